Source: an optimization exercise on an open RTL-to-GDS flow (aim: a short achievable clock period and few clock cycles). Production flows keep margins and buffers that such runs may drop.
In this exercise RTL edits were held to simulation tests only and were not proved equivalent to the original.
The runs stand in the order in which they began. Some may have run side by side, so a run need not build on the results above it, and the first need not be the original design.
Some runs may be left out. An edit can pass the tests and still lose a function that they never use.
Power and IR drop assume default switching activity.

===== design/flow/run.sh =====
#!/bin/bash
# synth_recipe.tcl (not shown) runs the flow's synth.tcl, then flattens the netlist and writes it again
# the make line also repeats each setting of config.mk as NAME=value (left out here)
make -C /OpenROAD-flow-scripts/flow DESIGN_CONFIG=/design/flow/config.mk WORK_HOME=/design/flow/orfs CLKGATE_MAP_FILE= SYNTH_SCRIPT=/design/flow/synth_recipe.tcl finish

===== design/flow/config.mk =====
export PLATFORM = sky130hd
export DESIGN_NAME = cpu
export DESIGN_NICKNAME = cpu
export VERILOG_FILES = /design/flow/design.v
export SDC_FILE = /design/flow/constraint.sdc
export NUM_CORES = 4
export LEC_CHECK = 0
export ABC_CLOCK_PERIOD_IN_PS = 3000
export CAP_MARGIN = 20
export CORE_MARGIN = 2
export CORE_UTILIZATION = 40
export SETUP_SLACK_MARGIN = 4.0
export SLEW_MARGIN = 20
export TNS_END_PERCENT = 100

===== design/flow/constraint.sdc =====
create_clock -name core_clock -period 7.0 [get_ports {clk}]
set_input_delay 1.4000 -clock core_clock [delete_from_list [all_inputs] [get_ports {clk}]]
set_output_delay 1.4000 -clock core_clock [all_outputs]
set_load 0.01 [all_outputs]

===== design/flow/design.v =====
module cpu(clk, reset, read_data, mem_addr, mem_cmd, out, N, V, Z, w);
    input clk, reset;
    input [15:0] read_data;
    output [8:0] mem_addr;
    output [1:0] mem_cmd;
    output [15:0] out;
    output N, V, Z, w;
    reg [127:0] rf;             
    reg [2:0]  flags;           
    reg [15:0] ir;              
    reg [8:0]  ir_pc;
    reg        irv;             
    reg        fq;              
    reg [8:0]  fa;
    reg [8:0]  pc_f;            
    reg        ld_q;            
    reg [7:0]  ld_wr;
    reg        halted;
    reg [1:0]  cmd_q;
    reg        use_maddr;
    reg [8:0]  maddr;
    reg [15:0] sdata;
    reg        ev;
    reg [15:0] opA, opB;
    reg        cin;
    reg [7:0]  e_wr;            
    reg [7:0]  e_ldrd;          
    reg        e_add, e_and, e_cmp, e_ld, e_st, e_redir, e_halt;
    assign mem_cmd = cmd_q;
    assign mem_addr = use_maddr ? maddr : pc_f;
    assign out = sdata;
    assign {V, N, Z} = flags;
    assign w = halted | e_halt;
    wire [15:0] sum = opA + opB + {15'b0, cin};
    wire [15:0] e_res = e_add ? sum : e_and ? (opA & opB) : opB;
    wire zf = &(opA ^ opB);
    wire vf = (opA[15] == opB[15]) & (sum[15] != opA[15]);
    wire [2:0] flags_n = e_cmp ? {vf, sum[15], zf} : flags;
    wire [15:0] wdata = ld_q ? read_data : e_res;
    wire [7:0]  we = ld_wr | e_wr;
    reg  [127:0] rf_n;
    integer k;
    always @(*) begin
        for (k = 0; k < 8; k = k + 1)
            rf_n[16*k +: 16] = we[k] ? wdata : rf[16*k +: 16];
    end
    wire arriving = fq & ~e_redir & ~e_halt & ~halted;
    wire irv_n = arriving | (irv & ~ev);
    wire ev_n = irv_n & ~e_ld & ~e_halt & ~halted;
    wire [15:0] nir = ld_q ? ir : read_data;
    wire [8:0]  npc = ld_q ? ir_pc : fa;
    wire [2:0] opc = nir[15:13];
    wire [1:0] op = nir[12:11];
    wire [2:0] rn = nir[10:8], rd = nir[7:5], rm = nir[2:0];
    wire [1:0] sh = nir[4:3];
    wire d_movi = (opc == 3'b110) & (op == 2'b10);
    wire d_movr = (opc == 3'b110) & (op == 2'b00);
    wire d_add  = (opc == 3'b101) & (op == 2'b00);
    wire d_cmp  = (opc == 3'b101) & (op == 2'b01);
    wire d_and  = (opc == 3'b101) & (op == 2'b10);
    wire d_mvn  = (opc == 3'b101) & (op == 2'b11);
    wire d_ldr  = (opc == 3'b011) & (op == 2'b00);
    wire d_str  = (opc == 3'b100) & (op == 2'b00);
    wire d_b    = (opc == 3'b001) & (op == 2'b00);
    wire d_bl   = (opc == 3'b010) & (op == 2'b11) & (rn == 3'b111);
    wire d_blx  = (opc == 3'b010) & (op == 2'b10) & (rn == 3'b111);
    wire d_bx   = (opc == 3'b010) & (op == 2'b00) & (rn == 3'b000);
    wire d_halt = ~(d_movi | d_movr | d_add | d_cmp | d_and | d_mvn | d_ldr | d_str |
                    d_b | d_bl | d_blx | d_bx);
    wire [15:0] vA = rf_n[16*rn +: 16];
    wire [15:0] vM = rf_n[16*rm +: 16];
    wire [15:0] vD = rf_n[16*rd +: 16];
    reg [15:0] vMs;
    always @(*) begin
        case (sh)
            2'b00: vMs = vM;
            2'b01: vMs = {vM[14:0], 1'b0};
            2'b10: vMs = {1'b0, vM[15:1]};
            default: vMs = {vM[15], vM[15:1]};
        endcase
    end
    wire [8:0] npc1 = npc + 9'd1;
    wire [15:0] sx8 = {{8{nir[7]}}, nir[7:0]};
    wire [8:0] sx5 = {{4{nir[4]}}, nir[4:0]};
    wire [15:0] opB_n = d_movi ? sx8 :
                        (d_bl | d_blx) ? {7'b0, npc1} :
                        (d_cmp | d_mvn) ? ~vMs : vMs;
    reg taken;
    always @(*) begin
        case (rn)
            3'd0: taken = 1'b1;
            3'd1: taken = (flags_n == 3'b001);
            3'd2: taken = ~flags_n[0];
            3'd3: taken = (flags_n == 3'b100) | (flags_n == 3'b010);
            3'd4: taken = (flags_n == 3'b100) | (flags_n == 3'b010) | (flags_n == 3'b001);
            default: taken = 1'b0;
        endcase
    end
    wire d_redir = (d_b & taken) | d_bl | d_blx | d_bx;
    wire [8:0] maddr_n = (d_ldr | d_str) ? vA[8:0] + sx5 :
                         (d_b | d_bl) ? npc1 + sx8[8:0] :
                         (d_blx & (rd == 3'b111)) ? npc1 : vD[8:0];
    wire [7:0] rd_oh = 8'b1 << rd;
    wire [7:0] rn_oh = 8'b1 << rn;
    wire [7:0] wr_n = d_movi ? rn_oh :
                      (d_movr | d_add | d_and | d_mvn) ? rd_oh :
                      (d_bl | d_blx) ? 8'b1000_0000 : 8'b0;
    wire halted_n = halted | e_halt;
    wire n_ld = ev_n & d_ldr, n_st = ev_n & d_str, n_redir = ev_n & d_redir;
    wire n_halt = ev_n & d_halt;
    wire fetching = cmd_q[1] & ~e_ld;
    wire [8:0] addr_now = mem_addr;
    always @(posedge clk) begin
        rf <= rf_n;
        flags <= flags_n;
        opA <= vA;
        opB <= opB_n;
        sdata <= vD;
        maddr <= maddr_n;
        cin <= d_cmp;
        e_add <= d_add | d_cmp;
        e_and <= d_and;
        e_ldrd <= rd_oh;
        ir <= arriving ? read_data : ir;
        ir_pc <= arriving ? fa : ir_pc;
        fa <= addr_now;
        if (reset) begin
            irv <= 1'b0;
            fq <= 1'b0;
            pc_f <= 9'd0;
            ld_q <= 1'b0;
            ld_wr <= 8'b0;
            halted <= 1'b0;
            cmd_q <= 2'b10;
            use_maddr <= 1'b0;
            ev <= 1'b0;
            e_wr <= 8'b0;
            e_cmp <= 1'b0;
            e_ld <= 1'b0;
            e_st <= 1'b0;
            e_redir <= 1'b0;
            e_halt <= 1'b0;
        end else begin
            irv <= irv_n;
            fq <= fetching;
            pc_f <= fetching ? addr_now + 9'd1 : pc_f;
            ld_q <= e_ld;
            ld_wr <= e_ld ? e_ldrd : 8'b0;
            halted <= halted_n;
            ev <= ev_n;
            e_wr <= ev_n ? wr_n : 8'b0;
            e_cmp <= ev_n & d_cmp;
            e_ld <= n_ld;
            e_st <= n_st;
            e_redir <= n_redir;
            e_halt <= n_halt;
            if (halted_n | n_halt) begin
                cmd_q <= 2'b00;
                use_maddr <= 1'b0;
            end else if (n_st) begin
                cmd_q <= 2'b01;
                use_maddr <= 1'b1;
            end else begin
                cmd_q <= 2'b10;
                use_maddr <= n_ld | n_redir;
            end
        end
    end
endmodule

==> results.sh, run 1 <==
export IMPL_status="finished clean"
export IMPL_fin_cells=2718
export IMPL_timing_hold_worst_path_depth=0
export IMPL_final_common_cell="dfxtp_1"
export IMPL_globalplace_congestion=0.9597
export IMPL_timing_final_hold_violations=0
export IMPL_p_leak_nw=8.609
export IMPL_cts_buffers=31
export IMPL_synth_distinct_cells=93
export IMPL_placement_rows=73
export IMPL_cts_tree="yes"
export IMPL_post_route_cells_drive_above_1_share=0.2906
export IMPL_async_reset_ff_frac=0
export IMPL_clock_sinks=270
export IMPL_multi_input_area_sq_mm=0.01188
export IMPL_post_route_drc=0
export IMPL_power_density_cell_area_mw_per_mm2=269.2
export IMPL_worst_path_max_fanout=7
export IMPL_final_max_slew_violation_count=0
export IMPL_count_of_maximum_capacitance_violations=0
export IMPL_floorplan_initialDensity=0.4062
export IMPL_number_of_enable_flip_flop_cells_after_synthesis=25
export IMPL_ant_nets=0
export IMPL_route_detailed_wl_per_inst_microns=26.57
export IMPL_setup_violations=0
export IMPL_cp_data_required_time_ns=7.49
export IMPL_yosysWarnings=1
export IMPL_synth_seq_cells=270
export IMPL_num_io_pins=49
export IMPL_dpl_cell_count=2498
export IMPL_worst_ir_drop_vdd_mv=0.2037
export IMPL_grt_remaining_overflow=0
export IMPL_cts_max_path_buffers=3
export IMPL_filler_cell_count=3508
export IMPL_drt_pass1_iter_count=9
export IMPL_syn_instance_count=2024
export IMPL_reg_clk_slew_reported_paths_ns=0.07
export IMPL_worstSetupPathType="reg -> reg"
export IMPL_time_the_final_worst_path_needs_with_i_o_delays_and_setup_ns=4.501
export IMPL_die_height_microns=205.3
export IMPL_vias_per_cell=6.538
export IMPL_buffer_ports_inserted=48
export IMPL_grt_max_degree=61
export IMPL_final_setup_tns_ns=0
export IMPL_coreArea_sq_mm=0.03991
export IMPL_rsz_0062_raised_after_global_routing="true"
export IMPL_design_die_area_sq_mm=0.04216
export IMPL_final_cell_mix="dfxtp_1 (241), nand2_1 (218), nor2_1 (207)"
export IMPL_min_path_type="reg -> reg"
export IMPL_die_width_microns=205.3
export IMPL_seq_area_frac_synth=0.3488
export IMPL_root_buffer="clkbuf_16"
export IMPL_dp_hpwl_microns=45440
export IMPL_post_route_period_util=0.6430
export IMPL_total_number_of_vias=17770
export IMPL_critical_path_arrival_ns=4.99
export IMPL_layout_core_utilization=0.5483
export IMPL_final_cell_area_sq_mm=0.02189
export IMPL_syn_area_sq_mm=0.01621
export IMPL_ys_flop_type="dfxtp_1"
export IMPL_clock_latency_ns=0.60
export IMPL_grt_pass1_vias=16420
export IMPL_design_final_nets=2225
export IMPL_timing_hold_ws_ns=0.4167
export IMPL_grt_pass1_wl_microns=103700
export IMPL_max_freq_ghz=0.2222
export IMPL_clock_tree_htree_level_count=1
export IMPL_ctsHoldBuffers=0
export IMPL_timing_critical_path_to_type="flop"
export IMPL_drt_first_iter_violations=2612
export IMPL_detail_route_wirelength_microns=72230
export IMPL_detailed_place_area_sq_mm=0.01741
export IMPL_transition_at_the_pin_with_the_smallest_max_transition_slack_ns=1.074
export IMPL_track_usage=0.3289
export IMPL_synth_area_per_cell_sq_um=8.011
export IMPL_fin_skew_ns=0.01585
export IMPL_timing_slew_headroom=0.2795
export IMPL_cp_start_kind="flop"
export IMPL_syn_to_final_growth_pct=34.98
export IMPL_antenna_found_initial=0
export IMPL_register_area_sq_mm=0.005668
export IMPL_reg2reg_depth=21
-- critical path, cell delays in order, from the launching register on --
cell and delay (ns):
dfxtp_4 0.36, inv_2 0.07, fa_2 0.21, inv_2 0.04, fa_2 0.35, a21o_1 0.22, a221o_2 0.41, xor2_4 0.18
a211oi_4 0.48, or2_4 0.33, o21ai_4 0.09, nor2_1 0.10, nor3_1 0.06, nor3_2 0.24, a31oi_4 0.09, ha_4 0.30
inv_2 0.04, o21bai_1 0.13, a21oi_1 0.09, xnor2_1 0.19, xnor2_1 0.10, a221o_1 0.29
-- final timing paths --
| kind | from | end | slack, ns |
|---|---|---|---|
| worst min-delay path | fa[7]$_DFF_P_ | ir_pc[7]$_DFFE_PP_ | 0.42 |
| worst min register to register | fa[7]$_DFF_P_ | ir_pc[7]$_DFFE_PP_ | 0.42 |
| worst max-delay path | opA[0]$_DFF_P_ | maddr[8]$_DFF_P_ | 2.50 |
| worst max register to register | opA[0]$_DFF_P_ | maddr[8]$_DFF_P_ | 2.50 |
-- cell type report --
cell class,count,area share
flip-flops and latches,270,0.2590
multi-input cells,1548,0.5430
clock inverters,15,0.007432
inverters,72,0.01464
repair inverters,1,0.0004002
diodes,1,0.0001143
clock buffers,41,0.03950
repair buffers,245,0.1059
well taps,525,0.03001
-- stage by stage --
stage | setup WS [ns] | power, mW
after floorplan | 2.672 | 3.096
after global placement | 1.523 | 3.571
after detailed placement | 1.468 | 3.602
after CTS | 2.598 | 5.602
after global routing | 2.382 | 6.111
final | 2.499 | 5.892
-- cells by family after synthesis --
family / synth area share
DFF: 0.3488
xor gates and xnor gates: 0.02215
buffers and inverters: 0.05155
and+or+nand+nor: 0.2061
adders and majority gates: 0.03118
muxes: 0.08133
AOI/OAI and AO/OA: 0.2589
-- synth_stat cells, types with 12 or more instances --
library cell	count	area, sq um
o211ai_1	44	330.3
a21oi_1	135	675.7
nor2_1	228	855.8
inv_1	66	247.7
o22ai_1	19	118.9
nand4_1	12	75.07
o311ai_0	12	105.1
and3_1	15	93.84
buf_2	20	100.1
edfxtp_1	25	750.7
ha_1	34	425.4
or2_2	15	93.84
clkbuf_1	99	371.6
dfxtp_1	245	4905
and2_1	25	156.4
xnor2_1	31	271.5
nand2_1	231	867.1
o31ai_1	13	97.59
a22oi_1	18	135.1
nor3_1	58	290.3
nand3_1	73	365.4
a211oi_1	35	262.8
buf_1	15	56.30
a31oi_1	30	187.7
mux2_2	41	461.7
mux2i_1	68	680.7
o21ai_0	112	560.5
or3_1	29	181.4
a221oi_1	13	113.9
a211o_1	15	131.4
a21o_1	20	150.1
-- timing repair --
item | 4_1_cts | 5_1_grt
setup buffers | 103 | 51
setup endpoints to repair | 138 | 119
cloned | 7 | 2
gates resized for setup | 349 | 153
pin swaps | 78 | 82
-- layer usage --
metal,GRT usage,wire length (microns),vias to the layer above
met5,0,0,-
met4,0.1778,4517,0
met3,0.07998,8441,280
met2,0.4896,30780,1229
met1,0.4377,28490,8520
li1,-,-,7741
-- power breakdown --
group          switching, mW  internal [mW]  total, mW
registers              0.137           1.84       1.97
clock network          0.709          0.975       1.68
logic                   1.32          0.913       2.24
-- state kept, by name, indices dropped and copies added (netlist names), 16 cells and up --
register,count
rf,128
ir,16
opA,16
opB,16
sdata,16
Testbench counts, summed over its fixed seeds: cycles 21,574.
==> run 2: changes to the inputs <==
--- a/design/flow/config.mk
+++ b/design/flow/config.mk
@@ -7,3 +7,2 @@
 export LEC_CHECK = 0
-export ABC_CLOCK_PERIOD_IN_PS = 3000
 export CAP_MARGIN = 20
@@ -11,4 +10,2 @@
 export CORE_UTILIZATION = 40
-export SETUP_SLACK_MARGIN = 4.0
 export SLEW_MARGIN = 20
-export TNS_END_PERCENT = 100
==> run 2 against run 1 <==
Compared with the run above: still clean; critical path depth unchanged; non-clock buffer count down 150; maximum frequency down 15%; design area is 16% lower; global-route usage fell by 1.7 points; power is 6.7% lower; hold slack better by 0.0046 ns; area after synthesis unchanged; via count fell by 6.6%; core utilization shrank 8.7 points; sequential cell count is the same; clock power up 12%.
==> results.sh, run 2 <==
export IMPL_grt_max_degree=62
export IMPL_die_width_microns=205.3
export IMPL_yosys_area_top_type_share=0.3025
export IMPL_synth_seq_cells=270
export IMPL_floorplan_initialDensity=0.4062
export IMPL_final_setup_tns_ns=0
export IMPL_timing_hold_ws_ns=0.4213
export IMPL_status="finished clean"
export IMPL_post_route_cells_drive_above_1_share=0.1019
export IMPL_setup_violations=0
export IMPL_async_reset_ff_frac=0
export IMPL_design_die_area_sq_mm=0.04216
export IMPL_regMostFlops="rf"
export IMPL_ctsHoldBuffers=0
export IMPL_drt_first_iter_violations=2303
export IMPL_seq_area_frac_synth=0.3488
export IMPL_cts_max_path_buffers=3
export IMPL_syn_area_sq_mm=0.01621
export IMPL_post_route_drc=0
export IMPL_timing_slew_headroom=0.2386
export IMPL_post_cts_resized_instances=0
export IMPL_timing_final_hold_violations=0
export IMPL_fin_skew_ns=0.02061
export IMPL_grt_pass1_wl_microns=97960
export IMPL_cp_start_kind="flop"
export IMPL_post_synth_main_area_contributors="dfxtp_1 (30%), nand2_1 (5.3%), nor2_1 (5.3%)"
export IMPL_detail_route_wirelength_microns=66360
export IMPL_grt_remaining_overflow=0
export IMPL_time_the_final_worst_path_needs_with_i_o_delays_and_setup_ns=5.306
export IMPL_clock_latency_ns=0.56
export IMPL_drt_pass1_iter_count=8
export IMPL_worstSetupPathType="reg -> reg"
export IMPL_syn_to_final_growth_pct=13.60
export IMPL_grt_pass1_vias=15250
export IMPL_syn_instance_count=2024
export IMPL_final_common_cell="dfxtp_1"
export IMPL_most_used_standard_cell_by_instance_count_after_synthesis="dfxtp_1"
export IMPL_critical_path_arrival_ns=5.75
export IMPL_antenna_found_initial=4
export IMPL_num_io_pins=49
export IMPL_coreArea_sq_mm=0.03991
export IMPL_worst_ir_drop_vdd_mv=0.1782
export IMPL_reg_clk_slew_reported_paths_ns=0.06
export IMPL_yosys_area_top_type="dfxtp_1"
export IMPL_die_height_microns=205.3
export IMPL_cts_buffers=35
export IMPL_route_detailed_wl_per_inst_microns=25.83
export IMPL_worst_path_max_fanout=8
export IMPL_number_of_enable_flip_flop_cells_after_synthesis=25
export IMPL_rsz_0062_raised_after_global_routing="false"
export IMPL_synth_area_per_cell_sq_um=8.011
export IMPL_dp_hpwl_microns=47050
export IMPL_crit_path_start="opA[0]$_DFF_P_"
export IMPL_regToRegStartpoint="opA[0]$_DFF_P_"
export IMPL_p_leak_nw=7.335
export IMPL_min_path_type="reg -> reg"
export IMPL_ant_nets=0
export IMPL_vias_per_cell=6.461
export IMPL_ys_top_cells_by_count="dfxtp_1 (245), nand2_1 (231), nor2_1 (228), a21oi_1 (135), o21ai_0 (112)"
export IMPL_globalplace_congestion=0.9649
export IMPL_cts_tree="yes"
export IMPL_track_usage=0.3123
export IMPL_transition_at_the_pin_with_the_smallest_max_transition_slack_ns=1.133
export IMPL_max_freq_ghz=0.1885
export IMPL_min_delay_start="e_ldrd[1]$_DFF_P_"
export IMPL_timing_critical_path_to_type="flop"
export IMPL_clock_sinks=270
export IMPL_final_max_slew_violation_count=0
export IMPL_buffer_ports_inserted=48
export IMPL_largest_register_ff_count=128
export IMPL_count_of_maximum_capacitance_violations=0
export IMPL_clock_tree_htree_level_count=2
export IMPL_design_final_nets=2073
export IMPL_total_number_of_vias=16600
export IMPL_final_cell_mix="dfxtp_1 (244), nand2_1 (231), nor2_1 (226)"
export IMPL_placement_rows=73
export IMPL_cp_data_required_time_ns=7.44
export IMPL_power_density_cell_area_mw_per_mm2=298.5
export IMPL_cts_post_setup_buffers_inserted=0
export IMPL_synth_distinct_cells=93
export IMPL_r2r_slack_ns=1.69
export IMPL_yosysWarnings=1
export IMPL_post_route_period_util=0.7581
export IMPL_ys_flop_type="dfxtp_1"
export IMPL_filler_cell_count=3898
export IMPL_finalPower_mw=5.498
export IMPL_root_buffer="clkbuf_16"
run 2: metal layers:
metal / global-route usage / share of wire / vias up
met5: 0 / 0.00023 / -
met3: 0.06969 / 0.11 / 193
met4: 0.1585 / 0.052 / 2
li1: - / - / 7415
met2: 0.4494 / 0.41 / 982
met1: 0.4359 / 0.43 / 8007
run 2: critical path, cell delays in order (launching register included):
cell and delay (ns):
dfxtp_1 0.36, inv_1 0.10, fa_1 0.22, inv_1 0.07, fa_1 0.41, a21o_1 0.20, a221o_1 0.46, xor2_1 0.21
a211oi_2 0.70, or2_1 0.36, o21ai_0 0.23, nor2_1 0.15, nor3_1 0.06, nor3_1 0.22, a31oi_1 0.14, ha_1 0.40
inv_1 0.09, o21bai_1 0.07, a21oi_1 0.18, xnor2_1 0.15, xnor2_1 0.09, a221o_1 0.30
run 2: cell families (layout without fill, tap and decap cells):
logic type,count (synthesis),count (layout),share of synthesized area
XOR/XNOR,41,41,0.02215
flip-flops,270,270,0.3488
AO/OA/AOI/OAI,610,610,0.2589
adder cells (fa/ha/maj),38,38,0.03118
buffers and inverters,211,229,0.05155
other,0,2,0
AND/OR/NAND/NOR,736,736,0.2061
multiplexers,118,118,0.08133
run 2: cell type report:
class                   instances  area (sq um)  area share
well taps                     525         656.9     0.03566
clock inverters                13         177.7    0.009645
clock buffers                  49          1010     0.05482
inverters                      72         270.3     0.01467
diodes                          2         5.005   0.0002717
repair buffers                 95         845.8     0.04592
multi-input cells            1543          9796      0.5318
flip-flops and latches        270          5659      0.3072
run 2: path summary, 6_finish.rpt:
path                              end  depth (start not counted)
hold reg to reg   ld_wr[1]$_SDFF_PP0_                          1
hold / removal    ld_wr[1]$_SDFF_PP0_                          1
setup / recovery     maddr[8]$_DFF_P_                         21
setup reg to reg     maddr[8]$_DFF_P_                         21
run 2: report_power, final:
part	switching (mW)	internal, mW	leakage (nW)	total (mW)
logic	1.06	0.592	4.49	1.65
registers	0.125	1.84	2.26	1.96
clock network	0.734	1.15	0.586	1.89
total	1.91	3.58	7.34	5.50
run 2: metrics by stage:
step	utilization	setup slack, ns	area, sq um	cells
4_1_cts	0.4611	1.637	18400	2566
5_1_grt	0.4614	1.361	18420	2567
3_5_place_dp	0.4313	1.289	17220	2504
2_1_floorplan	-	2.026	16210	2024
6_report	0.4615	1.694	18420	2569
3_3_place_gp	0.4312	1.365	17210	2504
==> run 3: changes to the inputs <==
==> design/flow/design.v (replaced) <==
module cpu(clk, reset, read_data, mem_addr, mem_cmd, out, N, V, Z, w);
    input clk, reset;
    input [15:0] read_data;
    output [8:0] mem_addr;
    output [1:0] mem_cmd;
    output [15:0] out;
    output N, V, Z, w;
    function [16:0] ks16(input [15:0] a, input [15:0] b, input ci);
        reg [15:0] p, g0, p0, g1, p1, g2, p2, g3, p3, g4;
        integer i;
        begin
            p = a ^ b;
            g0 = a & b;
            g0[0] = (a[0] & b[0]) | (p[0] & ci);
            p0 = p;
            for (i = 0; i < 16; i = i + 1) begin
                g1[i] = (i >= 1) ? g0[i] | (p0[i] & g0[i-1]) : g0[i];
                p1[i] = (i >= 1) ? p0[i] & p0[i-1] : p0[i];
            end
            for (i = 0; i < 16; i = i + 1) begin
                g2[i] = (i >= 2) ? g1[i] | (p1[i] & g1[i-2]) : g1[i];
                p2[i] = (i >= 2) ? p1[i] & p1[i-2] : p1[i];
            end
            for (i = 0; i < 16; i = i + 1) begin
                g3[i] = (i >= 4) ? g2[i] | (p2[i] & g2[i-4]) : g2[i];
                p3[i] = (i >= 4) ? p2[i] & p2[i-4] : p2[i];
            end
            for (i = 0; i < 16; i = i + 1)
                g4[i] = (i >= 8) ? g3[i] | (p3[i] & g3[i-8]) : g3[i];
            ks16 = {g4[15], p ^ {g4[14:0], ci}};
        end
    endfunction
    function [8:0] inc9(input [8:0] x);
        reg [16:0] t;
        begin
            t = ks16({7'b0, x}, 16'b0, 1'b1);
            inc9 = t[8:0];
        end
    endfunction
    function [8:0] add_sx5(input [8:0] r, input [4:0] i);
        reg [16:0] lo, up, dn;
        reg [3:0] hi;
        begin
            lo = ks16({11'b0, r[4:0]}, {11'b0, i}, 1'b0);
            up = ks16({12'b0, r[8:5]}, 16'b0, 1'b1);
            dn = ks16({12'b0, r[8:5]}, 16'h000f, 1'b0);
            case ({i[4], lo[5]})
                2'b01: hi = up[3:0];
                2'b10: hi = dn[3:0];
                default: hi = r[8:5];
            endcase
            add_sx5 = {hi, lo[4:0]};
        end
    endfunction
    function [15:0] shinv(input [15:0] x, input [1:0] s, input inv);
        reg [15:0] y;
        begin
            case (s)
                2'b00: y = x;
                2'b01: y = {x[14:0], 1'b0};
                2'b10: y = {1'b0, x[15:1]};
                default: y = {x[15], x[15:1]};
            endcase
            shinv = y ^ {16{inv}};
        end
    endfunction
    function [15:0] sel16(input [127:0] v, input [7:0] s);
        integer j;
        begin
            sel16 = 16'b0;
            for (j = 0; j < 8; j = j + 1)
                sel16 = sel16 | (v[16*j +: 16] & {16{s[j]}});
        end
    endfunction
    function [8:0] sel9(input [71:0] v, input [7:0] s);
        integer j;
        begin
            sel9 = 9'b0;
            for (j = 0; j < 8; j = j + 1)
                sel9 = sel9 | (v[9*j +: 9] & {9{s[j]}});
        end
    endfunction
    function cond_ok(input [2:0] c, input [2:0] f);
        case (c)
            3'd0: cond_ok = 1'b1;
            3'd1: cond_ok = (f == 3'b001);
            3'd2: cond_ok = ~f[0];
            3'd3: cond_ok = (f == 3'b100) | (f == 3'b010);
            3'd4: cond_ok = (f == 3'b100) | (f == 3'b010) | (f == 3'b001);
            default: cond_ok = 1'b0;
        endcase
    endfunction
    reg [127:0] rf;             
    reg [2:0]  flags;           
    reg [15:0] ir;              
    reg        irv;             
    reg        hold;            
    reg        fq;              
    reg [8:0]  pc_f;            
    reg        ld_q;            
    reg [7:0]  ld_wr;
    reg        halted;
    reg        w_q;
    reg [1:0]  cmd_q;
    reg        use_mem, use_jmp;
    reg [8:0]  mmem, mjmp;
    reg [15:0] sdata;
    reg        pA, pB, pD, pM, pT;   
    reg        y_ld, y_st, y_redir, y_halt, y_cmp, y_and, y_fast;
    reg [7:0]  y_wr, y_ldrd;
    reg        ev;
    reg [15:0] opA, opB, resA, resB;
    reg        bypA, bypB;
    reg        cin;
    reg [7:0]  e_wr;            
    reg        e_fast;          
    reg [7:0]  e_ldrd;
    reg        e_and, e_cmp, e_ld, e_st, e_redir, e_halt;
    assign mem_cmd = cmd_q;
    assign mem_addr = use_mem ? mmem : use_jmp ? mjmp : pc_f;
    assign out = sdata;
    assign {V, N, Z} = flags;
    assign w = w_q;
    wire [15:0] A = bypA ? resA : opA;
    wire [15:0] B = bypB ? resB : opB;
    wire [16:0] sumc = ks16(A, B, cin);
    wire [15:0] sum = sumc[15:0];
    wire [15:0] e_res = e_and ? (A & B) : sum;
    wire zf = &(A ^ B);
    wire s15 = sum[15];
    wire same15 = (A[15] == B[15]);
    wire v1 = same15 & ~A[15];     
    wire v0 = same15 & A[15];      
    wire [2:0] flags_n = e_cmp ? {same15 & (s15 ^ A[15]), s15, zf} : flags;
    wire [15:0] wdata = ld_q ? read_data : e_res;
    wire [7:0]  we = ld_wr | e_wr;
    reg  [127:0] rf_n;
    reg  [127:0] rf_fast;       
    reg  [127:0] shv;           
    reg  [71:0]  addr_k;        
    reg  [71:0]  base_k;
    integer k;
    wire arriving = fq & ~e_redir & ~e_halt & ~halted;
    wire [15:0] inst = read_data;
    wire [2:0] opc = inst[15:13];
    wire [1:0] op = inst[12:11];
    wire [2:0] rn = inst[10:8], rd = inst[7:5], rm = inst[2:0];
    wire [1:0] sh = inst[4:3];
    wire [4:0] im5 = inst[4:0];
    wire d_movi = (opc == 3'b110) & (op == 2'b10);
    wire d_movr = (opc == 3'b110) & (op == 2'b00);
    wire d_add  = (opc == 3'b101) & (op == 2'b00);
    wire d_cmp  = (opc == 3'b101) & (op == 2'b01);
    wire d_and  = (opc == 3'b101) & (op == 2'b10);
    wire d_mvn  = (opc == 3'b101) & (op == 2'b11);
    wire d_ldr  = (opc == 3'b011) & (op == 2'b00);
    wire d_str  = (opc == 3'b100) & (op == 2'b00);
    wire d_b    = (opc == 3'b001) & (op == 2'b00);
    wire d_bl   = (opc == 3'b010) & (op == 2'b11) & (rn == 3'b111);
    wire d_blx  = (opc == 3'b010) & (op == 2'b10) & (rn == 3'b111);
    wire d_bx   = (opc == 3'b010) & (op == 2'b00) & (rn == 3'b000);
    wire d_halt = ~(d_movi | d_movr | d_add | d_cmp | d_and | d_mvn | d_ldr | d_str |
                    d_b | d_bl | d_blx | d_bx);
    wire d_regA = d_add | d_cmp | d_and;                    
    wire d_regB = d_movr | d_add | d_cmp | d_and | d_mvn;   
    wire d_inv  = d_cmp | d_mvn;
    wire d_mem  = d_ldr | d_str;
    wire d_tgt  = d_bx | (d_blx & (rd != 3'b111));          
    wire [7:0] rd_oh = 8'b1 << rd;
    wire [7:0] rn_oh = 8'b1 << rn;
    wire [7:0] rm_oh = 8'b1 << rm;
    always @(*) begin
        for (k = 0; k < 8; k = k + 1) begin
            rf_n[16*k +: 16] = we[k] ? wdata : rf[16*k +: 16];
            rf_fast[16*k +: 16] = (e_fast & e_wr[k]) ? opB : rf[16*k +: 16];
            shv[16*k +: 16] = shinv(rf[16*k +: 16], sh, d_inv);
            base_k[9*k +: 9] = rf_fast[16*k +: 9];
            addr_k[9*k +: 9] = add_sx5(rf_fast[16*k +: 9], im5);
        end
    end
    wire [15:0] rA = sel16(rf, rn_oh);
    wire [15:0] rD = sel16(rf, rd_oh);
    wire [15:0] rMs = sel16(shv, rm_oh);
    wire [15:0] sx8 = {{8{inst[7]}}, inst[7:0]};
    wire [15:0] a_opA = d_regA ? rA : 16'b0;
    wire [15:0] a_opB = d_movi ? sx8 : (d_bl | d_blx) ? {7'b0, pc_f} : rMs;
    wire e_wr_rn = |(e_wr & rn_oh);
    wire e_wr_rm = |(e_wr & rm_oh);
    wire e_wr_rd = |(e_wr & rd_oh);
    wire a_bypA = d_regA & e_wr_rn;
    wire a_bypB = d_regB & e_wr_rm;
    wire [15:0] a_resB = shinv(e_res, sh, d_inv);
    wire [15:0] a_sdata = e_wr_rd ? e_res : rD;
    wire tk_old = cond_ok(rn, flags);
    wire tk1 = cond_ok(rn, {v1, 1'b1, zf});
    wire tk0 = cond_ok(rn, {v0, 1'b0, zf});
    wire taken = e_cmp ? (s15 ? tk1 : tk0) : tk_old;
    wire a_redir = (d_b & taken) | d_bl | d_blx | d_bx;
    wire [8:0] a_mem = sel9(addr_k, rn_oh);
    wire [16:0] br_s = ks16({7'b0, pc_f}, {7'b0, sx8[8:0]}, 1'b0);
    wire [8:0] a_jmp = (d_b | d_bl) ? br_s[8:0] : d_tgt ? sel9(base_k, rd_oh) : pc_f;
    wire a_hz = (d_mem & e_wr_rn & ~e_fast) | (d_tgt & e_wr_rd & ~e_fast);
    wire hz_n = arriving & a_hz;
    wire hold_n = arriving & (e_ld | a_hz);
    wire [7:0] pend = e_ld ? e_ldrd : e_wr;     
    wire [7:0] a_wr = d_movi ? rn_oh :
                      (d_movr | d_add | d_and | d_mvn) ? rd_oh :
                      (d_bl | d_blx) ? 8'b1000_0000 : 8'b0;
    wire c_ld    = hold ? y_ld : d_ldr;
    wire c_st    = hold ? y_st : d_str;
    wire c_redir = hold ? y_redir : a_redir;
    wire c_halt  = hold ? y_halt : d_halt;
    wire c_cmp   = hold ? y_cmp : d_cmp;
    wire c_and   = hold ? y_and : d_and;
    wire c_fast  = hold ? y_fast : (d_movi | d_bl | d_blx);
    wire [7:0] c_wr   = hold ? y_wr : a_wr;
    wire [7:0] c_ldrd = hold ? y_ldrd : rd_oh;
    wire irv_n = arriving | (irv & ~ev);
    wire ev_n = irv_n & ~e_ld & ~e_halt & ~halted & ~hz_n;
    wire [15:0] src = ld_q ? read_data : resA;
    wire y_inv = (ir[15:11] == 5'b10101) | (ir[15:11] == 5'b10111);
    wire halted_n = halted | e_halt;
    wire n_ld = ev_n & c_ld, n_st = ev_n & c_st, n_redir = ev_n & c_redir;
    wire n_halt = ev_n & c_halt;
    wire fetching = cmd_q[1] & ~e_ld;
    always @(posedge clk) begin
        rf <= rf_n;
        flags <= flags_n;
        resA <= e_res;
        resB <= a_resB;
        if (pA) opA <= src; else if (arriving) opA <= a_opA;
        if (pB) opB <= shinv(src, ir[4:3], y_inv); else if (arriving) opB <= a_opB;
        if (pD) sdata <= src; else if (arriving) sdata <= a_sdata;
        if (pM) mmem <= add_sx5(src[8:0], ir[4:0]); else if (arriving) mmem <= a_mem;
        if (pT) mjmp <= src[8:0]; else if (arriving) mjmp <= a_jmp;
        bypA <= arriving & a_bypA;
        bypB <= arriving & a_bypB;
        pA <= hold_n & d_regA & |(rn_oh & pend);
        pB <= hold_n & d_regB & |(rm_oh & pend);
        pD <= hold_n & |(rd_oh & pend);
        pM <= hold_n & d_mem & |(rn_oh & pend);
        pT <= hold_n & d_tgt & |(rd_oh & pend);
        if (arriving) begin
            ir <= read_data;
            y_ld <= d_ldr;
            y_st <= d_str;
            y_redir <= a_redir;
            y_halt <= d_halt;
            y_cmp <= d_cmp;
            y_and <= d_and;
            y_fast <= d_movi | d_bl | d_blx;
            y_wr <= a_wr;
            y_ldrd <= rd_oh;
        end
        cin <= c_cmp;
        e_and <= c_and;
        e_fast <= c_fast;
        e_ldrd <= c_ldrd;
        if (reset) begin
            irv <= 1'b0;
            hold <= 1'b0;
            fq <= 1'b0;
            pc_f <= 9'd0;
            ld_q <= 1'b0;
            ld_wr <= 8'b0;
            halted <= 1'b0;
            w_q <= 1'b0;
            cmd_q <= 2'b10;
            use_mem <= 1'b0;
            use_jmp <= 1'b0;
            ev <= 1'b0;
            e_wr <= 8'b0;
            e_cmp <= 1'b0;
            e_ld <= 1'b0;
            e_st <= 1'b0;
            e_redir <= 1'b0;
            e_halt <= 1'b0;
        end else begin
            irv <= irv_n;
            hold <= hold_n;
            fq <= fetching & ~hz_n;
            pc_f <= (fetching & ~hz_n) ? inc9(mem_addr) : pc_f;
            ld_q <= e_ld;
            ld_wr <= e_ld ? e_ldrd : 8'b0;
            halted <= halted_n;
            w_q <= halted_n | n_halt;
            ev <= ev_n;
            e_wr <= ev_n ? c_wr : 8'b0;
            e_cmp <= ev_n & c_cmp;
            e_ld <= n_ld;
            e_st <= n_st;
            e_redir <= n_redir;
            e_halt <= n_halt;
            if (halted_n | n_halt) begin
                cmd_q <= 2'b00;
                use_mem <= 1'b0;
                use_jmp <= 1'b0;
            end else begin
                cmd_q <= n_st ? 2'b01 : 2'b10;
                use_mem <= n_ld | n_st;
                use_jmp <= n_redir;
            end
        end
    end
endmodule
--- a/design/flow/config.mk
+++ b/design/flow/config.mk
@@ -7,2 +7,3 @@
 export LEC_CHECK = 0
+export ABC_CLOCK_PERIOD_IN_PS = 3000
 export CAP_MARGIN = 20
@@ -10,2 +11,4 @@
 export CORE_UTILIZATION = 40
+export SETUP_SLACK_MARGIN = 4.0
 export SLEW_MARGIN = 20
+export TNS_END_PERCENT = 100
==> run 3 against run 2 <==
Compared with the run above: hold slack gained 0.023 ns; power grew 48%; sequential power grew 31%; critical path type unchanged; highest routed layer unchanged.
==> results.sh, run 3 <==
export IMPL_status="finished clean"
export IMPL_cts_tree="yes"
export IMPL_critical_path_arrival_ns=3.93
export IMPL_cp_data_required_time_ns=7.32
export IMPL_timing_critical_path_to_type="flop"
export IMPL_post_route_drc=0
export IMPL_cp_start_kind="flop"
export IMPL_antenna_found_initial=7
export IMPL_filler_cell_count=5310
export IMPL_met2WireLength_microns=52090
export IMPL_floorplan_initialDensity=0.4043
export IMPL_dpl_cell_count=3409
export IMPL_p_leak_nw=12.67
export IMPL_pre_cts_ws_ns=1.667
export IMPL_post_route_period_util=0.5150
export IMPL_track_usage=0.3714
export IMPL_total_number_of_vias=26160
export IMPL_grt_remaining_overflow=0
export IMPL_design_die_area_sq_mm=0.06440
export IMPL_routed_top_layer="met5"
export IMPL_fin_cells=3779
export IMPL_layout_core_utilization=0.5425
export IMPL_buffer_ports_inserted=48
export IMPL_final_setup_tns_ns=0
export IMPL_synth_area_per_cell_sq_um=9.325
export IMPL_most_used_standard_cell_by_instance_count_after_synthesis="mux2i_1"
export IMPL_worstSetupPathType="reg -> reg"
export IMPL_count_of_maximum_capacitance_violations=0
export IMPL_async_reset_ff_frac=0
export IMPL_dp_hpwl_microns=80230
export IMPL_min_path_type="reg -> reg"
export IMPL_clock_latency_ns=0.59
export IMPL_die_height_microns=253.8
export IMPL_setup_violations=0
export IMPL_number_of_enable_flip_flop_cells_after_synthesis=229
export IMPL_post_route_cells_drive_above_1_share=0.3391
export IMPL_worst_path_max_fanout=6
export IMPL_time_the_final_worst_path_needs_with_i_o_delays_and_setup_ns=3.605
export IMPL_syn_area_sq_mm=0.02495
export IMPL_grt_pass1_wl_microns=172500
export IMPL_grt_pass1_vias=23930
export IMPL_globalplace_congestion=0.9888
export IMPL_cts_max_path_buffers=3
export IMPL_final_max_slew_violation_count=0
export IMPL_cts_buffers=39
export IMPL_met3_length_microns=17820
export IMPL_ant_nets=0
export IMPL_post_synth_main_area_contributors="edfxtp_1 (28%), mux2i_1 (9.6%), dfxtp_1 (7.2%)"
export IMPL_ys_flop_type="edfxtp_1"
export IMPL_clock_sinks=319
export IMPL_seq_area_frac_synth=0.3478
export IMPL_fin_skew_ns=0.02889
export IMPL_num_io_pins=49
export IMPL_yosys_area_top_type_share=0.2756
export IMPL_clock_tree_htree_level_count=2
export IMPL_yosysWarnings=1
export IMPL_synth_seq_cells=319
export IMPL_largest_register_ff_count=128
export IMPL_placement_rows=91
export IMPL_die_width_microns=253.8
export IMPL_regMostFlops="rf"
export IMPL_yosys_area_top_type="edfxtp_1"
export IMPL_timing_slew_headroom=0.1843
export IMPL_vias_per_cell=6.922
export IMPL_design_final_nets=3045
export IMPL_synth_distinct_cells=82
export IMPL_route_detailed_wl_per_inst_microns=33.48
export IMPL_detailed_place_area_sq_mm=0.02658
export IMPL_reg_clk_slew_reported_paths_ns=0.06
export IMPL_layout_setup_ws_ns=3.395
export IMPL_power_density_cell_area_mw_per_mm2=242.2
export IMPL_max_freq_ghz=0.2774
export IMPL_drt_first_iter_violations=4137
export IMPL_final_cell_mix="edfxtp_1 (229), buf_4 (219), mux2i_1 (216)"
export IMPL_transition_at_the_pin_with_the_smallest_max_transition_slack_ns=1.222
export IMPL_final_common_cell="edfxtp_1"
export IMPL_ys_top_cells_by_count="mux2i_1 (240), edfxtp_1 (229), nand2_1 (206), o21ai_0 (185), a22oi_1 (183)"
export IMPL_drt_pass1_iter_count=10
export IMPL_detail_route_wirelength_microns=126500
export IMPL_root_buffer="clkbuf_16"
export IMPL_grt_max_degree=62
export IMPL_timing_final_hold_violations=0
export IMPL_syn_to_final_growth_pct=34.18
export IMPL_detail_route_wirelength_met1_microns=46840
export IMPL_worst_ir_drop_vdd_mv=0.1768
export IMPL_coreArea_sq_mm=0.06171
export IMPL_rsz_0062_raised_after_global_routing="true"
export IMPL_syn_instance_count=2676
export IMPL_ctsHoldBuffers=0
export IMPL_final_cell_area_sq_mm=0.03348
run 3: cell types whose count changed in the layout (fill, tap and decap cells not counted), moves of 39 or more:
cell | previous run | this run
mux2i_1 | 66 | 216
dfxtp_1 | 244 | 72
a21oi_1 | 134 | 95
nor3_1 | 57 | 16
a22oi_1 | 18 | 160
buf_4 | 46 | 219
edfxtp_1 | 25 | 229
ha_4 | 0 | 42
nor2_1 | 226 | 114
nand2_1 | 231 | 185
nand4_1 | 12 | 69
buf_6 | 0 | 62
mux2_2 | 41 | 133
run 3: path summary, 6_finish.rpt:
kind | depth (start not counted) | slack (ns) | start | endpoint
min reg2reg | 2 | 0.44 | e_ldrd[7]$_DFF_P_ | ld_wr[7]$_SDFF_PP0_
min | 2 | 0.44 | e_ldrd[7]$_DFF_P_ | ld_wr[7]$_SDFF_PP0_
max reg2reg | 16 | 3.40 | e_fast$_DFF_P_ | mmem[8]$_DFFE_PP_
max | 16 | 3.40 | e_fast$_DFF_P_ | mmem[8]$_DFFE_PP_
run 3: worst max-delay path, cell delays in order (launching register included):
cell and delay, ns:
dfxtp_4 0.36, buf_12 0.18, nand2_8 0.10, mux2_4 0.37, ha_4 0.22, a21o_1 0.18, a21oi_4 0.18, nor2b_1 0.06
o21ai_1 0.16, nand2b_2 0.16, ha_4 0.31, nand2_2 0.07, o22ai_1 0.10, nor4_2 0.33, nand4_1 0.14, nor4_2 0.31
a21oi_1 0.11
run 3: layout make-up:
type                    instances  area [sq um]  share of cell area
flip-flops and latches        319          8726              0.2606
clock inverters                14         127.6            0.003812
multi-input cells            2060         17690              0.5283
well taps                     837          1047             0.03128
repair buffers                387          4229              0.1263
diodes                          5         12.51           0.0003737
repair inverters                3         26.28           0.0007848
clock buffers                  58          1194             0.03565
inverters                      96         429.2             0.01282
run 3: through the flow:
step | hold slack (ns) | total power, mW
after floorplan | 0.4178 | 4.144
after global placement | 0.4273 | 4.966
after global routing | 0.4572 | 8.332
final | 0.4439 | 8.109
after detailed placement | 0.4320 | 5.002
after CTS | 0.4435 | 7.534
run 3: cells by family (layout without fill, tap and decap cells):
group                    count (synthesis)  after routing  synth area share
AO/OA/AOI/OAI                          796            796            0.2105
AND/OR/NAND/NOR                        640            643            0.1244
multiplexers                           403            403            0.1712
flip-flops                             319            319            0.3478
buffers and inverters                  300            558           0.04784
adder cells (fa/ha/maj)                121            121           0.06428
XOR/XNOR                                97             97           0.03405
other                                    0              5                 0
run 3: repair_timing:
item,CTS,global route
endpoints found under the setup margin,286,218
setup buffers,162,106
gates cloned,17,8
pin swaps,106,179
gates resized for setup,462,302
run 3: metal layers:
layer  GRT usage  up-vias
met5    0.006178        -
met4      0.2074        4
met3      0.1405      673
met2      0.5405     2198
met1      0.4708    12640
li1            -    10640
run 3: power breakdown:
group / internal [mW] / switching (mW)
Clock: 1.23 / 0.877
Sequential: 2.44 / 0.134
Combinational: 1.40 / 2.03
Testbench counts for the RTL of run 3, summed over its fixed seeds: cycles 21,589.
==> run 4: changes to the inputs <==
--- a/design/flow/design.v
+++ b/design/flow/design.v
@@ -99,2 +99,9 @@
     reg [8:0]  pc_f;            
+    reg [8:0]  fa, fa1;         
+    reg        fpred, fpret;    
+    reg [8:0]  fptgt;           
+    reg [3:0]  bv, bret;
+    reg [35:0] bpc, btg;
+    reg [1:0]  bptr;
+    reg [8:0]  lr_pred;         
     reg        ld_q;            
@@ -112,3 +119,3 @@
     reg [15:0] opA, opB, resA, resB;
-    reg        bypA, bypB;
+    reg        bypA, bypB, bypD;
     reg        cin;
@@ -118,5 +125,10 @@
     reg        e_and, e_cmp, e_ld, e_st, e_redir, e_halt;
+    reg [7:0]  e_key;           
+    reg        e_ins, e_iret, e_call;
+    reg [8:0]  e_ipc;
+    reg        y_pred, y_pret, y_ins, y_iret, y_call;
+    reg [8:0]  y_pc;
     assign mem_cmd = cmd_q;
     assign mem_addr = use_mem ? mmem : use_jmp ? mjmp : pc_f;
-    assign out = sdata;
+    assign out = bypD ? resA : sdata;
     assign {V, N, Z} = flags;
@@ -138,35 +150,3 @@
     reg  [127:0] rf_fast;       
-    reg  [127:0] shv;           
-    reg  [71:0]  addr_k;        
-    reg  [71:0]  base_k;
     integer k;
-    wire arriving = fq & ~e_redir & ~e_halt & ~halted;
-    wire [15:0] inst = read_data;
-    wire [2:0] opc = inst[15:13];
-    wire [1:0] op = inst[12:11];
-    wire [2:0] rn = inst[10:8], rd = inst[7:5], rm = inst[2:0];
-    wire [1:0] sh = inst[4:3];
-    wire [4:0] im5 = inst[4:0];
-    wire d_movi = (opc == 3'b110) & (op == 2'b10);
-    wire d_movr = (opc == 3'b110) & (op == 2'b00);
-    wire d_add  = (opc == 3'b101) & (op == 2'b00);
-    wire d_cmp  = (opc == 3'b101) & (op == 2'b01);
-    wire d_and  = (opc == 3'b101) & (op == 2'b10);
-    wire d_mvn  = (opc == 3'b101) & (op == 2'b11);
-    wire d_ldr  = (opc == 3'b011) & (op == 2'b00);
-    wire d_str  = (opc == 3'b100) & (op == 2'b00);
-    wire d_b    = (opc == 3'b001) & (op == 2'b00);
-    wire d_bl   = (opc == 3'b010) & (op == 2'b11) & (rn == 3'b111);
-    wire d_blx  = (opc == 3'b010) & (op == 2'b10) & (rn == 3'b111);
-    wire d_bx   = (opc == 3'b010) & (op == 2'b00) & (rn == 3'b000);
-    wire d_halt = ~(d_movi | d_movr | d_add | d_cmp | d_and | d_mvn | d_ldr | d_str |
-                    d_b | d_bl | d_blx | d_bx);
-    wire d_regA = d_add | d_cmp | d_and;                    
-    wire d_regB = d_movr | d_add | d_cmp | d_and | d_mvn;   
-    wire d_inv  = d_cmp | d_mvn;
-    wire d_mem  = d_ldr | d_str;
-    wire d_tgt  = d_bx | (d_blx & (rd != 3'b111));          
-    wire [7:0] rd_oh = 8'b1 << rd;
-    wire [7:0] rn_oh = 8'b1 << rn;
-    wire [7:0] rm_oh = 8'b1 << rm;
     always @(*) begin
@@ -175,52 +155,84 @@
             rf_fast[16*k +: 16] = (e_fast & e_wr[k]) ? opB : rf[16*k +: 16];
-            shv[16*k +: 16] = shinv(rf[16*k +: 16], sh, d_inv);
-            base_k[9*k +: 9] = rf_fast[16*k +: 9];
-            addr_k[9*k +: 9] = add_sx5(rf_fast[16*k +: 9], im5);
         end
     end
-    wire [15:0] rA = sel16(rf, rn_oh);
-    wire [15:0] rD = sel16(rf, rd_oh);
-    wire [15:0] rMs = sel16(shv, rm_oh);
-    wire [15:0] sx8 = {{8{inst[7]}}, inst[7:0]};
-    wire [15:0] a_opA = d_regA ? rA : 16'b0;
-    wire [15:0] a_opB = d_movi ? sx8 : (d_bl | d_blx) ? {7'b0, pc_f} : rMs;
-    wire e_wr_rn = |(e_wr & rn_oh);
-    wire e_wr_rm = |(e_wr & rm_oh);
-    wire e_wr_rd = |(e_wr & rd_oh);
-    wire a_bypA = d_regA & e_wr_rn;
-    wire a_bypB = d_regB & e_wr_rm;
-    wire [15:0] a_resB = shinv(e_res, sh, d_inv);
-    wire [15:0] a_sdata = e_wr_rd ? e_res : rD;
-    wire tk_old = cond_ok(rn, flags);
-    wire tk1 = cond_ok(rn, {v1, 1'b1, zf});
-    wire tk0 = cond_ok(rn, {v0, 1'b0, zf});
-    wire taken = e_cmp ? (s15 ? tk1 : tk0) : tk_old;
-    wire a_redir = (d_b & taken) | d_bl | d_blx | d_bx;
-    wire [8:0] a_mem = sel9(addr_k, rn_oh);
-    wire [16:0] br_s = ks16({7'b0, pc_f}, {7'b0, sx8[8:0]}, 1'b0);
-    wire [8:0] a_jmp = (d_b | d_bl) ? br_s[8:0] : d_tgt ? sel9(base_k, rd_oh) : pc_f;
-    wire a_hz = (d_mem & e_wr_rn & ~e_fast) | (d_tgt & e_wr_rd & ~e_fast);
-    wire hz_n = arriving & a_hz;
-    wire hold_n = arriving & (e_ld | a_hz);
-    wire [7:0] pend = e_ld ? e_ldrd : e_wr;     
-    wire [7:0] a_wr = d_movi ? rn_oh :
-                      (d_movr | d_add | d_and | d_mvn) ? rd_oh :
-                      (d_bl | d_blx) ? 8'b1000_0000 : 8'b0;
-    wire c_ld    = hold ? y_ld : d_ldr;
-    wire c_st    = hold ? y_st : d_str;
-    wire c_redir = hold ? y_redir : a_redir;
-    wire c_halt  = hold ? y_halt : d_halt;
-    wire c_cmp   = hold ? y_cmp : d_cmp;
-    wire c_and   = hold ? y_and : d_and;
-    wire c_fast  = hold ? y_fast : (d_movi | d_bl | d_blx);
-    wire [7:0] c_wr   = hold ? y_wr : a_wr;
-    wire [7:0] c_ldrd = hold ? y_ldrd : rd_oh;
-    wire irv_n = arriving | (irv & ~ev);
-    wire ev_n = irv_n & ~e_ld & ~e_halt & ~halted & ~hz_n;
+    wire arriving = fq & ~e_redir & ~e_halt & ~halted;
+    wire [63:0] y0, y1, y2, y3, y4, y5, y6;
+    dcore #(.CONE(0)) D0(.inst(read_data), .fa1(fa1), .fpred(fpred), .fpret(fpret), .fptgt(fptgt), .rf(rf),
+              .rf_fast(rf_fast), .e_wr(e_wr), .e_fast(e_fast), .e_ld(e_ld), .e_ldrd(e_ldrd),
+              .e_st(e_st), .e_key(e_key), .e_res(e_res), .e_cmp(e_cmp), .flags(flags), .s15(s15),
+              .zf(zf), .v1(v1), .v0(v0), .sdata(out), .arriving(arriving), .hold(hold),
+              .irv(irv), .ev(ev), .e_halt(e_halt), .halted(halted), .y_ld(y_ld), .y_st(y_st),
+              .y_redir(y_redir), .y_halt(y_halt), .y_cmp(y_cmp), .y_and(y_and), .y_fast(y_fast),
+              .y_wr(y_wr), .y_ldrd(y_ldrd), .pT(pT), .y(y0));
+    dcore #(.CONE(1)) D1(.inst(read_data), .fa1(fa1), .fpred(fpred), .fpret(fpret), .fptgt(fptgt), .rf(rf),
+              .rf_fast(rf_fast), .e_wr(e_wr), .e_fast(e_fast), .e_ld(e_ld), .e_ldrd(e_ldrd),
+              .e_st(e_st), .e_key(e_key), .e_res(e_res), .e_cmp(e_cmp), .flags(flags), .s15(s15),
+              .zf(zf), .v1(v1), .v0(v0), .sdata(out), .arriving(arriving), .hold(hold),
+              .irv(irv), .ev(ev), .e_halt(e_halt), .halted(halted), .y_ld(y_ld), .y_st(y_st),
+              .y_redir(y_redir), .y_halt(y_halt), .y_cmp(y_cmp), .y_and(y_and), .y_fast(y_fast),
+              .y_wr(y_wr), .y_ldrd(y_ldrd), .pT(pT), .y(y1));
+    dcore #(.CONE(2)) D2(.inst(read_data), .fa1(fa1), .fpred(fpred), .fpret(fpret), .fptgt(fptgt), .rf(rf),
+              .rf_fast(rf_fast), .e_wr(e_wr), .e_fast(e_fast), .e_ld(e_ld), .e_ldrd(e_ldrd),
+              .e_st(e_st), .e_key(e_key), .e_res(e_res), .e_cmp(e_cmp), .flags(flags), .s15(s15),
+              .zf(zf), .v1(v1), .v0(v0), .sdata(out), .arriving(arriving), .hold(hold),
+              .irv(irv), .ev(ev), .e_halt(e_halt), .halted(halted), .y_ld(y_ld), .y_st(y_st),
+              .y_redir(y_redir), .y_halt(y_halt), .y_cmp(y_cmp), .y_and(y_and), .y_fast(y_fast),
+              .y_wr(y_wr), .y_ldrd(y_ldrd), .pT(pT), .y(y2));
+    dcore #(.CONE(3)) D3(.inst(read_data), .fa1(fa1), .fpred(fpred), .fpret(fpret), .fptgt(fptgt), .rf(rf),
+              .rf_fast(rf_fast), .e_wr(e_wr), .e_fast(e_fast), .e_ld(e_ld), .e_ldrd(e_ldrd),
+              .e_st(e_st), .e_key(e_key), .e_res(e_res), .e_cmp(e_cmp), .flags(flags), .s15(s15),
+              .zf(zf), .v1(v1), .v0(v0), .sdata(out), .arriving(arriving), .hold(hold),
+              .irv(irv), .ev(ev), .e_halt(e_halt), .halted(halted), .y_ld(y_ld), .y_st(y_st),
+              .y_redir(y_redir), .y_halt(y_halt), .y_cmp(y_cmp), .y_and(y_and), .y_fast(y_fast),
+              .y_wr(y_wr), .y_ldrd(y_ldrd), .pT(pT), .y(y3));
+    dcore #(.CONE(4)) D4(.inst(read_data), .fa1(fa1), .fpred(fpred), .fpret(fpret), .fptgt(fptgt), .rf(rf),
+              .rf_fast(rf_fast), .e_wr(e_wr), .e_fast(e_fast), .e_ld(e_ld), .e_ldrd(e_ldrd),
+              .e_st(e_st), .e_key(e_key), .e_res(e_res), .e_cmp(e_cmp), .flags(flags), .s15(s15),
+              .zf(zf), .v1(v1), .v0(v0), .sdata(out), .arriving(arriving), .hold(hold),
+              .irv(irv), .ev(ev), .e_halt(e_halt), .halted(halted), .y_ld(y_ld), .y_st(y_st),
+              .y_redir(y_redir), .y_halt(y_halt), .y_cmp(y_cmp), .y_and(y_and), .y_fast(y_fast),
+              .y_wr(y_wr), .y_ldrd(y_ldrd), .pT(pT), .y(y4));
+    dcore #(.CONE(5)) D5(.inst(read_data), .fa1(fa1), .fpred(fpred), .fpret(fpret), .fptgt(fptgt), .rf(rf),
+              .rf_fast(rf_fast), .e_wr(e_wr), .e_fast(e_fast), .e_ld(e_ld), .e_ldrd(e_ldrd),
+              .e_st(e_st), .e_key(e_key), .e_res(e_res), .e_cmp(e_cmp), .flags(flags), .s15(s15),
+              .zf(zf), .v1(v1), .v0(v0), .sdata(out), .arriving(arriving), .hold(hold),
+              .irv(irv), .ev(ev), .e_halt(e_halt), .halted(halted), .y_ld(y_ld), .y_st(y_st),
+              .y_redir(y_redir), .y_halt(y_halt), .y_cmp(y_cmp), .y_and(y_and), .y_fast(y_fast),
+              .y_wr(y_wr), .y_ldrd(y_ldrd), .pT(pT), .y(y5));
+    dcore #(.CONE(6)) D6(.inst(read_data), .fa1(fa1), .fpred(fpred), .fpret(fpret), .fptgt(fptgt), .rf(rf),
+              .rf_fast(rf_fast), .e_wr(e_wr), .e_fast(e_fast), .e_ld(e_ld), .e_ldrd(e_ldrd),
+              .e_st(e_st), .e_key(e_key), .e_res(e_res), .e_cmp(e_cmp), .flags(flags), .s15(s15),
+              .zf(zf), .v1(v1), .v0(v0), .sdata(out), .arriving(arriving), .hold(hold),
+              .irv(irv), .ev(ev), .e_halt(e_halt), .halted(halted), .y_ld(y_ld), .y_st(y_st),
+              .y_redir(y_redir), .y_halt(y_halt), .y_cmp(y_cmp), .y_and(y_and), .y_fast(y_fast),
+              .y_wr(y_wr), .y_ldrd(y_ldrd), .pT(pT), .y(y6));
+    wire [8:0] a_mem = y0[8:0];
+    wire [8:0] a_jmp = y1[8:0];
+    wire [15:0] a_opB = y2[15:0];
+    wire [15:0] a_opA = y3[31:16];
+    wire [15:0] a_sdata = y3[15:0];
+    wire [15:0] a_resB = y4[15:0];
+    wire n_ld = y5[7], n_st = y5[6], n_redir = y5[5], n_halt = y5[4];
+    wire ev_n = y5[3], hz_n = y5[2], hold_n = y5[1], irv_n = y5[0];
+    wire [7:0] c_wr = y6[63:56], c_ldrd = y6[55:48];
+    wire c_cmp = y6[47], c_and = y6[46], c_fast = y6[45], a_ins = y6[44], d_bx = y6[43];
+    wire d_call = y6[42], a_bypA = y6[41], a_bypB = y6[40], a_bypD = y6[39];
+    wire pA_n = y6[38], pB_n = y6[37], pD_n = y6[36], pM_n = y6[35], pT_n = y6[34];
+    wire d_ldr = y6[33], d_str = y6[32], a_redir = y6[31], d_halt = y6[30], d_cmp = y6[29];
+    wire d_and = y6[28], d_fastc = y6[27];
+    wire [7:0] a_wr = y6[26:19], rd_oh = y6[18:11];
+    wire halted_n = halted | e_halt;
     wire [15:0] src = ld_q ? read_data : resA;
     wire y_inv = (ir[15:11] == 5'b10101) | (ir[15:11] == 5'b10111);
-    wire halted_n = halted | e_halt;
-    wire n_ld = ev_n & c_ld, n_st = ev_n & c_st, n_redir = ev_n & c_redir;
-    wire n_halt = ev_n & c_halt;
     wire fetching = cmd_q[1] & ~e_ld;
+    reg [3:0] bhit;
+    integer j;
+    always @(*)
+        for (j = 0; j < 4; j = j + 1)
+            bhit[j] = bv[j] & (bpc[9*j +: 9] == mem_addr);
+    wire bpred = |bhit;
+    wire bpret = |(bhit & bret);
+    wire [8:0] btgt = bpret ? lr_pred : ({9{bhit[0]}} & btg[8:0]) | ({9{bhit[1]}} & btg[17:9]) |
+                                        ({9{bhit[2]}} & btg[26:18]) | ({9{bhit[3]}} & btg[35:27]);
+    wire [8:0] addr1 = inc9(mem_addr);
     always @(posedge clk) begin
@@ -229,2 +241,6 @@
         resA <= e_res;
+        fa <= mem_addr;
+        fa1 <= addr1;
+        fptgt <= btgt;
+        if (e_call) lr_pred <= opB[8:0];
         resB <= a_resB;
@@ -237,9 +253,16 @@
         bypB <= arriving & a_bypB;
-        pA <= hold_n & d_regA & |(rn_oh & pend);
-        pB <= hold_n & d_regB & |(rm_oh & pend);
-        pD <= hold_n & |(rd_oh & pend);
-        pM <= hold_n & d_mem & |(rn_oh & pend);
-        pT <= hold_n & d_tgt & |(rd_oh & pend);
+        bypD <= arriving & a_bypD;
+        pA <= pA_n;
+        pB <= pB_n;
+        pD <= pD_n;
+        pM <= pM_n;
+        pT <= pT_n;
         if (arriving) begin
             ir <= read_data;
+            y_pred <= fpred;
+            y_pret <= fpret;
+            y_ins <= a_ins;
+            y_iret <= d_bx;
+            y_call <= d_call;
+            y_pc <= fa;
             y_ld <= d_ldr;
@@ -250,3 +273,3 @@
             y_and <= d_and;
-            y_fast <= d_movi | d_bl | d_blx;
+            y_fast <= d_fastc;
             y_wr <= a_wr;
@@ -258,2 +281,7 @@
         e_ldrd <= c_ldrd;
+        e_ins <= ev_n & (hold ? y_ins : a_ins);
+        e_iret <= hold ? y_iret : d_bx;
+        e_ipc <= hold ? y_pc : fa;
+        e_call <= ev_n & (hold ? y_call : d_call);
+        e_key <= hold ? {ir[10:8], ir[4:0]} : {read_data[10:8], read_data[4:0]};
         if (reset) begin
@@ -263,2 +291,6 @@
             pc_f <= 9'd0;
+            bv <= 4'b0;
+            bptr <= 2'd0;
+            fpred <= 1'b0;
+            fpret <= 1'b0;
             ld_q <= 1'b0;
@@ -281,3 +313,14 @@
             fq <= fetching & ~hz_n;
-            pc_f <= (fetching & ~hz_n) ? inc9(mem_addr) : pc_f;
+            pc_f <= (fetching & ~hz_n) ? (bpred ? btgt : addr1) : pc_f;
+            if (fetching & ~hz_n) begin
+                fpred <= bpred;
+                fpret <= bpret;
+            end
+            if (e_ins) begin
+                bv[bptr] <= 1'b1;
+                bret[bptr] <= e_iret;
+                bpc[9*bptr +: 9] <= e_ipc;
+                btg[9*bptr +: 9] <= mjmp;
+                bptr <= bptr + 2'd1;
+            end
             ld_q <= e_ld;
@@ -304,2 +347,216 @@
     end
+endmodule
+module dcore(inst, fa1, fpred, fpret, fptgt, rf, rf_fast, e_wr, e_fast, e_ld, e_ldrd, e_st,
+             e_key, e_res, e_cmp, flags, s15, zf, v1, v0, sdata, arriving, hold, irv, ev,
+             e_halt, halted, y_ld, y_st, y_redir, y_halt, y_cmp, y_and, y_fast, y_wr, y_ldrd,
+             pT, y);
+    parameter CONE = 0;
+    input [15:0] inst;
+    input [8:0] fa1;
+    input fpred, fpret;
+    input [8:0] fptgt;
+    input [127:0] rf, rf_fast;
+    input [7:0] e_wr;
+    input e_fast, e_ld;
+    input [7:0] e_ldrd;
+    input e_st;
+    input [7:0] e_key;
+    input [15:0] e_res;
+    input e_cmp;
+    input [2:0] flags;
+    input s15, zf, v1, v0;
+    input [15:0] sdata;
+    input arriving, hold, irv, ev, e_halt, halted;
+    input y_ld, y_st, y_redir, y_halt, y_cmp, y_and, y_fast;
+    input [7:0] y_wr, y_ldrd;
+    input pT;
+    output reg [63:0] y;
+    function [16:0] ks16(input [15:0] a, input [15:0] b, input ci);
+        reg [15:0] p, g0, p0, g1, p1, g2, p2, g3, p3, g4;
+        integer i;
+        begin
+            p = a ^ b;
+            g0 = a & b;
+            g0[0] = (a[0] & b[0]) | (p[0] & ci);
+            p0 = p;
+            for (i = 0; i < 16; i = i + 1) begin
+                g1[i] = (i >= 1) ? g0[i] | (p0[i] & g0[i-1]) : g0[i];
+                p1[i] = (i >= 1) ? p0[i] & p0[i-1] : p0[i];
+            end
+            for (i = 0; i < 16; i = i + 1) begin
+                g2[i] = (i >= 2) ? g1[i] | (p1[i] & g1[i-2]) : g1[i];
+                p2[i] = (i >= 2) ? p1[i] & p1[i-2] : p1[i];
+            end
+            for (i = 0; i < 16; i = i + 1) begin
+                g3[i] = (i >= 4) ? g2[i] | (p2[i] & g2[i-4]) : g2[i];
+                p3[i] = (i >= 4) ? p2[i] & p2[i-4] : p2[i];
+            end
+            for (i = 0; i < 16; i = i + 1)
+                g4[i] = (i >= 8) ? g3[i] | (p3[i] & g3[i-8]) : g3[i];
+            ks16 = {g4[15], p ^ {g4[14:0], ci}};
+        end
+    endfunction
+    function [8:0] inc9(input [8:0] x);
+        reg [16:0] t;
+        begin
+            t = ks16({7'b0, x}, 16'b0, 1'b1);
+            inc9 = t[8:0];
+        end
+    endfunction
+    function [8:0] add_sx5(input [8:0] r, input [4:0] i);
+        reg [16:0] lo, up, dn;
+        reg [3:0] hi;
+        begin
+            lo = ks16({11'b0, r[4:0]}, {11'b0, i}, 1'b0);
+            up = ks16({12'b0, r[8:5]}, 16'b0, 1'b1);
+            dn = ks16({12'b0, r[8:5]}, 16'h000f, 1'b0);
+            case ({i[4], lo[5]})
+                2'b01: hi = up[3:0];
+                2'b10: hi = dn[3:0];
+                default: hi = r[8:5];
+            endcase
+            add_sx5 = {hi, lo[4:0]};
+        end
+    endfunction
+    function [15:0] shinv(input [15:0] x, input [1:0] s, input inv);
+        reg [15:0] y;
+        begin
+            case (s)
+                2'b00: y = x;
+                2'b01: y = {x[14:0], 1'b0};
+                2'b10: y = {1'b0, x[15:1]};
+                default: y = {x[15], x[15:1]};
+            endcase
+            shinv = y ^ {16{inv}};
+        end
+    endfunction
+    function [15:0] sel16(input [127:0] v, input [7:0] s);
+        integer j;
+        begin
+            sel16 = 16'b0;
+            for (j = 0; j < 8; j = j + 1)
+                sel16 = sel16 | (v[16*j +: 16] & {16{s[j]}});
+        end
+    endfunction
+    function [8:0] sel9(input [71:0] v, input [7:0] s);
+        integer j;
+        begin
+            sel9 = 9'b0;
+            for (j = 0; j < 8; j = j + 1)
+                sel9 = sel9 | (v[9*j +: 9] & {9{s[j]}});
+        end
+    endfunction
+    function cond_ok(input [2:0] c, input [2:0] f);
+        case (c)
+            3'd0: cond_ok = 1'b1;
+            3'd1: cond_ok = (f == 3'b001);
+            3'd2: cond_ok = ~f[0];
+            3'd3: cond_ok = (f == 3'b100) | (f == 3'b010);
+            3'd4: cond_ok = (f == 3'b100) | (f == 3'b010) | (f == 3'b001);
+            default: cond_ok = 1'b0;
+        endcase
+    endfunction
+    reg  [127:0] shv;           
+    reg  [71:0]  addr_k;        
+    reg  [71:0]  base_k;
+    integer k;
+    wire [2:0] opc = inst[15:13];
+    wire [1:0] op = inst[12:11];
+    wire [2:0] rn = inst[10:8], rd = inst[7:5], rm = inst[2:0];
+    wire [1:0] sh = inst[4:3];
+    wire [4:0] im5 = inst[4:0];
+    wire d_movi = (opc == 3'b110) & (op == 2'b10);
+    wire d_movr = (opc == 3'b110) & (op == 2'b00);
+    wire d_add  = (opc == 3'b101) & (op == 2'b00);
+    wire d_cmp  = (opc == 3'b101) & (op == 2'b01);
+    wire d_and  = (opc == 3'b101) & (op == 2'b10);
+    wire d_mvn  = (opc == 3'b101) & (op == 2'b11);
+    wire d_ldr  = (opc == 3'b011) & (op == 2'b00);
+    wire d_str  = (opc == 3'b100) & (op == 2'b00);
+    wire d_b    = (opc == 3'b001) & (op == 2'b00);
+    wire d_bl   = (opc == 3'b010) & (op == 2'b11) & (rn == 3'b111);
+    wire d_blx  = (opc == 3'b010) & (op == 2'b10) & (rn == 3'b111);
+    wire d_bx   = (opc == 3'b010) & (op == 2'b00) & (rn == 3'b000);
+    wire d_halt = ~(d_movi | d_movr | d_add | d_cmp | d_and | d_mvn | d_ldr | d_str |
+                    d_b | d_bl | d_blx | d_bx);
+    wire d_regA = d_add | d_cmp | d_and;                    
+    wire d_regB = d_movr | d_add | d_cmp | d_and | d_mvn;   
+    wire d_inv  = d_cmp | d_mvn;
+    wire d_mem  = d_ldr | d_str;
+    wire d_tgt  = d_bx | (d_blx & (rd != 3'b111));          
+    wire d_fwd  = d_ldr & e_st & (inst[10:8] == e_key[7:5]) & (inst[4:0] == e_key[4:0]);
+    wire [7:0] rd_oh = 8'b1 << rd;
+    wire [7:0] rn_oh = 8'b1 << rn;
+    wire [7:0] rm_oh = 8'b1 << rm;
+    always @(*) begin
+        for (k = 0; k < 8; k = k + 1) begin
+            shv[16*k +: 16] = shinv(rf[16*k +: 16], sh, d_inv);
+            base_k[9*k +: 9] = rf_fast[16*k +: 9];
+            addr_k[9*k +: 9] = add_sx5(rf[16*k +: 9], im5);
+        end
+    end
+    wire [15:0] rA = sel16(rf, rn_oh);
+    wire [15:0] rD = sel16(rf, rd_oh);
+    wire [15:0] rMs = sel16(shv, rm_oh);
+    wire [15:0] sx8 = {{8{inst[7]}}, inst[7:0]};
+    wire [15:0] a_opA = d_regA ? rA : 16'b0;
+    wire [15:0] a_opB = d_movi ? sx8 : (d_bl | d_blx) ? {7'b0, fa1} : d_fwd ? sdata : rMs;
+    wire e_wr_rn = |(e_wr & rn_oh);
+    wire e_wr_rm = |(e_wr & rm_oh);
+    wire e_wr_rd = |(e_wr & rd_oh);
+    wire a_bypA = d_regA & e_wr_rn;
+    wire a_bypB = d_regB & e_wr_rm;
+    wire [15:0] a_resB = shinv(e_res, sh, d_inv);
+    wire [15:0] a_sdata = rD;
+    wire tk_old = cond_ok(rn, flags);
+    wire tk1 = cond_ok(rn, {v1, 1'b1, zf});
+    wire tk0 = cond_ok(rn, {v0, 1'b0, zf});
+    wire taken = e_cmp ? (s15 ? tk1 : tk0) : tk_old;
+    wire r7_mis = (rf_fast[16*7 +: 9] != fptgt);
+    wire a_redir = fpred ? (fpret ? r7_mis : ~taken) : (d_b & taken) | d_bl | d_blx | d_bx;
+    wire a_ins = ~fpred & ((d_b & taken & inst[7]) | (d_bx & (rd == 3'b111)));
+    wire [8:0] a_mem = sel9(addr_k, rn_oh);
+    wire [16:0] br_s = ks16({7'b0, fa1}, {7'b0, sx8[8:0]}, 1'b0);
+    wire [8:0] a_jmp = (fpred & ~fpret) ? fa1 :
+                       (d_b | d_bl) ? br_s[8:0] : d_tgt ? sel9(base_k, rd_oh) : fa1;
+    wire a_hz = (d_mem & e_wr_rn) | (d_tgt & e_wr_rd & ~e_fast);
+    wire hz_n = arriving & a_hz;
+    wire hold_n = arriving & (e_ld | a_hz);
+    wire [7:0] pend = e_ld ? e_ldrd : e_wr;     
+    wire [7:0] a_wr = d_movi ? rn_oh :
+                      (d_movr | d_add | d_and | d_mvn | d_fwd) ? rd_oh :
+                      (d_bl | d_blx) ? 8'b1000_0000 : 8'b0;
+    wire c_ld    = hold ? y_ld : d_ldr & ~d_fwd;
+    wire c_st    = hold ? y_st : d_str;
+    wire c_redir = hold ? (y_redir | pT) : a_redir;
+    wire c_halt  = hold ? y_halt : d_halt;
+    wire c_cmp   = hold ? y_cmp : d_cmp;
+    wire c_and   = hold ? y_and : d_and;
+    wire c_fast  = hold ? y_fast : (d_movi | d_bl | d_blx | d_fwd);
+    wire [7:0] c_wr   = hold ? y_wr : a_wr;
+    wire [7:0] c_ldrd = hold ? y_ldrd : rd_oh;
+    wire irv_n = arriving | (irv & ~ev);
+    wire ev_n = irv_n & ~e_ld & ~e_halt & ~halted & ~hz_n;
+    wire halted_n = halted | e_halt;
+    wire n_ld = ev_n & c_ld, n_st = ev_n & c_st, n_redir = ev_n & c_redir;
+    wire n_halt = ev_n & c_halt;
+    wire [7:0] pend_m = pend;
+    always @(*) begin
+        y = 64'b0;
+        case (CONE)
+            0: y[8:0] = a_mem;
+            1: y[8:0] = a_jmp;
+            2: y[15:0] = a_opB;
+            3: y[31:0] = {a_opA, a_sdata};
+            4: y[15:0] = a_resB;
+            5: y[7:0] = {n_ld, n_st, n_redir, n_halt, ev_n, hz_n, hold_n, irv_n};
+            default: y[63:0] = {c_wr, c_ldrd, c_cmp, c_and, c_fast, a_ins, d_bx, d_bl | d_blx,
+                                a_bypA, a_bypB, e_wr_rd,
+                                hold_n & d_regA & |(rn_oh & pend), hold_n & d_regB & |(rm_oh & pend),
+                                hold_n & |(rd_oh & pend), hold_n & d_mem & |(rn_oh & pend),
+                                hold_n & d_tgt & |(rd_oh & pend),
+                                d_ldr, d_str, a_redir, d_halt, d_cmp, d_and,
+                                d_movi | d_bl | d_blx, a_wr, rd_oh, 11'b0};
+        endcase
+    end
 endmodule
--- a/design/flow/config.mk
+++ b/design/flow/config.mk
@@ -7,8 +7,8 @@
 export LEC_CHECK = 0
-export ABC_CLOCK_PERIOD_IN_PS = 3000
 export CAP_MARGIN = 20
 export CORE_MARGIN = 2
-export CORE_UTILIZATION = 40
+export CORE_UTILIZATION = 35
 export SETUP_SLACK_MARGIN = 4.0
 export SLEW_MARGIN = 20
+export SYNTH_HIERARCHICAL = 1
 export TNS_END_PERCENT = 100
==> run 4 against run 3 <==
Compared with the run above: still clean on timing, DRC and antenna; design area is 34% higher; synthesized cell count is 35% higher; first-iteration DRC count is 10% higher; critical path depth is 1 lower; clock-buffer cell count is 19 higher; power is 28% higher; hold slack worse by 0.018 ns; combinational power is about 10% higher; critical path type is now in -> reg; largest power group is now sequential cells.
==> results.sh, run 4 <==
export IMPL_status="finished clean"
export IMPL_timing_hold_ws_ns=0.4256
export IMPL_detailed_place_area_sq_mm=0.03762
export IMPL_buffer_ports_inserted=48
export IMPL_clock_tree_htree_level_count=2
export IMPL_design_final_nets=3950
export IMPL_globalplace_congestion=0.9875
export IMPL_post_route_drc=0
export IMPL_filler_cell_count=9417
export IMPL_setup_violations=0
export IMPL_cp_start_kind="primary input"
export IMPL_worst_path_max_fanout=6
export IMPL_die_width_microns=323.2
export IMPL_worst_ir_drop_vdd_mv=0.2158
export IMPL_coreArea_sq_mm=0.1014
export IMPL_dp_hpwl_microns=92490
export IMPL_drt_pass1_iter_count=6
export IMPL_total_number_of_vias=32460
export IMPL_final_common_cell="edfxtp_1"
export IMPL_post_route_period_util=0.5281
export IMPL_largest_register_ff_count=128
export IMPL_route_detailed_wl_per_inst_microns=28.23
export IMPL_sequentialPowerShare=0.366
export IMPL_yosysWarnings=14
export IMPL_fin_cells=5217
export IMPL_drt_first_iter_violations=4568
export IMPL_clock_sinks=476
export IMPL_antenna_found_initial=1
export IMPL_fin_skew_ns=0.01793
export IMPL_grt_max_degree=77
export IMPL_cts_max_path_buffers=3
export IMPL_post_route_cells_drive_above_1_share=0.3009
export IMPL_track_usage=0.2700
export IMPL_grt_pass1_wl_microns=208600
export IMPL_transition_at_the_pin_with_the_smallest_max_transition_slack_ns=1.215
export IMPL_final_cell_area_sq_mm=0.04480
export IMPL_power_switching_fraction=0.3503
export IMPL_comb_pwr_share=0.364
export IMPL_timing_critical_path_to_type="flop"
export IMPL_cp_data_required_time_ns=7.39
export IMPL_clock_latency_ns=0.65
export IMPL_finalPower_mw=10.40
export IMPL_use_met2=0.4062
export IMPL_syn_to_final_growth_pct=25.61
export IMPL_layout_core_utilization=0.4416
export IMPL_final_setup_tns_ns=0
export IMPL_grt_pass1_vias=30510
export IMPL_placement_rows=117
export IMPL_critical_path_arrival_ns=4.08
export IMPL_die_height_microns=323.2
export IMPL_vias_per_cell=6.222
export IMPL_layout_setup_ws_ns=3.303
export IMPL_num_io_pins=49
export IMPL_reg_clk_slew_reported_paths_ns=0.06
export IMPL_internal_power_mw=6.757
export IMPL_max_freq_ghz=0.2705
export IMPL_syn_instance_count=3622
export IMPL_p_leak_nw=16.96
export IMPL_worstSetupPathType="in -> reg"
export IMPL_regMostFlops="rf"
export IMPL_gr_usage_met1=0.3533
export IMPL_ctsHoldBuffers=0
export IMPL_power_density_cell_area_mw_per_mm2=232.1
export IMPL_multi_input_area_sq_mm=0.02310
export IMPL_grt_remaining_overflow=0
export IMPL_rsz_0062_raised_after_global_routing="true"
export IMPL_cts_buffers=52
export IMPL_timing_final_hold_violations=0
export IMPL_p_clk_frac=0.270
export IMPL_time_the_final_worst_path_needs_with_i_o_delays_and_setup_ns=3.697
export IMPL_detail_route_wirelength_microns=147300
export IMPL_floorplan_initialDensity=0.3516
export IMPL_root_buffer="clkbuf_16"
export IMPL_design_die_area_sq_mm=0.1045
export IMPL_ant_nets=0
export IMPL_timing_slew_headroom=0.1892
export IMPL_final_max_slew_violation_count=0
export IMPL_min_path_type="reg -> reg"
export IMPL_dpl_cell_count=4842
export IMPL_net_sw_power_mw=3.643
export IMPL_busiest_metal_layer_after_global_routing="met2"
export IMPL_pre_cts_ws_ns=2.094
export IMPL_layout_top_registers="rf x128, bpc x36, btg x36"
export IMPL_count_of_maximum_capacitance_violations=0
export IMPL_synth_area_per_cell_sq_um=9.847
export IMPL_register_area_sq_mm=0.01285
export IMPL_syn_area_sq_mm=0.03567
export IMPL_final_cell_mix="edfxtp_1 (329), nand2_1 (255), mux2i_1 (241)"
export IMPL_grtUsageMet3=0.06217
export IMPL_cts_tree="yes"
[run 4: changes by cell type in the layout (fill, tap and decap cells not counted), moves of 36 or more]
cell	change
mux2_4	+37
nand2_1	+70
mux4_2	+38
nor2_1	+63
o22a_1	+36
xnor2_1	+60
o21ai_0	+47
inv_1	+112
nand4_1	-36
dfxtp_1	+64
mux2_2	+79
edfxtp_1	+100
a22oi_1	-118
[run 4: layout make-up]
type,instances,area share
multi-input cells,2696,0.5155
inverters,198,0.01718
diodes,1,0.00005586
flip-flops and latches,476,0.2868
clock buffers,77,0.03471
repair buffers,380,0.1037
clock inverters,20,0.003687
repair inverters,1,0.0001117
well taps,1368,0.03821
[run 4: layer usage]
layer | vias to the layer above | wire length (microns)
met3 | 569 | 16700
met4 | 0 | 10090
met1 | 15830 | 57370
li1 | 13880 | -
met5 | - | 0
met2 | 2179 | 63100
[run 4: worst paths after layout]
kind | from | end | slack [ns] | cells past startpoint
max | read_data[1] | mmem[8]$_DFFE_PP_ | 3.30 | 15
min | fa[1]$_DFF_P_ | y_pc[1]$_DFFE_PP_ | 0.43 | 0
max reg2reg | bypB$_DFF_P_ | use_jmp$_SDFF_PP0_ | 3.32 | 16
min reg2reg | fa[1]$_DFF_P_ | y_pc[1]$_DFFE_PP_ | 0.43 | 0
[run 4: worst max-delay path, cell delays in order]
cell and delay [ns]:
buf_16 0.13, ha_4 0.21, a21o_1 0.17, a21oi_2 0.14
nor2b_1 0.06, o21ai_1 0.12, nand2b_1 0.14, ha_4 0.35
nor2_4 0.04, mux2_4 0.27, a222oi_1 0.43, o22ai_2 0.15
nor2_1 0.16, nand2_2 0.10, o21a_1 0.19
[run 4: power groups by stage]
| stage | clock (mW) | combinational, mW | sequential, mW |
|---|---|---|---|
| 4_1_cts | 2.84 | 3.42 | 3.80 |
| 2_1_floorplan | 0 | 1.97 | 3.72 |
| 6_report | 2.81 | 3.78 | 3.81 |
| 3_5_place_dp | 0 | 2.78 | 3.88 |
| 3_3_place_gp | 0 | 2.76 | 3.88 |
| 5_1_grt | 2.94 | 3.98 | 3.82 |
[run 4: repair_timing]
item | 4_1_cts | 5_1_grt
cloned | 26 | 9
endpoints found under the setup margin | 302 | 232
hold endpoints to repair | 0 | 0
pin swaps | 119 | 89
gates resized for setup | 498 | 209
buffers inserted | 170 | 72
Testbench counts for the RTL of run 4, summed over its fixed seeds: cycles 20,667.
==> run 5: changes to the inputs <==
--- a/design/flow/config.mk
+++ b/design/flow/config.mk
@@ -12,3 +12,2 @@
 export SLEW_MARGIN = 20
-export SYNTH_HIERARCHICAL = 1
 export TNS_END_PERCENT = 100
==> run 5 against run 4 <==
Compared with the run above: critical endpoint unchanged; largest power group is now combinational logic; combinational power grew 7.7%; area after synthesis down 9.2%; via count fell by 5.1%; global-route usage grew 2.8 points; non-clock buffer count grew 53.
==> results.sh, run 5 <==
export IMPL_final_cell_mix="edfxtp_1 (329), buf_4 (266), nand2_1 (255)"
export IMPL_synth_compound_area_share=0.1840
export IMPL_cp_start_kind="flop"
export IMPL_synth_seq_cells=476
export IMPL_detailed_place_area_sq_mm=0.03470
export IMPL_design_die_area_sq_mm=0.09500
export IMPL_syn_area_sq_mm=0.03239
export IMPL_largest_register_ff_count=128
export IMPL_final_setup_tns_ns=0
export IMPL_seq_area_frac_synth=0.3958
export IMPL_yosys_area_top_type="edfxtp_1"
export IMPL_reg_clk_slew_reported_paths_ns=0.08
export IMPL_worst_ir_drop_vdd_mv=0.2085
export IMPL_grt_pass1_wl_microns=206100
export IMPL_clock_tree_htree_level_count=2
export IMPL_syn_to_final_growth_pct=31.10
export IMPL_post_route_cells_drive_above_1_share=0.3254
export IMPL_timing_critical_path_cells="buf_4 -> mux2i_4 -> inv_1 -> ha_2 -> a21o_1 -> a21oi_2 -> o21bai_1 -> a21o_1 -> inv_1 -> ha_1 -> nor2_1 -> o221ai_2 -> o31a_1"
export IMPL_num_io_pins=49
export IMPL_routed_top_layer="met5"
export IMPL_timing_slew_headroom=0.2245
export IMPL_transition_at_the_pin_with_the_smallest_max_transition_slack_ns=1.162
export IMPL_async_reset_ff_frac=0
export IMPL_grt_remaining_overflow=0
export IMPL_timing_hold_ws_ns=0.4214
export IMPL_most_used_standard_cell_by_instance_count_after_synthesis="edfxtp_1"
export IMPL_p_leak_nw=16.25
export IMPL_ctsHoldBuffers=0
export IMPL_ys_flop_type="edfxtp_1"
export IMPL_total_number_of_vias=30810
export IMPL_count_of_maximum_capacitance_violations=0
export IMPL_route_detailed_wl_per_inst_microns=31.15
export IMPL_setup_violations=0
export IMPL_pre_cts_ws_ns=1.915
export IMPL_coreArea_sq_mm=0.09166
export IMPL_dp_hpwl_microns=93430
export IMPL_ant_nets=0
export IMPL_yosysWarnings=8
export IMPL_worst_path_max_fanout=39
export IMPL_fin_skew_ns=0.03700
export IMPL_drt_pass1_iter_count=10
export IMPL_track_usage=0.2980
export IMPL_layout_setup_ws_ns=3.347
export IMPL_final_max_slew_violation_count=0
export IMPL_detail_route_wirelength_met1_microns=57100
export IMPL_vias_per_cell=6.468
export IMPL_status="finished clean"
export IMPL_r2r_slack_ns=3.35
export IMPL_detail_route_wirelength_microns=148400
export IMPL_cts_tree="yes"
export IMPL_max_stage_delay_ns=0.61
export IMPL_max_freq_ghz=0.2737
export IMPL_cts_buffers=53
export IMPL_timing_final_hold_violations=0
export IMPL_root_buffer="clkbuf_16"
export IMPL_post_route_drc=0
export IMPL_time_the_final_worst_path_needs_with_i_o_delays_and_setup_ns=3.653
export IMPL_synth_area_per_cell_sq_um=9.897
export IMPL_rsz_0062_raised_after_global_routing="true"
export IMPL_ys_top_cells_by_count="edfxtp_1 (329), nand2_1 (269), mux2i_1 (248), mux2_2 (220), o21ai_0 (216)"
export IMPL_post_synth_main_area_contributors="edfxtp_1 (30%), dfxtp_1 (9.1%), mux2i_1 (7.7%)"
export IMPL_antenna_found_initial=6
export IMPL_yosys_area_top_type_share=0.3050
export IMPL_antennaDiodeCount=0
export IMPL_number_of_enable_flip_flop_cells_after_synthesis=329
export IMPL_cts_max_path_buffers=3
export IMPL_grt_max_degree=53
export IMPL_post_route_period_util=0.5219
export IMPL_die_width_microns=308.2
export IMPL_post_synth_fa_ha_maj_area_fraction=0.05137
export IMPL_final_cell_area_sq_mm=0.04247
export IMPL_timing_critical_path_to_type="flop"
export IMPL_met3_length_microns=20520
export IMPL_synth_distinct_cells=87
export IMPL_grt_pass1_vias=28480
export IMPL_buffer_ports_inserted=48
export IMPL_final_common_cell="edfxtp_1"
export IMPL_syn_instance_count=3273
export IMPL_design_final_nets=3676
export IMPL_synthXorXnorAreaFrac=0.03461
export IMPL_drt_first_iter_violations=4974
export IMPL_clock_sinks=476
export IMPL_layout_top_registers="rf x128, bpc x36, btg x36"
export IMPL_synth_simple_gate_area_frac=0.1145
export IMPL_worst_path_max_delay_cell="buf_4"
export IMPL_die_height_microns=308.2
export IMPL_power_density_cell_area_mw_per_mm2=258.4
export IMPL_critical_path_arrival_ns=4.06
export IMPL_min_path_type="reg -> reg"
export IMPL_cp_data_required_time_ns=7.41
export IMPL_regMostFlops="rf"
export IMPL_clock_latency_ns=0.66
export IMPL_globalplace_congestion=1.047
export IMPL_synthMuxAreaShare=0.1696
export IMPL_synth_top_family_by_area="compound AO/OA/AOI/OAI gates"
export IMPL_met2WireLength_microns=60240
export IMPL_floorplan_initialDensity=0.3534
export IMPL_placement_rows=111
export IMPL_worstSetupPathType="reg -> reg"
run 5: worst max-delay path: cells and delay by family, from the launching register on:
kind	cells	cell delay (ns)
compound gates	6	0.91
fa+ha+maj	2	0.57
buf+inv	3	0.86
flops	1	0.32
mux	1	0.51
simple gates	1	0.18
run 5: kinds of logic (layout without fill, tap and decap cells):
| family | Yosys count | count (layout) |
|---|---|---|
| AOI/OAI and AO/OA | 885 | 885 |
| and+or+nand+nor | 753 | 756 |
| muxes | 493 | 493 |
| DFF | 476 | 476 |
| buffers and inverters | 412 | 713 |
| xor gates and xnor gates | 128 | 128 |
| adders and majority gates | 126 | 126 |
run 5: worst paths after layout:
path | from | end | cells past startpoint
setup / recovery | ld_q$_SDFF_PP0_ | mmem[8]$_DFFE_PP_ | 13
hold / removal | fa[7]$_DFF_P_ | y_pc[7]$_DFFE_PP_ | 0
setup reg to reg | ld_q$_SDFF_PP0_ | mmem[8]$_DFFE_PP_ | 13
hold reg to reg | fa[7]$_DFF_P_ | y_pc[7]$_DFFE_PP_ | 0
run 5: report_power, final:
part | switching, mW | internal [mW]
Combinational | 2.40 | 1.67
Sequential | 0.294 | 3.57
Clock | 1.26 | 1.78
run 5: cell type report:
type,count,area (sq um)
Clock buffer,73,1589
Tap cell,1186,1484
Timing Repair inverter,2,20.02
Timing Repair Buffer,433,4785
Inverter,179,763.2
Fill cell,8340,49200
Clock inverter,26,281.5
Sequential cell,476,12850
Multi-Input combinational cell,2388,20700
run 5: timing repair:
item / CTS / global route
pin swaps: 98 / 114
endpoints found under the setup margin: 359 / 295
setup buffers: 181 / 111
resized for setup: 550 / 225
gates cloned: 22 / 10
hold endpoints to repair: 0 / 0
run 5: stage by stage:
step,std cells,util,power [mW]
4_1_cts,4642,0.4404,10.51
6_report,4763,0.4633,10.97
5_1_grt,4763,0.4633,11.26
3_3_place_gp,4340,0.3785,6.915
3_5_place_dp,4340,0.3785,6.936
2_1_floorplan,3273,-,5.806
run 5: per-layer routing:
metal / up-vias / track usage
met5: - / 0.007752
met4: 8 / 0.1535
met3: 620 / 0.09579
met2: 2408 / 0.4298
met1: 14920 / 0.3962
li1: 12850 / -
==> run 6: changes to the inputs <==
--- a/design/flow/design.v
+++ b/design/flow/design.v
@@ -111,3 +111,3 @@
     reg [1:0]  cmd_q;
-    reg        use_mem, use_jmp;
+    reg        use_mem, use_jmp, use_pcf;
     reg [8:0]  mmem, mjmp;
@@ -126,8 +126,9 @@
     reg [7:0]  e_key;           
-    reg        e_ins, e_iret, e_call;
+    reg        e_iret, e_call;
     reg [8:0]  e_ipc;
-    reg        y_pred, y_pret, y_ins, y_iret, y_call;
+    reg        y_iret, y_call, y_bk, y_r7;
+    reg        e_bk, e_r7;
     reg [8:0]  y_pc;
     assign mem_cmd = cmd_q;
-    assign mem_addr = use_mem ? mmem : use_jmp ? mjmp : pc_f;
+    assign mem_addr = ({9{use_mem}} & mmem) | ({9{use_jmp}} & mjmp) | ({9{use_pcf}} & pc_f);
     assign out = bypD ? resA : sdata;
@@ -158,10 +159,14 @@
     wire arriving = fq & ~e_redir & ~e_halt & ~halted;
-    wire [63:0] y0, y1, y2, y3, y4, y5, y6;
-    dcore #(.CONE(0)) D0(.inst(read_data), .fa1(fa1), .fpred(fpred), .fpret(fpret), .fptgt(fptgt), .rf(rf),
-              .rf_fast(rf_fast), .e_wr(e_wr), .e_fast(e_fast), .e_ld(e_ld), .e_ldrd(e_ldrd),
-              .e_st(e_st), .e_key(e_key), .e_res(e_res), .e_cmp(e_cmp), .flags(flags), .s15(s15),
-              .zf(zf), .v1(v1), .v0(v0), .sdata(out), .arriving(arriving), .hold(hold),
-              .irv(irv), .ev(ev), .e_halt(e_halt), .halted(halted), .y_ld(y_ld), .y_st(y_st),
-              .y_redir(y_redir), .y_halt(y_halt), .y_cmp(y_cmp), .y_and(y_and), .y_fast(y_fast),
-              .y_wr(y_wr), .y_ldrd(y_ldrd), .pT(pT), .y(y0));
+    wire [63:0] y0, y1, y2, y3, y4, y5, y6, y5b, y6b, y7;
+    wire [7:0] mrn_oh;
+    wire [71:0] maddr_k;
+    dec3 MD(.x(read_data[10:8]), .y(mrn_oh));
+    genvar gk;
+    generate
+        for (gk = 0; gk < 8; gk = gk + 1) begin : MA
+            addk A(.r(rf[16*gk +: 9]), .i(read_data[4:0]), .s(maddr_k[9*gk +: 9]));
+        end
+    endgenerate
+    wire [8:0] a_mem;
+    sel8x9 MS(.v(maddr_k), .s(mrn_oh), .y(a_mem));
     dcore #(.CONE(1)) D1(.inst(read_data), .fa1(fa1), .fpred(fpred), .fpret(fpret), .fptgt(fptgt), .rf(rf),
@@ -194,3 +199,3 @@
               .y_wr(y_wr), .y_ldrd(y_ldrd), .pT(pT), .y(y4));
-    dcore #(.CONE(5)) D5(.inst(read_data), .fa1(fa1), .fpred(fpred), .fpret(fpret), .fptgt(fptgt), .rf(rf),
+    dcore #(.CONE(5), .TK(1)) D5(.inst(read_data), .fa1(fa1), .fpred(fpred), .fpret(fpret), .fptgt(fptgt), .rf(rf),
               .rf_fast(rf_fast), .e_wr(e_wr), .e_fast(e_fast), .e_ld(e_ld), .e_ldrd(e_ldrd),
@@ -201,3 +206,10 @@
               .y_wr(y_wr), .y_ldrd(y_ldrd), .pT(pT), .y(y5));
-    dcore #(.CONE(6)) D6(.inst(read_data), .fa1(fa1), .fpred(fpred), .fpret(fpret), .fptgt(fptgt), .rf(rf),
+    dcore #(.CONE(5), .TK(2)) D5b(.inst(read_data), .fa1(fa1), .fpred(fpred), .fpret(fpret), .fptgt(fptgt), .rf(rf),
+              .rf_fast(rf_fast), .e_wr(e_wr), .e_fast(e_fast), .e_ld(e_ld), .e_ldrd(e_ldrd),
+              .e_st(e_st), .e_key(e_key), .e_res(e_res), .e_cmp(e_cmp), .flags(flags), .s15(s15),
+              .zf(zf), .v1(v1), .v0(v0), .sdata(out), .arriving(arriving), .hold(hold),
+              .irv(irv), .ev(ev), .e_halt(e_halt), .halted(halted), .y_ld(y_ld), .y_st(y_st),
+              .y_redir(y_redir), .y_halt(y_halt), .y_cmp(y_cmp), .y_and(y_and), .y_fast(y_fast),
+              .y_wr(y_wr), .y_ldrd(y_ldrd), .pT(pT), .y(y5b));
+    dcore #(.CONE(6), .TK(1)) D6(.inst(read_data), .fa1(fa1), .fpred(fpred), .fpret(fpret), .fptgt(fptgt), .rf(rf),
               .rf_fast(rf_fast), .e_wr(e_wr), .e_fast(e_fast), .e_ld(e_ld), .e_ldrd(e_ldrd),
@@ -208,3 +220,16 @@
               .y_wr(y_wr), .y_ldrd(y_ldrd), .pT(pT), .y(y6));
-    wire [8:0] a_mem = y0[8:0];
+    dcore #(.CONE(7), .TK(3)) D7(.inst(read_data), .fa1(fa1), .fpred(fpred), .fpret(fpret), .fptgt(fptgt), .rf(rf),
+              .rf_fast(rf_fast), .e_wr(e_wr), .e_fast(e_fast), .e_ld(e_ld), .e_ldrd(e_ldrd),
+              .e_st(e_st), .e_key(e_key), .e_res(e_res), .e_cmp(e_cmp), .flags(flags), .s15(s15),
+              .zf(zf), .v1(v1), .v0(v0), .sdata(out), .arriving(arriving), .hold(hold),
+              .irv(irv), .ev(ev), .e_halt(e_halt), .halted(halted), .y_ld(y_ld), .y_st(y_st),
+              .y_redir(y_redir), .y_halt(y_halt), .y_cmp(y_cmp), .y_and(y_and), .y_fast(y_fast),
+              .y_wr(y_wr), .y_ldrd(y_ldrd), .pT(pT), .y(y7));
+    dcore #(.CONE(6), .TK(2)) D6b(.inst(read_data), .fa1(fa1), .fpred(fpred), .fpret(fpret), .fptgt(fptgt), .rf(rf),
+              .rf_fast(rf_fast), .e_wr(e_wr), .e_fast(e_fast), .e_ld(e_ld), .e_ldrd(e_ldrd),
+              .e_st(e_st), .e_key(e_key), .e_res(e_res), .e_cmp(e_cmp), .flags(flags), .s15(s15),
+              .zf(zf), .v1(v1), .v0(v0), .sdata(out), .arriving(arriving), .hold(hold),
+              .irv(irv), .ev(ev), .e_halt(e_halt), .halted(halted), .y_ld(y_ld), .y_st(y_st),
+              .y_redir(y_redir), .y_halt(y_halt), .y_cmp(y_cmp), .y_and(y_and), .y_fast(y_fast),
+              .y_wr(y_wr), .y_ldrd(y_ldrd), .pT(pT), .y(y6b));
     wire [8:0] a_jmp = y1[8:0];
@@ -214,10 +239,17 @@
     wire [15:0] a_resB = y4[15:0];
-    wire n_ld = y5[7], n_st = y5[6], n_redir = y5[5], n_halt = y5[4];
+    wire n_ld = y5[7], n_st = y5[6], n_halt = y5[4];
+    wire br_taken;
+    takenm TKM(.c(read_data[10:8]), .flags(flags), .e_cmp(e_cmp), .s15(s15), .zf(zf), .v1(v1), .v0(v0),
+               .t(br_taken));
+    wire n_redir = br_taken ? y5b[5] : y5[5];
     wire ev_n = y5[3], hz_n = y5[2], hold_n = y5[1], irv_n = y5[0];
     wire [7:0] c_wr = y6[63:56], c_ldrd = y6[55:48];
-    wire c_cmp = y6[47], c_and = y6[46], c_fast = y6[45], a_ins = y6[44], d_bx = y6[43];
+    wire c_cmp = y6[47], c_and = y6[46], c_fast = y6[45], d_bx = y6[43];
+    wire c_bk = y6[44], c_r7 = y6[10];    
+    wire y_redir_n = y7[0];             
     wire d_call = y6[42], a_bypA = y6[41], a_bypB = y6[40], a_bypD = y6[39];
     wire pA_n = y6[38], pB_n = y6[37], pD_n = y6[36], pM_n = y6[35], pT_n = y6[34];
-    wire d_ldr = y6[33], d_str = y6[32], a_redir = y6[31], d_halt = y6[30], d_cmp = y6[29];
+    wire d_ldr = y6[33], d_str = y6[32], d_halt = y6[30], d_cmp = y6[29];
     wire d_and = y6[28], d_fastc = y6[27];
+    wire a_redir = br_taken ? y6b[31] : y6[31];
     wire [7:0] a_wr = y6[26:19], rd_oh = y6[18:11];
@@ -227,2 +259,3 @@
     wire fetching = cmd_q[1] & ~e_ld;
+    wire e_ins = (e_bk & e_redir) | e_r7;
     reg [3:0] bhit;
@@ -261,5 +294,4 @@
             ir <= read_data;
-            y_pred <= fpred;
-            y_pret <= fpret;
-            y_ins <= a_ins;
+            y_bk <= c_bk;
+            y_r7 <= c_r7;
             y_iret <= d_bx;
@@ -269,3 +301,3 @@
             y_st <= d_str;
-            y_redir <= a_redir;
+            y_redir <= y_redir_n;
             y_halt <= d_halt;
@@ -281,3 +313,4 @@
         e_ldrd <= c_ldrd;
-        e_ins <= ev_n & (hold ? y_ins : a_ins);
+        e_bk <= ev_n & (hold ? y_bk : c_bk);
+        e_r7 <= ev_n & (hold ? y_r7 : c_r7);
         e_iret <= hold ? y_iret : d_bx;
@@ -302,2 +335,3 @@
             use_jmp <= 1'b0;
+            use_pcf <= 1'b1;
             ev <= 1'b0;
@@ -318,3 +352,3 @@
             end
-            if (e_ins) begin
+            if (e_ins) begin   
                 bv[bptr] <= 1'b1;
@@ -340,2 +374,3 @@
                 use_jmp <= 1'b0;
+                use_pcf <= 1'b1;
             end else begin
@@ -344,2 +379,3 @@
                 use_jmp <= n_redir;
+                use_pcf <= ~(n_ld | n_st | n_redir);
             end
@@ -353,2 +389,3 @@
     parameter CONE = 0;
+    parameter TK = 0;       
     input [15:0] inst;
@@ -513,3 +550,4 @@
     wire tk0 = cond_ok(rn, {v0, 1'b0, zf});
-    wire taken = e_cmp ? (s15 ? tk1 : tk0) : tk_old;
+    wire taken = (TK == 1) ? 1'b0 : (TK == 2) ? 1'b1 : (TK == 3) ? tk_old :
+                 e_cmp ? (s15 ? tk1 : tk0) : tk_old;
     wire r7_mis = (rf_fast[16*7 +: 9] != fptgt);
@@ -552,3 +590,4 @@
             5: y[7:0] = {n_ld, n_st, n_redir, n_halt, ev_n, hz_n, hold_n, irv_n};
-            default: y[63:0] = {c_wr, c_ldrd, c_cmp, c_and, c_fast, a_ins, d_bx, d_bl | d_blx,
+            7: y[0] = a_redir;
+            default: y[63:0] = {c_wr, c_ldrd, c_cmp, c_and, c_fast, ~fpred & d_b & inst[7], d_bx, d_bl | d_blx,
                                 a_bypA, a_bypB, e_wr_rd,
@@ -558,3 +597,3 @@
                                 d_ldr, d_str, a_redir, d_halt, d_cmp, d_and,
-                                d_movi | d_bl | d_blx, a_wr, rd_oh, 11'b0};
+                                d_movi | d_bl | d_blx, a_wr, rd_oh, ~fpred & d_bx & (rd == 3'b111), 10'b0};
         endcase
@@ -562 +601,77 @@
 endmodule
+module dec3(x, y);
+    input [2:0] x;
+    output [7:0] y;
+    assign y = 8'b1 << x;
+endmodule
+module sel8x9(v, s, y);
+    input [71:0] v;
+    input [7:0] s;
+    output [8:0] y;
+    assign y = (v[8:0] & {9{s[0]}}) | (v[17:9] & {9{s[1]}}) | (v[26:18] & {9{s[2]}}) |
+               (v[35:27] & {9{s[3]}}) | (v[44:36] & {9{s[4]}}) | (v[53:45] & {9{s[5]}}) |
+               (v[62:54] & {9{s[6]}}) | (v[71:63] & {9{s[7]}});
+endmodule
+module addk(r, i, s);
+    input [8:0] r;
+    input [4:0] i;
+    output [8:0] s;
+    wire [4:0] lo;
+    wire c5;
+    add5 L(.a(r[4:0]), .b(i), .s(lo), .co(c5));
+    wire [3:0] up = r[8:5] + 4'd1;
+    wire [3:0] dn = r[8:5] - 4'd1;
+    wire [3:0] hi;
+    hisel H(.r(r[8:5]), .up(up), .dn(dn), .neg(i[4]), .c(c5), .y(hi));
+    assign s = {hi, lo};
+endmodule
+module add5(a, b, s, co);
+    input [4:0] a, b;
+    output [4:0] s;
+    output co;
+    wire [4:0] g = a & b;
+    wire [4:0] t = a | b;
+    wire c1 = g[0];
+    wire c2 = g[1] | (t[1] & g[0]);
+    wire c3 = g[2] | (t[2] & g[1]) | (t[2] & t[1] & g[0]);
+    wire c4 = g[3] | (t[3] & g[2]) | (t[3] & t[2] & g[1]) | (t[3] & t[2] & t[1] & g[0]);
+    assign co = g[4] | (t[4] & c4);
+    assign s = (a ^ {c4, c3, c2, c1, 1'b0}) ^ b;
+endmodule
+module hisel(r, up, dn, neg, c, y);
+    input [3:0] r, up, dn;
+    input neg, c;
+    output [3:0] y;
+    assign y = (neg == c) ? r : c ? up : dn;
+endmodule
+module takenm(c, flags, e_cmp, s15, zf, v1, v0, t);
+    input [2:0] c, flags;
+    input e_cmp, s15, zf, v1, v0;
+    output t;
+    wire [4:0] cand;
+    tkcand TC(.c(c), .flags(flags), .v1(v1), .v0(v0), .cand(cand));
+    tksel TS(.cand(cand), .e_cmp(e_cmp), .s15(s15), .zf(zf), .t(t));
+endmodule
+module tkcand(c, flags, v1, v0, cand);
+    input [2:0] c, flags;
+    input v1, v0;
+    output [4:0] cand;      
+    function cond_ok(input [2:0] cc, input [2:0] f);
+        case (cc)
+            3'd0: cond_ok = 1'b1;
+            3'd1: cond_ok = (f == 3'b001);
+            3'd2: cond_ok = ~f[0];
+            3'd3: cond_ok = (f == 3'b100) | (f == 3'b010);
+            3'd4: cond_ok = (f == 3'b100) | (f == 3'b010) | (f == 3'b001);
+            default: cond_ok = 1'b0;
+        endcase
+    endfunction
+    assign cand = {cond_ok(c, flags), cond_ok(c, {v1, 1'b1, 1'b1}), cond_ok(c, {v1, 1'b1, 1'b0}),
+                   cond_ok(c, {v0, 1'b0, 1'b1}), cond_ok(c, {v0, 1'b0, 1'b0})};
+endmodule
+module tksel(cand, e_cmp, s15, zf, t);
+    input [4:0] cand;
+    input e_cmp, s15, zf;
+    output t;
+    assign t = ~e_cmp ? cand[4] : s15 ? (zf ? cand[3] : cand[2]) : (zf ? cand[1] : cand[0]);
+endmodule
--- a/design/flow/config.mk
+++ b/design/flow/config.mk
@@ -12,2 +12,3 @@
 export SLEW_MARGIN = 20
+export SYNTH_HIERARCHICAL = 1
 export TNS_END_PERCENT = 100
==> run 6 against run 5 <==
Compared with the run above: maximum frequency grew 2.5%; power shrank 3.7%; first-iteration DRC count fell by 8.8%; largest power group unchanged; area after synthesis increased by 11%; cell count up 9.2%; clock-buffer cell count stayed put; die area grew 11%; synthesized cell count rose by 10%; design area is 5.7% higher.
==> results.sh, run 6 <==
export IMPL_grt_pass1_wl_microns=204900
export IMPL_cp_start_kind="flop"
export IMPL_antenna_found_initial=5
export IMPL_regToRegStartpoint="bypA$_DFF_P_"
export IMPL_transition_at_the_pin_with_the_smallest_max_transition_slack_ns=1.188
export IMPL_layout_core_utilization=0.4413
export IMPL_gr_usage_met1=0.3512
export IMPL_timing_critical_path_to_type="flop"
export IMPL_r2r_slack_ns=3.44
export IMPL_finalPower_mw=10.56
export IMPL_fin_skew_ns=0.03322
export IMPL_crit_path_start="bypA$_DFF_P_"
export IMPL_design_die_area_sq_mm=0.1052
export IMPL_min_delay_start="fa[4]$_DFF_P_"
export IMPL_regMostFlops="rf"
export IMPL_max_freq_ghz=0.2805
export IMPL_yosysWarnings=17
export IMPL_syn_area_sq_mm=0.03593
export IMPL_status="finished clean"
export IMPL_post_route_drc=0
export IMPL_busiest_metal_layer_after_global_routing="met2"
export IMPL_post_route_cells_drive_above_1_share=0.3031
export IMPL_count_of_maximum_capacitance_violations=0
export IMPL_detail_route_wirelength_microns=144600
export IMPL_clock_sinks=479
export IMPL_final_setup_tns_ns=0
export IMPL_cts_tree="yes"
export IMPL_timing_final_hold_violations=0
export IMPL_worst_path_max_fanout=6
export IMPL_final_cell_area_sq_mm=0.04490
export IMPL_buffer_ports_inserted=48
export IMPL_placement_rows=117
export IMPL_final_max_slew_violation_count=0
export IMPL_setup_worst_path_end="use_pcf$_SDFF_PP1_"
export IMPL_ant_nets=0
export IMPL_syn_instance_count=3606
export IMPL_die_height_microns=324.4
export IMPL_cts_max_path_buffers=3
export IMPL_track_usage=0.2583
export IMPL_final_cell_mix="mux2i_1 (345), edfxtp_1 (330), nand2_1 (260)"
export IMPL_power_density_cell_area_mw_per_mm2=235.2
export IMPL_rsz_0062_raised_after_global_routing="true"
export IMPL_vias_per_cell=6.107
export IMPL_use_met2=0.3785
export IMPL_reg_clk_slew_reported_paths_ns=0.07
export IMPL_post_route_period_util=0.5093
export IMPL_dp_hpwl_microns=90830
export IMPL_ctsHoldBuffers=0
export IMPL_rr_endpoint="use_pcf$_SDFF_PP1_"
export IMPL_worst_ir_drop_vdd_mv=0.2566
export IMPL_drt_pass1_iter_count=6
export IMPL_cts_buffers=52
export IMPL_clock_tree_htree_level_count=2
export IMPL_clock_latency_ns=0.64
export IMPL_die_width_microns=324.4
export IMPL_cp_data_required_time_ns=7.56
export IMPL_timing_slew_headroom=0.2078
export IMPL_synth_area_per_cell_sq_um=9.965
export IMPL_grt_pass1_vias=29530
export IMPL_globalplace_congestion=0.9781
export IMPL_grt_remaining_overflow=0
export IMPL_detailed_place_area_sq_mm=0.03764
export IMPL_p_leak_nw=17.57
export IMPL_min_path_type="reg -> reg"
export IMPL_largest_register_ff_count=128
export IMPL_design_final_nets=3889
export IMPL_num_io_pins=49
export IMPL_total_number_of_vias=31760
export IMPL_time_the_final_worst_path_needs_with_i_o_delays_and_setup_ns=3.565
export IMPL_coreArea_sq_mm=0.1017
export IMPL_grt_max_degree=77
export IMPL_layout_top_registers="rf x128, bpc x36, btg x36"
export IMPL_reg2reg_depth=15
export IMPL_route_detailed_wl_per_inst_microns=27.81
export IMPL_setup_violations=0
export IMPL_root_buffer="clkbuf_16"
export IMPL_critical_path_arrival_ns=4.12
export IMPL_worstSetupPathType="reg -> reg"
export IMPL_drt_first_iter_violations=4537
export IMPL_syn_to_final_growth_pct=24.96
export IMPL_grtUsageMet3=0.06045
export IMPL_final_common_cell="mux2i_1"
export IMPL_floorplan_initialDensity=0.3532
run 6: final cells by class:
cell class	instances	area, sq um
Antenna cell	3	7.507
Clock inverter	23	202.7
Inverter	255	1032
Tap cell	1368	1712
Clock buffer	73	1525
Sequential cell	479	12920
Fill cell	9528	56840
Timing Repair Buffer	397	5020
Multi-Input combinational cell	2603	22480
run 6: per-layer routing:
| layer | wire [microns] | vias to the layer above | share of wire |
|---|---|---|---|
| li1 | - | 13670 | - |
| met1 | 57800 | 15470 | 0.40 |
| met2 | 60760 | 2102 | 0.42 |
| met3 | 16750 | 518 | 0.12 |
| met4 | 9295 | 4 | 0.064 |
| met5 | 26 | - | 0.00018 |
run 6: worst min path at each step:
| stage | to | cells after the start | slack [ns] |
|---|---|---|---|
| 3_5_place_dp | y_pc[4]$_DFFE_PP_ | 0 | 0.42 |
| 5_1_grt | y_pc[4]$_DFFE_PP_ | 0 | 0.45 |
| 2_1_floorplan | y_pc[0]$_DFFE_PP_ | 0 | 0.40 |
| 3_3_place_gp | y_pc[4]$_DFFE_PP_ | 0 | 0.41 |
| 6_report | y_pc[4]$_DFFE_PP_ | 0 | 0.43 |
| 4_1_cts | y_pc[4]$_DFFE_PP_ | 0 | 0.43 |
run 6: what timing repair did:
| item | in CTS | in global routing |
|---|---|---|
| setup endpoints to repair | 301 | 216 |
| pin swaps | 90 | 113 |
| buffers inserted | 157 | 81 |
| cloned | 33 | 9 |
| resized for setup | 484 | 229 |
run 6: worst max-delay path: stages, from the launching register on:
cell      delay, ns
dfxtp_4        0.44
buf_12         0.15
mux2_4         0.31
ha_4           0.23
a21o_1         0.18
o21ba_4        0.20
a211o_1        0.27
a21oi_2        0.14
o21ai_2        0.08
a31o_2         0.25
xor2_4         0.18
o311ai_4       0.48
mux2i_1        0.24
nor2_1         0.07
and3_1         0.17
nor2_1         0.08
run 6: per-stage QoR:
stage	hold WS, ns	instances	setup WS [ns]
global placement	0.4140	4822	2.125
finish	0.4310	5201	3.435
global route	0.4459	5198	3.332
floorplan	0.4044	3606	3.252
detailed placement	0.4155	4822	2.059
CTS	0.4317	5108	3.489
run 6: power breakdown:
group          switching (mW)  internal (mW)
Combinational            2.15           1.73
Sequential              0.284           3.54
Clock                    1.25           1.60
Total                    3.69           6.87
Testbench counts for the RTL of run 6, summed over its fixed seeds: cycles 20,667.
==> run 7: changes to the inputs <==
--- a/design/flow/design.v
+++ b/design/flow/design.v
@@ -112,3 +112,4 @@
     reg        use_mem, use_jmp, use_pcf;
-    reg [8:0]  mmem, mjmp;
+    reg [8:0]  mmem, mjmp, mmem_p;
+    reg        use_mp;
     reg [15:0] sdata;
@@ -132,4 +133,5 @@
     assign mem_cmd = cmd_q;
-    assign mem_addr = ({9{use_mem}} & mmem) | ({9{use_jmp}} & mjmp) | ({9{use_pcf}} & pc_f);
-    assign out = bypD ? resA : sdata;
+    assign mem_addr = ({9{use_mem}} & mmem) | ({9{use_mp}} & mmem_p) | ({9{use_jmp}} & mjmp) |
+                      ({9{use_pcf}} & pc_f);
+    assign out = sdata;
     assign {V, N, Z} = flags;
@@ -138,3 +140,4 @@
     wire [15:0] B = bypB ? resB : opB;
-    wire [16:0] sumc = ks16(A, B, cin);
+    wire [16:0] sumc;
+    ksadd16 ADD(.a(A), .b(B), .ci(cin), .s(sumc[15:0]), .co(sumc[16]));
     wire [15:0] sum = sumc[15:0];
@@ -177,3 +180,3 @@
               .y_redir(y_redir), .y_halt(y_halt), .y_cmp(y_cmp), .y_and(y_and), .y_fast(y_fast),
-              .y_wr(y_wr), .y_ldrd(y_ldrd), .pT(pT), .y(y1));
+              .y_wr(y_wr), .y_ldrd(y_ldrd), .pT(pT), .pM(pM), .y(y1));
     dcore #(.CONE(2)) D2(.inst(read_data), .fa1(fa1), .fpred(fpred), .fpret(fpret), .fptgt(fptgt), .rf(rf),
@@ -184,3 +187,3 @@
               .y_redir(y_redir), .y_halt(y_halt), .y_cmp(y_cmp), .y_and(y_and), .y_fast(y_fast),
-              .y_wr(y_wr), .y_ldrd(y_ldrd), .pT(pT), .y(y2));
+              .y_wr(y_wr), .y_ldrd(y_ldrd), .pT(pT), .pM(pM), .y(y2));
     dcore #(.CONE(3)) D3(.inst(read_data), .fa1(fa1), .fpred(fpred), .fpret(fpret), .fptgt(fptgt), .rf(rf),
@@ -191,3 +194,3 @@
               .y_redir(y_redir), .y_halt(y_halt), .y_cmp(y_cmp), .y_and(y_and), .y_fast(y_fast),
-              .y_wr(y_wr), .y_ldrd(y_ldrd), .pT(pT), .y(y3));
+              .y_wr(y_wr), .y_ldrd(y_ldrd), .pT(pT), .pM(pM), .y(y3));
     dcore #(.CONE(4)) D4(.inst(read_data), .fa1(fa1), .fpred(fpred), .fpret(fpret), .fptgt(fptgt), .rf(rf),
@@ -198,3 +201,3 @@
               .y_redir(y_redir), .y_halt(y_halt), .y_cmp(y_cmp), .y_and(y_and), .y_fast(y_fast),
-              .y_wr(y_wr), .y_ldrd(y_ldrd), .pT(pT), .y(y4));
+              .y_wr(y_wr), .y_ldrd(y_ldrd), .pT(pT), .pM(pM), .y(y4));
     dcore #(.CONE(5), .TK(1)) D5(.inst(read_data), .fa1(fa1), .fpred(fpred), .fpret(fpret), .fptgt(fptgt), .rf(rf),
@@ -205,3 +208,3 @@
               .y_redir(y_redir), .y_halt(y_halt), .y_cmp(y_cmp), .y_and(y_and), .y_fast(y_fast),
-              .y_wr(y_wr), .y_ldrd(y_ldrd), .pT(pT), .y(y5));
+              .y_wr(y_wr), .y_ldrd(y_ldrd), .pT(pT), .pM(pM), .y(y5));
     dcore #(.CONE(5), .TK(2)) D5b(.inst(read_data), .fa1(fa1), .fpred(fpred), .fpret(fpret), .fptgt(fptgt), .rf(rf),
@@ -212,3 +215,3 @@
               .y_redir(y_redir), .y_halt(y_halt), .y_cmp(y_cmp), .y_and(y_and), .y_fast(y_fast),
-              .y_wr(y_wr), .y_ldrd(y_ldrd), .pT(pT), .y(y5b));
+              .y_wr(y_wr), .y_ldrd(y_ldrd), .pT(pT), .pM(pM), .y(y5b));
     dcore #(.CONE(6), .TK(1)) D6(.inst(read_data), .fa1(fa1), .fpred(fpred), .fpret(fpret), .fptgt(fptgt), .rf(rf),
@@ -219,3 +222,3 @@
               .y_redir(y_redir), .y_halt(y_halt), .y_cmp(y_cmp), .y_and(y_and), .y_fast(y_fast),
-              .y_wr(y_wr), .y_ldrd(y_ldrd), .pT(pT), .y(y6));
+              .y_wr(y_wr), .y_ldrd(y_ldrd), .pT(pT), .pM(pM), .y(y6));
     dcore #(.CONE(7), .TK(3)) D7(.inst(read_data), .fa1(fa1), .fpred(fpred), .fpret(fpret), .fptgt(fptgt), .rf(rf),
@@ -226,10 +229,3 @@
               .y_redir(y_redir), .y_halt(y_halt), .y_cmp(y_cmp), .y_and(y_and), .y_fast(y_fast),
-              .y_wr(y_wr), .y_ldrd(y_ldrd), .pT(pT), .y(y7));
-    dcore #(.CONE(6), .TK(2)) D6b(.inst(read_data), .fa1(fa1), .fpred(fpred), .fpret(fpret), .fptgt(fptgt), .rf(rf),
-              .rf_fast(rf_fast), .e_wr(e_wr), .e_fast(e_fast), .e_ld(e_ld), .e_ldrd(e_ldrd),
-              .e_st(e_st), .e_key(e_key), .e_res(e_res), .e_cmp(e_cmp), .flags(flags), .s15(s15),
-              .zf(zf), .v1(v1), .v0(v0), .sdata(out), .arriving(arriving), .hold(hold),
-              .irv(irv), .ev(ev), .e_halt(e_halt), .halted(halted), .y_ld(y_ld), .y_st(y_st),
-              .y_redir(y_redir), .y_halt(y_halt), .y_cmp(y_cmp), .y_and(y_and), .y_fast(y_fast),
-              .y_wr(y_wr), .y_ldrd(y_ldrd), .pT(pT), .y(y6b));
+              .y_wr(y_wr), .y_ldrd(y_ldrd), .pT(pT), .pM(pM), .y(y7));
     wire [8:0] a_jmp = y1[8:0];
@@ -240,6 +236,10 @@
     wire n_ld = y5[7], n_st = y5[6], n_halt = y5[4];
-    wire br_taken;
-    takenm TKM(.c(read_data[10:8]), .flags(flags), .e_cmp(e_cmp), .s15(s15), .zf(zf), .v1(v1), .v0(v0),
-               .t(br_taken));
-    wire n_redir = br_taken ? y5b[5] : y5[5];
+    wire tk_s0, tk_s1;
+    takenm TKM(.c(read_data[10:8]), .flags(flags), .e_cmp(e_cmp), .zf(zf), .v1(v1), .v0(v0),
+               .t0(tk_s0), .t1(tk_s1));
+    wire [2:0] ytk0 = tk_s0 ? {y5b[11], y5b[10], y5b[5]} : {y5[11], y5[10], y5[5]};
+    wire [2:0] ytk1 = tk_s1 ? {y5b[11], y5b[10], y5b[5]} : {y5[11], y5[10], y5[5]};
+    wire [2:0] ytk = s15 ? ytk1 : ytk0;
+    wire n_redir = ytk[0];
+    wire [14:0] y5s = {y5[14:12], ytk[2:1], y5[9:0]};
     wire ev_n = y5[3], hz_n = y5[2], hold_n = y5[1], irv_n = y5[0];
@@ -253,3 +253,2 @@
     wire d_and = y6[28], d_fastc = y6[27];
-    wire a_redir = br_taken ? y6b[31] : y6[31];
     wire [7:0] a_wr = y6[26:19], rd_oh = y6[18:11];
@@ -281,4 +280,6 @@
         if (pB) opB <= shinv(src, ir[4:3], y_inv); else if (arriving) opB <= a_opB;
-        if (pD) sdata <= src; else if (arriving) sdata <= a_sdata;
-        if (pM) mmem <= add_sx5(src[8:0], ir[4:0]); else if (arriving) mmem <= a_mem;
+        if (arriving & a_bypD & ~pD) sdata <= e_res;
+        else if (pD) sdata <= src; else if (arriving) sdata <= a_sdata;
+        if (arriving) mmem <= a_mem;
+        mmem_p <= ld_q ? add_sx5(read_data[8:0], ir[4:0]) : add_sx5(resA[8:0], ir[4:0]);
         if (pT) mjmp <= src[8:0]; else if (arriving) mjmp <= a_jmp;
@@ -334,2 +335,3 @@
             use_mem <= 1'b0;
+            use_mp <= 1'b0;
             use_jmp <= 1'b0;
@@ -362,3 +364,3 @@
             halted <= halted_n;
-            w_q <= halted_n | n_halt;
+            w_q <= y5s[14];
             ev <= ev_n;
@@ -370,13 +372,3 @@
             e_halt <= n_halt;
-            if (halted_n | n_halt) begin
-                cmd_q <= 2'b00;
-                use_mem <= 1'b0;
-                use_jmp <= 1'b0;
-                use_pcf <= 1'b1;
-            end else begin
-                cmd_q <= n_st ? 2'b01 : 2'b10;
-                use_mem <= n_ld | n_st;
-                use_jmp <= n_redir;
-                use_pcf <= ~(n_ld | n_st | n_redir);
-            end
+            {use_mem, use_mp, use_jmp, use_pcf, cmd_q} <= y5s[13:8];
         end
@@ -387,3 +379,3 @@
              e_halt, halted, y_ld, y_st, y_redir, y_halt, y_cmp, y_and, y_fast, y_wr, y_ldrd,
-             pT, y);
+             pT, pM, y);
     parameter CONE = 0;
@@ -408,3 +400,3 @@
     input [7:0] y_wr, y_ldrd;
-    input pT;
+    input pT, pM;
     output reg [63:0] y;
@@ -581,2 +573,9 @@
     wire [7:0] pend_m = pend;
+    wire bz = halted_n | n_halt;
+    wire u_mem = ~bz & (n_ld | n_st) & ~pM;
+    wire u_mp = ~bz & (n_ld | n_st) & pM;
+    wire u_jmp = ~bz & n_redir;
+    wire u_pcf = bz | ~(n_ld | n_st | n_redir);
+    wire cmd1 = ~bz & ~n_st;
+    wire cmd0 = ~bz & n_st;
     always @(*) begin
@@ -589,3 +588,4 @@
             4: y[15:0] = a_resB;
-            5: y[7:0] = {n_ld, n_st, n_redir, n_halt, ev_n, hz_n, hold_n, irv_n};
+            5: y[14:0] = {bz, u_mem, u_mp, u_jmp, u_pcf, cmd1, cmd0,
+                          n_ld, n_st, n_redir, n_halt, ev_n, hz_n, hold_n, irv_n};
             7: y[0] = a_redir;
@@ -646,9 +646,10 @@
 endmodule
-module takenm(c, flags, e_cmp, s15, zf, v1, v0, t);
+module takenm(c, flags, e_cmp, zf, v1, v0, t0, t1);
     input [2:0] c, flags;
-    input e_cmp, s15, zf, v1, v0;
-    output t;
+    input e_cmp, zf, v1, v0;
+    output t0, t1;
     wire [4:0] cand;
     tkcand TC(.c(c), .flags(flags), .v1(v1), .v0(v0), .cand(cand));
-    tksel TS(.cand(cand), .e_cmp(e_cmp), .s15(s15), .zf(zf), .t(t));
+    tksel TS0(.cand(cand), .e_cmp(e_cmp), .s15(1'b0), .zf(zf), .t(t0));
+    tksel TS1(.cand(cand), .e_cmp(e_cmp), .s15(1'b1), .zf(zf), .t(t1));
 endmodule
@@ -677 +678,82 @@
 endmodule
+module ksadd16(a, b, ci, s, co);
+    input [15:0] a, b;
+    input ci;
+    output [15:0] s;
+    output co;
+    wire [15:0] g0, t0;
+    wire [15:0] g1, t1, g2, t2, g3, t3, g4, t4;
+    genvar i;
+    generate
+        for (i = 0; i < 16; i = i + 1) begin : GP
+            if (i == 0) begin : B0
+                gp0 U(.a(a[0]), .b(b[0]), .ci(ci), .g(g0[0]), .t(t0[0]));
+            end else begin : BI
+                gp U(.a(a[i]), .b(b[i]), .g(g0[i]), .t(t0[i]));
+            end
+        end
+        for (i = 0; i < 16; i = i + 1) begin : L1
+            if (i >= 1) begin : N
+                pgnode U(.gh(g0[i]), .th(t0[i]), .gl(g0[i-1]), .tl(t0[i-1]), .g(g1[i]), .t(t1[i]));
+            end else begin : W
+                assign g1[i] = g0[i];
+                assign t1[i] = t0[i];
+            end
+        end
+        for (i = 0; i < 16; i = i + 1) begin : L2
+            if (i >= 2) begin : N
+                pgnode U(.gh(g1[i]), .th(t1[i]), .gl(g1[i-2]), .tl(t1[i-2]), .g(g2[i]), .t(t2[i]));
+            end else begin : W
+                assign g2[i] = g1[i];
+                assign t2[i] = t1[i];
+            end
+        end
+        for (i = 0; i < 16; i = i + 1) begin : L3
+            if (i >= 4) begin : N
+                pgnode U(.gh(g2[i]), .th(t2[i]), .gl(g2[i-4]), .tl(t2[i-4]), .g(g3[i]), .t(t3[i]));
+            end else begin : W
+                assign g3[i] = g2[i];
+                assign t3[i] = t2[i];
+            end
+        end
+        for (i = 0; i < 16; i = i + 1) begin : L4
+            if (i >= 8) begin : N
+                pgnode U(.gh(g3[i]), .th(t3[i]), .gl(g3[i-8]), .tl(t3[i-8]), .g(g4[i]), .t(t4[i]));
+            end else begin : W
+                assign g4[i] = g3[i];
+                assign t4[i] = t3[i];
+            end
+        end
+        for (i = 0; i < 16; i = i + 1) begin : SUM
+            if (i == 0) begin : B0
+                sumbit U(.a(a[0]), .b(b[0]), .c(ci), .s(s[0]));
+            end else begin : BI
+                sumbit U(.a(a[i]), .b(b[i]), .c(g4[i-1]), .s(s[i]));
+            end
+        end
+    endgenerate
+    assign co = g4[15];
+endmodule
+module gp0(a, b, ci, g, t);
+    input a, b, ci;
+    output g, t;
+    assign g = (a & b) | ((a | b) & ci);
+    assign t = 1'b0;
+endmodule
+module gp(a, b, g, t);
+    input a, b;
+    output g, t;
+    assign g = a & b;
+    assign t = a | b;
+endmodule
+module pgnode(gh, th, gl, tl, g, t);
+    input gh, th, gl, tl;
+    output g, t;
+    assign g = gh | (th & gl);
+    assign t = th & tl;
+endmodule
+module sumbit(a, b, c, s);
+    input a, b, c;
+    output s;
+    assign s = a ^ b ^ c;
+endmodule
==> run 7 against run 6 <==
Compared with the run above: die area increased by 5.7%; register-to-register slack improved by 0.36 ns; synthesized cell count increased by 5.0%; core utilization decreased by 1.0 points; maximum frequency increased by 8.7%; first-iteration DRC count increased by 6.7%; non-clock buffer count decreased by 30; critical path depth decreased by 12; global-route usage increased by 0.10 points; critical path type is now reg -> out; largest cell class unchanged.
==> results.sh, run 7 <==
export IMPL_status="finished clean"
export IMPL_grt_remaining_overflow=0
export IMPL_clock_sinks=488
export IMPL_p_leak_nw=18.38
export IMPL_cts_max_path_buffers=3
export IMPL_p_clk_frac=0.274
export IMPL_transition_at_the_pin_with_the_smallest_max_transition_slack_ns=1.147
export IMPL_fin_skew_ns=0.04963
export IMPL_grt_pass1_vias=30820
export IMPL_die_height_microns=333.5
export IMPL_final_setup_tns_ns=0
export IMPL_sequentialPowerShare=0.373
export IMPL_cp_start_kind="flop"
export IMPL_worstSetupPathType="reg -> out"
export IMPL_net_sw_power_mw=3.765
export IMPL_synth_area_per_cell_sq_um=10.04
export IMPL_rsz_0062_raised_after_global_routing="true"
export IMPL_coreArea_sq_mm=0.1074
export IMPL_min_path_type="reg -> reg"
export IMPL_timing_critical_path_to_type="output pin"
export IMPL_clock_latency_ns=0.67
export IMPL_cts_tree="yes"
export IMPL_timing_final_hold_violations=0
export IMPL_root_buffer="clkbuf_16"
export IMPL_clock_tree_htree_level_count=2
export IMPL_setup_violations=0
export IMPL_syn_instance_count=3786
export IMPL_time_the_final_worst_path_needs_with_i_o_delays_and_setup_ns=3.279
export IMPL_vias_per_cell=6.220
export IMPL_grt_pass1_wl_microns=215300
export IMPL_drt_first_iter_violations=4840
export IMPL_timing_slew_headroom=0.2343
export IMPL_grt_max_degree=71
export IMPL_layout_top_registers="rf x128, bpc x36, btg x36"
export IMPL_post_route_drc=0
export IMPL_total_number_of_vias=33510
export IMPL_power_switching_fraction=0.3513
export IMPL_post_route_cells_drive_above_1_share=0.2808
export IMPL_comb_pwr_share=0.353
export IMPL_dp_hpwl_microns=95650
export IMPL_syn_to_final_growth_pct=21.74
export IMPL_globalplace_congestion=0.9461
export IMPL_drt_pass1_iter_count=8
export IMPL_route_detailed_wl_per_inst_microns=28.31
export IMPL_final_max_slew_violation_count=0
export IMPL_detailed_place_area_sq_mm=0.03939
export IMPL_floorplan_initialDensity=0.3540
export IMPL_max_freq_ghz=0.3049
export IMPL_final_cell_mix="mux2i_1 (376), edfxtp_1 (330), nand2_1 (247)"
export IMPL_post_route_period_util=0.4685
export IMPL_finalPower_mw=10.72
export IMPL_reg_clk_slew_reported_paths_ns=0.06
export IMPL_worst_ir_drop_vdd_mv=0.2158
export IMPL_track_usage=0.2593
export IMPL_buffer_ports_inserted=48
export IMPL_count_of_maximum_capacitance_violations=0
export IMPL_placement_rows=120
export IMPL_regMostFlops="rf"
export IMPL_final_common_cell="mux2i_1"
export IMPL_final_cell_area_sq_mm=0.04626
export IMPL_syn_area_sq_mm=0.03800
export IMPL_antenna_found_initial=7
export IMPL_internal_power_mw=6.951
export IMPL_detail_route_wirelength_microns=152500
export IMPL_critical_path_arrival_ns=1.88
export IMPL_cts_buffers=53
export IMPL_num_io_pins=49
export IMPL_design_final_nets=4045
export IMPL_power_density_cell_area_mw_per_mm2=231.6
export IMPL_ctsHoldBuffers=0
export IMPL_worst_path_max_fanout=2
export IMPL_die_width_microns=333.5
export IMPL_yosysWarnings=16
export IMPL_largest_register_ff_count=128
export IMPL_design_die_area_sq_mm=0.1112
export IMPL_cp_data_required_time_ns=5.60
export IMPL_ant_nets=0
-- run 7: power groups by stage --
stage               sequential (mW)  combinational, mW  clock (mW)
finish                         4.00               3.78        2.94
CTS                            3.98               3.51        2.96
detailed placement             4.08               3.01           0
global route                   4.02               3.98        3.06
global placement               4.08               2.99           0
floorplan                      3.87               2.15           0
-- run 7: stage by stage --
step	hold WS [ns]	std cells	util	worst slack [ns]
detailed placement	0.4138	5018	0.3669	2.099
global placement	0.4118	5017	0.3667	1.995
floorplan	0.4044	3788	-	2.758
CTS	0.4281	5283	0.4153	3.680
global route	0.4493	5384	0.4308	3.716
finish	0.4260	5387	0.4309	3.721
-- run 7: layout make-up --
type                       instances  area [sq um]
clock inverter                    26         251.5
inverter                         246         996.0
clock buffer                      74          1530
multi-input combinational       2780         24150
fill                            9989         61090
tap                             1403          1755
antenna                            3         7.507
timing repair buffer             367          4464
sequential                       488         13100
-- run 7: critical path, cell delays in order, from the launching register on --
cell and delay (ns):
edfxtp_1 0.52, a22oi_2 0.36, nand2_4 0.12, clkdlybuf4s15_1 0.25
-- run 7: routing by layer --
metal,GRT usage,vias up,part of all wire
met1,0.3459,16340,0.40
met4,0.1382,6,0.066
met3,0.05407,580,0.11
li1,-,14320,-
met2,0.3932,2264,0.43
met5,0,-,0.00026
-- run 7: repair_timing --
item                       in CTS  in global routing
buffers inserted              132                 90
setup endpoints to repair     309                250
pin swaps                     103                 89
resized for setup             411                194
cloned                         33                 11
-- run 7: final timing paths --
| path | start | end | slack, ns | cells past startpoint |
|---|---|---|---|---|
| worst min register to register | fa[8]$_DFF_P_ | y_pc[8]$_DFFE_PP_ | 0.43 | 0 |
| worst max register to register | mjmp[8]$_DFFE_PP_ | pc_f[6]$_SDFFE_PP0P_ | 3.79 | 9 |
| worst max-delay path | mmem[5]$_DFFE_PP_ | mem_addr[5] | 3.72 | 3 |
| worst min-delay path | fa[8]$_DFF_P_ | y_pc[8]$_DFFE_PP_ | 0.43 | 0 |
Testbench counts for the RTL of run 7, summed over its fixed seeds: cycles 20,667.
==> run 8: changes to the inputs <==
--- a/design/flow/design.v
+++ b/design/flow/design.v
@@ -259,7 +259,10 @@
     wire e_ins = (e_bk & e_redir) | e_r7;
-    reg [3:0] bhit;
+    reg [3:0] bhit_p, bhit_j;
     integer j;
     always @(*)
-        for (j = 0; j < 4; j = j + 1)
-            bhit[j] = bv[j] & (bpc[9*j +: 9] == mem_addr);
+        for (j = 0; j < 4; j = j + 1) begin
+            bhit_p[j] = bv[j] & (bpc[9*j +: 9] == pc_f);
+            bhit_j[j] = bv[j] & (bpc[9*j +: 9] == mjmp);
+        end
+    wire [3:0] bhit = use_jmp ? bhit_j : bhit_p;
     wire bpred = |bhit;
@@ -268,3 +271,4 @@
                                         ({9{bhit[2]}} & btg[26:18]) | ({9{bhit[3]}} & btg[35:27]);
-    wire [8:0] addr1 = inc9(mem_addr);
+    wire [8:0] addr1 = use_jmp ? inc9(mjmp) : inc9(pc_f);
+    wire [8:0] faddr = use_jmp ? mjmp : pc_f;
     always @(posedge clk) begin
@@ -273,3 +277,3 @@
         resA <= e_res;
-        fa <= mem_addr;
+        fa <= faddr;
         fa1 <= addr1;
==> run 8 against run 7 <==
Compared with the run above: die area up 0.84%; clock-buffer cell count down 3; hold slack worse by 0.0014 ns; critical endpoint is now rf[107]$_DFFE_PP_; clock skew down 0.0095 ns; still clean; cell count down 0.46%; combinational power up 2%; critical path type is now reg -> reg; first-iteration DRC count down 5.0%; largest cell class unchanged; global-route usage down 0.42 points.
==> results.sh, run 8 <==
export IMPL_hold_path_end="y_pc[3]$_DFFE_PP_"
export IMPL_worstSetupPathType="reg -> reg"
export IMPL_final_common_cell="mux2i_1"
export IMPL_syn_to_final_growth_pct=20.30
export IMPL_vias_per_cell=6.146
export IMPL_grt_max_degree=77
export IMPL_p_leak_nw=18.25
export IMPL_post_route_period_util=0.4505
export IMPL_layout_top_registers="rf x128, bpc x36, btg x36"
export IMPL_worst_ir_drop_vdd_mv=0.2073
export IMPL_final_cell_area_sq_mm=0.04610
export IMPL_post_route_drc=0
export IMPL_critical_path_arrival_ns=3.54
export IMPL_status="finished clean"
export IMPL_route_detailed_wl_per_inst_microns=28.10
export IMPL_final_setup_tns_ns=0
export IMPL_post_route_cells_drive_above_1_share=0.2663
export IMPL_detail_route_wirelength_microns=150700
export IMPL_grt_pass1_vias=30500
export IMPL_net_sw_power_mw=3.842
export IMPL_grt_remaining_overflow=0
export IMPL_filler_cell_count=10290
export IMPL_clock_sinks=488
export IMPL_fin_cells=5362
export IMPL_final_cell_mix="mux2i_1 (382), edfxtp_1 (330), nand2_1 (249)"
export IMPL_dp_hpwl_microns=95990
export IMPL_clock_tree_htree_level_count=2
export IMPL_drt_first_iter_violations=4600
export IMPL_total_number_of_vias=32950
export IMPL_track_usage=0.2551
export IMPL_coreArea_sq_mm=0.1087
export IMPL_die_height_microns=334.9
export IMPL_reg2reg_depth=12
export IMPL_comb_pwr_share=0.353
export IMPL_cp_start_kind="flop"
export IMPL_p_clk_frac=0.280
export IMPL_worst_path_max_fanout=8
export IMPL_rr_endpoint="rf[107]$_DFFE_PP_"
export IMPL_detailed_place_area_sq_mm=0.03970
export IMPL_regMostFlops="rf"
export IMPL_min_delay_start="fa[3]$_DFF_P_"
export IMPL_num_io_pins=49
export IMPL_syn_area_sq_mm=0.03832
export IMPL_timing_critical_path_to_type="flop"
export IMPL_timing_final_hold_violations=0
export IMPL_max_freq_ghz=0.3171
export IMPL_reg_clk_slew_reported_paths_ns=0.07
export IMPL_cts_max_path_buffers=3
export IMPL_clock_latency_ns=0.68
export IMPL_setup_violations=0
export IMPL_die_width_microns=334.9
export IMPL_buffer_ports_inserted=48
export IMPL_min_path_type="reg -> reg"
export IMPL_ctsHoldBuffers=0
export IMPL_placement_rows=121
export IMPL_cp_data_required_time_ns=7.39
export IMPL_syn_instance_count=3829
export IMPL_ant_nets=0
export IMPL_fin_skew_ns=0.04010
export IMPL_transition_at_the_pin_with_the_smallest_max_transition_slack_ns=1.096
export IMPL_rsz_0062_raised_after_global_routing="true"
export IMPL_count_of_maximum_capacitance_violations=0
export IMPL_internal_power_mw=7.041
export IMPL_globalplace_congestion=0.9207
export IMPL_final_max_slew_violation_count=0
export IMPL_r2r_slack_ns=3.85
export IMPL_cts_buffers=52
export IMPL_synth_area_per_cell_sq_um=10.01
export IMPL_yosysWarnings=16
export IMPL_sequentialPowerShare=0.367
export IMPL_largest_register_ff_count=128
export IMPL_timing_hold_worst_path_depth=0
export IMPL_grt_pass1_wl_microns=212900
export IMPL_antenna_found_initial=5
export IMPL_floorplan_initialDensity=0.3525
export IMPL_time_the_final_worst_path_needs_with_i_o_delays_and_setup_ns=3.154
export IMPL_regToRegStartpoint="bypA$_DFF_P_"
export IMPL_design_final_nets=4013
export IMPL_root_buffer="clkbuf_16"
export IMPL_dpl_cell_count=5059
export IMPL_timing_slew_headroom=0.2681
export IMPL_drt_pass1_iter_count=8
export IMPL_cts_tree="yes"
export IMPL_power_density_cell_area_mw_per_mm2=236.1
export IMPL_power_switching_fraction=0.3530
export IMPL_design_die_area_sq_mm=0.1121
-- run 8: layout make-up --
type	instances	area, sq um	share of cell area
Antenna cell	1	2.502	0.00005429
Clock buffer	71	1549	0.03360
Clock inverter	27	314.1	0.006813
Inverter	256	1022	0.02218
Multi-Input combinational cell	2801	24410	0.5296
Sequential cell	488	13100	0.2842
Tap cell	1414	1769	0.03838
Timing Repair Buffer	304	3925	0.08515
-- run 8: worst max path at each step --
stage                         end  slack, ns  cells past startpoint               from
3_3_place_gp    opB[13]$_DFFE_PP_       1.95                      7      read_data[14]
6_report        rf[107]$_DFFE_PP_       3.85                     12       bypA$_DFF_P_
2_1_floorplan  sdata[6]$_DFFE_PP_       2.76                      5  e_halt$_SDFF_PP0_
3_5_place_dp    opB[13]$_DFFE_PP_       1.94                      7      read_data[14]
5_1_grt          resB[11]$_DFF_P_       3.78                     15       bypA$_DFF_P_
4_1_cts        use_pcf$_SDFF_PP1_       3.79                      8      read_data[12]
-- run 8: power groups by stage --
stage	Clock (mW)	Combinational, mW	Sequential [mW]
after floorplan	0	2.20	3.85
after global placement	0	3.00	4.09
after detailed placement	0	3.02	4.09
after CTS	3.07	3.49	3.96
after global routing	3.18	4.04	4.01
final	3.05	3.84	4.00
-- run 8: what timing repair did --
item / 4_1_cts / 5_1_grt
setup buffers: 102 / 59
cloned: 34 / 8
setup endpoints to repair: 307 / 205
resized for setup: 360 / 193
pin swaps: 82 / 84
-- run 8: critical path, stage by stage (launching register included) --
cell and delay [ns]:
dfxtp_4 0.36, buf_12 0.13, buf_12 0.14, mux2_4 0.33
or2_4 0.24, a21o_1 0.18, a21o_1 0.18, buf_6 0.11
a21o_1 0.14, a21o_1 0.17, xor3_1 0.19, mux2_4 0.32
mux2_4 0.37
-- run 8: layer usage --
metal / wire length (microns) / global-route usage
met2: 64990 / 0.3853
met1: 59870 / 0.3425
met5: 17 / 0
met4: 9760 / 0.1375
met3: 16020 / 0.05089
-- run 8: stage by stage --
stage	total power, mW	hold WS [ns]	utilization	worst slack, ns
CTS	10.52	0.4276	0.4098	3.794
detailed placement	7.108	0.4144	0.3652	1.944
global placement	7.084	0.4065	0.3651	1.949
global route	11.24	0.4387	0.4240	3.777
floorplan	6.043	0.4044	-	2.758
finish	10.88	0.4245	0.4241	3.846
Testbench counts for the RTL of run 8, summed over its fixed seeds: cycles 20,667.
==> run 9: changes to the inputs <==
--- a/design/flow/design.v
+++ b/design/flow/design.v
@@ -120,2 +120,4 @@
     reg [15:0] opA, opB, resA, resB;
+    reg [7:0]  wE, wL;          
+    reg [15:0] wld;
     reg        bypA, bypB, bypD;
@@ -150,5 +152,3 @@
     wire [2:0] flags_n = e_cmp ? {same15 & (s15 ^ A[15]), s15, zf} : flags;
-    wire [15:0] wdata = ld_q ? read_data : e_res;
-    wire [7:0]  we = ld_wr | e_wr;
-    reg  [127:0] rf_n;
+    reg  [127:0] rf_n;          
     reg  [127:0] rf_fast;       
@@ -157,4 +157,4 @@
         for (k = 0; k < 8; k = k + 1) begin
-            rf_n[16*k +: 16] = we[k] ? wdata : rf[16*k +: 16];
-            rf_fast[16*k +: 16] = (e_fast & e_wr[k]) ? opB : rf[16*k +: 16];
+            rf_n[16*k +: 16] = wE[k] ? resA : wL[k] ? wld : rf[16*k +: 16];
+            rf_fast[16*k +: 16] = (e_fast & e_wr[k]) ? opB : rf_n[16*k +: 16];
         end
@@ -169,3 +169,3 @@
         for (gk = 0; gk < 8; gk = gk + 1) begin : MA
-            addk A(.r(rf[16*gk +: 9]), .i(read_data[4:0]), .s(maddr_k[9*gk +: 9]));
+            addk A(.r(rf_n[16*gk +: 9]), .i(read_data[4:0]), .s(maddr_k[9*gk +: 9]));
         end
@@ -174,3 +174,3 @@
     sel8x9 MS(.v(maddr_k), .s(mrn_oh), .y(a_mem));
-    dcore #(.CONE(1)) D1(.inst(read_data), .fa1(fa1), .fpred(fpred), .fpret(fpret), .fptgt(fptgt), .rf(rf),
+    dcore #(.CONE(1)) D1(.inst(read_data), .fa1(fa1), .fpred(fpred), .fpret(fpret), .fptgt(fptgt), .rf(rf_n),
               .rf_fast(rf_fast), .e_wr(e_wr), .e_fast(e_fast), .e_ld(e_ld), .e_ldrd(e_ldrd),
@@ -181,3 +181,3 @@
               .y_wr(y_wr), .y_ldrd(y_ldrd), .pT(pT), .pM(pM), .y(y1));
-    dcore #(.CONE(2)) D2(.inst(read_data), .fa1(fa1), .fpred(fpred), .fpret(fpret), .fptgt(fptgt), .rf(rf),
+    dcore #(.CONE(2)) D2(.inst(read_data), .fa1(fa1), .fpred(fpred), .fpret(fpret), .fptgt(fptgt), .rf(rf_n),
               .rf_fast(rf_fast), .e_wr(e_wr), .e_fast(e_fast), .e_ld(e_ld), .e_ldrd(e_ldrd),
@@ -188,3 +188,3 @@
               .y_wr(y_wr), .y_ldrd(y_ldrd), .pT(pT), .pM(pM), .y(y2));
-    dcore #(.CONE(3)) D3(.inst(read_data), .fa1(fa1), .fpred(fpred), .fpret(fpret), .fptgt(fptgt), .rf(rf),
+    dcore #(.CONE(3)) D3(.inst(read_data), .fa1(fa1), .fpred(fpred), .fpret(fpret), .fptgt(fptgt), .rf(rf_n),
               .rf_fast(rf_fast), .e_wr(e_wr), .e_fast(e_fast), .e_ld(e_ld), .e_ldrd(e_ldrd),
@@ -195,3 +195,3 @@
               .y_wr(y_wr), .y_ldrd(y_ldrd), .pT(pT), .pM(pM), .y(y3));
-    dcore #(.CONE(4)) D4(.inst(read_data), .fa1(fa1), .fpred(fpred), .fpret(fpret), .fptgt(fptgt), .rf(rf),
+    dcore #(.CONE(4)) D4(.inst(read_data), .fa1(fa1), .fpred(fpred), .fpret(fpret), .fptgt(fptgt), .rf(rf_n),
               .rf_fast(rf_fast), .e_wr(e_wr), .e_fast(e_fast), .e_ld(e_ld), .e_ldrd(e_ldrd),
@@ -202,3 +202,3 @@
               .y_wr(y_wr), .y_ldrd(y_ldrd), .pT(pT), .pM(pM), .y(y4));
-    dcore #(.CONE(5), .TK(1)) D5(.inst(read_data), .fa1(fa1), .fpred(fpred), .fpret(fpret), .fptgt(fptgt), .rf(rf),
+    dcore #(.CONE(5), .TK(1)) D5(.inst(read_data), .fa1(fa1), .fpred(fpred), .fpret(fpret), .fptgt(fptgt), .rf(rf_n),
               .rf_fast(rf_fast), .e_wr(e_wr), .e_fast(e_fast), .e_ld(e_ld), .e_ldrd(e_ldrd),
@@ -209,3 +209,3 @@
               .y_wr(y_wr), .y_ldrd(y_ldrd), .pT(pT), .pM(pM), .y(y5));
-    dcore #(.CONE(5), .TK(2)) D5b(.inst(read_data), .fa1(fa1), .fpred(fpred), .fpret(fpret), .fptgt(fptgt), .rf(rf),
+    dcore #(.CONE(5), .TK(2)) D5b(.inst(read_data), .fa1(fa1), .fpred(fpred), .fpret(fpret), .fptgt(fptgt), .rf(rf_n),
               .rf_fast(rf_fast), .e_wr(e_wr), .e_fast(e_fast), .e_ld(e_ld), .e_ldrd(e_ldrd),
@@ -216,3 +216,3 @@
               .y_wr(y_wr), .y_ldrd(y_ldrd), .pT(pT), .pM(pM), .y(y5b));
-    dcore #(.CONE(6), .TK(1)) D6(.inst(read_data), .fa1(fa1), .fpred(fpred), .fpret(fpret), .fptgt(fptgt), .rf(rf),
+    dcore #(.CONE(6), .TK(1)) D6(.inst(read_data), .fa1(fa1), .fpred(fpred), .fpret(fpret), .fptgt(fptgt), .rf(rf_n),
               .rf_fast(rf_fast), .e_wr(e_wr), .e_fast(e_fast), .e_ld(e_ld), .e_ldrd(e_ldrd),
@@ -223,3 +223,3 @@
               .y_wr(y_wr), .y_ldrd(y_ldrd), .pT(pT), .pM(pM), .y(y6));
-    dcore #(.CONE(7), .TK(3)) D7(.inst(read_data), .fa1(fa1), .fpred(fpred), .fpret(fpret), .fptgt(fptgt), .rf(rf),
+    dcore #(.CONE(7), .TK(3)) D7(.inst(read_data), .fa1(fa1), .fpred(fpred), .fpret(fpret), .fptgt(fptgt), .rf(rf_n),
               .rf_fast(rf_fast), .e_wr(e_wr), .e_fast(e_fast), .e_ld(e_ld), .e_ldrd(e_ldrd),
@@ -259,9 +259,5 @@
     wire e_ins = (e_bk & e_redir) | e_r7;
-    reg [3:0] bhit_p, bhit_j;
-    integer j;
-    always @(*)
-        for (j = 0; j < 4; j = j + 1) begin
-            bhit_p[j] = bv[j] & (bpc[9*j +: 9] == pc_f);
-            bhit_j[j] = bv[j] & (bpc[9*j +: 9] == mjmp);
-        end
+    wire [3:0] bhit_p, bhit_j;
+    btbhit BP(.bv(bv), .bpc(bpc), .a(pc_f), .hit(bhit_p));
+    btbhit BJ(.bv(bv), .bpc(bpc), .a(mjmp), .hit(bhit_j));
     wire [3:0] bhit = use_jmp ? bhit_j : bhit_p;
@@ -275,2 +271,5 @@
         rf <= rf_n;
+        wE <= e_wr;
+        wL <= ld_wr;
+        wld <= read_data;
         flags <= flags_n;
@@ -637,7 +636,9 @@
     wire [4:0] t = a | b;
-    wire c1 = g[0];
-    wire c2 = g[1] | (t[1] & g[0]);
-    wire c3 = g[2] | (t[2] & g[1]) | (t[2] & t[1] & g[0]);
-    wire c4 = g[3] | (t[3] & g[2]) | (t[3] & t[2] & g[1]) | (t[3] & t[2] & t[1] & g[0]);
-    assign co = g[4] | (t[4] & c4);
+    wire c1 = a[0] & b[0];
+    wire c2 = g[1] | (t[1] & a[0] & b[0]);
+    wire c3 = g[2] | (t[2] & a[1] & b[1]) | (t[2] & t[1] & a[0] & b[0]);
+    wire c4 = g[3] | (t[3] & a[2] & b[2]) | (t[3] & t[2] & a[1] & b[1]) |
+              (t[3] & t[2] & t[1] & a[0] & b[0]);
+    assign co = g[4] | (t[4] & a[3] & b[3]) | (t[4] & t[3] & a[2] & b[2]) |
+                (t[4] & t[3] & t[2] & a[1] & b[1]) | (t[4] & t[3] & t[2] & t[1] & a[0] & b[0]);
     assign s = (a ^ {c4, c3, c2, c1, 1'b0}) ^ b;
@@ -763 +764,9 @@
 endmodule
+module btbhit(bv, bpc, a, hit);
+    input [3:0] bv;
+    input [35:0] bpc;
+    input [8:0] a;
+    output [3:0] hit;
+    assign hit = {bv[3] & (bpc[35:27] == a), bv[2] & (bpc[26:18] == a),
+                  bv[1] & (bpc[17:9] == a), bv[0] & (bpc[8:0] == a)};
+endmodule
==> run 9 against run 8 <==
Compared with the run above: synthesized cell count is 13% higher; via count is 11% higher; global-route usage is 1.0 points higher; sequential power is 9.0% higher.
==> results.sh, run 9 <==
export IMPL_grt_pass1_wl_microns=234300
export IMPL_total_number_of_vias=36430
export IMPL_ant_nets=0
export IMPL_max_freq_ghz=0.3130
export IMPL_fin_skew_ns=0.04272
export IMPL_post_route_drc=0
export IMPL_num_io_pins=49
export IMPL_largest_register_ff_count=128
export IMPL_synth_area_per_cell_sq_um=9.376
export IMPL_timing_hold_worst_path_depth=0
export IMPL_globalplace_congestion=0.9742
export IMPL_count_of_maximum_capacitance_violations=0
export IMPL_yosysWarnings=16
export IMPL_grt_max_degree=73
export IMPL_regToRegStartpoint="wL[5]$_DFF_P_"
export IMPL_rsz_0062_raised_after_global_routing="true"
export IMPL_clock_tree_htree_level_count=2
export IMPL_drt_pass1_iter_count=6
export IMPL_regMostFlops="rf"
export IMPL_route_detailed_wl_per_inst_microns=27.67
export IMPL_worstSetupPathType="in -> reg"
export IMPL_antenna_found_initial=4
export IMPL_timing_critical_path_cells="clkbuf_16 -> inv_8 -> buf_16 -> mux4_2 -> xnor2_1 -> a211oi_2 -> a31oi_1 -> a211o_1 -> inv_1 -> o21ai_1"
export IMPL_drt_first_iter_violations=4204
export IMPL_timing_final_hold_violations=0
export IMPL_placement_rows=124
export IMPL_p_leak_nw=19.32
export IMPL_detail_route_wirelength_microns=167100
export IMPL_design_final_nets=4573
export IMPL_post_route_cells_drive_above_1_share=0.2763
export IMPL_final_common_cell="mux2i_1"
export IMPL_cts_buffers=57
export IMPL_coreArea_sq_mm=0.1143
export IMPL_cts_max_path_buffers=3
export IMPL_grt_remaining_overflow=0
export IMPL_power_density_cell_area_mw_per_mm2=293.4
export IMPL_syn_instance_count=4309
export IMPL_hold_path_end="wL[1]$_DFF_P_"
export IMPL_max_stage_delay_ns=0.38
export IMPL_filler_cell_count=10880
export IMPL_layout_setup_ws_ns=3.805
export IMPL_clock_sinks=520
export IMPL_multi_input_area_sq_mm=0.02684
export IMPL_detailed_place_area_sq_mm=0.04218
export IMPL_cp_start_kind="primary input"
export IMPL_design_die_area_sq_mm=0.1182
export IMPL_time_the_final_worst_path_needs_with_i_o_delays_and_setup_ns=3.195
export IMPL_setup_violations=0
export IMPL_worst_ir_drop_vdd_mv=0.2913
export IMPL_dp_hpwl_microns=107000
export IMPL_fin_cells=6040
export IMPL_reg_clk_slew_reported_paths_ns=0.07
export IMPL_worst_path_max_delay_cell="mux4_2"
export IMPL_cp_data_required_time_ns=7.38
export IMPL_critical_path_arrival_ns=3.57
export IMPL_min_path_type="reg -> reg"
export IMPL_dpl_cell_count=5670
export IMPL_r2r_slack_ns=3.83
export IMPL_die_width_microns=343.7
export IMPL_status="finished clean"
export IMPL_final_setup_tns_ns=0
export IMPL_grt_pass1_vias=33780
export IMPL_layout_core_utilization=0.4333
export IMPL_syn_to_final_growth_pct=22.62
export IMPL_ctsHoldBuffers=0
export IMPL_layout_top_registers="rf x128, bpc x36, btg x36"
export IMPL_worst_path_stages=10
export IMPL_worst_path_max_fanout=27
export IMPL_die_height_microns=343.7
export IMPL_cp_num_buf_inv=4
export IMPL_final_cell_mix="mux2i_1 (520), nand2_1 (410), buf_4 (304)"
export IMPL_vias_per_cell=6.031
export IMPL_timing_slew_headroom=0.2660
export IMPL_buffer_ports_inserted=48
export IMPL_track_usage=0.2653
export IMPL_clock_latency_ns=0.67
export IMPL_pre_cts_ws_ns=2.184
export IMPL_final_max_slew_violation_count=0
export IMPL_critical_path_top_delay_family="compound AO/OA/AOI/OAI gates"
export IMPL_timing_critical_path_to_type="flop"
export IMPL_syn_area_sq_mm=0.04040
export IMPL_cts_tree="yes"
export IMPL_min_delay_start="ld_wr[1]$_SDFF_PP0_"
export IMPL_root_buffer="clkbuf_16"
export IMPL_rr_endpoint="mmem[6]$_DFFE_PP_"
export IMPL_register_area_sq_mm=0.01252
export IMPL_final_cell_area_sq_mm=0.04954
export IMPL_post_route_period_util=0.4564
export IMPL_transition_at_the_pin_with_the_smallest_max_transition_slack_ns=1.100
export IMPL_reg2reg_depth=13
export IMPL_floorplan_initialDensity=0.3533
-- run 9: what timing repair did --
item,4_1_cts,5_1_grt
pin swaps,49,96
endpoints found under the setup margin,212,93
resized for setup,458,264
buffers inserted,120,101
gates cloned,26,15
-- run 9: worst max path at each step --
| stage | to | from |
|---|---|---|
| final | opB[7]$_DFFE_PP_ | read_data[4] |
| after global routing | mmem[5]$_DFFE_PP_ | wL[1]$_DFF_P_ |
| after CTS | mem_addr[7] | mmem[7]$_DFFE_PP_ |
| after detailed placement | opB[13]$_DFFE_PP_ | read_data[14] |
| after global placement | opB[13]$_DFFE_PP_ | read_data[14] |
| after floorplan | sdata[6]$_DFFE_PP_ | e_halt$_SDFF_PP0_ |
-- run 9: layer usage --
metal,share of wire,vias to the layer above,GRT usage
met3,0.099,581,0.05283
met4,0.078,2,0.1596
met1,0.40,17660,0.3497
met2,0.42,2140,0.4002
li1,-,16050,-
met5,0.000096,-,0
-- run 9: power by group --
part	switching [mW]	leakage (nW)	internal, mW
Sequential	0.568	4.53	3.79
Combinational	3.85	13.8	3.05
Clock	1.39	0.982	1.88
Total	5.81	19.3	8.73
-- run 9: metrics by stage --
stage | hold slack (ns) | power, mW
2_1_floorplan | 0.3096 | 8.277
5_1_grt | 0.3228 | 15.10
3_3_place_gp | 0.3107 | 10.13
3_5_place_dp | 0.3121 | 10.23
4_1_cts | 0.3180 | 13.91
6_report | 0.3161 | 14.54
-- run 9: layout make-up --
type                            instances  area share
Tap cell                             1512     0.03819
Clock inverter                         27    0.007577
Sequential cell                       520      0.2527
Multi-Input combinational cell       3233      0.5419
Inverter                              182     0.01404
Timing Repair Buffer                  485      0.1128
Clock buffer                           80     0.03276
Antenna cell                            1  0.00005051
Testbench counts for the RTL of run 9, summed over its fixed seeds: cycles 20,667.
==> run 10: changes to the inputs <==
--- a/design/flow/config.mk
+++ b/design/flow/config.mk
@@ -9,3 +9,4 @@
 export CORE_MARGIN = 2
-export CORE_UTILIZATION = 35
+export CORE_UTILIZATION = 45
+export PLACE_DENSITY = 0.65
 export SETUP_SLACK_MARGIN = 4.0
==> run 10 against run 9 <==
Compared with the run above: non-clock buffer count down 10; combinational power about the same; maximum frequency down 1.1%; die area down 22%; setup slack worse by 0.034 ns; critical path depth up 2; critical endpoint is now opB[5]$_DFFE_PP_; highest routed layer unchanged.
==> results.sh, run 10 <==
export IMPL_regMostFlops="rf"
export IMPL_rsz_0062_raised_after_global_routing="true"
export IMPL_placement_rows=109
export IMPL_net_sw_power_mw=5.844
export IMPL_die_width_microns=303.6
export IMPL_cp_num_buf_inv=4
export IMPL_post_route_period_util=0.4614
export IMPL_detailed_place_area_sq_mm=0.04163
export IMPL_buffer_ports_inserted=48
export IMPL_critical_path_arrival_ns=3.72
export IMPL_cts_tree="yes"
export IMPL_detail_route_wirelength_microns=164500
export IMPL_final_cell_area_sq_mm=0.04939
export IMPL_status="finished clean"
export IMPL_met3_length_microns=18050
export IMPL_power_switching_fraction=0.3963
export IMPL_cp_start_kind="flop"
export IMPL_synth_area_per_cell_sq_um=9.376
export IMPL_layout_top_registers="rf x128, bpc x36, btg x36"
export IMPL_syn_to_final_growth_pct=22.25
export IMPL_ctsHoldBuffers=0
export IMPL_count_of_maximum_capacitance_violations=0
export IMPL_final_max_slew_violation_count=0
export IMPL_p_clk_frac=0.231
export IMPL_fin_skew_ns=0.03728
export IMPL_antenna_found_initial=7
export IMPL_fin_cells=5687
export IMPL_timing_slew_headroom=0.2763
export IMPL_post_route_drc=0
export IMPL_post_route_cells_drive_above_1_share=0.2834
export IMPL_grt_pass1_wl_microns=228800
export IMPL_drt_pass1_iter_count=9
export IMPL_drt_first_iter_violations=4863
export IMPL_grt_pass1_vias=34020
export IMPL_dpl_cell_count=5301
export IMPL_cp_data_required_time_ns=7.49
export IMPL_transition_at_the_pin_with_the_smallest_max_transition_slack_ns=1.084
export IMPL_total_number_of_vias=36940
export IMPL_detail_route_wirelength_met1_microns=61760
export IMPL_reg2reg_depth=12
export IMPL_timing_hold_worst_path_depth=0
export IMPL_routed_top_layer="met5"
export IMPL_cts_max_path_buffers=3
export IMPL_yosysWarnings=16
export IMPL_root_buffer="clkbuf_16"
export IMPL_internal_power_mw=8.901
export IMPL_critical_path_top_delay_family="compound AO/OA/AOI/OAI gates"
export IMPL_power_density_cell_area_mw_per_mm2=298.6
export IMPL_clock_latency_ns=0.67
export IMPL_filler_cell_count=7645
export IMPL_final_setup_tns_ns=0
export IMPL_final_common_cell="mux2i_1"
export IMPL_worst_path_stages=12
export IMPL_num_io_pins=49
export IMPL_coreArea_sq_mm=0.08865
export IMPL_comb_pwr_share=0.470
export IMPL_worstSetupPathType="reg -> reg"
export IMPL_worst_ir_drop_vdd_mv=0.2949
export IMPL_clock_sinks=520
export IMPL_ant_nets=0
export IMPL_vias_per_cell=6.496
export IMPL_layout_core_utilization=0.5571
export IMPL_design_final_nets=4565
export IMPL_globalplace_congestion=1.035
export IMPL_clock_tree_htree_level_count=2
export IMPL_worst_path_max_fanout=6
export IMPL_max_stage_delay_ns=0.56
export IMPL_final_cell_mix="mux2i_1 (507), nand2_1 (413), buf_4 (280)"
export IMPL_cts_buffers=58
export IMPL_timing_critical_path_cells="buf_12 -> buf_4 -> mux2i_1 -> o21ai_1 -> buf_4 -> mux2i_1 -> o21ai_0 -> nand2_1 -> a21oi_1 -> o32a_1 -> inv_1 -> o21ai_0"
export IMPL_design_die_area_sq_mm=0.09219
export IMPL_timing_critical_path_to_type="flop"
export IMPL_layout_setup_ws_ns=3.771
export IMPL_reg_clk_slew_reported_paths_ns=0.07
export IMPL_syn_instance_count=4309
export IMPL_p_leak_nw=19.39
export IMPL_track_usage=0.3289
export IMPL_floorplan_initialDensity=0.4557
export IMPL_dp_hpwl_microns=104000
export IMPL_timing_final_hold_violations=0
export IMPL_grt_max_degree=82
export IMPL_met2WireLength_microns=70630
export IMPL_pre_cts_ws_ns=2.219
export IMPL_setup_violations=0
export IMPL_grt_remaining_overflow=0
export IMPL_time_the_final_worst_path_needs_with_i_o_delays_and_setup_ns=3.229
export IMPL_largest_register_ff_count=128
export IMPL_worst_path_max_delay_cell="o21ai_0"
export IMPL_timing_hold_ws_ns=0.3257
export IMPL_max_freq_ghz=0.3096
export IMPL_finalPower_mw=14.75
export IMPL_sequentialPowerShare=0.299
export IMPL_route_detailed_wl_per_inst_microns=28.93
export IMPL_die_height_microns=303.6
export IMPL_min_path_type="reg -> reg"
export IMPL_syn_area_sq_mm=0.04040
-- run 10: what timing repair did --
item                                    CTS  global route
endpoints found under the setup margin  170           169
pin swaps                                84           116
resized for setup                       496           292
cloned                                   25            14
buffers inserted                        128           108
-- run 10: worst reg2reg max path, cell delays in order, from the launching register on --
cell and delay [ns]:
dfxtp_4 0.38, buf_12 0.17, buf_4 0.15, mux2i_1 0.11, o21ai_1 0.51, buf_4 0.29
mux2i_1 0.09, o21ai_0 0.56, nand2_1 0.12, a21oi_1 0.32, o32a_1 0.21, inv_1 0.03
o21ai_0 0.14
-- run 10: per-layer routing --
metal  vias to the layer above  track usage
li1                      16030            -
met1                     17690       0.4222
met2                      2499       0.4985
met3                       715      0.06823
met4                         4       0.2226
met5                         -            0
-- run 10: power by group through the flow --
stage / registers, mW / clock network, mW / logic [mW]
after global placement: 4.49 / 0 / 5.54
after CTS: 4.34 / 3.42 / 6.19
after global routing: 4.43 / 3.54 / 7.28
after floorplan: 4.04 / 0 / 4.24
final: 4.41 / 3.41 / 6.93
after detailed placement: 4.50 / 0 / 5.61
-- run 10: cell type report --
| type | instances | area [sq um] | area share |
|---|---|---|---|
| antenna | 2 | 5.005 | 0.0001013 |
| clock buffer | 75 | 1670 | 0.03382 |
| clock inverter | 34 | 430.4 | 0.008715 |
| inverter | 182 | 700.7 | 0.01419 |
| multi-input combinational | 3233 | 27060 | 0.5479 |
| sequential | 520 | 12540 | 0.2540 |
| tap | 1165 | 1458 | 0.02951 |
| timing repair buffer | 475 | 5513 | 0.1116 |
| timing repair inverter | 1 | 8.758 | 0.0001773 |
-- run 10: path summary, 6_finish.rpt --
path	slack, ns	startpoint	end
worst max-delay path	3.77	wL[7]$_DFF_P_	opB[5]$_DFFE_PP_
worst min-delay path	0.33	ld_wr[4]$_SDFF_PP0_	wL[4]$_DFF_P_
worst max register to register	3.77	wL[7]$_DFF_P_	opB[5]$_DFFE_PP_
worst min register to register	0.33	ld_wr[4]$_SDFF_PP0_	wL[4]$_DFF_P_
==> run 11: changes to the inputs <==
--- a/design/flow/design.v
+++ b/design/flow/design.v
@@ -531,3 +531,3 @@
     wire [15:0] rD = sel16(rf, rd_oh);
-    wire [15:0] rMs = sel16(shv, rm_oh);
+    wire [15:0] rMs = shinv(sel16(rf, rm_oh), sh, d_inv);
     wire [15:0] sx8 = {{8{inst[7]}}, inst[7:0]};
--- a/design/flow/config.mk
+++ b/design/flow/config.mk
@@ -9,4 +9,3 @@
 export CORE_MARGIN = 2
-export CORE_UTILIZATION = 45
-export PLACE_DENSITY = 0.65
+export CORE_UTILIZATION = 35
 export SETUP_SLACK_MARGIN = 4.0
==> run 11 against run 10 <==
Compared with the run above: combinational power down 17%; clock-buffer cell count rose by 3; global-route usage down 7.8 points; wire length fell by 13%; setup slack better by 0.081 ns; clock power down 2%; synthesized cell count is 8.9% lower; maximum frequency up 2.6%; critical path depth is 2 lower; power is 8.4% lower; sequential power about the same; highest routed layer unchanged.
==> results.sh, run 11 <==
export IMPL_status="finished clean"
export IMPL_final_common_cell="mux2i_1"
export IMPL_post_route_period_util=0.4497
export IMPL_setup_violations=0
export IMPL_internal_power_mw=8.262
export IMPL_min_delay_start="ld_wr[1]$_SDFF_PP0_"
export IMPL_cp_start_kind="primary input"
export IMPL_fin_skew_ns=0.04867
export IMPL_power_switching_fraction=0.3886
export IMPL_dpl_cell_count=5162
export IMPL_layout_setup_ws_ns=3.852
export IMPL_synth_area_per_cell_sq_um=9.505
export IMPL_critical_path_arrival_ns=3.50
export IMPL_ant_nets=0
export IMPL_final_cell_area_sq_mm=0.04438
export IMPL_drt_pass1_iter_count=6
export IMPL_p_clk_frac=0.246
export IMPL_timing_slew_headroom=0.2629
export IMPL_final_max_slew_violation_count=0
export IMPL_cts_tree="yes"
export IMPL_num_io_pins=49
export IMPL_regMostFlops="rf"
export IMPL_final_setup_tns_ns=0
export IMPL_p_leak_nw=17.12
export IMPL_layout_top_registers="rf x128, bpc x36, btg x36"
export IMPL_die_width_microns=330.5
export IMPL_dp_hpwl_microns=92050
export IMPL_vias_per_cell=5.949
export IMPL_route_detailed_wl_per_inst_microns=26.20
export IMPL_time_the_final_worst_path_needs_with_i_o_delays_and_setup_ns=3.148
export IMPL_coreArea_sq_mm=0.1056
export IMPL_worst_path_max_fanout=8
export IMPL_placement_rows=119
export IMPL_max_freq_ghz=0.3176
export IMPL_detailed_place_area_sq_mm=0.03882
export IMPL_count_of_maximum_capacitance_violations=0
export IMPL_track_usage=0.2510
export IMPL_detail_route_wirelength_microns=143000
export IMPL_globalplace_congestion=0.9265
export IMPL_root_buffer="clkbuf_16"
export IMPL_net_sw_power_mw=5.251
export IMPL_rsz_0062_raised_after_global_routing="true"
export IMPL_cp_data_required_time_ns=7.35
export IMPL_comb_pwr_share=0.427
export IMPL_sequentialPowerShare=0.327
export IMPL_clock_sinks=520
export IMPL_power_density_cell_area_mw_per_mm2=304.5
export IMPL_design_final_nets=4110
export IMPL_post_route_drc=0
export IMPL_transition_at_the_pin_with_the_smallest_max_transition_slack_ns=1.106
export IMPL_cts_buffers=59
export IMPL_timing_hold_ws_ns=0.3257
export IMPL_floorplan_initialDensity=0.3535
export IMPL_cts_max_path_buffers=3
export IMPL_grt_max_degree=77
export IMPL_buffer_ports_inserted=48
export IMPL_min_path_type="reg -> reg"
export IMPL_worstSetupPathType="in -> reg"
export IMPL_syn_area_sq_mm=0.03732
export IMPL_antenna_found_initial=7
export IMPL_clock_tree_htree_level_count=2
export IMPL_grt_pass1_wl_microns=204900
export IMPL_yosysWarnings=16
export IMPL_worst_ir_drop_vdd_mv=0.2016
export IMPL_clock_latency_ns=0.66
export IMPL_regToRegStartpoint="wL[5]$_DFF_P_"
export IMPL_largest_register_ff_count=128
export IMPL_syn_to_final_growth_pct=18.93
export IMPL_fin_cells=5458
export IMPL_grt_remaining_overflow=0
export IMPL_timing_final_hold_violations=0
export IMPL_drt_first_iter_violations=4103
export IMPL_post_route_cells_drive_above_1_share=0.2367
export IMPL_design_die_area_sq_mm=0.1092
export IMPL_die_height_microns=330.5
export IMPL_crit_path_start="read_data[2]"
export IMPL_pre_cts_ws_ns=2.023
export IMPL_grt_pass1_vias=30290
export IMPL_timing_critical_path_to_type="flop"
export IMPL_reg_clk_slew_reported_paths_ns=0.06
export IMPL_syn_instance_count=3926
export IMPL_final_cell_mix="mux2i_1 (455), nand2_1 (375), dfxtp_1 (281)"
export IMPL_total_number_of_vias=32470
## run 11: cell types whose count changed in the layout (fill, tap and decap cells not counted), sizes merged, moves of 7 or more
cell,delta
nand2,-44
buf,-99
mux4,-7
nor2,-8
o22ai,-24
nor3,-14
a22oi,-14
clkbuf,-9
a22o,+7
o21ai,-37
mux2i,-78
xnor2,-29
mux2,-53
## run 11: layout make-up
type | count | area, sq um
inverters | 182 | 698.2
diodes | 2 | 5.005
multi-input cells | 2890 | 23420
flip-flops and latches | 520 | 12510
fillers | 10030 | 61190
repair buffers | 363 | 3974
clock inverters | 32 | 414.1
well taps | 1391 | 1740
clock buffers | 78 | 1619
## run 11: through the flow
step | power, mW | util
after floorplan | 7.834 | -
after global placement | 9.435 | 0.3677
after detailed placement | 9.526 | 0.3677
after CTS | 13.14 | 0.4104
after global routing | 14.03 | 0.4204
final | 13.51 | 0.4204
## run 11: timing repair
action	4_1_cts	5_1_grt
gates resized for setup	343	160
hold buffers	0	0
endpoints found under the setup margin	189	99
pin swaps	53	59
gates cloned	20	3
setup buffers	117	44
## run 11: final timing paths
kind | depth (start not counted) | endpoint | slack [ns]
max | 10 | mmem[6]$_DFFE_PP_ | 3.85
min | 0 | wL[1]$_DFF_P_ | 0.33
max reg2reg | 14 | opB[7]$_DFFE_PP_ | 3.86
min reg2reg | 0 | wL[1]$_DFF_P_ | 0.33
## run 11: power by group through the flow
stage | Clock, mW | Sequential [mW] | Combinational, mW
2_1_floorplan | 0 | 4.06 | 3.78
3_3_place_gp | 0 | 4.55 | 4.88
3_5_place_dp | 0 | 4.56 | 4.97
4_1_cts | 3.35 | 4.37 | 5.43
5_1_grt | 3.46 | 4.44 | 6.13
6_report | 3.33 | 4.42 | 5.76
## run 11: per-layer routing
metal / GRT usage / routed length [microns]
met5: 0 / 66
met4: 0.1430 / 9452
met3: 0.04563 / 13500
met2: 0.3796 / 61340
met1: 0.3363 / 58610
## run 11: critical path: stages
cell,delay [ns]
buf_16,0.14
buf_16,0.16
o2111ai_2,0.18
o211ai_2,0.16
maj3_2,0.35
maj3_4,0.42
mux2i_1,0.17
mux2i_1,0.11
a22oi_1,0.23
nand4_1,0.15
Testbench counts for the RTL of run 11, summed over its fixed seeds: cycles 20,667.
==> run 12: changes to the inputs <==
--- a/design/flow/config.mk
+++ b/design/flow/config.mk
@@ -9,3 +9,3 @@
 export CORE_MARGIN = 2
-export CORE_UTILIZATION = 35
+export CORE_UTILIZATION = 30
 export SETUP_SLACK_MARGIN = 4.0
==> run 12 against run 11 <==
Compared with the run above: area after synthesis stayed put; wire length hardly changed; core utilization is 5.5 points lower; still clean on timing, DRC and antenna; non-clock buffer count is 34 higher; clock power is 4% lower; clock-buffer cell count is 1 higher; sequential power hardly changed; highest routed layer unchanged; combinational power is 3.8% higher; critical path depth is 7 lower; first-iteration DRC count is 1.9% higher; register-to-register slack better by 0.04 ns.
==> results.sh, run 12 <==
export IMPL_status="finished clean"
export IMPL_reg2reg_depth=11
export IMPL_floorplan_initialDensity=0.3018
export IMPL_num_io_pins=49
export IMPL_vias_per_cell=5.676
export IMPL_antenna_found_initial=2
export IMPL_post_route_period_util=0.4471
export IMPL_r2r_slack_ns=3.90
export IMPL_regToRegStartpoint="resA[2]$_DFF_P_"
export IMPL_clock_latency_ns=0.67
export IMPL_timing_hold_ws_ns=0.3296
export IMPL_layout_setup_ws_ns=3.871
export IMPL_final_setup_tns_ns=0
export IMPL_transition_at_the_pin_with_the_smallest_max_transition_slack_ns=1.116
export IMPL_syn_area_sq_mm=0.03732
export IMPL_largest_register_ff_count=128
export IMPL_worst_path_max_fanout=1
export IMPL_critical_path_arrival_ns=1.73
export IMPL_die_height_microns=356.7
export IMPL_worst_path_stages=3
export IMPL_timing_final_hold_violations=0
export IMPL_fin_skew_ns=0.04001
export IMPL_buffer_ports_inserted=48
export IMPL_worst_ir_drop_vdd_mv=0.2245
export IMPL_grt_pass1_vias=30560
export IMPL_worstSetupPathType="reg -> out"
export IMPL_rsz_0062_raised_after_global_routing="true"
export IMPL_timing_critical_path_cells="a22oi_1 -> nand3_1 -> buf_2"
export IMPL_time_the_final_worst_path_needs_with_i_o_delays_and_setup_ns=3.129
export IMPL_clock_tree_htree_level_count=2
export IMPL_power_density_cell_area_mw_per_mm2=301.4
export IMPL_layout_top_registers="rf x128, bpc x36, btg x36"
export IMPL_cts_buffers=59
export IMPL_total_number_of_vias=32560
export IMPL_grt_pass1_wl_microns=206600
export IMPL_setup_worst_path_end="mem_addr[7]"
export IMPL_post_route_cells_drive_above_1_share=0.2566
export IMPL_cp_start_kind="flop"
export IMPL_timing_slew_headroom=0.2561
export IMPL_globalplace_congestion=0.9207
export IMPL_pre_cts_ws_ns=2.179
export IMPL_regMostFlops="rf"
export IMPL_cts_tree="yes"
export IMPL_critical_path_top_delay_family="flip-flops"
export IMPL_track_usage=0.2147
export IMPL_max_freq_ghz=0.3196
export IMPL_ant_nets=0
export IMPL_cp_data_required_time_ns=5.60
export IMPL_ctsHoldBuffers=0
export IMPL_post_route_drc=0
export IMPL_final_max_slew_violation_count=0
export IMPL_final_cell_mix="mux2i_1 (446), nand2_1 (375), dfxtp_1 (276)"
export IMPL_coreArea_sq_mm=0.1236
export IMPL_route_detailed_wl_per_inst_microns=24.94
export IMPL_die_width_microns=356.7
export IMPL_grt_remaining_overflow=0
export IMPL_cp_num_buf_inv=1
export IMPL_dp_hpwl_microns=93080
export IMPL_design_die_area_sq_mm=0.1272
export IMPL_clock_sinks=520
export IMPL_timing_critical_path_to_type="output pin"
export IMPL_crit_path_start="mmem[7]$_DFFE_PP_"
export IMPL_count_of_maximum_capacitance_violations=0
export IMPL_min_path_type="reg -> reg"
export IMPL_max_stage_delay_ns=0.53
export IMPL_rr_endpoint="use_pcf$_SDFF_PP1_"
export IMPL_drt_pass1_iter_count=7
export IMPL_syn_to_final_growth_pct=21.13
export IMPL_layout_core_utilization=0.3656
export IMPL_drt_first_iter_violations=4179
export IMPL_detail_route_wirelength_microns=143000
export IMPL_worst_path_max_delay_cell="edfxtp_1"
export IMPL_reg_clk_slew_reported_paths_ns=0.06
export IMPL_antennaDiodeCount=0
export IMPL_placement_rows=129
export IMPL_p_leak_nw=17.26
export IMPL_design_final_nets=4145
export IMPL_yosysWarnings=16
export IMPL_root_buffer="clkbuf_16"
export IMPL_cts_max_path_buffers=3
export IMPL_finalPower_mw=13.62
export IMPL_synth_area_per_cell_sq_um=9.505
export IMPL_grt_max_degree=77
export IMPL_setup_violations=0
export IMPL_syn_instance_count=3926
export IMPL_final_common_cell="mux2i_1"
export IMPL_filler_cell_count=12360
run 12: changes by cell type in the layout (fill, tap and decap cells not counted), moves of 9 or more:
| cell | previous run | this run |
|---|---|---|
| o21ai_2 | 17 | 31 |
| buf_4 | 238 | 270 |
| mux2_4 | 43 | 53 |
| and2_4 | 3 | 13 |
| o21ai_0 | 232 | 215 |
| mux2i_1 | 455 | 446 |
| mux2_2 | 130 | 120 |
run 12: worst min-delay path by stage:
stage,startpoint,cells past startpoint,end
final,ld_wr[3]$_SDFF_PP0_,0,wL[3]$_DFF_P_
after global routing,ld_wr[2]$_SDFF_PP0_,0,wL[2]$_DFF_P_
after CTS,ld_wr[0]$_SDFF_PP0_,0,wL[0]$_DFF_P_
after detailed placement,ld_wr[4]$_SDFF_PP0_,0,wL[4]$_DFF_P_
after global placement,ld_wr[6]$_SDFF_PP0_,0,wL[6]$_DFF_P_
after floorplan,ld_wr[0]$_SDFF_PP0_,0,wL[0]$_DFF_P_
run 12: where the power goes:
part | switching, mW | leakage, nW | internal (mW) | total (mW)
clock network | 1.39 | 0.949 | 1.82 | 3.21
logic | 3.32 | 11.8 | 2.65 | 5.98
registers | 0.630 | 4.53 | 3.81 | 4.44
run 12: per-stage QoR:
stage,cell area [sq um],std cells
2_1_floorplan,37660,3928
3_3_place_gp,39070,5400
3_5_place_dp,39090,5400
4_1_cts,43490,5659
5_1_grt,45200,5736
6_report,45200,5736
run 12: repair_timing:
action	CTS	global route
cloned	12	5
resized for setup	354	234
buffers inserted	138	71
pin swaps	71	98
endpoints found under the setup margin	226	106
run 12: worst register-to-register path, stage by stage (launching register included):
cell and delay [ns]:
dfxtp_2 0.48, mux2_4 0.35, buf_4 0.14, or2_1 0.24, and2_4 0.18, a21o_1 0.19
a21o_1 0.17, a21o_1 0.16, xor3_2 0.28, mux2i_4 0.44, nor2b_1 0.09, a211o_1 0.28
run 12: cell type report:
type	instances	area, sq um	area share
Sequential cell	520	12520	0.2771
Multi-Input combinational cell	2891	23840	0.5274
Tap cell	1637	2048	0.04531
Clock inverter	30	287.8	0.006367
Inverter	182	698.2	0.01545
Timing Repair Buffer	397	4130	0.09138
Clock buffer	79	1673	0.03701
run 12: routing by layer:
metal,wire (microns),up-vias,global-route usage
met2,62310,1841,0.3276
met4,9424,4,0.1242
met3,12760,441,0.03990
met5,25,-,0
met1,58520,15830,0.2833
li1,-,14440,-
==> run 13: changes to the inputs <==
--- a/design/flow/design.v
+++ b/design/flow/design.v
@@ -120,4 +120,2 @@
     reg [15:0] opA, opB, resA, resB;
-    reg [7:0]  wE, wL;          
-    reg [15:0] wld;
     reg        bypA, bypB, bypD;
@@ -152,3 +150,5 @@
     wire [2:0] flags_n = e_cmp ? {same15 & (s15 ^ A[15]), s15, zf} : flags;
-    reg  [127:0] rf_n;          
+    wire [15:0] wdata = ld_q ? read_data : e_res;
+    wire [7:0]  we = ld_wr | e_wr;
+    reg  [127:0] rf_n;
     reg  [127:0] rf_fast;       
@@ -157,4 +157,4 @@
         for (k = 0; k < 8; k = k + 1) begin
-            rf_n[16*k +: 16] = wE[k] ? resA : wL[k] ? wld : rf[16*k +: 16];
-            rf_fast[16*k +: 16] = (e_fast & e_wr[k]) ? opB : rf_n[16*k +: 16];
+            rf_n[16*k +: 16] = we[k] ? wdata : rf[16*k +: 16];
+            rf_fast[16*k +: 16] = (e_fast & e_wr[k]) ? opB : rf[16*k +: 16];
         end
@@ -169,3 +169,3 @@
         for (gk = 0; gk < 8; gk = gk + 1) begin : MA
-            addk A(.r(rf_n[16*gk +: 9]), .i(read_data[4:0]), .s(maddr_k[9*gk +: 9]));
+            addk A(.r(rf[16*gk +: 9]), .i(read_data[4:0]), .s(maddr_k[9*gk +: 9]));
         end
@@ -174,3 +174,3 @@
     sel8x9 MS(.v(maddr_k), .s(mrn_oh), .y(a_mem));
-    dcore #(.CONE(1)) D1(.inst(read_data), .fa1(fa1), .fpred(fpred), .fpret(fpret), .fptgt(fptgt), .rf(rf_n),
+    dcore #(.CONE(1)) D1(.inst(read_data), .fa1(fa1), .fpred(fpred), .fpret(fpret), .fptgt(fptgt), .rf(rf),
               .rf_fast(rf_fast), .e_wr(e_wr), .e_fast(e_fast), .e_ld(e_ld), .e_ldrd(e_ldrd),
@@ -181,3 +181,3 @@
               .y_wr(y_wr), .y_ldrd(y_ldrd), .pT(pT), .pM(pM), .y(y1));
-    dcore #(.CONE(2)) D2(.inst(read_data), .fa1(fa1), .fpred(fpred), .fpret(fpret), .fptgt(fptgt), .rf(rf_n),
+    dcore #(.CONE(2)) D2(.inst(read_data), .fa1(fa1), .fpred(fpred), .fpret(fpret), .fptgt(fptgt), .rf(rf),
               .rf_fast(rf_fast), .e_wr(e_wr), .e_fast(e_fast), .e_ld(e_ld), .e_ldrd(e_ldrd),
@@ -188,3 +188,3 @@
               .y_wr(y_wr), .y_ldrd(y_ldrd), .pT(pT), .pM(pM), .y(y2));
-    dcore #(.CONE(3)) D3(.inst(read_data), .fa1(fa1), .fpred(fpred), .fpret(fpret), .fptgt(fptgt), .rf(rf_n),
+    dcore #(.CONE(3)) D3(.inst(read_data), .fa1(fa1), .fpred(fpred), .fpret(fpret), .fptgt(fptgt), .rf(rf),
               .rf_fast(rf_fast), .e_wr(e_wr), .e_fast(e_fast), .e_ld(e_ld), .e_ldrd(e_ldrd),
@@ -195,3 +195,3 @@
               .y_wr(y_wr), .y_ldrd(y_ldrd), .pT(pT), .pM(pM), .y(y3));
-    dcore #(.CONE(4)) D4(.inst(read_data), .fa1(fa1), .fpred(fpred), .fpret(fpret), .fptgt(fptgt), .rf(rf_n),
+    dcore #(.CONE(4)) D4(.inst(read_data), .fa1(fa1), .fpred(fpred), .fpret(fpret), .fptgt(fptgt), .rf(rf),
               .rf_fast(rf_fast), .e_wr(e_wr), .e_fast(e_fast), .e_ld(e_ld), .e_ldrd(e_ldrd),
@@ -202,3 +202,3 @@
               .y_wr(y_wr), .y_ldrd(y_ldrd), .pT(pT), .pM(pM), .y(y4));
-    dcore #(.CONE(5), .TK(1)) D5(.inst(read_data), .fa1(fa1), .fpred(fpred), .fpret(fpret), .fptgt(fptgt), .rf(rf_n),
+    dcore #(.CONE(5), .TK(1)) D5(.inst(read_data), .fa1(fa1), .fpred(fpred), .fpret(fpret), .fptgt(fptgt), .rf(rf),
               .rf_fast(rf_fast), .e_wr(e_wr), .e_fast(e_fast), .e_ld(e_ld), .e_ldrd(e_ldrd),
@@ -209,3 +209,3 @@
               .y_wr(y_wr), .y_ldrd(y_ldrd), .pT(pT), .pM(pM), .y(y5));
-    dcore #(.CONE(5), .TK(2)) D5b(.inst(read_data), .fa1(fa1), .fpred(fpred), .fpret(fpret), .fptgt(fptgt), .rf(rf_n),
+    dcore #(.CONE(5), .TK(2)) D5b(.inst(read_data), .fa1(fa1), .fpred(fpred), .fpret(fpret), .fptgt(fptgt), .rf(rf),
               .rf_fast(rf_fast), .e_wr(e_wr), .e_fast(e_fast), .e_ld(e_ld), .e_ldrd(e_ldrd),
@@ -216,3 +216,3 @@
               .y_wr(y_wr), .y_ldrd(y_ldrd), .pT(pT), .pM(pM), .y(y5b));
-    dcore #(.CONE(6), .TK(1)) D6(.inst(read_data), .fa1(fa1), .fpred(fpred), .fpret(fpret), .fptgt(fptgt), .rf(rf_n),
+    dcore #(.CONE(6), .TK(1)) D6(.inst(read_data), .fa1(fa1), .fpred(fpred), .fpret(fpret), .fptgt(fptgt), .rf(rf),
               .rf_fast(rf_fast), .e_wr(e_wr), .e_fast(e_fast), .e_ld(e_ld), .e_ldrd(e_ldrd),
@@ -223,3 +223,3 @@
               .y_wr(y_wr), .y_ldrd(y_ldrd), .pT(pT), .pM(pM), .y(y6));
-    dcore #(.CONE(7), .TK(3)) D7(.inst(read_data), .fa1(fa1), .fpred(fpred), .fpret(fpret), .fptgt(fptgt), .rf(rf_n),
+    dcore #(.CONE(7), .TK(3)) D7(.inst(read_data), .fa1(fa1), .fpred(fpred), .fpret(fpret), .fptgt(fptgt), .rf(rf),
               .rf_fast(rf_fast), .e_wr(e_wr), .e_fast(e_fast), .e_ld(e_ld), .e_ldrd(e_ldrd),
@@ -259,5 +259,9 @@
     wire e_ins = (e_bk & e_redir) | e_r7;
-    wire [3:0] bhit_p, bhit_j;
-    btbhit BP(.bv(bv), .bpc(bpc), .a(pc_f), .hit(bhit_p));
-    btbhit BJ(.bv(bv), .bpc(bpc), .a(mjmp), .hit(bhit_j));
+    reg [3:0] bhit_p, bhit_j;
+    integer j;
+    always @(*)
+        for (j = 0; j < 4; j = j + 1) begin
+            bhit_p[j] = bv[j] & (bpc[9*j +: 9] == pc_f);
+            bhit_j[j] = bv[j] & (bpc[9*j +: 9] == mjmp);
+        end
     wire [3:0] bhit = use_jmp ? bhit_j : bhit_p;
@@ -271,5 +275,2 @@
         rf <= rf_n;
-        wE <= e_wr;
-        wL <= ld_wr;
-        wld <= read_data;
         flags <= flags_n;
@@ -490,3 +491,2 @@
     endfunction
-    reg  [127:0] shv;           
     reg  [71:0]  addr_k;        
@@ -524,3 +524,2 @@
         for (k = 0; k < 8; k = k + 1) begin
-            shv[16*k +: 16] = shinv(rf[16*k +: 16], sh, d_inv);
             base_k[9*k +: 9] = rf_fast[16*k +: 9];
@@ -636,9 +635,7 @@
     wire [4:0] t = a | b;
-    wire c1 = a[0] & b[0];
-    wire c2 = g[1] | (t[1] & a[0] & b[0]);
-    wire c3 = g[2] | (t[2] & a[1] & b[1]) | (t[2] & t[1] & a[0] & b[0]);
-    wire c4 = g[3] | (t[3] & a[2] & b[2]) | (t[3] & t[2] & a[1] & b[1]) |
-              (t[3] & t[2] & t[1] & a[0] & b[0]);
-    assign co = g[4] | (t[4] & a[3] & b[3]) | (t[4] & t[3] & a[2] & b[2]) |
-                (t[4] & t[3] & t[2] & a[1] & b[1]) | (t[4] & t[3] & t[2] & t[1] & a[0] & b[0]);
+    wire c1 = g[0];
+    wire c2 = g[1] | (t[1] & g[0]);
+    wire c3 = g[2] | (t[2] & g[1]) | (t[2] & t[1] & g[0]);
+    wire c4 = g[3] | (t[3] & g[2]) | (t[3] & t[2] & g[1]) | (t[3] & t[2] & t[1] & g[0]);
+    assign co = g[4] | (t[4] & c4);
     assign s = (a ^ {c4, c3, c2, c1, 1'b0}) ^ b;
@@ -764,9 +761 @@
 endmodule
-module btbhit(bv, bpc, a, hit);
-    input [3:0] bv;
-    input [35:0] bpc;
-    input [8:0] a;
-    output [3:0] hit;
-    assign hit = {bv[3] & (bpc[35:27] == a), bv[2] & (bpc[26:18] == a),
-                  bv[1] & (bpc[17:9] == a), bv[0] & (bpc[8:0] == a)};
-endmodule
==> run 13 against run 12 <==
Compared with the run above: critical path depth is 9 higher; power fell by 20%; die area fell by 5.6%; design area fell by 4.7%; sequential power down 11%; wire length fell by 7.7%; combinational power fell by 39%; sequential share of layout area increased by 2.7 points; non-clock buffer count down 111; cell count down 11%; register-to-register slack got worse by 0.11 ns; synthesized cell count shrank 12%; critical path type is now reg -> reg.
==> results.sh, run 13 <==
export IMPL_worst_path_max_delay_cell="dfxtp_4"
export IMPL_floorplan_initialDensity=0.3026
export IMPL_ant_nets=0
export IMPL_yosysWarnings=16
export IMPL_clock_tree_htree_level_count=2
export IMPL_fin_cells=5120
export IMPL_rsz_0062_raised_after_global_routing="true"
export IMPL_syn_to_final_growth_pct=22.34
export IMPL_reg_clk_slew_reported_paths_ns=0.06
export IMPL_grt_pass1_wl_microns=188000
export IMPL_worstSetupPathType="reg -> reg"
export IMPL_drt_first_iter_violations=3218
export IMPL_setup_violations=0
export IMPL_timing_critical_path_to_type="flop"
export IMPL_clock_latency_ns=0.66
export IMPL_drt_pass1_iter_count=6
export IMPL_die_width_microns=346.6
export IMPL_fin_skew_ns=0.02930
export IMPL_p_leak_nw=16.91
export IMPL_final_cell_mix="edfxtp_1 (330), mux2i_1 (300), inv_1 (245)"
export IMPL_status="finished clean"
export IMPL_post_route_cells_drive_above_1_share=0.2726
export IMPL_globalplace_congestion=0.9627
export IMPL_regMostFlops="rf"
export IMPL_cts_max_path_buffers=3
export IMPL_timing_final_hold_violations=0
export IMPL_final_setup_tns_ns=0
export IMPL_design_final_nets=3654
export IMPL_max_freq_ghz=0.3112
export IMPL_die_height_microns=346.6
export IMPL_filler_cell_count=11380
export IMPL_timing_slew_headroom=0.2480
export IMPL_final_max_slew_violation_count=0
export IMPL_buffer_ports_inserted=48
export IMPL_dpl_cell_count=4811
export IMPL_largest_register_ff_count=128
export IMPL_vias_per_cell=5.679
export IMPL_track_usage=0.2078
export IMPL_grt_max_degree=77
export IMPL_syn_instance_count=3441
export IMPL_time_the_final_worst_path_needs_with_i_o_delays_and_setup_ns=3.213
export IMPL_design_die_area_sq_mm=0.1201
export IMPL_layout_top_registers="rf x128, bpc x36, btg x36"
export IMPL_coreArea_sq_mm=0.1164
export IMPL_min_path_type="reg -> reg"
export IMPL_critical_path_arrival_ns=3.60
export IMPL_final_common_cell="edfxtp_1"
export IMPL_layout_core_utilization=0.3702
export IMPL_power_density_cell_area_mw_per_mm2=254.5
export IMPL_worst_path_max_fanout=8
export IMPL_cts_tree="yes"
export IMPL_route_detailed_wl_per_inst_microns=25.78
export IMPL_root_buffer="clkbuf_16"
export IMPL_clock_sinks=488
export IMPL_post_route_drc=0
export IMPL_num_io_pins=49
export IMPL_transition_at_the_pin_with_the_smallest_max_transition_slack_ns=1.127
export IMPL_timing_critical_path_cells="buf_16 -> buf_6 -> mux2_4 -> or2_4 -> and2_4 -> a21o_1 -> buf_4 -> a21o_1 -> a21o_1 -> xor3_1 -> mux2_4 -> mux2_4"
export IMPL_count_of_maximum_capacitance_violations=0
export IMPL_antenna_found_initial=6
export IMPL_grt_remaining_overflow=0
export IMPL_dp_hpwl_microns=84610
export IMPL_synth_area_per_cell_sq_um=10.23
export IMPL_critical_path_top_delay_family="multiplexers"
export IMPL_cp_data_required_time_ns=7.38
export IMPL_cp_num_buf_inv=3
export IMPL_cp_start_kind="flop"
export IMPL_max_stage_delay_ns=0.42
export IMPL_detail_route_wirelength_microns=132000
export IMPL_cts_buffers=56
export IMPL_total_number_of_vias=29080
export IMPL_syn_area_sq_mm=0.03521
export IMPL_worst_ir_drop_vdd_mv=0.2487
export IMPL_grt_pass1_vias=27570
export IMPL_post_route_period_util=0.4590
export IMPL_placement_rows=125
==> run 13: report_power, final <==
group / switching (mW) / total (mW) / internal, mW
Clock: 1.34 / 3.33 / 1.99
Combinational: 2.05 / 3.66 / 1.61
Sequential: 0.341 / 3.97 / 3.63
==> run 13: metrics by stage <==
step | cell area [sq um] | worst slack [ns] | hold slack (ns) | total power [mW]
global route | 43070 | 3.733 | 0.4355 | 11.37
CTS | 41580 | 3.765 | 0.4259 | 10.65
finish | 43080 | 3.787 | 0.4233 | 10.97
detailed placement | 36900 | 2.380 | 0.4138 | 6.892
global placement | 36900 | 2.394 | 0.4083 | 6.856
floorplan | 35800 | 2.758 | 0.4044 | 5.905
==> run 13: final timing paths <==
kind | startpoint | end | slack, ns | cells past startpoint
worst max-delay path | bypA$_DFF_P_ | rf[11]$_DFFE_PP_ | 3.79 | 12
worst min-delay path | fa[1]$_DFF_P_ | y_pc[1]$_DFFE_PP_ | 0.42 | 0
worst max register to register | bypA$_DFF_P_ | rf[11]$_DFFE_PP_ | 3.79 | 12
worst min register to register | fa[1]$_DFF_P_ | y_pc[1]$_DFFE_PP_ | 0.42 | 0
==> run 13: metal layers <==
layer,global-route usage,vias to the layer above,wire length (microns)
li1,-,12820,-
met1,0.2737,14220,53910
met2,0.3234,1581,58210
met3,0.04303,448,11990
met4,0.1008,6,7809
met5,0.004402,-,80
==> run 13: what timing repair did <==
action                                  in CTS  in global routing
buffers inserted                           104                 72
pin swaps                                   62                 89
endpoints found under the setup margin     294                293
gates cloned                                17                  6
resized for setup                          345                183
hold buffers                                 0                  0
==> run 13: layout make-up <==
cell class / count / area (sq um) / area share
Clock buffer: 73 / 1630 / 0.03784
Sequential cell: 488 / 13110 / 0.3043
Inverter: 261 / 1032 / 0.02396
Clock inverter: 33 / 459.2 / 0.01066
Timing Repair Buffer: 286 / 3467 / 0.08048
Tap cell: 1524 / 1907 / 0.04426
Multi-Input combinational cell: 2451 / 21470 / 0.4983
Antenna cell: 4 / 10.01 / 0.0002324
Testbench counts for the RTL of run 13, summed over its fixed seeds: cycles 20,667.
==> run 14: changes to the inputs <==
==> design/flow/design.v: back to that of run 11 <==
--- a/design/flow/config.mk
+++ b/design/flow/config.mk
@@ -9,3 +9,3 @@
 export CORE_MARGIN = 2
-export CORE_UTILIZATION = 30
+export CORE_UTILIZATION = 25
 export SETUP_SLACK_MARGIN = 4.0
==> run 14 against run 13 <==
Compared with the run above: via count is 12% higher; critical path depth is the same; design area grew 4.7%; still clean on timing, DRC and antenna; clock-buffer cell count up 13; hold slack got worse by 0.096 ns.
==> results.sh, run 14 <==
export IMPL_syn_area_sq_mm=0.03732
export IMPL_largest_register_ff_count=128
export IMPL_max_freq_ghz=0.3166
export IMPL_grt_max_degree=77
export IMPL_root_buffer="clkbuf_16"
export IMPL_timing_critical_path_cells="buf_12 -> mux2_4 -> ha_1 -> nand4_1 -> nor4_2 -> buf_4 -> mux2_4 -> nand3_4 -> o311ai_4 -> mux2i_4 -> nor2b_1 -> a211o_1"
export IMPL_final_cell_mix="mux2i_1 (451), nand2_1 (369), dfxtp_1 (279)"
export IMPL_p_leak_nw=17.14
export IMPL_dp_hpwl_microns=94320
export IMPL_design_die_area_sq_mm=0.1524
export IMPL_syn_instance_count=3926
export IMPL_layout_top_registers="rf x128, bpc x36, btg x36"
export IMPL_fin_skew_ns=0.02600
export IMPL_grt_remaining_overflow=0
export IMPL_max_stage_delay_ns=0.37
export IMPL_cts_buffers=59
export IMPL_synth_area_per_cell_sq_um=9.505
export IMPL_floorplan_initialDensity=0.2521
export IMPL_antenna_found_initial=5
export IMPL_placement_rows=141
export IMPL_grt_pass1_vias=30390
export IMPL_layout_core_utilization=0.3047
export IMPL_timing_critical_path_to_type="flop"
export IMPL_coreArea_sq_mm=0.1480
export IMPL_drt_pass1_iter_count=7
export IMPL_die_width_microns=390.3
export IMPL_design_final_nets=4120
export IMPL_pre_cts_ws_ns=2.149
export IMPL_setup_violations=0
export IMPL_final_setup_tns_ns=0
export IMPL_syn_to_final_growth_pct=20.84
export IMPL_cp_data_required_time_ns=7.52
export IMPL_worst_ir_drop_vdd_mv=0.2091
export IMPL_transition_at_the_pin_with_the_smallest_max_transition_slack_ns=1.087
export IMPL_drt_first_iter_violations=3957
export IMPL_post_route_period_util=0.4512
export IMPL_ant_nets=0
export IMPL_worst_path_max_delay_cell="dfxtp_4"
export IMPL_post_route_cells_drive_above_1_share=0.2432
export IMPL_timing_hold_worst_path_depth=0
export IMPL_cts_max_path_buffers=3
export IMPL_rsz_0062_raised_after_global_routing="true"
export IMPL_count_of_maximum_capacitance_violations=0
export IMPL_timing_final_hold_violations=0
export IMPL_post_route_drc=0
export IMPL_yosysWarnings=16
export IMPL_cp_start_kind="flop"
export IMPL_final_common_cell="mux2i_1"
export IMPL_num_io_pins=49
export IMPL_regMostFlops="rf"
export IMPL_timing_slew_headroom=0.2546
export IMPL_finalPower_mw=13.49
export IMPL_total_number_of_vias=32530
export IMPL_critical_path_arrival_ns=3.68
export IMPL_clock_tree_htree_level_count=2
export IMPL_detail_route_wirelength_microns=144100
export IMPL_final_cell_area_sq_mm=0.04509
export IMPL_status="finished clean"
export IMPL_detailed_place_area_sq_mm=0.03951
export IMPL_clock_sinks=520
export IMPL_buffer_ports_inserted=48
export IMPL_power_density_cell_area_mw_per_mm2=299.2
export IMPL_time_the_final_worst_path_needs_with_i_o_delays_and_setup_ns=3.158
export IMPL_reg_clk_slew_reported_paths_ns=0.07
export IMPL_route_detailed_wl_per_inst_microns=24.00
export IMPL_clock_latency_ns=0.65
export IMPL_reg2reg_depth=12
export IMPL_worstSetupPathType="reg -> reg"
export IMPL_min_path_type="reg -> reg"
export IMPL_die_height_microns=390.3
export IMPL_worst_path_max_fanout=8
export IMPL_cts_tree="yes"
export IMPL_crit_top_cell="mux2_4"
export IMPL_final_max_slew_violation_count=0
export IMPL_layout_setup_ws_ns=3.842
export IMPL_vias_per_cell=5.417
export IMPL_globalplace_congestion=0.9353
export IMPL_track_usage=0.1781
export IMPL_grt_pass1_wl_microns=205800
==> run 14: layer usage <==
| layer | wire (microns) | GRT usage | vias up |
|---|---|---|---|
| met5 | 37 | 0 | - |
| met4 | 9683 | 0.1000 | 6 |
| met3 | 13170 | 0.03018 | 484 |
| met2 | 63760 | 0.2798 | 1925 |
| met1 | 57490 | 0.2311 | 15730 |
| li1 | - | - | 14380 |
==> run 14: critical path, delay by kind of cell (launching register included) <==
family	cells	cell delay (ns)
simple gates	4	0.63
buf+inv	2	0.34
mux	3	1.01
fa+ha+maj	1	0.30
compound gates	2	0.39
flops	1	0.37
==> run 14: repair_timing <==
item / CTS / global route
setup endpoints to repair: 171 / 108
hold buffers: 0 / 0
buffers inserted: 111 / 59
pin swaps: 67 / 70
cloned: 11 / 11
resized for setup: 398 / 137
==> run 14: power breakdown <==
group | leakage, nW | switching, mW | internal, mW
sequential | 4.53 | 0.634 | 3.81
combinational | 11.6 | 3.29 | 2.60
clock | 0.960 | 1.38 | 1.78
==> run 14: final timing paths <==
path                  startpoint                 end  slack (ns)
max reg2reg         bypA$_DFF_P_  use_pcf$_SDFF_PP1_        3.84
max                 bypA$_DFF_P_  use_pcf$_SDFF_PP1_        3.84
min reg2reg  ld_wr[4]$_SDFF_PP0_       wL[4]$_DFF_P_        0.33
min          ld_wr[4]$_SDFF_PP0_       wL[4]$_DFF_P_        0.33
==> run 14: through the flow <==
step | cells | hold WS (ns)
finish | 6005 | 0.3273
global route | 6005 | 0.3307
CTS | 5933 | 0.3281
detailed placement | 5702 | 0.3121
global placement | 5700 | 0.3115
floorplan | 3928 | 0.3096
==> run 14: layout make-up <==
cell class	instances	area (sq um)
flip-flops and latches	520	12520
clock inverters	23	140.1
repair buffers	373	4016
diodes	1	2.502
clock buffers	86	1795
inverters	182	701.9
fillers	15060	102900
well taps	1930	2415
multi-input cells	2890	23510
Testbench counts for the RTL of run 14, summed over its fixed seeds: cycles 20,667.

-- afterwards: timing with drivers on the ports --
How much do the figures lean on ideal ports? The routed layouts below were timed once more, with nothing changed but the port constraints. Step 1 sets driving cells, clkbuf_16 on the clock port and buf_2 on the other inputs (assumed; they add their load-dependent delay and slew). Step 2, shift: input delay + t, output delay - t, t = (earliest + latest rising clock arrival at the registers) / 2. This alone moves slack from input paths to output paths. a / b / c = ideal ports / drivers / drivers and shift; a / b = the first two.
run | t (ns) | setup slack, ns | latest minus earliest clock arrival (ns) | slew at the worst register clock pin (ns) | worst slew at a driven data input, ns
run 1 | 0.643 | 2.499 / 2.499 / 2.033 | 0.016 / 0.016 | 0.07 / 0.07 | 0.04
run 2 | 0.601 | 1.694 / 1.694 / 1.201 | 0.021 / 0.021 | 0.07 / 0.07 | 0.05
run 3 | 0.639 | 3.395 / 3.246 / 2.607 | 0.029 / 0.029 | 0.06 / 0.06 | 0.45
run 4 | 0.706 | 3.303 / 3.033 / 2.326 | 0.019 / 0.019 | 0.07 / 0.07 | 0.42
run 5 | 0.710 | 3.347 / 3.290 / 2.579 | 0.037 / 0.037 | 0.08 / 0.08 | 0.33
run 6 | 0.696 | 3.435 / 3.354 / 2.658 | 0.035 / 0.034 | 0.07 / 0.07 | 0.41
run 7 | 0.720 | 3.721 / 3.474 / 2.755 | 0.050 / 0.051 | 0.07 / 0.07 | 0.53
run 8 | 0.734 | 3.846 / 3.542 / 2.809 | 0.041 / 0.041 | 0.07 / 0.07 | 0.49
run 9 | 0.724 | 3.805 / 3.583 / 2.858 | 0.049 / 0.049 | 0.07 / 0.07 | 0.39
run 10 | 0.725 | 3.771 / 3.684 / 2.959 | 0.038 / 0.038 | 0.08 / 0.08 | 0.44
run 11 | 0.707 | 3.852 / 3.582 / 2.876 | 0.049 / 0.049 | 0.07 / 0.07 | 0.39
run 12 | 0.730 | 3.871 / 3.787 / 3.078 | 0.043 / 0.043 | 0.07 / 0.07 | 0.37
run 13 | 0.722 | 3.787 / 3.624 / 2.902 | 0.030 / 0.030 | 0.08 / 0.08 | 0.46
run 14 | 0.720 | 3.842 / 3.749 / 3.029 | 0.028 / 0.028 | 0.07 / 0.07 | 0.40
After both steps setup and hold are still met in every run listed. The setup slack of run 8, which loses most, moves by -0.304 ns with the drivers and by -1.037 ns with both steps.
